This design comes from an exercise in tuning for small area on the open sky130 flow, not from production work. RTL that was checked went through simulation tests only; none was proved equivalent to the original. Runs are listed by start time; runs that overlapped did not see each other's results, and the first one shown may already differ from the original design. The series may have gaps, and a smaller design here may also do less where the tests do not look. Only the layout flow was run in run 1; the RTL was not checked for function there. Power figures rest on the tool's default switching activity, not on a simulated workload.

--- run.sh ---
#!/bin/bash
# synth_recipe.tcl (not shown) runs the flow's synth.tcl, then flattens the netlist and writes it again
# the make line also repeats each setting of config.mk as NAME=value (left out here)
make -C /OpenROAD-flow-scripts/flow DESIGN_CONFIG=/design/flow/config.mk WORK_HOME=/design/flow/orfs CLKGATE_MAP_FILE= SYNTH_SCRIPT=/design/flow/synth_recipe.tcl finish
--- config.mk ---
export PLATFORM = sky130hd
export DESIGN_NAME = Inverter_25Hz
export DESIGN_NICKNAME = Inverter_25Hz
export VERILOG_FILES = /design/flow/design.v
export SDC_FILE = /design/flow/constraint.sdc
export NUM_CORES = 4
export LEC_CHECK = 0
export CAP_MARGIN = 20
export CORE_MARGIN = 2
export CORE_UTILIZATION = 40
export SLEW_MARGIN = 20
--- constraint.sdc ---
create_clock -name core_clock -period 10.0 [get_ports {CLK_50M}]
set_input_delay 2.0000 -clock core_clock [delete_from_list [all_inputs] [get_ports {CLK_50M}]]
set_output_delay 2.0000 -clock core_clock [all_outputs]
set_load 0.01 [all_outputs]
--- design.v ---
module Inverter_25Hz(CLK_50M,DEV_CLRn,
                     R_PWM_LH_D,R_PWM_RH_D,
							I_PWM1_LL_D,I_PWM1_LH_D,I_PWM1_RL_D,I_PWM1_RH_D,
							I_PWM2_LL_D,I_PWM2_LH_D,I_PWM2_RL_D,I_PWM2_RH_D,
							BusOvp,IP_Ocp,InvOcp1,OP_Ovp1,InvOcp2,OP_Ovp2,
							Reset_D,CPLD1,
							OP_Rly1_D,OP_Rly2_D,OP_Scr1_D,OP_Scr2_D,
							COM1_IPF_C,COM2_IPF_C,COM1_OUT_D,COM2_OUT_D,
							R_PWM_LH_C,R_PWM_RH_C,
							I_PWM1_LL_C,I_PWM1_LH_C,I_PWM1_RL_C,I_PWM1_RH_C,
							I_PWM2_LL_C,I_PWM2_LH_C,I_PWM2_RL_C,I_PWM2_RH_C,
							BusOvp_D,IP_Ocp_D,InvOcp1_D,OP_Ovp1_D,InvOcp2_D,OP_Ovp2_D,
							CPLD2,CPLD_Data,
							EN1_4245,EN2_4245,
							OP_Rly1_C,OP_Rly2_C,OP_Scr1_C,OP_Scr2_C,
							COM1_IPF_D,COM2_IPF_D,COM1_OUT_C,COM2_OUT_C,
							LED1,LED2,LED3,LED4,LED5,LED6);
input CLK_50M,DEV_CLRn;
input R_PWM_LH_D,R_PWM_RH_D;
input I_PWM1_LL_D,I_PWM1_LH_D,I_PWM1_RL_D,I_PWM1_RH_D;
input I_PWM2_LL_D,I_PWM2_LH_D,I_PWM2_RL_D,I_PWM2_RH_D;
input BusOvp,IP_Ocp,InvOcp1,OP_Ovp1,InvOcp2,OP_Ovp2;
input Reset_D;
input CPLD1;
input OP_Rly1_D,OP_Rly2_D,OP_Scr1_D,OP_Scr2_D;
input COM1_IPF_C,COM2_IPF_C,COM1_OUT_D,COM2_OUT_D;
output R_PWM_LH_C,R_PWM_RH_C;
output I_PWM1_LL_C,I_PWM1_LH_C,I_PWM1_RL_C,I_PWM1_RH_C;
output I_PWM2_LL_C,I_PWM2_LH_C,I_PWM2_RL_C,I_PWM2_RH_C;
output BusOvp_D,IP_Ocp_D,InvOcp1_D,OP_Ovp1_D,InvOcp2_D,OP_Ovp2_D;
output CPLD2,CPLD_Data;
output EN1_4245,EN2_4245;
output OP_Rly1_C,OP_Rly2_C,OP_Scr1_C,OP_Scr2_C;
output COM1_IPF_D;
output reg COM2_IPF_D;
output COM1_OUT_C,COM2_OUT_C;
output LED1,LED2,LED3,LED4,LED5,LED6;
wire BusOvp_F,IP_Ocp_F,InvOcp1_F,OP_Ovp1_F,InvOcp2_F,OP_Ovp2_F;
wire R_PWM_LH_w,R_PWM_RH_w;
wire I_PWM1_LL_w,I_PWM1_LH_w,I_PWM1_RL_w,I_PWM1_RH_w;
wire I_PWM2_LL_w,I_PWM2_LH_w,I_PWM2_RL_w,I_PWM2_RH_w;
wire CPLD1_F;
wire InvOcp1_Dy,InvOcp2_Dy,OP_Ovp1_Dy,OP_Ovp2_Dy;
wire CP1;
Protect_Filter PF1(.CLK_50M(CLK_50M),.Rst_n(DEV_CLRn),
                   .BusOvp(BusOvp),.IP_Ocp(IP_Ocp),.InvOcp1(InvOcp1),.OP_Ovp1(OP_Ovp1),.InvOcp2(InvOcp2),.OP_Ovp2(OP_Ovp2),
                   .BusOvp_F(BusOvp_F),.IP_Ocp_F(IP_Ocp_F),.InvOcp1_F(InvOcp1_F),.OP_Ovp1_F(OP_Ovp1_F),.InvOcp2_F(InvOcp2_F),.OP_Ovp2_F(OP_Ovp2_F));
LED_drive LD1(.BusOvp(BusOvp_F),.IP_Ocp(IP_Ocp_F),.InvOcp1(InvOcp1_F),.OP_Ovp1(OP_Ovp1_F),.InvOcp2(InvOcp2_F),.OP_Ovp2(OP_Ovp2_F),
              .LED1(LED1),.LED2(LED2),.LED3(LED3),.LED4(LED4),.LED5(LED5),.LED6(LED6));
PWM_drive PD1(.CLK_50M(CLK_50M),.Rst_n(DEV_CLRn),
              .R_PWM_LH_D(R_PWM_LH_D),.R_PWM_RH_D(R_PWM_RH_D),
				  .I_PWM1_LL_D(I_PWM1_LL_D),.I_PWM1_LH_D(I_PWM1_LH_D),.I_PWM1_RL_D(I_PWM1_RL_D),.I_PWM1_RH_D(I_PWM1_RH_D),
				  .I_PWM2_LL_D(I_PWM2_LL_D),.I_PWM2_LH_D(I_PWM2_LH_D),.I_PWM2_RL_D(I_PWM2_RL_D),.I_PWM2_RH_D(I_PWM2_RH_D),
				  .BusOvp(BusOvp_F),.IP_Ocp(IP_Ocp_F),.InvOcp1(InvOcp1_F),.OP_Ovp1(OP_Ovp1_F),.InvOcp2(InvOcp2_F),.OP_Ovp2(OP_Ovp2_F),
				  .Reset_D(Reset_D),.CPLD1(CPLD1),
				  .R_PWM_LH(R_PWM_LH_w),.R_PWM_RH(R_PWM_RH_w),
				  .I_PWM1_LL(I_PWM1_LL_w),.I_PWM1_LH(I_PWM1_LH_w),.I_PWM1_RL(I_PWM1_RL_w),.I_PWM1_RH(I_PWM1_RH_w),
				  .I_PWM2_LL(I_PWM2_LL_w),.I_PWM2_LH(I_PWM2_LH_w),.I_PWM2_RL(I_PWM2_RL_w),.I_PWM2_RH(I_PWM2_RH_w),
				  .CP1(CP1)
				  );
PWM_4245En PE1(.clk(CLK_50M),.Rst_n(DEV_CLRn),.OP_Rly1_D(OP_Rly1_D),.OP_Rly2_D(OP_Rly2_D),.OP_Scr1_D(OP_Scr1_D),
               .OP_Scr2_D(OP_Scr2_D),.COM1_OUT_D(COM1_OUT_D),.COM2_OUT_D(COM2_OUT_D),
               .En1(EN1_4245),.En2(EN2_4245),
               .OP_Rly1_C(OP_Rly1_C),.OP_Rly2_C(OP_Rly2_C),.OP_Scr1_C(OP_Scr1_C),
					.OP_Scr2_C(OP_Scr2_C),.COM1_OUT_C(COM1_OUT_C),.COM2_OUT_C(COM2_OUT_C));
Protect_CountCur PC1(.CLK_50M(CLK_50M),.Rst_n(DEV_CLRn),.ResetD(Reset_D),.ProTect(InvOcp1_F),.PWMEN(InvOcp1_D));
Protect_CountCur PC2(.CLK_50M(CLK_50M),.Rst_n(DEV_CLRn),.ResetD(Reset_D),.ProTect(InvOcp2_F),.PWMEN(InvOcp2_D));
Protect_CountVol PCV1(.CLK_50M(CLK_50M),.Rst_n(DEV_CLRn),.ResetD(Reset_D),.ProTect(OP_Ovp1_F),.PWMEN(OP_Ovp1_D));
Protect_CountVol PCV2(.CLK_50M(CLK_50M),.Rst_n(DEV_CLRn),.ResetD(Reset_D),.ProTect(OP_Ovp2_F),.PWMEN(OP_Ovp2_D));
Protect_delay pdya1(.clk(CLK_50M),.Rst_n(DEV_CLRn),.Prt(InvOcp1_D),.Prt_dly(InvOcp1_Dy));
Protect_delay pdya2(.clk(CLK_50M),.Rst_n(DEV_CLRn),.Prt(OP_Ovp1_D),.Prt_dly(OP_Ovp1_Dy));
Protect_delay pdyb1(.clk(CLK_50M),.Rst_n(DEV_CLRn),.Prt(InvOcp2_D),.Prt_dly(InvOcp2_Dy));
Protect_delay pdyb2(.clk(CLK_50M),.Rst_n(DEV_CLRn),.Prt(OP_Ovp2_D),.Prt_dly(OP_Ovp2_Dy));
 assign R_PWM_LH_C=(~EN1_4245) ? R_PWM_LH_w : 1'b0; 
 assign R_PWM_RH_C=(~EN1_4245) ? R_PWM_RH_w : 1'b0;
 assign I_PWM1_LL_C=I_PWM1_LL_w;
 assign I_PWM1_LH_C=(InvOcp1_D & OP_Ovp1_D) ? I_PWM1_LH_w : 1'b0; 
 assign I_PWM1_RL_C=I_PWM1_RL_w;
 assign I_PWM1_RH_C=(InvOcp1_D & OP_Ovp1_D) ? I_PWM1_RH_w : 1'b0; 
 assign I_PWM2_LL_C=I_PWM2_LL_w;
 assign I_PWM2_LH_C=(InvOcp2_D & OP_Ovp2_D) ? I_PWM2_LH_w : 1'b0; 
 assign I_PWM2_RL_C=I_PWM2_RL_w;
 assign I_PWM2_RH_C=(InvOcp2_D & OP_Ovp2_D) ? I_PWM2_RH_w : 1'b0; 
COM_Filter CF1(.CLK_50M(CLK_50M),.Rst_n(DEV_CLRn),.COM1_IPF_C(COM1_IPF_C),.COM1_IPF_D(COM1_IPF_D));
always @(posedge CLK_50M)
 begin
   COM2_IPF_D<=COM2_IPF_C; 
 end
assign CPLD_Data=IP_Ocp_F;				  
assign BusOvp_D=BusOvp_F; assign IP_Ocp_D=CP1; 
assign CPLD2=1'b0;
endmodule
module PWM_drive(CLK_50M,Rst_n,
                 R_PWM_LH_D,R_PWM_RH_D,
					  I_PWM1_LL_D,I_PWM1_LH_D,I_PWM1_RL_D,I_PWM1_RH_D,
					  I_PWM2_LL_D,I_PWM2_LH_D,I_PWM2_RL_D,I_PWM2_RH_D,
					  BusOvp,IP_Ocp,InvOcp1,OP_Ovp1,InvOcp2,OP_Ovp2,
					  Reset_D,CPLD1,
					  R_PWM_LH,R_PWM_RH,
					  I_PWM1_LL,I_PWM1_LH,I_PWM1_RL,I_PWM1_RH,
					  I_PWM2_LL,I_PWM2_LH,I_PWM2_RL,I_PWM2_RH,
					  CP1
					  );
input CLK_50M,Rst_n;
input R_PWM_LH_D,R_PWM_RH_D;
input I_PWM1_LL_D,I_PWM1_LH_D,I_PWM1_RL_D,I_PWM1_RH_D;
input I_PWM2_LL_D,I_PWM2_LH_D,I_PWM2_RL_D,I_PWM2_RH_D;
input BusOvp,IP_Ocp,InvOcp1,OP_Ovp1,InvOcp2,OP_Ovp2,Reset_D,CPLD1;
output R_PWM_LH,R_PWM_RH;
output I_PWM1_LL,I_PWM1_LH,I_PWM1_RL,I_PWM1_RH;
output I_PWM2_LL,I_PWM2_LH,I_PWM2_RL,I_PWM2_RH;
output CP1;
reg PFC_EN1,PFC_EN2;
reg INV1_ENE,INV2_ENE;
reg INV1_ENI,INV2_ENI;
reg [7:0] count1,count2;
parameter [1:0] NormalState_PFC=2'b01,ProtectState_PFC=2'b10;
parameter [1:0] NormalState_INV2=2'b01,ProtectState_INV2=2'b10;
parameter [1:0] NormalState_INV1=2'b01,ProtectState_INV1=2'b10;
reg [1:0] State_PFC1,State_PFC2,State_INV2,State_INV1;
wire INV1_ENE_w,INV2_ENE_w;
assign INV1_ENE_w= (InvOcp1 & OP_Ovp1); assign INV2_ENE_w=(InvOcp2 & OP_Ovp2);
reg r_R_PWM_LH1,r_R_PWM_LH2;
reg r_R_PWM_RH1,r_R_PWM_RH2;
always @(posedge CLK_50M)
begin
 if(!Rst_n)
  begin r_R_PWM_LH1<=1'b0; r_R_PWM_LH2<=1'b0; end
 else
  begin r_R_PWM_LH1<=R_PWM_LH_D; r_R_PWM_LH2<=r_R_PWM_LH1; end
end
always @(posedge CLK_50M)
begin
 if(!Rst_n)
  begin r_R_PWM_RH1<=1'b0; r_R_PWM_RH2<=1'b0; end
 else
  begin r_R_PWM_RH1<=R_PWM_RH_D; r_R_PWM_RH2<=r_R_PWM_RH1; end
end
wire Rec_pos1,Rec_pos2;
wire Rec_pos;
assign Rec_pos1=(~r_R_PWM_LH2)&(r_R_PWM_LH1);
assign Rec_pos2=(~r_R_PWM_RH2)&(r_R_PWM_RH1);
assign Rec_pos=Rec_pos1 | Rec_pos2;
reg r_I_PWM1_LH1,r_I_PWM1_RH1,r_I_PWM2_LH1,r_I_PWM2_RH1;
reg r_I_PWM1_LH2,r_I_PWM1_RH2,r_I_PWM2_LH2,r_I_PWM2_RH2;
always @(posedge CLK_50M)
begin
 if(!Rst_n)
  begin r_I_PWM1_LH1<=1'b0; r_I_PWM1_LH2<=1'b0; end
 else
  begin r_I_PWM1_LH1<=I_PWM1_LH_D; r_I_PWM1_LH2<=r_I_PWM1_LH1; end
end
always @(posedge CLK_50M)
begin
 if(!Rst_n)
  begin r_I_PWM1_RH1<=1'b0; r_I_PWM1_RH2<=1'b0; end
 else
  begin r_I_PWM1_RH1<=I_PWM1_RH_D; r_I_PWM1_RH2<=r_I_PWM1_RH1; end
end
always @(posedge CLK_50M)
begin
 if(!Rst_n)
  begin r_I_PWM2_LH1<=1'b0; r_I_PWM2_LH2<=1'b0; end
 else
  begin r_I_PWM2_LH1<=I_PWM2_LH_D; r_I_PWM2_LH2<=r_I_PWM2_LH1; end
end
always @(posedge CLK_50M)
begin
 if(!Rst_n)
  begin r_I_PWM2_RH1<=1'b0; r_I_PWM2_RH2<=1'b0; end
 else
  begin r_I_PWM2_RH1<=I_PWM2_RH_D; r_I_PWM2_RH2<=r_I_PWM2_RH1; end
end
wire Inv1_pos1,Inv1_pos4,Inv2_pos1,Inv2_pos4;
wire Inv1_pos,Inv2_pos;
assign Inv1_pos1=(~r_I_PWM1_LH2)&(r_I_PWM1_LH1);
assign Inv1_pos4=(~r_I_PWM1_RH2)&(r_I_PWM1_RH1);
assign Inv2_pos1=(~r_I_PWM2_LH2)&(r_I_PWM2_LH1);
assign Inv2_pos4=(~r_I_PWM2_RH2)&(r_I_PWM2_RH1);
assign Inv1_pos= Inv1_pos1 | Inv1_pos4;
assign Inv2_pos= Inv2_pos1 | Inv2_pos4;
always @(posedge CLK_50M)
 begin
  if(!Rst_n)
   begin State_PFC1<=NormalState_PFC; PFC_EN1<=1'b1; end
  else
   begin
    case(State_PFC1)
	  NormalState_PFC:
	   begin
	    if(!IP_Ocp)
		  begin State_PFC1<=ProtectState_PFC; PFC_EN1<=1'b0; end
		 else
		  begin State_PFC1<=NormalState_PFC; PFC_EN1<=1'b1; end
	   end
	  ProtectState_PFC:
	   begin
	    if(Reset_D)
		  begin State_PFC1<=NormalState_PFC; PFC_EN1<=1'b1; end
		 else
		  begin
		   if(CPLD1)
			 begin
			  if((Rec_pos)&(IP_Ocp))
			   begin State_PFC1<=NormalState_PFC; PFC_EN1<=1'b1; end
			  else
			   begin State_PFC1<=ProtectState_PFC; PFC_EN1<=1'b0; end
			 end
			else
          begin State_PFC1<=ProtectState_PFC; PFC_EN1<=1'b0; end
	     end
		 end
	  default:
	   begin State_PFC1<=NormalState_PFC;PFC_EN1<=1'b1; end
	 endcase
	end
 end
 always @(posedge CLK_50M)
 begin
  if(!Rst_n)
   begin State_PFC2<=NormalState_PFC; PFC_EN2<=1'b1; end
  else
   begin
    case(State_PFC2)
	  NormalState_PFC:
	   begin
	    if(!BusOvp)
		  begin State_PFC2<=ProtectState_PFC; PFC_EN2<=1'b0; end
		 else
		  begin State_PFC2<=NormalState_PFC; PFC_EN2<=1'b1; end
	   end
	  ProtectState_PFC:
	   begin
	    if((Rec_pos)&(BusOvp))
		  begin State_PFC2<=NormalState_PFC; PFC_EN2<=1'b1; end
		 else
		  begin State_PFC2<=ProtectState_PFC; PFC_EN2<=1'b0; end
	   end
	  default:
	   begin State_PFC2<=NormalState_PFC;PFC_EN2<=1'b1; end
	 endcase
	end
 end
 always @(posedge CLK_50M)
 begin
  if(!Rst_n)
   begin State_INV1<=NormalState_INV1; INV1_ENE<=1'b1; end
  else
   begin
    case(State_INV1)
	  NormalState_INV1:
	   begin
	    if(!INV1_ENE_w)
		  begin State_INV1<=ProtectState_INV1; INV1_ENE<=1'b0; end
		 else
		  begin State_INV1<=NormalState_INV1; INV1_ENE<=1'b1; end
	   end
	  ProtectState_INV1:
	   begin
	    if((Inv1_pos)&(INV1_ENE_w))
		  begin State_INV1<=NormalState_INV1; INV1_ENE<=1'b1; end
		 else
		  begin State_INV1<=ProtectState_INV1; INV1_ENE<=1'b0; end
	   end
	  default:
	   begin State_INV1<=NormalState_INV1;INV1_ENE<=1'b1; end
	 endcase
	end
 end
 always @(posedge CLK_50M)
 begin
  if(!Rst_n)
   begin State_INV2<=NormalState_INV2; INV2_ENE<=1'b1; end
  else
   begin
    case(State_INV2)
	  NormalState_INV2:
	   begin
	    if(!INV2_ENE_w)
		  begin State_INV2<=ProtectState_INV2; INV2_ENE<=1'b0; end
		 else
		  begin State_INV2<=NormalState_INV2; INV2_ENE<=1'b1; end
	   end
	  ProtectState_INV2:
	   begin
	    if((Inv2_pos)&(INV2_ENE_w))
		  begin State_INV2<=NormalState_INV2; INV2_ENE<=1'b1; end
		 else
		  begin State_INV2<=ProtectState_INV2; INV2_ENE<=1'b0; end
	   end
	  default:
	   begin State_INV2<=NormalState_INV2;INV2_ENE<=1'b1; end
	 endcase
	end
 end
always @(posedge CLK_50M)
 begin 
  if(!Rst_n)
   begin count1<=8'd0; end
  else
   begin
	 if(!INV1_ENE)
	  begin
	   if(count1<8'd150)
		 begin count1<=count1+1'b1; end
		else
		 begin count1<=8'd150; end
	  end
	 else
	  begin count1<=8'd0; end
	end
 end
always @(posedge CLK_50M)
 begin
  if(!Rst_n)
   begin INV1_ENI<=1'b0; end
  else
   begin
	 if(count1!=8'd150)
	  begin INV1_ENI<=1'b1; end
	 else
	  begin INV1_ENI<=1'b0; end
	end
 end
 always @(posedge CLK_50M)
 begin 
  if(!Rst_n)
   begin count2<=8'd0; end
  else
   begin
	 if(!INV2_ENE)
	  begin
	   if(count2<8'd150)
		 begin count2<=count2+1'b1; end
		else
		 begin count2<=8'd150; end
	  end
	 else
	  begin count2<=8'd0; end
	end
 end
always @(posedge CLK_50M)
 begin
  if(!Rst_n)
   begin INV2_ENI<=1'b0; end
  else
   begin
	 if(count2!=8'd150)
	  begin INV2_ENI<=1'b1; end
	 else
	  begin INV2_ENI<=1'b0; end
	end
 end
 wire PWM_Pre1,PWM_Pre2;
 assign PWM_Pre1=~((I_PWM1_LL_D & I_PWM1_LH_D) | (I_PWM1_RL_D & I_PWM1_RH_D));
 assign PWM_Pre2=~((I_PWM2_LL_D & I_PWM2_LH_D) | (I_PWM2_RL_D & I_PWM2_RH_D));
 assign R_PWM_LH=(PFC_EN1 & PFC_EN2) ? R_PWM_LH_D : 1'b0; 
 assign R_PWM_RH=(PFC_EN1 & PFC_EN2) ? R_PWM_RH_D : 1'b0;
 assign I_PWM1_LL=I_PWM1_LL_D;
 assign I_PWM1_LH=(INV1_ENE & PWM_Pre1) ? I_PWM1_LH_D : 1'b0; 
 assign I_PWM1_RL=I_PWM1_RL_D;
 assign I_PWM1_RH=(INV1_ENE & PWM_Pre1) ? I_PWM1_RH_D : 1'b0; 
 assign I_PWM2_LL=I_PWM2_LL_D;
 assign I_PWM2_LH=(INV2_ENE & PWM_Pre2) ? I_PWM2_LH_D : 1'b0; 
 assign I_PWM2_RL=I_PWM2_RL_D;
 assign I_PWM2_RH=(INV2_ENE & PWM_Pre2) ? I_PWM2_RH_D : 1'b0; 
 assign CP1=PFC_EN1;	 
endmodule
module Protect_Filter(CLK_50M,Rst_n,
                      BusOvp,IP_Ocp,InvOcp1,OP_Ovp1,InvOcp2,OP_Ovp2,
                      BusOvp_F,IP_Ocp_F,InvOcp1_F,OP_Ovp1_F,InvOcp2_F,OP_Ovp2_F);
input CLK_50M,Rst_n;
input BusOvp,IP_Ocp,InvOcp1,OP_Ovp1,InvOcp2,OP_Ovp2;
output reg BusOvp_F,IP_Ocp_F,InvOcp1_F,OP_Ovp1_F,InvOcp2_F,OP_Ovp2_F;
reg [5:0] count1,count4;
reg [5:0] count2,count5;
reg [5:0] count3,count6;
always @(posedge CLK_50M)
 begin
  if(!Rst_n)
   begin count1<=6'd0; end
  else
   begin
	 if(!IP_Ocp) 
	  begin 
	   if(count1<6'd50)
		 begin count1<=count1+1'b1; end
		else
		 begin count1<=6'd50; end
	  end
	 else
	  begin count1<=6'd0; end
	end
 end	  
 always @(posedge CLK_50M)
 begin
  if(!Rst_n)
   begin count2<=6'd0; end
  else
   begin
	 if(!InvOcp1) 
	  begin 
	   if(count2<6'd50)
		 begin count2<=count2+1'b1; end
		else
		 begin count2<=6'd50; end
	  end
	 else
	  begin count2<=6'd0; end
	end
 end
 always @(posedge CLK_50M)
 begin
  if(!Rst_n)
   begin count3<=6'd0; end
  else
   begin
	 if(!InvOcp2) 
	  begin 
	   if(count3<6'd50)
		 begin count3<=count3+1'b1; end
		else
		 begin count3<=6'd50; end
	  end
	 else
	  begin count3<=6'd0; end
	end
 end
always @(posedge CLK_50M)
 begin
  if(!Rst_n)
   begin count4<=6'd0; end
  else
   begin
	 if(!BusOvp)
	  begin 
	   if(count4<6'd50)
		 begin count4<=count4+1'b1; end
		else
		 begin count4<=6'd50; end
	  end
	 else
	  begin count4<=6'd0; end
	end
 end	  
 always @(posedge CLK_50M)
 begin
  if(!Rst_n)
   begin count5<=6'd0; end
  else
   begin
	 if(!OP_Ovp1) 
	  begin 
	   if(count5<6'd50)
		 begin count5<=count5+1'b1; end
		else
		 begin count5<=6'd50; end
	  end
	 else
	  begin count5<=6'd0; end
	end
 end	  
 always @(posedge CLK_50M)
 begin
  if(!Rst_n)
   begin count6<=6'd0; end
  else
   begin
	 if(!OP_Ovp2) 
	  begin 
	   if(count6<6'd50)
		 begin count6<=count6+1'b1; end
		else
		 begin count6<=6'd50; end
	  end
	 else
	  begin count6<=6'd0; end
	end
 end	  
 always @(posedge CLK_50M)
 begin
   if(!Rst_n)
	 begin IP_Ocp_F<=1'b1; end 
	else
	 begin
	  if(count1!=6'd50)
		begin IP_Ocp_F<=1'b1; end 
	  else 
		begin IP_Ocp_F<=1'b0; end 
	 end
 end
 always @(posedge CLK_50M)
 begin
   if(!Rst_n)
	 begin InvOcp1_F<=1'b1; end 
	else
	 begin
	  if(count2!=6'd50)
		begin InvOcp1_F<=1'b1; end 
	  else 
		begin InvOcp1_F<=1'b0; end 
	 end
 end
 always @(posedge CLK_50M)
 begin
   if(!Rst_n)
	 begin InvOcp2_F<=1'b1; end 
	else
	 begin
	  if(count3!=6'd50)
		begin InvOcp2_F<=1'b1; end 
	  else 
		begin InvOcp2_F<=1'b0; end 
	 end
 end 
 always @(posedge CLK_50M)
 begin
   if(!Rst_n)
	 begin BusOvp_F<=1'b1; end 
	else
	 begin
	  if(count4!=6'd50)
		begin BusOvp_F<=1'b1; end 
	  else 
		begin BusOvp_F<=1'b0; end 
	 end
 end
 always @(posedge CLK_50M)
 begin
   if(!Rst_n)
	 begin OP_Ovp1_F<=1'b1; end 
	else
	 begin
	  if(count5!=6'd50)
		begin OP_Ovp1_F<=1'b1; end 
	  else 
		begin OP_Ovp1_F<=1'b0; end 
	 end
 end
 always @(posedge CLK_50M)
 begin
   if(!Rst_n)
	 begin OP_Ovp2_F<=1'b1; end 
	else
	 begin
	  if(count6!=6'd50)
		begin OP_Ovp2_F<=1'b1; end 
	  else 
		begin OP_Ovp2_F<=1'b0; end 
	 end
 end
endmodule  
module LED_drive(BusOvp,IP_Ocp,InvOcp1,OP_Ovp1,InvOcp2,OP_Ovp2,
                 LED1,LED2,LED3,LED4,LED5,LED6);
input BusOvp,IP_Ocp,InvOcp1,OP_Ovp1,InvOcp2,OP_Ovp2;
output LED1,LED2,LED3,LED4,LED5,LED6;
assign LED1=BusOvp; assign LED2=IP_Ocp; assign LED3=InvOcp1;
assign LED4=OP_Ovp1; assign LED5=InvOcp2; assign LED6=OP_Ovp2;
endmodule
module PWM_4245En(clk,Rst_n,OP_Rly1_D,OP_Rly2_D,OP_Scr1_D,OP_Scr2_D,COM1_OUT_D,COM2_OUT_D,En1,En2,OP_Rly1_C,OP_Rly2_C,OP_Scr1_C,OP_Scr2_C,COM1_OUT_C,COM2_OUT_C);
input clk,Rst_n;
input OP_Rly1_D,OP_Rly2_D,OP_Scr1_D,OP_Scr2_D;
input COM1_OUT_D,COM2_OUT_D;
output reg En1,En2;
output reg OP_Rly1_C,OP_Rly2_C,OP_Scr1_C,OP_Scr2_C;
output reg COM1_OUT_C,COM2_OUT_C;
reg r_COM1_OUT_D1,r_COM1_OUT_D11;
reg [24:0] count;
always @(posedge clk)
 begin
  if(!Rst_n)
   begin count<=25'b0; end
  else
   begin
	   if(count<25'd20000000)
	    begin 
	     count<=count+1'b1; En1<=1'b1; En2<=1'b0; 
		  OP_Rly1_C<=1'b0; OP_Rly2_C<=1'b0; OP_Scr1_C<=1'b1; OP_Scr2_C<=1'b1;
        COM1_OUT_C<=1'b1; COM2_OUT_C<=1'b1;
	    end
	   else
	    begin
	      count<=25'd20000000; En1<=1'b0; En2<=1'b0; 
	      OP_Rly1_C<=OP_Rly1_D; OP_Rly2_C<=OP_Rly2_D; OP_Scr1_C<=OP_Scr1_D; OP_Scr2_C<=OP_Scr2_D;
         COM1_OUT_C<=COM1_OUT_D; COM2_OUT_C<=COM2_OUT_D;
	    end
   end
 end
 endmodule
module Protect_CountCur(CLK_50M,Rst_n,ResetD,ProTect,PWMEN);
input CLK_50M,Rst_n,ResetD,ProTect;
output reg PWMEN;
reg [9:0] count1;
reg [21:0] count2;
reg [1:0] State_INV,State_Circuit;
parameter [1:0] NormalState_INV=2'b01,CountState_INV=2'b10;
parameter [1:0] NormalState_Circuit=2'b01,ShortState_Circuit=2'b10;
reg r_ProTect1,r_ProTect2;
wire ProTect_neg;
reg count_en;
reg Circuit_short;
reg CountFull;
always @(posedge CLK_50M)
 begin
  if(!Rst_n)
   begin
	 r_ProTect1<=1'b0; r_ProTect2<=1'b0;
	end
  else
   begin
	 r_ProTect1<=ProTect; r_ProTect2<=r_ProTect1;
	end
 end
assign ProTect_neg=(r_ProTect2)&(~r_ProTect1);
always @(posedge CLK_50M)
 begin
  if(!Rst_n)
   begin
	 State_INV<=NormalState_INV; count_en<=1'b0;
	end
  else
   begin
	 case(State_INV)
	  NormalState_INV:
	   begin
		 if(!ProTect)
		  begin State_INV<=CountState_INV; count_en<=1'b1; end
		 else
		  begin State_INV<=NormalState_INV; count_en<=1'b0; end
		end
	  CountState_INV:
	   begin
		 if(CountFull)
		  begin State_INV<=NormalState_INV; count_en<=1'b0; end
		 else
		  begin State_INV<=CountState_INV; count_en<=1'b1; end
		end
	  default:
	   begin State_INV<=NormalState_INV; count_en<=1'b0; end
	 endcase
	end
 end
always @(posedge CLK_50M)
 begin
  if(!Rst_n)
   begin count2<=22'd0; CountFull<=1'b0; end
  else
   begin
	 if(count_en)
	  begin 
	   if(count2<22'd3999999)
		 begin count2<=count2+1'b1; CountFull<=1'b0; end
	   else
	    begin count2<=22'd0; CountFull<=1'b1; end
	  end
	 else
	  begin 
	   count2<=22'd0; CountFull<=1'b0;
	  end
	end
 end
always @(posedge CLK_50M)
 begin
  if(!Rst_n)
   begin count1<=10'd0; Circuit_short<=1'b0; end
  else
   begin
	 if(count_en)
	  begin
	   if(!CountFull)
		 begin
	     if(ProTect_neg)
		   begin
		    if(count1<10'd399)
		     begin count1<=count1+1'b1; Circuit_short<=1'b0; end
		    else
		     begin count1<=10'd0; Circuit_short<=1'b1; end
	      end
	     else
	      begin count1<=count1; Circuit_short<=Circuit_short; end
	    end
	   else
	    begin count1<=10'd0; Circuit_short<=1'b0; end
	  end
    else
	  begin count1<=10'd0; Circuit_short<=1'b0; end
	end
 end
always @(posedge CLK_50M)
 begin
  if(!Rst_n)
   begin 
	 State_Circuit<=NormalState_INV; PWMEN<=1'b1; 
	end
  else
   begin
	 case(State_Circuit)
	  NormalState_Circuit:
	   begin
		 if(!Circuit_short)
		  begin State_Circuit<=NormalState_Circuit; PWMEN<=1'b1; end
		 else
		  begin State_Circuit<=ShortState_Circuit;PWMEN<=1'b0; end
		end
	  ShortState_Circuit:
	   begin
		 if(ResetD)
		  begin State_Circuit<=NormalState_Circuit; PWMEN<=1'b1; end
		 else
		  begin State_Circuit<=ShortState_Circuit;PWMEN<=1'b0; end
		end
	  default:
	   begin State_Circuit<=NormalState_Circuit; PWMEN<=1'b1; end
	 endcase
	end
 end
endmodule  
module Protect_CountVol(CLK_50M,Rst_n,ResetD,ProTect,PWMEN);
input CLK_50M,Rst_n,ResetD,ProTect;
output reg PWMEN;
reg [3:0] count1;
reg [19:0] count2;
reg [1:0] State_INV,State_Circuit;
parameter [1:0] NormalState_INV=2'b01,CountState_INV=2'b10;
parameter [1:0] NormalState_Circuit=2'b01,ShortState_Circuit=2'b10;
reg r_ProTect1,r_ProTect2;
wire ProTect_neg;
reg count_en;
reg Circuit_short;
reg CountFull;
always @(posedge CLK_50M)
 begin
  if(!Rst_n)
   begin
	 r_ProTect1<=1'b0; r_ProTect2<=1'b0;
	end
  else
   begin
	 r_ProTect1<=ProTect; r_ProTect2<=r_ProTect1;
	end
 end
assign ProTect_neg=(r_ProTect2)&(~r_ProTect1);
always @(posedge CLK_50M)
 begin
  if(!Rst_n)
   begin
	 State_INV<=NormalState_INV; count_en<=1'b0;
	end
  else
   begin
	 case(State_INV)
	  NormalState_INV:
	   begin
		 if(!ProTect)
		  begin State_INV<=CountState_INV; count_en<=1'b1; end
		 else
		  begin State_INV<=NormalState_INV; count_en<=1'b0; end
		end
	  CountState_INV:
	   begin
		 if(CountFull)
		  begin State_INV<=NormalState_INV; count_en<=1'b0; end
		 else
		  begin State_INV<=CountState_INV; count_en<=1'b1; end
		end
	  default:
	   begin State_INV<=NormalState_INV; count_en<=1'b0; end
	 endcase
	end
 end
always @(posedge CLK_50M)
 begin
  if(!Rst_n)
   begin count2<=20'd0; CountFull<=1'b0; end
  else
   begin
	 if(count_en)
	  begin 
	   if(count2<20'd999999)
		 begin count2<=count2+1'b1; CountFull<=1'b0; end
	   else
	    begin count2<=20'd0; CountFull<=1'b1; end
	  end
	 else
	  begin 
	   count2<=20'd0; CountFull<=1'b0;
	  end
	end
 end
always @(posedge CLK_50M)
 begin
  if(!Rst_n)
   begin count1<=4'd0; Circuit_short<=1'b0; end
  else
   begin
	 if(count_en)
	  begin
	   if(!CountFull)
		 begin
	     if(ProTect_neg)
		   begin
		    if(count1<4'd9)
		     begin count1<=count1+1'b1; Circuit_short<=1'b0; end
		    else
		     begin count1<=4'd0; Circuit_short<=1'b1; end
	      end
	     else
	      begin count1<=count1; Circuit_short<=Circuit_short; end
	    end
	   else
	    begin count1<=4'd0; Circuit_short<=1'b0; end
	  end
    else
	  begin count1<=4'd0; Circuit_short<=1'b0; end
	end
 end
always @(posedge CLK_50M)
 begin
  if(!Rst_n)
   begin 
	 State_Circuit<=NormalState_INV; PWMEN<=1'b1; 
	end
  else
   begin
	 case(State_Circuit)
	  NormalState_Circuit:
	   begin
		 if(!Circuit_short)
		  begin State_Circuit<=NormalState_Circuit; PWMEN<=1'b1; end
		 else
		  begin State_Circuit<=ShortState_Circuit;PWMEN<=1'b0; end
		end
	  ShortState_Circuit:
	   begin
		 if(ResetD)
		  begin State_Circuit<=NormalState_Circuit; PWMEN<=1'b1; end
		 else
		  begin State_Circuit<=ShortState_Circuit;PWMEN<=1'b0; end
		end
	  default:
	   begin State_Circuit<=NormalState_Circuit; PWMEN<=1'b1; end
	 endcase
	end
 end
endmodule  
module Protect_delay(clk,Rst_n,Prt,Prt_dly);
input clk,Rst_n,Prt;
output reg Prt_dly;
reg [7:0] count1;
always @(posedge clk)
 begin 
  if(!Rst_n)
   begin count1<=8'd0; end
  else
   begin
	 if(!Prt)
	  begin
	   if(count1<8'd150)
		 begin count1<=count1+1'b1; end
		else
		 begin count1<=8'd150; end
	  end
	 else
	  begin count1<=8'd0; end
	end
 end
always @(posedge clk)
 begin
  if(!Rst_n)
   begin Prt_dly<=1'b0; end
  else
   begin
	 if(count1!=8'd150)
	  begin Prt_dly<=1'b1; end
	 else
	  begin Prt_dly<=1'b0; end
	end
 end
 endmodule
module COM_Filter(CLK_50M,Rst_n,COM1_IPF_C,COM1_IPF_D);
input CLK_50M,Rst_n,COM1_IPF_C;
output reg COM1_IPF_D;
reg  [9:0] COMFT;
always @(posedge CLK_50M)
 begin
  if(!Rst_n)
   begin
	 COMFT<=10'b0;
	end
  else
   begin
    COMFT[0]<=COM1_IPF_C;COMFT[1]<=COMFT[0];COMFT[2]<=COMFT[1];COMFT[3]<=COMFT[2];COMFT[4]<=COMFT[3];
    COMFT[5]<=COMFT[4];COMFT[6]<=COMFT[5];COMFT[7]<=COMFT[6];COMFT[8]<=COMFT[7];COMFT[9]<=COMFT[8];
	end
 end
wire COMFT_w1,COMFT_w2;
wire [1:0] COMFT_w;
assign COMFT_w1= COMFT[0] & COMFT[1] & COMFT[2] & COMFT[3] & COMFT[4] & COMFT[5] & COMFT[6] & COMFT[7] & COMFT[8] & COMFT[9];
assign COMFT_w2= (~COMFT[0]) & (~COMFT[1]) & (~COMFT[2]) & (~COMFT[3]) & (~COMFT[4]) & (~COMFT[5]) & (~COMFT[6]) & (~COMFT[7]) & (~COMFT[8]) & (~COMFT[9]);
assign COMFT_w={COMFT_w1,COMFT_w2} ;
always @(posedge CLK_50M)
 begin
  if(!Rst_n)
   begin
	 COM1_IPF_D<=1'b0;
	end
  else
   begin
	 case(COMFT_w)
	  2'b10:
	   begin COM1_IPF_D<=1'b1; end
	  2'b01:
	   begin COM1_IPF_D<=1'b0; end
	  2'b00,2'b11:
	   begin COM1_IPF_D<=COM1_IPF_D; end
	  default:
	   begin COM1_IPF_D<=COM1_IPF_D; end
	 endcase
	end
 end
 endmodule
==> results of run 1 <==
## worst max-delay path: stages
cell and delay, ns:
clkdlybuf4s50_1 0.45, a2111oi_0 0.52, clkdlybuf4s50_1 0.63
## where the power goes
| part | internal (uW) | leakage, uW | switching, uW |
|---|---|---|---|
| clock network | 611 | 0.000444 | 392 |
| registers | 1010 | 0.00202 | 4.97 |
| logic | 23.6 | 0.00208 | 22.1 |
## per-stage QoR
stage                     cells  util, %  power [uW]  instance area, um2  hold slack, ns
after floorplan            1155        -        1060               10600           0.418
after global placement     1522     44.0        1080               11500           0.429
after detailed placement   1522     44.0        1080               11500           0.437
after CTS                  1570     47.5        2100               12400           0.451
after global routing       1570     47.5        2140               12400           0.472
final                      1570     47.5        2060               12400           0.445
## state kept, by name, indices dropped and copies added (netlist names), 4 cells and up
| register | flops |
|---|---|
| PCV1.count1 | 4 |
| PCV1.count2 | 20 |
| PC1.count2 | 22 |
| PC1.count1 | 10 |
| PF1.count2 | 6 |
| PF1.count5 | 6 |
| PF1.count4 | 6 |
| PCV2.count2 | 20 |
| PF1.count1 | 6 |
| PC2.count1 | 10 |
| PF1.count6 | 6 |
| PCV2.count1 | 4 |
| PC2.count2 | 22 |
| PE1.count | 25 |
| PF1.count3 | 6 |
| CF1.COMFT | 10 |
## cell usage in the layout (no fill, tap or decap), drive strengths merged, types with 16 or more instances in the layout
cell type      synthesis  routed
ha                    47      47
nand3                 64      64
clkbuf                17      41
nand2                 69      69
xor2                  75      75
nand2b                32      32
nand4                 31      31
a21oi                 25      25
and2                  32      32
nor3                  25      25
inv                   60      60
dfxtp                243     243
a31oi                 16      16
xnor2                 52      52
and3                  34      34
nor2                 184     184
clkdlybuf4s50          0      58
## final cells by class
cell class | instances | share of cell area [%]
multi-input combinational | 813 | 41.5
clock buffer | 41 | 6.61
sequential | 250 | 41.0
clock inverter | 7 | 0.727
timing repair buffer | 64 | 5.03
tap | 335 | 3.38
inverter | 60 | 1.82
## synthesized netlist by cell type (4+ instances only)
library cell	instances	share of area, %
dfxtp_1	243	46
nor2_1	166	5.9
xor2_1	75	6.2
nand2_1	69	2.4
nand3_1	64	3.0
inv_1	60	2.1
xnor2_1	52	4.3
ha_1	47	5.5
and3_1	34	2.0
and2_1	32	1.9
nand2b_1	32	1.9
nand4_1	31	1.8
nor3_1	25	1.2
a21oi_1	24	1.1
nor2_2	18	1.1
clkbuf_1	17	0.60
a31oi_1	16	0.94
nor2b_1	14	0.83
a21boi_0	10	0.71
nor3b_1	9	0.64
o21ai_0	9	0.42
a22oi_1	8	0.57
buf_4	8	0.57
nor4_1	8	0.47
edfxtp_1	7	2.0
and4_1	6	0.50
o311ai_0	6	0.50
buf_2	5	0.24
a2111oi_0	4	0.33
a211oi_1	4	0.28
a221o_1	4	0.38
nand4b_1	4	0.33
or2_2	4	0.24
## worst max path at each step
| stage | endpoint | startpoint | cells past startpoint |
|---|---|---|---|
| 6_report | I_PWM2_LH_C | I_PWM2_RL_D | 3 |
| 5_1_grt | I_PWM2_LH_C | I_PWM2_RL_D | 3 |
| 4_1_cts | I_PWM2_LH_C | I_PWM2_RL_D | 3 |
| 3_5_place_dp | I_PWM2_LH_C | I_PWM2_RL_D | 3 |
| 3_3_place_gp | I_PWM1_RH_C | I_PWM1_RH_D | 4 |
| 2_1_floorplan | I_PWM1_RH_C | I_PWM1_RH_D | 2 |
## cells by family (layout without fill, tap and decap cells)
group | count (synthesis) | count (layout) | synth area share [%]
flops | 250 | 250 | 47.9
compound gates | 110 | 110 | 7.17
mux | 2 | 2 | 0.189
other cells | 1 | 2 | 0.0354
simple gates | 525 | 525 | 25.0
xor+xnor | 127 | 127 | 10.5
fa+ha+maj | 47 | 47 | 5.55
buf+inv | 92 | 172 | 3.74
## metal layers
layer	routed length [um]	vias up	track usage (%)
met3	671	31	2.59
met5	0	-	0
met1	9420	3468	17.7
met4	459	0	4.05
met2	8340	90	22.4
li1	-	4029	-
==> results.cfg, run 1 <==
[min_path]
min_path_cells = 1
min_to = PCV2.count2[0]
holdCritStartpoint = PCV2.count2[0]
hold_class = reg -> reg

[cts]
cts.sinks = 250
cts.repair.resized = 0
clockBufferDepth = 3
clock_latency_ns = 0.52
post_cts_buffers = 0
cts_hold_buffers = 0
path_clk_slew_ns = 0.06
cts_htree_levels = 1
cts_tree = built
cts_root_buf = clkbuf_16
cts_buffers = 27

[route]
firstDrtPassIters = 4
via_per_inst = 4.85
drcViolationCount = 0
antenna_left = 0
drtIter0Drc = 280
wl_per_cell_um = 12.0
routed_wl_um = 18900
vias = 7618

[timing]
hold_viol = 0
max_freq_ghz = 0.179
drv_slew = 0
relSlewSlack_pct = 32.3
finalSetupTns_ns = 0
fin_ws_ns = 4.41
setup_viol_count_final = 0
skew_ns = 0.00807
period_minus_slack_ns = 5.59
worst_pin_slew_ns = 1.01
finalCritPeriodShare_pct = 55.9
rsz0062_at_grt = false

[logic_synthesis]
synthArstFlopShare_pct = 0
synth.yosys.seq_area_share_pct = 47.9
avgSynthCellArea_um2 = 9.19
synth-edff-count = 7
ys_types = 58
ys_ff_latch = 250
synth_cells = 1154
syn_area_mm2 = 0.0106
ys.flop_type = dfxtp_1
yosysWarnings = 8

[flow_run]
cap_violations = 0

[run_status]
status = timing/DRC/antenna clean

[cells_and_area]
syn2layout_area_growth_pct = 16.8
fin_nets = 1291
antenna_cells = 0
multi_input_area_mm2 = 0.00514
layout.area.seq_mm2 = 0.00507
n_fill_cell = 2439
drive_gt1_share_pct = 6.07

[floorplan]
pin_count = 62
core_area_mm2 = 0.0261
dieArea_mm2 = 0.0278
initial_core_util_pct = 40.7
row_count = 59
die-height_um = 167
fp.dieW_um = 167

[global_route]
grt_pass1_vias = 7156
grt_use_total_pct = 13.5
grt-ovfl-total = 0
antenna_found_initial = 0
grt_pass1_wl_um = 32600
grt_max_degree = 56

[placement]
place.gp.congestion = 0.747
place_ws_ns = 4.39
portBuffers = 59
hpwl_um = 12700

[critical_path]
r2r-start = PC1.count2[0]
worstPathArrival_ns = 3.59
cp_data_required_time_ns = 8.00
crit_type = in -> out
rrSetupSlack_ns = 7.84
end_kind = output pin
ff2ff_path_depth = 6
crit_fanout = 3
r2r-end = PC1.count2[2]
critPathLaunchType = primary input

[pwr]
ir_drop_uv = 104
leakage_uw = 0.00455
power_density_mw_per_mm2 = 167
==> inputs of run 2 (changes only) <==
==> design.v (replaced) <==
module Inverter_25Hz(CLK_50M,DEV_CLRn,
                     R_PWM_LH_D,R_PWM_RH_D,
							I_PWM1_LL_D,I_PWM1_LH_D,I_PWM1_RL_D,I_PWM1_RH_D,
							I_PWM2_LL_D,I_PWM2_LH_D,I_PWM2_RL_D,I_PWM2_RH_D,
							BusOvp,IP_Ocp,InvOcp1,OP_Ovp1,InvOcp2,OP_Ovp2,
							Reset_D,CPLD1,
							OP_Rly1_D,OP_Rly2_D,OP_Scr1_D,OP_Scr2_D,
							COM1_IPF_C,COM2_IPF_C,COM1_OUT_D,COM2_OUT_D,
							R_PWM_LH_C,R_PWM_RH_C,
							I_PWM1_LL_C,I_PWM1_LH_C,I_PWM1_RL_C,I_PWM1_RH_C,
							I_PWM2_LL_C,I_PWM2_LH_C,I_PWM2_RL_C,I_PWM2_RH_C,
							BusOvp_D,IP_Ocp_D,InvOcp1_D,OP_Ovp1_D,InvOcp2_D,OP_Ovp2_D,
							CPLD2,CPLD_Data,
							EN1_4245,EN2_4245,
							OP_Rly1_C,OP_Rly2_C,OP_Scr1_C,OP_Scr2_C,
							COM1_IPF_D,COM2_IPF_D,COM1_OUT_C,COM2_OUT_C,
							LED1,LED2,LED3,LED4,LED5,LED6);
input CLK_50M,DEV_CLRn;
input R_PWM_LH_D,R_PWM_RH_D;
input I_PWM1_LL_D,I_PWM1_LH_D,I_PWM1_RL_D,I_PWM1_RH_D;
input I_PWM2_LL_D,I_PWM2_LH_D,I_PWM2_RL_D,I_PWM2_RH_D;
input BusOvp,IP_Ocp,InvOcp1,OP_Ovp1,InvOcp2,OP_Ovp2;
input Reset_D;
input CPLD1;
input OP_Rly1_D,OP_Rly2_D,OP_Scr1_D,OP_Scr2_D;
input COM1_IPF_C,COM2_IPF_C,COM1_OUT_D,COM2_OUT_D;
output R_PWM_LH_C,R_PWM_RH_C;
output I_PWM1_LL_C,I_PWM1_LH_C,I_PWM1_RL_C,I_PWM1_RH_C;
output I_PWM2_LL_C,I_PWM2_LH_C,I_PWM2_RL_C,I_PWM2_RH_C;
output BusOvp_D,IP_Ocp_D,InvOcp1_D,OP_Ovp1_D,InvOcp2_D,OP_Ovp2_D;
output CPLD2,CPLD_Data;
output EN1_4245,EN2_4245;
output OP_Rly1_C,OP_Rly2_C,OP_Scr1_C,OP_Scr2_C;
output COM1_IPF_D;
output reg COM2_IPF_D;
output COM1_OUT_C,COM2_OUT_C;
output LED1,LED2,LED3,LED4,LED5,LED6;
wire BusOvp_F,IP_Ocp_F,InvOcp1_F,OP_Ovp1_F,InvOcp2_F,OP_Ovp2_F;
wire R_PWM_LH_w,R_PWM_RH_w;
wire I_PWM1_LL_w,I_PWM1_LH_w,I_PWM1_RL_w,I_PWM1_RH_w;
wire I_PWM2_LL_w,I_PWM2_LH_w,I_PWM2_RL_w,I_PWM2_RH_w;
wire CPLD1_F;
wire InvOcp1_Dy,InvOcp2_Dy,OP_Ovp1_Dy,OP_Ovp2_Dy;
wire CP1;
Protect_Filter PF1(.CLK_50M(CLK_50M),.Rst_n(DEV_CLRn),
                   .BusOvp(BusOvp),.IP_Ocp(IP_Ocp),.InvOcp1(InvOcp1),.OP_Ovp1(OP_Ovp1),.InvOcp2(InvOcp2),.OP_Ovp2(OP_Ovp2),
                   .BusOvp_F(BusOvp_F),.IP_Ocp_F(IP_Ocp_F),.InvOcp1_F(InvOcp1_F),.OP_Ovp1_F(OP_Ovp1_F),.InvOcp2_F(InvOcp2_F),.OP_Ovp2_F(OP_Ovp2_F));
LED_drive LD1(.BusOvp(BusOvp_F),.IP_Ocp(IP_Ocp_F),.InvOcp1(InvOcp1_F),.OP_Ovp1(OP_Ovp1_F),.InvOcp2(InvOcp2_F),.OP_Ovp2(OP_Ovp2_F),
              .LED1(LED1),.LED2(LED2),.LED3(LED3),.LED4(LED4),.LED5(LED5),.LED6(LED6));
PWM_drive PD1(.CLK_50M(CLK_50M),.Rst_n(DEV_CLRn),
              .R_PWM_LH_D(R_PWM_LH_D),.R_PWM_RH_D(R_PWM_RH_D),
				  .I_PWM1_LL_D(I_PWM1_LL_D),.I_PWM1_LH_D(I_PWM1_LH_D),.I_PWM1_RL_D(I_PWM1_RL_D),.I_PWM1_RH_D(I_PWM1_RH_D),
				  .I_PWM2_LL_D(I_PWM2_LL_D),.I_PWM2_LH_D(I_PWM2_LH_D),.I_PWM2_RL_D(I_PWM2_RL_D),.I_PWM2_RH_D(I_PWM2_RH_D),
				  .BusOvp(BusOvp_F),.IP_Ocp(IP_Ocp_F),.InvOcp1(InvOcp1_F),.OP_Ovp1(OP_Ovp1_F),.InvOcp2(InvOcp2_F),.OP_Ovp2(OP_Ovp2_F),
				  .Reset_D(Reset_D),.CPLD1(CPLD1),
				  .R_PWM_LH(R_PWM_LH_w),.R_PWM_RH(R_PWM_RH_w),
				  .I_PWM1_LL(I_PWM1_LL_w),.I_PWM1_LH(I_PWM1_LH_w),.I_PWM1_RL(I_PWM1_RL_w),.I_PWM1_RH(I_PWM1_RH_w),
				  .I_PWM2_LL(I_PWM2_LL_w),.I_PWM2_LH(I_PWM2_LH_w),.I_PWM2_RL(I_PWM2_RL_w),.I_PWM2_RH(I_PWM2_RH_w),
				  .CP1(CP1)
				  );
PWM_4245En PE1(.clk(CLK_50M),.Rst_n(DEV_CLRn),.OP_Rly1_D(OP_Rly1_D),.OP_Rly2_D(OP_Rly2_D),.OP_Scr1_D(OP_Scr1_D),
               .OP_Scr2_D(OP_Scr2_D),.COM1_OUT_D(COM1_OUT_D),.COM2_OUT_D(COM2_OUT_D),
               .En1(EN1_4245),.En2(EN2_4245),
               .OP_Rly1_C(OP_Rly1_C),.OP_Rly2_C(OP_Rly2_C),.OP_Scr1_C(OP_Scr1_C),
					.OP_Scr2_C(OP_Scr2_C),.COM1_OUT_C(COM1_OUT_C),.COM2_OUT_C(COM2_OUT_C));
Protect_CountCur PC1(.CLK_50M(CLK_50M),.Rst_n(DEV_CLRn),.ResetD(Reset_D),.ProTect(InvOcp1_F),.PWMEN(InvOcp1_D));
Protect_CountCur PC2(.CLK_50M(CLK_50M),.Rst_n(DEV_CLRn),.ResetD(Reset_D),.ProTect(InvOcp2_F),.PWMEN(InvOcp2_D));
Protect_CountVol PCV1(.CLK_50M(CLK_50M),.Rst_n(DEV_CLRn),.ResetD(Reset_D),.ProTect(OP_Ovp1_F),.PWMEN(OP_Ovp1_D));
Protect_CountVol PCV2(.CLK_50M(CLK_50M),.Rst_n(DEV_CLRn),.ResetD(Reset_D),.ProTect(OP_Ovp2_F),.PWMEN(OP_Ovp2_D));
 assign R_PWM_LH_C=(~EN1_4245) ? R_PWM_LH_w : 1'b0;
 assign R_PWM_RH_C=(~EN1_4245) ? R_PWM_RH_w : 1'b0;
 assign I_PWM1_LL_C=I_PWM1_LL_w;
 assign I_PWM1_LH_C=(InvOcp1_D & OP_Ovp1_D) ? I_PWM1_LH_w : 1'b0; 
 assign I_PWM1_RL_C=I_PWM1_RL_w;
 assign I_PWM1_RH_C=(InvOcp1_D & OP_Ovp1_D) ? I_PWM1_RH_w : 1'b0; 
 assign I_PWM2_LL_C=I_PWM2_LL_w;
 assign I_PWM2_LH_C=(InvOcp2_D & OP_Ovp2_D) ? I_PWM2_LH_w : 1'b0; 
 assign I_PWM2_RL_C=I_PWM2_RL_w;
 assign I_PWM2_RH_C=(InvOcp2_D & OP_Ovp2_D) ? I_PWM2_RH_w : 1'b0; 
COM_Filter CF1(.CLK_50M(CLK_50M),.Rst_n(DEV_CLRn),.COM1_IPF_C(COM1_IPF_C),.COM1_IPF_D(COM1_IPF_D));
always @(posedge CLK_50M)
 begin
   COM2_IPF_D<=COM2_IPF_C; 
 end
assign CPLD_Data=IP_Ocp_F;				  
assign BusOvp_D=BusOvp_F; assign IP_Ocp_D=CP1; 
assign CPLD2=1'b0;
endmodule
module PWM_drive(CLK_50M,Rst_n,
                 R_PWM_LH_D,R_PWM_RH_D,
					  I_PWM1_LL_D,I_PWM1_LH_D,I_PWM1_RL_D,I_PWM1_RH_D,
					  I_PWM2_LL_D,I_PWM2_LH_D,I_PWM2_RL_D,I_PWM2_RH_D,
					  BusOvp,IP_Ocp,InvOcp1,OP_Ovp1,InvOcp2,OP_Ovp2,
					  Reset_D,CPLD1,
					  R_PWM_LH,R_PWM_RH,
					  I_PWM1_LL,I_PWM1_LH,I_PWM1_RL,I_PWM1_RH,
					  I_PWM2_LL,I_PWM2_LH,I_PWM2_RL,I_PWM2_RH,
					  CP1
					  );
input CLK_50M,Rst_n;
input R_PWM_LH_D,R_PWM_RH_D;
input I_PWM1_LL_D,I_PWM1_LH_D,I_PWM1_RL_D,I_PWM1_RH_D;
input I_PWM2_LL_D,I_PWM2_LH_D,I_PWM2_RL_D,I_PWM2_RH_D;
input BusOvp,IP_Ocp,InvOcp1,OP_Ovp1,InvOcp2,OP_Ovp2,Reset_D,CPLD1;
output R_PWM_LH,R_PWM_RH;
output I_PWM1_LL,I_PWM1_LH,I_PWM1_RL,I_PWM1_RH;
output I_PWM2_LL,I_PWM2_LH,I_PWM2_RL,I_PWM2_RH;
output CP1;
reg PFC_EN1,PFC_EN2,INV1_ENE,INV2_ENE;
reg r_R_PWM_LH1,r_R_PWM_LH2,r_R_PWM_RH1,r_R_PWM_RH2;
reg r_I_PWM1_LH1,r_I_PWM1_RH1,r_I_PWM2_LH1,r_I_PWM2_RH1;
reg r_I_PWM1_LH2,r_I_PWM1_RH2,r_I_PWM2_LH2,r_I_PWM2_RH2;
always @(posedge CLK_50M)
 begin
  r_R_PWM_LH1<=R_PWM_LH_D; r_R_PWM_LH2<=r_R_PWM_LH1;
  r_R_PWM_RH1<=R_PWM_RH_D; r_R_PWM_RH2<=r_R_PWM_RH1;
  r_I_PWM1_LH1<=I_PWM1_LH_D; r_I_PWM1_LH2<=r_I_PWM1_LH1;
  r_I_PWM1_RH1<=I_PWM1_RH_D; r_I_PWM1_RH2<=r_I_PWM1_RH1;
  r_I_PWM2_LH1<=I_PWM2_LH_D; r_I_PWM2_LH2<=r_I_PWM2_LH1;
  r_I_PWM2_RH1<=I_PWM2_RH_D; r_I_PWM2_RH2<=r_I_PWM2_RH1;
 end
wire Rec_pos  = (~r_R_PWM_LH2 & r_R_PWM_LH1) | (~r_R_PWM_RH2 & r_R_PWM_RH1);
wire Inv1_pos = (~r_I_PWM1_LH2 & r_I_PWM1_LH1) | (~r_I_PWM1_RH2 & r_I_PWM1_RH1);
wire Inv2_pos = (~r_I_PWM2_LH2 & r_I_PWM2_LH1) | (~r_I_PWM2_RH2 & r_I_PWM2_RH1);
wire INV1_ENE_w = InvOcp1 & OP_Ovp1;
wire INV2_ENE_w = InvOcp2 & OP_Ovp2;
always @(posedge CLK_50M)
 begin
  if(!Rst_n)
   begin PFC_EN1<=1'b1; PFC_EN2<=1'b1; INV1_ENE<=1'b1; INV2_ENE<=1'b1; end
  else
   begin
    PFC_EN1 <= PFC_EN1 ? IP_Ocp : (Reset_D | (CPLD1 & Rec_pos & IP_Ocp));
    PFC_EN2 <= BusOvp & (PFC_EN2 | Rec_pos);
    INV1_ENE <= INV1_ENE_w & (INV1_ENE | Inv1_pos);
    INV2_ENE <= INV2_ENE_w & (INV2_ENE | Inv2_pos);
   end
 end
wire PWM_Pre1 = ~((I_PWM1_LL_D & I_PWM1_LH_D) | (I_PWM1_RL_D & I_PWM1_RH_D));
wire PWM_Pre2 = ~((I_PWM2_LL_D & I_PWM2_LH_D) | (I_PWM2_RL_D & I_PWM2_RH_D));
assign R_PWM_LH = PFC_EN1 & PFC_EN2 & R_PWM_LH_D;
assign R_PWM_RH = PFC_EN1 & PFC_EN2 & R_PWM_RH_D;
assign I_PWM1_LL = I_PWM1_LL_D;
assign I_PWM1_LH = INV1_ENE & PWM_Pre1 & I_PWM1_LH_D;
assign I_PWM1_RL = I_PWM1_RL_D;
assign I_PWM1_RH = INV1_ENE & PWM_Pre1 & I_PWM1_RH_D;
assign I_PWM2_LL = I_PWM2_LL_D;
assign I_PWM2_LH = INV2_ENE & PWM_Pre2 & I_PWM2_LH_D;
assign I_PWM2_RL = I_PWM2_RL_D;
assign I_PWM2_RH = INV2_ENE & PWM_Pre2 & I_PWM2_RH_D;
assign CP1 = PFC_EN1;
endmodule
module Filt6(clk, rst_n, x, f);
input clk, rst_n, x;
output reg f;
localparam [5:0] C   = 6'd53;
localparam [5:0] POL = 6'b101010;    
reg  [5:0] s;
wire [5:0] b  = s ^ POL;
wire       a  = &b[4:0];
wire       fb = ~(b[5] ^ b[4]) | a;
wire       clr = x | ~rst_n;
always @(posedge clk)
 begin
  s <= (clr ? C : {b[4:0], fb}) ^ POL;
  f <= ~rst_n | ~(a & b[5]);
 end
endmodule
module Protect_Filter(CLK_50M,Rst_n,
                      BusOvp,IP_Ocp,InvOcp1,OP_Ovp1,InvOcp2,OP_Ovp2,
                      BusOvp_F,IP_Ocp_F,InvOcp1_F,OP_Ovp1_F,InvOcp2_F,OP_Ovp2_F);
input CLK_50M,Rst_n;
input BusOvp,IP_Ocp,InvOcp1,OP_Ovp1,InvOcp2,OP_Ovp2;
output BusOvp_F,IP_Ocp_F,InvOcp1_F,OP_Ovp1_F,InvOcp2_F,OP_Ovp2_F;
Filt6 f1(.clk(CLK_50M),.rst_n(Rst_n),.x(IP_Ocp), .f(IP_Ocp_F));
Filt6 f2(.clk(CLK_50M),.rst_n(Rst_n),.x(InvOcp1),.f(InvOcp1_F));
Filt6 f3(.clk(CLK_50M),.rst_n(Rst_n),.x(InvOcp2),.f(InvOcp2_F));
Filt6 f4(.clk(CLK_50M),.rst_n(Rst_n),.x(BusOvp), .f(BusOvp_F));
Filt6 f5(.clk(CLK_50M),.rst_n(Rst_n),.x(OP_Ovp1),.f(OP_Ovp1_F));
Filt6 f6(.clk(CLK_50M),.rst_n(Rst_n),.x(OP_Ovp2),.f(OP_Ovp2_F));
endmodule
module LED_drive(BusOvp,IP_Ocp,InvOcp1,OP_Ovp1,InvOcp2,OP_Ovp2,
                 LED1,LED2,LED3,LED4,LED5,LED6);
input BusOvp,IP_Ocp,InvOcp1,OP_Ovp1,InvOcp2,OP_Ovp2;
output LED1,LED2,LED3,LED4,LED5,LED6;
assign LED1=BusOvp; assign LED2=IP_Ocp; assign LED3=InvOcp1;
assign LED4=OP_Ovp1; assign LED5=InvOcp2; assign LED6=OP_Ovp2;
endmodule
module PWM_4245En(clk,Rst_n,OP_Rly1_D,OP_Rly2_D,OP_Scr1_D,OP_Scr2_D,COM1_OUT_D,COM2_OUT_D,En1,En2,OP_Rly1_C,OP_Rly2_C,OP_Scr1_C,OP_Scr2_C,COM1_OUT_C,COM2_OUT_C);
input clk,Rst_n;
input OP_Rly1_D,OP_Rly2_D,OP_Scr1_D,OP_Scr2_D;
input COM1_OUT_D,COM2_OUT_D;
output En1,En2;
output OP_Rly1_C,OP_Rly2_C,OP_Scr1_C,OP_Scr2_C;
output COM1_OUT_C,COM2_OUT_C;
localparam [24:0] C0  = 25'd8163750;
localparam [24:0] POL = {13{2'b10}};
reg  [24:0] s;
wire [24:0] b  = s ^ POL;
wire        a  = &b[23:0];
wire        fb = ~(b[24] ^ b[21]) | a;
reg r_rly1, r_rly2, r_scr1, r_scr2, r_com1, r_com2;
always @(posedge clk)
 begin
  s <= (Rst_n ? {b[23:0], fb} : C0) ^ POL;
  r_rly1 <= OP_Rly1_D; r_rly2 <= OP_Rly2_D; r_scr1 <= OP_Scr1_D; r_scr2 <= OP_Scr2_D;
  r_com1 <= COM1_OUT_D; r_com2 <= COM2_OUT_D;
 end
assign En1 = ~(a & b[24]);
assign En2 = 1'b0;
assign OP_Rly1_C = ~En1 & r_rly1;
assign OP_Rly2_C = ~En1 & r_rly2;
assign OP_Scr1_C = En1 | r_scr1;
assign OP_Scr2_C = En1 | r_scr2;
assign COM1_OUT_C = En1 | r_com1;
assign COM2_OUT_C = En1 | r_com2;
endmodule
module ProtCount #(parameter NW = 22, WA = 22, WB = 21,
                   parameter [NW-1:0] WC0 = 0, WT = 0,
                   parameter NE = 9, EA = 9, EB = 5,
                   parameter [NE-1:0] E0 = 0, ECS = 0)
  (clk, rst_n, rd, p, pwmen);
input clk, rst_n, rd, p;
output reg pwmen;
localparam [NW-1:0] WPOL = {(NW+1)/2{2'b10}};
localparam [NE-1:0] EPOL = {(NE+1)/2{2'b10}};
reg r1, r2, en;
reg [NW-1:0] ws;
reg [NE-1:0] es;
wire [NW-1:0] wb = ws ^ WPOL;
wire [NE-1:0] eb = es ^ EPOL;
wire full     = (wb == WT);
wire counting = en & ~full & rst_n;
wire wfb      = ~(wb[WA-1] ^ wb[WB-1]);
wire cs       = (eb == ECS);
wire efb      = ~(eb[EA-1] ^ eb[EB-1]) ^ cs;
wire neg      = r2 & ~r1;
always @(posedge clk)
 begin
  r1 <= p; r2 <= r1;
  en <= rst_n & (en ? ~full : ~p);
  ws <= (counting ? {wb[NW-2:0], wfb} : WC0) ^ WPOL;
  es <= (counting ? (neg ? {eb[NE-2:0], efb} : eb) : E0) ^ EPOL;
  pwmen <= ~rst_n | (pwmen ? ~cs : rd);
 end
endmodule
module Protect_CountCur(CLK_50M,Rst_n,ResetD,ProTect,PWMEN);
input CLK_50M,Rst_n,ResetD,ProTect;
output PWMEN;
ProtCount #(.NW(22), .WA(22), .WB(21), .WC0(22'd0), .WT(22'd1052672),
            .NE(9), .EA(9), .EB(5), .E0(9'd207), .ECS(9'd463))
  pc(.clk(CLK_50M), .rst_n(Rst_n), .rd(ResetD), .p(ProTect), .pwmen(PWMEN));
endmodule
module Protect_CountVol(CLK_50M,Rst_n,ResetD,ProTect,PWMEN);
input CLK_50M,Rst_n,ResetD,ProTect;
output PWMEN;
ProtCount #(.NW(20), .WA(20), .WB(17), .WC0(20'd0), .WT(20'd554474),
            .NE(4), .EA(4), .EB(3), .E0(4'd4), .ECS(4'd12))
  pc(.clk(CLK_50M), .rst_n(Rst_n), .rd(ResetD), .p(ProTect), .pwmen(PWMEN));
endmodule
module Protect_delay(clk,Rst_n,Prt,Prt_dly);
input clk,Rst_n,Prt;
output reg Prt_dly;
reg [7:0] count1;
always @(posedge clk)
 begin 
  if(!Rst_n)
   begin count1<=8'd0; end
  else
   begin
	 if(!Prt)
	  begin
	   if(count1<8'd150)
		 begin count1<=count1+1'b1; end
		else
		 begin count1<=8'd150; end
	  end
	 else
	  begin count1<=8'd0; end
	end
 end
always @(posedge clk)
 begin
  if(!Rst_n)
   begin Prt_dly<=1'b0; end
  else
   begin
	 if(count1!=8'd150)
	  begin Prt_dly<=1'b1; end
	 else
	  begin Prt_dly<=1'b0; end
	end
 end
 endmodule
module COM_Filter(CLK_50M,Rst_n,COM1_IPF_C,COM1_IPF_D);
input CLK_50M,Rst_n,COM1_IPF_C;
output reg COM1_IPF_D;
localparam [3:0] R1  = 4'd2;
localparam [3:0] POL = 4'b1010;
reg v;
reg  [3:0] s;
wire [3:0] b   = s ^ POL;
wire       a   = &b[2:0];
wire       sat = a & b[3];
wire       fb  = ~(b[3] ^ b[2]) | a;
always @(posedge CLK_50M)
 begin
  if(!Rst_n)
   begin v <= 1'b0; s <= 4'b1111 ^ POL; COM1_IPF_D <= 1'b0; end
  else
   begin
    v <= COM1_IPF_C;
    s <= ((COM1_IPF_C ^ v) ? R1 : {b[2:0], fb}) ^ POL;
    if(sat) COM1_IPF_D <= v;
   end
 end
endmodule
==> results.cfg, run 2 <==
[placement]
portBuffers = 59
hpwl_um = 7950
place.gp.congestion = 0.713
place_ws_ns = 4.03

[route]
routed_wl_um = 11800
wl_per_cell_um = 12.5
drtIter0Drc = 150
antenna_left = 0
firstDrtPassIters = 4
drcViolationCount = 0
via_per_inst = 4.73
vias = 4459

[cts]
post_cts_buffers = 0
cts_hold_buffers = 0
cts_root_buf = clkbuf_16
clockBufferDepth = 3
cts_tree = built
cts.repair.resized = 0
cts_htree_levels = 1
clock_latency_ns = 0.50
cts_buffers = 23
cts.sinks = 222
path_clk_slew_ns = 0.06

[floorplan]
dieArea_mm2 = 0.0179
pin_count = 62
initial_core_util_pct = 40.8
core_area_mm2 = 0.0165
row_count = 47
fp.dieW_um = 134
die-height_um = 134

[critical_path]
crit_slowest_cell = clkdlybuf4s50_1
crit_type = in -> out
crit_buf_inv = 3
critPathLaunchType = primary input
cp_data_required_time_ns = 8.00
crit_family = buffers and inverters
crit_fanout = 3
crit_path_max_incr_delay_ns = 0.70
end_kind = output pin
worstPathArrival_ns = 3.84
crit_chain = clkdlybuf4s50_1, inv_1, a2111oi_0, clkdlybuf4s50_1
cp_common_cell = clkdlybuf4s50_1

[global_route]
grt_pass1_vias = 4416
antenna_found_initial = 0
grt-ovfl-total = 0
grt_pass1_wl_um = 20100
grt_use_total_pct = 13.5
grt_max_degree = 69

[logic_synthesis]
ys.flop_type = dfxtp_1
syn_area_mm2 = 0.00674
ys_types = 50
yosys.area.top_type_share_pct = 66.0
synthArstFlopShare_pct = 0
ys_ff_latch = 222
synth_top_area_cell = dfxtp_1
netlist_top_cells_area = dfxtp_1 (66%), nand2_1 (6.2%), nor2_1 (4.1%)
synth.yosys.seq_area_share_pct = 66.0
synth-edff-count = 0
avgSynthCellArea_um2 = 10.4
yosysMostFrequentCell = dfxtp_1
synth_commonest_cells = dfxtp_1 (222), nand2_1 (111), nor2_1 (73), nor2b_1 (27), inv_1 (19)
yosysWarnings = 7
synth_cells = 646

[pwr]
ir_drop_uv = 136
power_density_mw_per_mm2 = 219
leakage_uw = 0.00331

[run_status]
status = timing/DRC/antenna clean

[timing]
fin_ws_ns = 4.16
period_minus_slack_ns = 5.84
worst_pin_slew_ns = 1.08
finalSetupTns_ns = 0
skew_ns = 0.0110
hold_viol = 0
whs_ns = 0.342
setup_viol_count_final = 0
rsz0062_at_grt = false
drv_slew = 0
finalCritPeriodShare_pct = 58.4
max_freq_ghz = 0.171
relSlewSlack_pct = 27.9

[min_path]
hold_class = reg -> reg

[cells_and_area]
multi_input_area_mm2 = 0.00209
regMostFlops = PE1.s
syn2layout_area_growth_pct = 22.6
final_common_cell = dfxtp_1
reg_top3 = PE1.s: 25 flops, PC1.pc.ws: 22 flops, PC2.pc.ws: 22 flops
final_util_pct = 50.0
layout_common_cells = dfxtp_1 (222), nand2_1 (111), nor2_1 (73)
drive_gt1_share_pct = 6.64
fin_nets = 738
antenna_cells = 0
layout.area.seq_mm2 = 0.00444
n_fill_cell = 1478
largest_register_ff_count = 25

[flow_run]
cap_violations = 0
-- run 2: cell types whose count changed after synthesis, moves of 21 or more --
cell and change:
and2_1 -29, and3_1 -30, dfxtp_1 -21, ha_1 -43, inv_1 -41, nand2_1 +42
nand2b_1 -23, nand3_1 -50, nand4_1 -24, nor2_1 -93, xnor2_1 -43, xor2_1 -74
-- run 2: power breakdown --
part           internal (uW)  switching [uW]
Combinational           24.5            21.2
Clock                    520             330
Sequential               905            10.9
-- run 2: layout make-up --
type	instances	area share [%]
inverters	19	0.864
flip-flops and latches	222	53.8
clock buffers	32	8.11
repair buffers	61	7.27
multi-input cells	379	25.3
well taps	220	3.33
clock inverters	10	1.30
-- run 2: worst register-to-register path, cell delays in order, from the launching register on --
cell and delay [ns]:
dfxtp_1 0.33, ha_1 0.15, and4_1 0.20, nand4_1 0.14, o311ai_2 0.96, o21ai_0 0.19
-- run 2: through the flow --
step / total power, uW / std cells / instance area, um2
2_1_floorplan: 958 / 647 / 6740
3_3_place_gp: 979 / 901 / 7480
3_5_place_dp: 981 / 901 / 7480
4_1_cts: 1840 / 943 / 8260
5_1_grt: 1880 / 943 / 8260
6_report: 1810 / 943 / 8260
-- run 2: path summary, 6_finish.rpt --
kind                               startpoint           to  depth (start not counted)  slack [ns]
worst min-delay path               PCV2.pc.r1   PCV2.pc.r2                          0        0.34
worst min register to register     PCV2.pc.r1   PCV2.pc.r2                          0        0.34
worst max-delay path              I_PWM2_RH_D  I_PWM2_RH_C                          4        4.16
worst max register to register  PC2.pc.ws[20]    PC2.pc.en                          5        7.86
-- run 2: kinds of logic (layout without fill, tap and decap cells) --
kind of cell             after synthesis  after routing  share of synthesized area (%)
AND/OR/NAND/NOR                      296            296                           21.8
flip-flops                           222            222                           66.0
AO/OA/AOI/OAI                         66             66                           6.93
buffers and inverters                 46            122                           3.06
XOR/XNOR                              10             10                           1.30
adder cells (fa/ha/maj)                4              4                          0.743
other                                  1              2                         0.0557
multiplexers                           1              1                          0.149
-- run 2: per-layer routing --
metal / vias up / share of wire [%] / global-route usage (%)
li1: 2282 / - / -
met1: 2052 / 48 / 17.1
met2: 96 / 44 / 22.3
met3: 29 / 4.9 / 3.06
met4: 0 / 2.6 / 5.26
met5: - / 0 / 0
==> inputs of run 3 (changes only) <==
==> flow/run.sh (new file) <==
#!/bin/bash
# Standard ORFS layout (bash standard.sh), with two changes made through ORFS's own knobs:
# the port buffers are buf_1 cells, and CTS uses small clock buffers and no dummy loads.
set -euo pipefail
export BUFFER_PORTS_ARGS="-buffer_cell sky130_fd_sc_hd__buf_1"
export CTS_ARGS="-sink_clustering_enable -repair_clock_nets -dont_use_dummy_load -buf_list {sky130_fd_sc_hd__clkbuf_4 sky130_fd_sc_hd__clkbuf_8} -root_buf sky130_fd_sc_hd__clkbuf_8"
bash standard.sh > standard.log 2>&1
==> standard.sh (new file) <==
#!/bin/bash
# synth_recipe.tcl (not shown) runs the flow's synth.tcl, then flattens the netlist and writes it again
# the make line also repeats each setting of config.mk as NAME=value (left out here)
make -C /OpenROAD-flow-scripts/flow DESIGN_CONFIG=/design/flow/config.mk WORK_HOME=/design/flow/orfs CLKGATE_MAP_FILE= SYNTH_SCRIPT=/design/flow/synth_recipe.tcl "${@:-finish}"
removed: run.sh
==> results.cfg, run 3 <==
[floorplan]
fp.dieW_um = 134
initial_core_util_pct = 40.8
die-height_um = 134
dieArea_mm2 = 0.0179
core_area_mm2 = 0.0165
pin_count = 62
row_count = 47

[pwr]
finalPower_uw = 1570
p_comb_share_pct = 2.3
leakage_uw = 0.00303
pwr-share-seq_pct = 58.4
p_int_uw = 1250
power_switching_uw = 324
power.clock.fraction_pct = 39.4
swShare_pct = 20.6
ir_drop_uv = 104
power_density_mw_per_mm2 = 206

[route]
drcViolationCount = 0
routed_wl_um = 11700
firstDrtPassIters = 4
via_per_inst = 4.76
antenna_left = 0
vias = 4462
wl_per_cell_um = 12.5
drtIter0Drc = 182

[critical_path]
worstPathArrival_ns = 2.98
critPathLaunchType = primary input
crit_type = in -> out
end_kind = output pin
cp_data_required_time_ns = 8.00
crit_fanout = 3

[min_path]
hold_class = reg -> reg

[logic_synthesis]
syn_area_mm2 = 0.00674
avgSynthCellArea_um2 = 10.4
yosys.area.top_type_share_pct = 66.0
ys_ff_latch = 222
ys_types = 50
synth_commonest_cells = dfxtp_1 (222), nand2_1 (111), nor2_1 (73), nor2b_1 (27), inv_1 (19)
synthArstFlopShare_pct = 0
yosysMostFrequentCell = dfxtp_1
netlist_top_cells_area = dfxtp_1 (66%), nand2_1 (6.2%), nor2_1 (4.1%)
synth.yosys.seq_area_share_pct = 66.0
yosysWarnings = 7
synth_top_area_cell = dfxtp_1
synth_cells = 646
synth-edff-count = 0
ys.flop_type = dfxtp_1

[placement]
place.gp.congestion = 0.758
portBuffers = 59
hpwl_um = 7860

[cells_and_area]
fin_nets = 752
syn2layout_area_growth_pct = 13.4
largest_register_ff_count = 25
regMostFlops = PE1.s
antenna_cells = 0
reg_top3 = PE1.s: 25 flops, PC1.pc.ws: 22 flops, PC2.pc.ws: 22 flops
final_common_cell = dfxtp_1
layout_common_cells = dfxtp_1 (222), nand2_1 (111), nor2_1 (73)
drive_gt1_share_pct = 6.41

[cts]
cts.repair.resized = 0
cts.sinks = 222
cts_root_buf = clkbuf_8
clockBufferDepth = 3
cts_hold_buffers = 0
cts_buffers = 37
cts_tree = built
cts_htree_levels = 2
clock_latency_ns = 0.50
post_cts_buffers = 0
path_clk_slew_ns = 0.06

[timing]
setup_viol_count_final = 0
hold_viol = 0
period_minus_slack_ns = 4.98
max_freq_ghz = 0.201
relSlewSlack_pct = 45.2
finalSetupTns_ns = 0
finalCritPeriodShare_pct = 49.8
drv_slew = 0
rsz0062_at_grt = false
worst_pin_slew_ns = 0.811
skew_ns = 0.0210

[global_route]
grt_use_total_pct = 13.7
antenna_found_initial = 0
grt_pass1_vias = 4503
grt-ovfl-total = 0
grt_pass1_wl_um = 20200
grt_max_degree = 69

[run_status]
status = timing/DRC/antenna clean

[flow_run]
cap_violations = 0
## run 3: per-stage QoR
step | instance area, um2 | hold slack, ns | instances | utilization, % | setup slack [ns]
CTS | 7630 | 0.338 | 938 | 46.2 | 4.92
detailed placement | 7120 | 0.334 | 901 | 43.1 | 4.92
global placement | 7120 | 0.329 | 901 | 43.1 | 4.90
global route | 7640 | 0.346 | 938 | 46.2 | 4.87
floorplan | 6740 | 0.323 | 647 | - | 5.31
finish | 7640 | 0.339 | 938 | 46.2 | 5.02
## run 3: worst paths after layout
check	start	depth (start not counted)	slack [ns]	endpoint
min	PD1.r_R_PWM_RH1	0	0.34	PD1.r_R_PWM_RH2
max reg2reg	PC1.pc.ws[6]	5	8.14	PC1.pc.ws[0]
min reg2reg	PD1.r_R_PWM_RH1	0	0.34	PD1.r_R_PWM_RH2
max	I_PWM2_RH_D	4	5.02	I_PWM2_RH_C
## run 3: worst max-delay path: stages
cell	delay [ns]
buf_1	0.11
inv_1	0.04
a2111oi_0	0.55
buf_1	0.27
## run 3: power by group through the flow
| stage | Combinational [uW] | Sequential, uW | Clock (uW) |
|---|---|---|---|
| 2_1_floorplan | 25.7 | 932 | 0 |
| 3_3_place_gp | 34.9 | 934 | 0 |
| 3_5_place_dp | 36.5 | 935 | 0 |
| 4_1_cts | 36.7 | 917 | 649 |
| 5_1_grt | 41.6 | 918 | 688 |
| 6_report | 36.1 | 917 | 618 |
## run 3: logic make-up (layout without fill, tap and decap cells)
| logic type | count (synthesis) | count (layout) | share of synthesized area (%) |
|---|---|---|---|
| AOI/OAI and AO/OA | 66 | 66 | 6.93 |
| xor gates and xnor gates | 10 | 10 | 1.30 |
| adders and majority gates | 4 | 4 | 0.743 |
| buffers and inverters | 46 | 117 | 3.06 |
| DFF | 222 | 222 | 66.0 |
| muxes | 1 | 1 | 0.149 |
| other | 1 | 2 | 0.0557 |
| and+or+nand+nor | 296 | 296 | 21.8 |
## run 3: final cells by class
type	instances	area [um2]
Fill cell	1549	8890
Inverter	19	71.3
Clock buffer	37	509
Multi-Input combinational cell	379	2100
Timing Repair Buffer	61	238
Sequential cell	222	4440
Tap cell	220	275
## run 3: layer usage
layer  vias to the layer above  track usage [%]  part of all wire, %
met4                         0             6.62                  2.8
met3                        33             3.74                  5.8
met2                        98             21.9                   45
li1                       2285                -                    -
met1                      2046             17.1                   47
met5                         -                0                    0
==> inputs of run 4 (changes only) <==
==> flow/run.sh (replaced) <==
#!/bin/bash
# Standard ORFS layout (bash standard.sh) with changes made through ORFS's own knobs:
#  - port buffers are buf_1 cells;
#  - CTS uses clkbuf_4 leaf clusters of up to 16 sinks and no dummy loads;
#  - after floorplan, logic cells that synthesis sized up are set back to drive 1.
# standard.sh's make output goes to standard.log; each step's log is under orfs/logs/.
set -euo pipefail
export BUFFER_PORTS_ARGS="-buffer_cell sky130_fd_sc_hd__buf_1"
export CTS_ARGS="-sink_clustering_enable -repair_clock_nets -dont_use_dummy_load -buf_list sky130_fd_sc_hd__clkbuf_8 -root_buf sky130_fd_sc_hd__clkbuf_8 -sink_clustering_size 18 -sink_clustering_max_diameter 60"
export POST_FLOORPLAN_TCL="$PWD/flow/downsize.tcl"
bash standard.sh > standard.log 2>&1
==> flow/downsize.tcl (new file) <==
# Hook run after floorplan (POST_FLOORPLAN_TCL): synthesis sizes some logic cells up for
# fanout; put every combinational cell back to its drive-1 variant. Flip-flops and clock
# cells are left alone. The resizer's later repair_design fixes any slew or cap it needs.
set n 0
foreach inst [[ord::get_db_block] getInsts] {
  set m [[$inst getMaster] getName]
  if {![regexp {^sky130_fd_sc_hd__(\w+)_(\d+)$} $m -> base drv]} { continue }
  if {$drv <= 1} { continue }
  if {[regexp {^(df|edf|sdf|dl|clk|conb|tap|fill|decap)} $base]} { continue }
  set new "sky130_fd_sc_hd__${base}_1"
  if {[get_lib_cells -quiet $new] eq ""} { continue }
  replace_cell [$inst getName] $new
  incr n
}
puts "downsize.tcl: $n cells set to drive 1"
--- a/config.mk
+++ b/config.mk
@@ -9,3 +9,4 @@
 export CORE_MARGIN = 2
-export CORE_UTILIZATION = 40
+export CORE_UTILIZATION = 70
+export PLACE_DENSITY = 0.8
 export SLEW_MARGIN = 20
==> results.cfg, run 4 <==
[timing]
setup_viol_count_final = 0
rsz0062_at_grt = false
period_minus_slack_ns = 4.72
finalSetupTns_ns = 0
hold_viol = 0
relSlewSlack_pct = 44.3
worst_pin_slew_ns = 0.823
finalCritPeriodShare_pct = 47.2
skew_ns = 0.0474
max_freq_ghz = 0.212
drv_slew = 0

[cells_and_area]
antenna_cells = 0
largest_register_ff_count = 25
final_common_cell = dfxtp_1
fin_nets = 732
syn2layout_area_growth_pct = 6.65
drive_gt1_share_pct = 2.87
final_area_mm2 = 0.00718
regMostFlops = PE1.s
layout_common_cells = dfxtp_1 (222), nand2_1 (111), nor2_1 (73)
final_util_pct = 77.4
reg_top3 = PE1.s: 25 flops, PC1.pc.ws: 22 flops, PC2.pc.ws: 22 flops

[route]
firstDrtPassIters = 4
routed_wl_um = 10800
vias = 4429
antenna_left = 0
drtIter0Drc = 124
via_per_inst = 5.36
wl_per_cell_um = 13.0
drcViolationCount = 0

[logic_synthesis]
ys.flop_type = dfxtp_1
synthAdderAreaFrac_pct = 0.743
synth_top_family_by_area = simple AND/OR/NAND/NOR gates
synthSimpleGateAreaFrac_pct = 21.8
yosys.area.top_type_share_pct = 66.0
synth-edff-count = 0
syn_area_mm2 = 0.00674
netlist_top_cells_area = dfxtp_1 (66%), nand2_1 (6.2%), nor2_1 (4.1%)
synth_compound_area_share_pct = 6.93
synth_top_area_cell = dfxtp_1
synth_commonest_cells = dfxtp_1 (222), nand2_1 (111), nor2_1 (73), nor2b_1 (27), inv_1 (19)
yosysMostFrequentCell = dfxtp_1
avgSynthCellArea_um2 = 10.4
yosysWarnings = 7
ys_types = 50
synth-xor-area-share_pct = 1.30
synthArstFlopShare_pct = 0
ys_ff_latch = 222
synth_mux_area_share_pct = 0.149
synth_cells = 646
synth.yosys.seq_area_share_pct = 66.0

[floorplan]
row_count = 35
pin_count = 62
fp.dieW_um = 102
core_area_mm2 = 0.00928
die-height_um = 102
initial_core_util_pct = 72.6
dieArea_mm2 = 0.0104

[min_path]
hold_class = reg -> reg

[critical_path]
crit_family = compound AO/OA/AOI/OAI gates
crit_path_max_incr_delay_ns = 0.38
crit_fanout = 3
cp_data_required_time_ns = 8.00
critPathLaunchType = primary input
crit_buf_inv = 3
end_kind = output pin
crit_slowest_cell = a2111oi_0
crit_chain = buf_1, inv_1, a2111oi_0, buf_1
crit_type = in -> out
cp_common_cell = buf_1
worstPathArrival_ns = 2.72

[run_status]
status = timing/DRC/antenna clean

[placement]
hpwl_um = 7400
place.gp.congestion = 0.772
dpl-instance-area_mm2 = 0.00696
portBuffers = 59

[cts]
cts_buffers = 16
post_cts_buffers = 0
cts.sinks = 222
cts_tree = built
cts_hold_buffers = 0
clockBufferDepth = 3
path_clk_slew_ns = 0.10
cts_root_buf = clkbuf_8
cts.repair.resized = 0
cts_htree_levels = 1
clock_latency_ns = 0.48

[pwr]
p_int_uw = 1060
power.clock.fraction_pct = 29.1
pwr-share-seq_pct = 68.3
finalPower_uw = 1340
ir_drop_uv = 133
leakage_uw = 0.00285
power_switching_uw = 275
power_density_mw_per_mm2 = 186
p_comb_share_pct = 2.6
swShare_pct = 20.6

[global_route]
grt_max_degree = 69
grt_pass1_vias = 4201
grt_use_total_pct = 21.1
grt-ovfl-total = 0
antenna_found_initial = 0
grt_pass1_wl_um = 18100

[flow_run]
cap_violations = 0
## run 4: final timing paths
path                               startpoint           to  slack, ns  cells after the start
worst max-delay path              I_PWM1_RH_D  I_PWM1_RH_C       5.28                      4
worst min-delay path              PF1.f3.s[3]  PF1.f3.s[4]       0.32                      1
worst max register to register  PC2.pc.ws[18]    PC2.pc.en       7.92                      5
worst min register to register    PF1.f3.s[3]  PF1.f3.s[4]       0.32                      1
## run 4: per-layer routing
| metal | share of wire (%) | GRT usage [%] | up-vias |
|---|---|---|---|
| li1 | - | - | 2246 |
| met1 | 46 | 26.6 | 2081 |
| met2 | 48 | 36.9 | 86 |
| met3 | 4.6 | 4.38 | 16 |
| met4 | 1.4 | 6.26 | 0 |
| met5 | 0 | 0 | - |
## run 4: through the flow
| step | setup WS [ns] | std cells | hold WS, ns |
|---|---|---|---|
| floorplan | 5.31 | 647 | 0.323 |
| global placement | 5.33 | 811 | 0.327 |
| detailed placement | 5.26 | 811 | 0.333 |
| CTS | 5.27 | 827 | 0.328 |
| global route | 5.17 | 827 | 0.336 |
| finish | 5.28 | 827 | 0.324 |
## run 4: cells by family after synthesis
kind of cell	count (synthesis)
and+or+nand+nor	296
adders and majority gates	4
buffers and inverters	46
DFF	222
muxes	1
xor gates and xnor gates	10
other	1
AOI/OAI and AO/OA	66
## run 4: power by group through the flow
stage	clock (uW)	combinational (uW)	sequential, uW
final	389	34.7	914
after global routing	430	39.3	917
after CTS	398	34.9	915
after detailed placement	0	34.8	935
after global placement	0	33.1	934
after floorplan	0	25.7	932
## run 4: layout make-up
| type | count | area [um2] |
|---|---|---|
| clock buffer | 16 | 220 |
| tap | 129 | 161 |
| multi-input combinational | 379 | 2040 |
| fill | 661 | 2100 |
| inverter | 19 | 71.3 |
| timing repair buffer | 62 | 245 |
| sequential | 222 | 4440 |
## run 4: worst reg2reg max path: stages (launching register included)
cell and delay, ns:
dfxtp_1 0.33, nor4b_1 0.36, nand3b_1 0.15, o311ai_1 0.74
buf_4 0.30, o21ai_0 0.10
==> inputs of run 5 (changes only) <==
--- a/flow/run.sh
+++ b/flow/run.sh
@@ -8,3 +8,3 @@
 export BUFFER_PORTS_ARGS="-buffer_cell sky130_fd_sc_hd__buf_1"
-export CTS_ARGS="-sink_clustering_enable -repair_clock_nets -dont_use_dummy_load -buf_list sky130_fd_sc_hd__clkbuf_8 -root_buf sky130_fd_sc_hd__clkbuf_8 -sink_clustering_size 18 -sink_clustering_max_diameter 60"
+export CTS_ARGS="-sink_clustering_enable -repair_clock_nets -dont_use_dummy_load -buf_list sky130_fd_sc_hd__clkbuf_4 -root_buf sky130_fd_sc_hd__clkbuf_8 -sink_clustering_size 10 -sink_clustering_max_diameter 50"
 export POST_FLOORPLAN_TCL="$PWD/flow/downsize.tcl"
==> results.cfg, run 5 <==
[logic_synthesis]
ys_ff_latch = 222
synthArstFlopShare_pct = 0
yosysMostFrequentCell = dfxtp_1
netlist_top_cells_area = dfxtp_1 (66%), nand2_1 (6.2%), nor2_1 (4.1%)
syn_area_mm2 = 0.00674
avgSynthCellArea_um2 = 10.4
yosysWarnings = 7
synth_commonest_cells = dfxtp_1 (222), nand2_1 (111), nor2_1 (73), nor2b_1 (27), inv_1 (19)
synth-edff-count = 0
synth.yosys.seq_area_share_pct = 66.0
synth_top_area_cell = dfxtp_1
yosys.area.top_type_share_pct = 66.0
ys_types = 50
synth_cells = 646
ys.flop_type = dfxtp_1

[critical_path]
r2r-start = PC2.pc.ws[20]
cp_data_required_time_ns = 8.00
crit_path_max_incr_delay_ns = 0.38
crit_slowest_cell = a2111oi_0
crit_chain = buf_1, inv_1, a2111oi_0, buf_1
r2r-end = PC2.pc.en
end_kind = output pin
cp_common_cell = buf_1
crit_fanout = 3
worstPathArrival_ns = 2.72
rrSetupSlack_ns = 7.89
ff2ff_path_depth = 6
critPathLaunchType = primary input
crit_type = in -> out

[route]
via_per_inst = 5.29
vias = 4427
wl_per_cell_um = 12.6
antenna_left = 0
firstDrtPassIters = 4
drtIter0Drc = 128
drcViolationCount = 0
routed_wl_um = 10600

[cells_and_area]
reg_top3 = PE1.s: 25 flops, PC1.pc.ws: 22 flops, PC2.pc.ws: 22 flops
antenna_cells = 0
final_common_cell = dfxtp_1
drive_gt1_share_pct = 4.24
final_util_pct = 77.3
fin_nets = 742
regMostFlops = PE1.s
layout_common_cells = dfxtp_1 (222), nand2_1 (111), nor2_1 (73)
largest_register_ff_count = 25
syn2layout_area_growth_pct = 6.56

[global_route]
met3_usage_pct = 4.24
antenna_found_initial = 0
grt_use_total_pct = 21.2
grt_busiest_layer = met2
grt_max_degree = 69
use_met1_pct = 27.0
grt_pass1_wl_um = 18100
grt_pass1_vias = 4214
use_met2_pct = 35.8
grt-ovfl-total = 0

[timing]
finalSetupTns_ns = 0
finalCritPeriodShare_pct = 47.2
setup_viol_count_final = 0
drv_slew = 0
worst_pin_slew_ns = 0.858
skew_ns = 0.0540
max_freq_ghz = 0.212
relSlewSlack_pct = 41.9
hold_viol = 0
rsz0062_at_grt = false
period_minus_slack_ns = 4.72

[cts]
cts_tree = built
cts_htree_levels = 1
clock_latency_ns = 0.50
clockBufferDepth = 3
cts_hold_buffers = 0
path_clk_slew_ns = 0.09
post_cts_buffers = 0
cts.repair.resized = 0
cts_root_buf = clkbuf_8
cts_buffers = 26
cts.sinks = 222

[floorplan]
core_area_mm2 = 0.00928
fp.dieW_um = 102
die-height_um = 102
pin_count = 62
dieArea_mm2 = 0.0104
initial_core_util_pct = 72.6
row_count = 35

[pwr]
power_density_mw_per_mm2 = 185
ir_drop_uv = 116
leakage_uw = 0.00286

[min_path]
holdCritStartpoint = PC2.pc.r1
hold_class = reg -> reg
min_path_cells = 0
min_to = PC2.pc.r2

[placement]
portBuffers = 59
place.gp.congestion = 0.772
hpwl_um = 7400

[flow_run]
cap_violations = 0

[run_status]
status = timing/DRC/antenna clean
[run 5: layout make-up]
type                            count  area, um2
Clock buffer                       26        214
Fill cell                         669       2110
Inverter                           19       71.3
Multi-Input combinational cell    379       2040
Sequential cell                   222       4440
Tap cell                          129        161
Timing Repair Buffer               62        245
[run 5: worst max-delay path, delay by kind of cell]
kind | cells | cell delay [ns]
compound gates | 1 | 0.38
buf+inv | 3 | 0.34
[run 5: through the flow]
step	std cells	hold slack (ns)	worst slack [ns]	instance area, um2	total power, uW
5_1_grt	837	0.273	5.17	7180	1390
3_5_place_dp	811	0.333	5.26	6960	970
6_report	837	0.284	5.28	7180	1330
2_1_floorplan	647	0.323	5.31	6740	958
3_3_place_gp	811	0.327	5.33	6960	967
4_1_cts	837	0.284	5.27	7180	1340
[run 5: cells by family after synthesis]
group,after synthesis,synth area share [%]
AND/OR/NAND/NOR,296,21.8
adder cells (fa/ha/maj),4,0.743
other,1,0.0557
flip-flops,222,66.0
XOR/XNOR,10,1.30
AO/OA/AOI/OAI,66,6.93
multiplexers,1,0.149
buffers and inverters,46,3.06
[run 5: worst max-delay path by stage]
stage | cells after the start | end | slack [ns] | start
after floorplan | 2 | I_PWM1_RH_C | 5.31 | I_PWM1_RH_D
after global placement | 4 | I_PWM2_RH_C | 5.33 | I_PWM2_RH_D
after detailed placement | 4 | I_PWM1_RH_C | 5.26 | I_PWM1_RH_D
after CTS | 4 | I_PWM1_RH_C | 5.27 | I_PWM1_RH_D
after global routing | 4 | I_PWM1_RH_C | 5.17 | I_PWM1_RH_D
final | 4 | I_PWM1_RH_C | 5.28 | I_PWM1_RH_D
[run 5: per-layer routing]
layer,wire length (um),share of wire (%)
met5,0,0
met4,209,2.0
met2,5080,48
met1,4840,46
met3,450,4.3
[run 5: report_power, final]
part	switching, uW	internal (uW)	total, uW
sequential	10.7	904	914
clock	247	134	381
combinational	20.0	14.7	34.6
==> inputs of run 6 (changes only) <==
--- a/design.v
+++ b/design.v
@@ -249,3 +249,3 @@
 output PWMEN;
-ProtCount #(.NW(22), .WA(22), .WB(21), .WC0(22'd0), .WT(22'd1052672),
+ProtCount #(.NW(22), .WA(22), .WB(21), .WC0(22'd2796202), .WT(22'd3492522),
             .NE(9), .EA(9), .EB(5), .E0(9'd207), .ECS(9'd463))
@@ -256,3 +256,3 @@
 output PWMEN;
-ProtCount #(.NW(20), .WA(20), .WB(17), .WC0(20'd0), .WT(20'd554474),
+ProtCount #(.NW(20), .WA(20), .WB(17), .WC0(20'd699050), .WT(20'd330777),
             .NE(4), .EA(4), .EB(3), .E0(4'd4), .ECS(4'd12))
--- a/config.mk
+++ b/config.mk
@@ -9,4 +9,4 @@
 export CORE_MARGIN = 2
-export CORE_UTILIZATION = 70
-export PLACE_DENSITY = 0.8
+export CORE_UTILIZATION = 80
+export PLACE_DENSITY = 0.9
 export SLEW_MARGIN = 20
==> results.cfg, run 6 <==
[critical_path]
end_kind = output pin
critPathLaunchType = primary input
r2r-start = PC1.pc.ws[4]
crit_fanout = 3
crit_type = in -> out
r2r-end = PC1.pc.es[0]
rrSetupSlack_ns = 7.86
ff2ff_path_depth = 5
cp_data_required_time_ns = 8.00
worstPathArrival_ns = 2.88

[logic_synthesis]
netlist_top_cells_area = dfxtp_1 (66%), nor2_1 (7.0%), nand2_1 (3.7%)
synthArstFlopShare_pct = 0
yosys.area.top_type_share_pct = 66.1
ys_types = 48
avgSynthCellArea_um2 = 10.4
synth.yosys.seq_area_share_pct = 66.1
synth_commonest_cells = dfxtp_1 (222), nor2_1 (125), nand2_1 (66), nor2b_1 (26), inv_1 (23)
synth-edff-count = 0
yosysMostFrequentCell = dfxtp_1
syn_area_mm2 = 0.00672
ys.flop_type = dfxtp_1
synth_cells = 648
ys_ff_latch = 222
synth_top_area_cell = dfxtp_1
yosysWarnings = 7

[cells_and_area]
largest_register_ff_count = 25
layout_common_cells = dfxtp_1 (222), nor2_1 (125), nand2_1 (66)
reg_top3 = PE1.s: 25 flops, PC1.pc.ws: 22 flops, PC2.pc.ws: 22 flops
final_cells = 814
syn2layout_area_growth_pct = 6.44
antenna_cells = 0
drive_gt1_share_pct = 4.80
fin_nets = 743
final_common_cell = dfxtp_1
regMostFlops = PE1.s

[cts]
cts_htree_levels = 1
cts_hold_buffers = 0
cts.sinks = 222
path_clk_slew_ns = 0.09
cts.repair.resized = 0
cts_root_buf = clkbuf_8
cts_tree = built
clock_latency_ns = 0.51
cts_buffers = 26
clockBufferDepth = 3
post_cts_buffers = 0

[global_route]
grt_max_degree = 61
grt-ovfl-total = 0
grt_use_total_pct = 26.6
grt_pass1_vias = 4463
grt_pass1_wl_um = 19300
antenna_found_initial = 0

[run_status]
status = timing/DRC/antenna clean

[route]
firstDrtPassIters = 4
wl_per_cell_um = 14.7
routed_wl_um = 11900
antenna_left = 0
drtIter0Drc = 192
vias = 4491
via_per_inst = 5.52
drcViolationCount = 0

[min_path]
hold_class = reg -> reg
min_to = PF1.f2.s[1]
holdCritStartpoint = PF1.f2.s[0]
min_path_cells = 1

[timing]
period_minus_slack_ns = 4.88
worst_pin_slew_ns = 0.830
skew_ns = 0.0501
relSlewSlack_pct = 44.6
setup_viol_count_final = 0
rsz0062_at_grt = false
max_freq_ghz = 0.205
fin_ws_ns = 5.12
finalCritPeriodShare_pct = 48.8
whs_ns = 0.345
hold_viol = 0
finalSetupTns_ns = 0
drv_slew = 0

[placement]
portBuffers = 59
hpwl_um = 8310
place_ws_ns = 5.08
dpl.cell_count = 787
place.gp.congestion = 0.808

[floorplan]
core_area_mm2 = 0.00818
die-height_um = 95.6
initial_core_util_pct = 82.2
row_count = 33
dieArea_mm2 = 0.00915
fp.dieW_um = 95.6
pin_count = 62

[pwr]
ir_drop_uv = 140
leakage_uw = 0.00308
finalPower_uw = 1340
p_comb_share_pct = 2.8
power_density_mw_per_mm2 = 188
swShare_pct = 21.4
power_switching_uw = 287
p_int_uw = 1060
power.clock.fraction_pct = 28.7
pwr-share-seq_pct = 68.4

[flow_run]
cap_violations = 0
==> run 6: cell count changes in the layout (fill, tap and decap cells not counted), moves of 3 or more <==
cell      before  now
o211ai_1      14    3
inv_1         19   23
nor4bb_1       2    5
nand2_1      111   66
nand3_1       14    7
nor2_1        73  125
a211o_1        2   14
==> run 6: through the flow <==
step	area (um2)	util, %
2_1_floorplan	6720	-
3_3_place_gp	6930	84.8
3_5_place_dp	6930	84.8
4_1_cts	7150	87.4
5_1_grt	7150	87.5
6_report	7150	87.5
==> run 6: cell families after synthesis <==
kind of cell	count (synthesis)	share of synthesized area, %
AND/OR/NAND/NOR	293	21.4
flip-flops	222	66.1
AO/OA/AOI/OAI	64	6.74
buffers and inverters	53	3.48
XOR/XNOR	10	1.30
adder cells (fa/ha/maj)	4	0.745
other	1	0.0558
multiplexers	1	0.149
==> run 6: worst max-delay path by stage <==
stage | slack [ns] | startpoint | endpoint | cells past startpoint
3_3_place_gp | 5.01 | I_PWM1_RH_D | I_PWM1_RH_C | 4
5_1_grt | 5.10 | I_PWM1_RH_D | I_PWM1_RH_C | 4
2_1_floorplan | 5.31 | I_PWM1_RH_D | I_PWM1_RH_C | 2
6_report | 5.12 | I_PWM1_RH_D | I_PWM1_RH_C | 4
3_5_place_dp | 5.08 | I_PWM1_RH_D | I_PWM1_RH_C | 4
4_1_cts | 5.13 | I_PWM1_RH_D | I_PWM1_RH_C | 4
==> run 6: layout make-up <==
cell class | instances | area, um2
clock buffers | 26 | 214
inverters | 23 | 86.3
multi-input cells | 374 | 2020
well taps | 105 | 131
repair buffers | 64 | 258
fillers | 431 | 1020
flip-flops and latches | 222 | 4440
==> run 6: per-layer routing <==
metal | vias up | wire length [um] | global-route usage (%)
met3 | 38 | 561 | 5.45
li1 | 2248 | - | -
met2 | 100 | 5960 | 47.8
met5 | - | 0 | 0
met4 | 0 | 354 | 9.52
met1 | 2105 | 5060 | 31.4
==> run 6: worst max-delay path: stages <==
cell and delay (ns):
buf_1 0.12, inv_1 0.05, a2111oi_0 0.44, buf_1 0.26
==> run 6: power groups by stage <==
stage          registers, uW  logic [uW]  clock network, uW
2_1_floorplan            936        26.5                  0
3_3_place_gp             937        34.8                  0
3_5_place_dp             939        37.6                  0
4_1_cts                  919        37.7                391
5_1_grt                  922        42.4                429
6_report                 919        37.8                386
==> inputs of run 7 (changes only) <==
--- a/config.mk
+++ b/config.mk
@@ -9,4 +9,4 @@
 export CORE_MARGIN = 2
-export CORE_UTILIZATION = 80
-export PLACE_DENSITY = 0.9
+export CORE_UTILIZATION = 70
+export PLACE_DENSITY = 0.8
 export SLEW_MARGIN = 20
==> results.cfg, run 7 <==
[run_status]
status = timing/DRC/antenna clean

[route]
firstDrtPassIters = 4
drcViolationCount = 0
met2WireLength_um = 5190
top_layer = met4
drtIter0Drc = 107
wl_met1_um = 4850
wl_met3_um = 407
vias = 4314
antenna_left = 0
routed_wl_um = 10700
via_per_inst = 5.15
wl_per_cell_um = 12.8

[logic_synthesis]
syn_area_mm2 = 0.00672
netlist_top_cells_area = dfxtp_1 (66%), nor2_1 (7.0%), nand2_1 (3.7%)
ys_ff_latch = 222
synth_cells = 648
synth-edff-count = 0
synth.yosys.seq_area_share_pct = 66.1
synthArstFlopShare_pct = 0
synth_top_area_cell = dfxtp_1
synth_commonest_cells = dfxtp_1 (222), nor2_1 (125), nand2_1 (66), nor2b_1 (26), inv_1 (23)
ys.flop_type = dfxtp_1
yosys.area.top_type_share_pct = 66.1
yosysWarnings = 7
yosysMostFrequentCell = dfxtp_1
avgSynthCellArea_um2 = 10.4
ys_types = 48

[pwr]
finalPower_uw = 1340
power_switching_uw = 285
power.clock.fraction_pct = 28.8
p_int_uw = 1060
p_comb_share_pct = 2.7
leakage_uw = 0.00308
power_density_mw_per_mm2 = 187
swShare_pct = 21.3
ir_drop_uv = 127
pwr-share-seq_pct = 68.5

[critical_path]
cp_data_required_time_ns = 8.00
worstPathArrival_ns = 2.75
crit_fanout = 3
cp_common_cell = buf_1
critPathLaunchType = primary input
end_kind = output pin
crit_slowest_cell = a2111oi_0
crit_chain = buf_1, inv_1, a2111oi_0, buf_1
crit_path_max_incr_delay_ns = 0.38
crit_type = in -> out

[cells_and_area]
regMostFlops = PE1.s
reg_top3 = PE1.s: 25 flops, PC1.pc.ws: 22 flops, PC2.pc.ws: 22 flops
syn2layout_area_growth_pct = 6.96
layout_common_cells = dfxtp_1 (222), nor2_1 (125), nand2_1 (66)
final_common_cell = dfxtp_1
antenna_cells = 0
final_area_mm2 = 0.00719
drive_gt1_share_pct = 4.66
fin_nets = 742
largest_register_ff_count = 25

[timing]
setup_viol_count_final = 0
drv_slew = 0
skew_ns = 0.0493
rsz0062_at_grt = false
max_freq_ghz = 0.211
worst_pin_slew_ns = 0.987
hold_viol = 0
relSlewSlack_pct = 33.9
finalCritPeriodShare_pct = 47.5
period_minus_slack_ns = 4.75
finalSetupTns_ns = 0

[cts]
cts_tree = built
cts_root_buf = clkbuf_8
cts.repair.resized = 0
clock_latency_ns = 0.50
path_clk_slew_ns = 0.09
cts_buffers = 26
cts_hold_buffers = 0
post_cts_buffers = 0
cts.sinks = 222
cts_htree_levels = 1
clockBufferDepth = 3

[global_route]
grt-ovfl-total = 0
grt_pass1_vias = 4072
antenna_found_initial = 0
grt_use_total_pct = 20.4
grt_max_degree = 61
grt_pass1_wl_um = 17400

[floorplan]
initial_core_util_pct = 72.4
dieArea_mm2 = 0.0104
fp.dieW_um = 102
row_count = 35
die-height_um = 102
pin_count = 62
core_area_mm2 = 0.00928

[placement]
hpwl_um = 7280
dpl-instance-area_mm2 = 0.00696
portBuffers = 59
place.gp.congestion = 0.775

[flow_run]
cap_violations = 0

[min_path]
hold_class = reg -> reg
run 7: cell counts after synthesis:
Identical to the previous run, type by type.
run 7: worst max-delay path: cells and delay by family:
family | cells | cell delay (ns)
compound gates | 1 | 0.38
buf+inv | 3 | 0.36
run 7: metal layers:
layer,GRT usage (%),vias to the layer above
li1,-,2246
met1,25.7,1982
met2,35.6,68
met3,4.31,18
met4,6.15,0
met5,0,-
run 7: kinds of logic after synthesis:
group	count (synthesis)	synth area share (%)
other	1	0.0558
AO/OA/AOI/OAI	64	6.74
flip-flops	222	66.1
adder cells (fa/ha/maj)	4	0.745
multiplexers	1	0.149
buffers and inverters	53	3.48
XOR/XNOR	10	1.30
AND/OR/NAND/NOR	293	21.4
run 7: power groups by stage:
stage,registers (uW),clock network (uW),logic [uW]
floorplan,936,0,26.5
global placement,937,0,34.5
detailed placement,938,0,36.3
CTS,918,395,36.4
global route,921,428,41.2
finish,918,387,36.0
run 7: worst paths after layout:
| check | startpoint | end | slack [ns] | cells past startpoint |
|---|---|---|---|---|
| min | PC1.pc.r1 | PC1.pc.r2 | 0.35 | 0 |
| max | I_PWM1_RH_D | I_PWM1_RH_C | 5.25 | 4 |
| max reg2reg | PC2.pc.ws[21] | PC2.pc.ws[9] | 7.75 | 7 |
| min reg2reg | PC1.pc.r1 | PC1.pc.r2 | 0.35 | 0 |
run 7: cell type report:
type	count	area, um2
Clock buffer	26	214
Inverter	23	86.3
Timing Repair Buffer	63	253
Multi-Input combinational cell	374	2030
Fill cell	652	2100
Tap cell	129	161
Sequential cell	222	4440
run 7: through the flow:
stage / hold slack [ns] / util (%) / worst slack (ns) / cells
2_1_floorplan: 0.323 / - / 5.31 / 649
6_report: 0.350 / 77.4 / 5.25 / 837
4_1_cts: 0.351 / 77.3 / 5.22 / 837
5_1_grt: 0.348 / 77.4 / 5.11 / 837
3_3_place_gp: 0.325 / 75.0 / 5.32 / 811
3_5_place_dp: 0.332 / 75.0 / 5.22 / 811
==> inputs of run 8 (changes only) <==
--- a/config.mk
+++ b/config.mk
@@ -7,3 +7,3 @@
 export LEC_CHECK = 0
-export CAP_MARGIN = 20
+export CAP_MARGIN = 0
 export CORE_MARGIN = 2
@@ -11,2 +11,2 @@
 export PLACE_DENSITY = 0.8
-export SLEW_MARGIN = 20
+export SLEW_MARGIN = 0
==> results.cfg, run 8 <==
[run_status]
status = timing/DRC/antenna clean

[cells_and_area]
final_common_cell = dfxtp_1
final_area_mm2 = 0.00718
n_fill_cell = 655
largest_register_ff_count = 25
reg_top3 = PE1.s: 25 flops, PC1.pc.ws: 22 flops, PC2.pc.ws: 22 flops
fin_nets = 742
syn2layout_area_growth_pct = 6.82
drive_gt1_share_pct = 4.66
regMostFlops = PE1.s
multi_input_area_mm2 = 0.00202
layout.area.seq_mm2 = 0.00444
antenna_cells = 0
layout_common_cells = dfxtp_1 (222), nor2_1 (125), nand2_1 (66)

[critical_path]
critPathLaunchType = primary input
crit_fanout = 3
cp_data_required_time_ns = 8.00
end_kind = output pin
worstPathArrival_ns = 2.75
crit_type = in -> out

[placement]
portBuffers = 59
hpwl_um = 7280
place.gp.congestion = 0.775
dpl-instance-area_mm2 = 0.00696

[cts]
cts_buffers = 26
post_cts_buffers = 0
clockBufferDepth = 3
path_clk_slew_ns = 0.10
cts_htree_levels = 1
clock_latency_ns = 0.50
cts_root_buf = clkbuf_8
cts_hold_buffers = 0
cts_tree = built
cts.sinks = 222
cts.repair.resized = 0

[route]
drtIter0Drc = 104
via_per_inst = 5.17
antenna_left = 0
firstDrtPassIters = 4
drcViolationCount = 0
vias = 4330
routed_wl_um = 10600
wl_per_cell_um = 12.7

[timing]
finalCritPeriodShare_pct = 47.5
finalSetupTns_ns = 0
relSlewSlack_pct = 26.6
hold_viol = 0
skew_ns = 0.0493
worst_pin_slew_ns = 1.10
rsz0062_at_grt = false
max_freq_ghz = 0.211
period_minus_slack_ns = 4.75
drv_slew = 0
setup_viol_count_final = 0

[logic_synthesis]
synth-edff-count = 0
synthArstFlopShare_pct = 0
yosys.area.top_type_share_pct = 66.1
ys.flop_type = dfxtp_1
yosysMostFrequentCell = dfxtp_1
synth.yosys.seq_area_share_pct = 66.1
syn_area_mm2 = 0.00672
yosysWarnings = 7
synth_cells = 648
ys_ff_latch = 222
synth_top_area_cell = dfxtp_1
ys_types = 48
avgSynthCellArea_um2 = 10.4
synth_commonest_cells = dfxtp_1 (222), nor2_1 (125), nand2_1 (66), nor2b_1 (26), inv_1 (23)
netlist_top_cells_area = dfxtp_1 (66%), nor2_1 (7.0%), nand2_1 (3.7%)

[floorplan]
core_area_mm2 = 0.00928
initial_core_util_pct = 72.4
dieArea_mm2 = 0.0104
fp.dieW_um = 102
pin_count = 62
row_count = 35
die-height_um = 102

[pwr]
ir_drop_uv = 127
power_density_mw_per_mm2 = 187
leakage_uw = 0.00308

[min_path]
hold_class = reg -> reg

[global_route]
antenna_found_initial = 0
grt_max_degree = 61
grt_pass1_wl_um = 17400
grt-ovfl-total = 0
grt_use_total_pct = 20.4
grt_pass1_vias = 4072

[flow_run]
cap_violations = 0
[run 8: cell count changes in the layout (fill, tap and decap cells not counted)]
cell      change
o311ai_2      +1
o311ai_4      -1
[run 8: final cells by class]
class                      instances  area share [%]
clock buffer                      26            2.98
inverter                          23            1.20
multi-input combinational        374            28.1
sequential                       222            61.9
tap                              129            2.25
timing repair buffer              63            3.52
[run 8: power breakdown]
| group | total (uW) | internal [uW] | switching [uW] |
|---|---|---|---|
| Combinational | 35.9 | 15.4 | 20.4 |
| Clock | 387 | 134 | 253 |
| Sequential | 918 | 906 | 12.0 |
| Total | 1340 | 1060 | 285 |
[run 8: logic make-up (layout without fill, tap and decap cells)]
family                     after synthesis  after routing  share of synthesized area [%]
AOI/OAI and AO/OA                       64             64                           6.74
xor gates and xnor gates                10             10                           1.30
adders and majority gates                4              4                          0.745
buffers and inverters                   53            112                           3.48
DFF                                    222            222                           66.1
muxes                                    1              1                          0.149
other                                    1              2                         0.0558
and+or+nand+nor                        293            293                           21.4
[run 8: through the flow]
step	util (%)	std cells	setup slack [ns]	total power (uW)	hold slack, ns
2_1_floorplan	-	649	5.31	962	0.323
3_3_place_gp	75.0	811	5.32	972	0.325
3_5_place_dp	75.0	811	5.22	975	0.332
4_1_cts	77.3	837	5.22	1350	0.351
5_1_grt	77.3	837	5.11	1390	0.348
6_report	77.3	837	5.25	1340	0.348
[run 8: path summary, 6_finish.rpt]
check	slack [ns]	cells past startpoint	from	to
worst min register to register	0.35	0	PC1.pc.r1	PC1.pc.r2
worst max-delay path	5.25	4	I_PWM1_RH_D	I_PWM1_RH_C
worst min-delay path	0.35	0	PC1.pc.r1	PC1.pc.r2
worst max register to register	7.63	5	PC1.pc.ws[4]	PC1.pc.es[5]
[run 8: worst max-delay path, stage by stage]
cell and delay (ns):
buf_1 0.11, inv_1 0.04, a2111oi_0 0.38, buf_1 0.21
[run 8: layer usage]
| layer | vias to the layer above | routed length [um] | track usage (%) |
|---|---|---|---|
| met2 | 66 | 5170 | 35.6 |
| met3 | 18 | 400 | 4.31 |
| li1 | 2245 | - | - |
| met5 | - | 0 | 0 |
| met1 | 2001 | 4840 | 25.7 |
| met4 | 0 | 238 | 6.15 |
==> inputs of run 9 (changes only) <==
==> flow/run.sh (replaced) <==
#!/bin/bash
# Standard ORFS layout (bash standard.sh) with changes made through ORFS's own knobs:
#  - port buffers are buf_1 cells;
#  - CTS uses only clkbuf_4 cells, leaf clusters of up to 10 sinks, and no dummy loads;
#  - after floorplan, logic cells that synthesis sized up are set back to drive 1.
# standard.sh's make output goes to standard.log; each step's log is under orfs/logs/.
set -euo pipefail
export BUFFER_PORTS_ARGS="-buffer_cell sky130_fd_sc_hd__buf_1"
export CTS_ARGS="-sink_clustering_enable -repair_clock_nets -dont_use_dummy_load -buf_list sky130_fd_sc_hd__clkbuf_4 -root_buf sky130_fd_sc_hd__clkbuf_4 -sink_clustering_size 10 -sink_clustering_max_diameter 50"
export POST_FLOORPLAN_TCL="$PWD/flow/downsize.tcl"
bash standard.sh > standard.log 2>&1
==> results.cfg, run 9 <==
[run_status]
status = timing/DRC/antenna clean

[logic_synthesis]
synth-edff-count = 0
synth_cells = 648
netlist_top_cells_area = dfxtp_1 (66%), nor2_1 (7.0%), nand2_1 (3.7%)
synth-xor-area-share_pct = 1.30
synth_top_family_by_area = simple AND/OR/NAND/NOR gates
yosysWarnings = 7
avgSynthCellArea_um2 = 10.4
ys.flop_type = dfxtp_1
yosysMostFrequentCell = dfxtp_1
synthArstFlopShare_pct = 0
ys_ff_latch = 222
synth_commonest_cells = dfxtp_1 (222), nor2_1 (125), nand2_1 (66), nor2b_1 (26), inv_1 (23)
yosys.area.top_type_share_pct = 66.1
synth_top_area_cell = dfxtp_1
syn_area_mm2 = 0.00672
ys_types = 48
synth_mux_area_share_pct = 0.149
synthAdderAreaFrac_pct = 0.745
synth.yosys.seq_area_share_pct = 66.1
synthSimpleGateAreaFrac_pct = 21.4
synth_compound_area_share_pct = 6.74

[cells_and_area]
fin_nets = 742
largest_register_ff_count = 25
antenna_cells = 0
regMostFlops = PE1.s
n_fill_cell = 657
reg_top3 = PE1.s: 25 flops, PC1.pc.ws: 22 flops, PC2.pc.ws: 22 flops
final_cells = 837
drive_gt1_share_pct = 4.66
final_common_cell = dfxtp_1
layout_common_cells = dfxtp_1 (222), nor2_1 (125), nand2_1 (66)
syn2layout_area_growth_pct = 6.54

[timing]
worst_pin_slew_ns = 1.11
max_freq_ghz = 0.211
finalCritPeriodShare_pct = 47.5
setup_viol_count_final = 0
finalSetupTns_ns = 0
hold_viol = 0
drv_slew = 0
rsz0062_at_grt = false
relSlewSlack_pct = 26.1
period_minus_slack_ns = 4.75
skew_ns = 0.0540

[placement]
dpl.cell_count = 811
portBuffers = 59
hpwl_um = 7280
place.gp.congestion = 0.775

[global_route]
grt_use_total_pct = 20.5
grt_max_degree = 61
grt-ovfl-total = 0
grt_pass1_vias = 4069
grt_pass1_wl_um = 17400
antenna_found_initial = 0

[cts]
cts_hold_buffers = 0
clock_latency_ns = 0.60
path_clk_slew_ns = 0.10
cts_htree_levels = 1
cts_tree = built
cts_buffers = 26
cts_root_buf = clkbuf_4
post_cts_buffers = 0
clockBufferDepth = 3
cts.repair.resized = 0
cts.sinks = 222

[critical_path]
crit_type = in -> out
crit_fanout = 3
worstPathArrival_ns = 2.75
cp_data_required_time_ns = 8.00
critPathLaunchType = primary input
end_kind = output pin

[floorplan]
die-height_um = 102
pin_count = 62
fp.dieW_um = 102
row_count = 35
core_area_mm2 = 0.00928
initial_core_util_pct = 72.4
dieArea_mm2 = 0.0104

[pwr]
ir_drop_uv = 127
power_density_mw_per_mm2 = 185
leakage_uw = 0.00307

[route]
drcViolationCount = 0
via_per_inst = 5.17
wl_per_cell_um = 12.7
antenna_left = 0
firstDrtPassIters = 4
routed_wl_um = 10600
drtIter0Drc = 126
vias = 4329

[flow_run]
cap_violations = 0

[min_path]
hold_class = reg -> reg
run 9: cell counts after synthesis:
Identical to the previous run, type by type.
run 9: area by class of cell:
class | count | area [um2] | share of cell area, %
sequential | 222 | 4440 | 62.1
tap | 129 | 161 | 2.25
multi-input combinational | 374 | 2020 | 28.2
clock buffer | 26 | 195 | 2.73
timing repair buffer | 63 | 253 | 3.53
inverter | 23 | 86.3 | 1.21
run 9: kinds of logic (layout without fill, tap and decap cells):
kind of cell | count (synthesis) | count (layout)
muxes | 1 | 1
other | 1 | 2
xor gates and xnor gates | 10 | 10
buffers and inverters | 53 | 112
AOI/OAI and AO/OA | 64 | 64
and+or+nand+nor | 293 | 293
DFF | 222 | 222
adders and majority gates | 4 | 4
run 9: metrics by stage:
stage          setup slack, ns  utilization (%)  hold WS (ns)  total power (uW)  instance area, um2
3_5_place_dp              5.22             75.0         0.332               975                6960
3_3_place_gp              5.32             75.0         0.325               972                6960
4_1_cts                   5.22             77.1         0.351              1330                7160
5_1_grt                   5.11             77.1         0.348              1370                7160
6_report                  5.25             77.1         0.348              1320                7160
2_1_floorplan             5.31                -         0.323               962                6720
run 9: per-layer routing:
layer / global-route usage (%) / part of all wire, %
met1: 25.7 / 45
met2: 35.6 / 48
met3: 4.51 / 3.9
met4: 6.15 / 2.3
met5: 0 / 0
run 9: worst paths after layout:
kind | startpoint | endpoint | depth (start not counted) | slack [ns]
max | I_PWM1_RH_D | I_PWM1_RH_C | 4 | 5.25
min reg2reg | PC1.pc.r1 | PC1.pc.r2 | 0 | 0.35
max reg2reg | PC1.pc.ws[4] | PC1.pc.es[5] | 5 | 7.63
min | PC1.pc.r1 | PC1.pc.r2 | 0 | 0.35
run 9: critical path: stages:
cell	delay, ns
buf_1	0.11
inv_1	0.04
a2111oi_0	0.38
buf_1	0.21
run 9: power breakdown:
part / switching, uW / internal, uW / leakage (uW)
logic: 20.4 / 15.4 / 0.00114
registers: 12.0 / 906 / 0.00181
clock network: 251 / 120 / 0.000120
total: 283 / 1040 / 0.00307
==> inputs of run 10 (changes only) <==
--- a/design.v
+++ b/design.v
@@ -241,3 +241,3 @@
   en <= rst_n & (en ? ~full : ~p);
-  ws <= (counting ? {wb[NW-2:0], wfb} : WC0) ^ WPOL;
+  ws <= (en ? {wb[NW-2:0], wfb} : WC0) ^ WPOL;
   es <= (counting ? (neg ? {eb[NE-2:0], efb} : eb) : E0) ^ EPOL;
@@ -249,3 +249,3 @@
 output PWMEN;
-ProtCount #(.NW(22), .WA(22), .WB(21), .WC0(22'd2796202), .WT(22'd3492522),
+ProtCount #(.NW(22), .WA(22), .WB(21), .WC0(22'd1398101), .WT(22'd1746261),
             .NE(9), .EA(9), .EB(5), .E0(9'd207), .ECS(9'd463))
@@ -256,3 +256,3 @@
 output PWMEN;
-ProtCount #(.NW(20), .WA(20), .WB(17), .WC0(20'd699050), .WT(20'd330777),
+ProtCount #(.NW(20), .WA(20), .WB(17), .WC0(20'd349525), .WT(20'd165388),
             .NE(4), .EA(4), .EB(3), .E0(4'd4), .ECS(4'd12))
==> results.cfg, run 10 <==
[run_status]
status = timing/DRC/antenna clean

[cells_and_area]
layout_common_cells = dfxtp_1 (222), nand2_1 (150), buf_1 (58)
regMostFlops = PE1.s
syn2layout_area_growth_pct = 6.12
drive_gt1_share_pct = 4.01
final_area_mm2 = 0.00711
reg_top3 = PE1.s: 25 flops, PC1.pc.ws: 22 flops, PC2.pc.ws: 22 flops
final_common_cell = dfxtp_1
fin_nets = 733
largest_register_ff_count = 25
antenna_cells = 0

[logic_synthesis]
netlist_top_cells_area = dfxtp_1 (66%), nand2_1 (8.4%), nor2b_1 (2.4%)
avgSynthCellArea_um2 = 10.5
synth_top_area_cell = dfxtp_1
synth.yosys.seq_area_share_pct = 66.3
ys.flop_type = dfxtp_1
yosys.area.top_type_share_pct = 66.3
synthArstFlopShare_pct = 0
ys_ff_latch = 222
synth_commonest_cells = dfxtp_1 (222), nand2_1 (150), nor2_1 (32), nor2b_1 (26), inv_1 (20)
yosysWarnings = 7
synth_cells = 640
syn_area_mm2 = 0.00670
yosysMostFrequentCell = dfxtp_1
ys_types = 52
synth-edff-count = 0

[critical_path]
critPathLaunch = I_PWM1_RL_D
crit_slowest_cell = a2111oi_0
crit_path_max_incr_delay_ns = 0.47
worstPathArrival_ns = 2.76
cp_common_cell = buf_1
ff2ff_path_depth = 4
crit_type = in -> out
crit_family = compound AO/OA/AOI/OAI gates
rrSetupSlack_ns = 7.80
crit_buf_inv = 2
crit_chain = buf_1, a2111oi_0, buf_1
cp.depth = 3
critPathLaunchType = primary input
cp_data_required_time_ns = 8.00
r2r-end = PC2.pc.en
r2r-start = PC2.pc.ws[18]
end_kind = output pin
crit_fanout = 3
critPathCapture = I_PWM1_LH_C

[floorplan]
initial_core_util_pct = 72.2
fp.dieW_um = 102
die-height_um = 102
dieArea_mm2 = 0.0104
pin_count = 62
core_area_mm2 = 0.00928
row_count = 35

[timing]
period_minus_slack_ns = 4.76
finalSetupTns_ns = 0
hold_viol = 0
rsz0062_at_grt = false
setup_viol_count_final = 0
finalCritPeriodShare_pct = 47.6
skew_ns = 0.0519
worst_pin_slew_ns = 1.10
max_freq_ghz = 0.210
drv_slew = 0
relSlewSlack_pct = 25.6

[route]
firstDrtPassIters = 4
drtIter0Drc = 174
antenna_left = 0
wl_per_cell_um = 12.5
via_per_inst = 5.21
routed_wl_um = 10400
vias = 4313
drcViolationCount = 0

[global_route]
grt-ovfl-total = 0
grt_pass1_wl_um = 17600
antenna_found_initial = 0
grt_max_degree = 60
grt_use_total_pct = 20.6
grt_pass1_vias = 4162

[cts]
clockBufferDepth = 3
cts.repair.resized = 0
cts_hold_buffers = 0
cts_buffers = 26
cts.sinks = 222
post_cts_buffers = 0
cts_root_buf = clkbuf_4
path_clk_slew_ns = 0.09
cts_tree = built
clock_latency_ns = 0.57
cts_htree_levels = 1

[pwr]
leakage_uw = 0.00284
ir_drop_uv = 119
power_density_mw_per_mm2 = 186
finalPower_uw = 1320

[placement]
place.gp.congestion = 0.747
dpl-instance-area_mm2 = 0.00692
portBuffers = 59
hpwl_um = 7250

[min_path]
holdCritStartpoint = PC2.pc.ws[12]
min_path_cells = 1
hold_class = reg -> reg

[flow_run]
cap_violations = 0
run 10: cell types whose count changed after synthesis, sizes merged, moves of 2 or more:
cell | before | now
a21oi | 15 | 12
nor4bb | 5 | 2
nand2 | 66 | 150
a211o | 14 | 5
or4 | 1 | 3
a21boi | 1 | 3
o211ai | 3 | 11
nor2 | 125 | 32
and4b | 2 | 0
a21o | 6 | 8
nand2b | 8 | 11
buf | 15 | 12
inv | 23 | 20
run 10: cells by family (layout without fill, tap and decap cells):
family          after synthesis  after routing  synth area share [%]
buf+inv                      48            106                  3.14
flops                       222            222                  66.3
fa+ha+maj                     4              4                 0.747
xor+xnor                     10             10                  1.31
other cells                   1              2                0.0560
mux                           1              1                 0.149
simple gates                288            288                  21.3
compound gates               66             66                  6.96
run 10: stage by stage:
step           hold WS (ns)  util (%)  cells  worst slack (ns)
6_report              0.323      76.6    828              5.24
5_1_grt               0.327      76.6    828              5.19
4_1_cts               0.320      76.6    828              5.19
3_5_place_dp          0.331      74.5    802              5.19
3_3_place_gp          0.328      74.5    802              5.31
2_1_floorplan         0.323         -    641              5.31
run 10: final cells by class:
cell class / instances / area, um2
sequential: 222 / 4440
fill: 690 / 2170
multi-input combinational: 371 / 2010
timing repair buffer: 60 / 230
clock buffer: 26 / 195
tap: 129 / 161
inverter: 20 / 75.1
run 10: report_power, final:
group | switching, uW | internal, uW | total, uW
Clock | 244 | 120 | 364
Sequential | 14.2 | 908 | 922
Combinational | 20.5 | 16.5 | 37.0
Total | 279 | 1040 | 1320
run 10: how the worst min path moves through the flow:
| stage | slack [ns] | end |
|---|---|---|
| 2_1_floorplan | 0.32 | PC1.pc.r2 |
| 3_3_place_gp | 0.33 | PCV2.pc.r2 |
| 3_5_place_dp | 0.33 | PC2.pc.r2 |
| 4_1_cts | 0.32 | PC2.pc.ws[13] |
| 5_1_grt | 0.33 | PC2.pc.ws[13] |
| 6_report | 0.32 | PC2.pc.ws[13] |
run 10: layer usage:
metal	global-route usage, %	vias up	share of wire (%)
li1	-	2239	-
met3	4.31	18	4.5
met1	26.4	1974	48
met5	0	-	0
met4	6.05	0	1.6
met2	35.3	82	46
==> inputs of run 11 (changes only) <==
--- a/design.v
+++ b/design.v
@@ -308,3 +308,3 @@
   if(!Rst_n)
-   begin v <= 1'b0; s <= 4'b1111 ^ POL; COM1_IPF_D <= 1'b0; end
+   begin v <= 1'b0; s <= 4'b1111 ^ POL; end
   else
@@ -313,4 +313,4 @@
     s <= ((COM1_IPF_C ^ v) ? R1 : {b[2:0], fb}) ^ POL;
-    if(sat) COM1_IPF_D <= v;
    end
+  if(sat) COM1_IPF_D <= v;
  end
==> results.cfg, run 11 <==
[run_status]
status = timing/DRC/antenna clean

[route]
antenna_left = 0
vias = 4320
wl_per_cell_um = 12.6
drcViolationCount = 0
drtIter0Drc = 84
routed_wl_um = 10400
firstDrtPassIters = 4
via_per_inst = 5.23

[cts]
cts_htree_levels = 1
cts_root_buf = clkbuf_4
cts.repair.resized = 0
cts_tree = built
path_clk_slew_ns = 0.10
clockBufferDepth = 3
cts_hold_buffers = 0
cts_buffers = 26
post_cts_buffers = 0
cts.sinks = 222
clock_latency_ns = 0.60

[cells_and_area]
reg_top3 = PE1.s: 25 flops, PC1.pc.ws: 22 flops, PC2.pc.ws: 22 flops
largest_register_ff_count = 25
antenna_cells = 0
syn2layout_area_growth_pct = 6.13
layout.area.seq_mm2 = 0.00445
drive_gt1_share_pct = 4.02
n_fill_cell = 650
multi_input_area_mm2 = 0.00199
layout_common_cells = dfxtp_1 (221), nand2_1 (150), buf_1 (58)
fin_nets = 731
final_util_pct = 76.9
regMostFlops = PE1.s
final_common_cell = dfxtp_1

[timing]
skew_ns = 0.0471
finalCritPeriodShare_pct = 47.7
drv_slew = 0
worst_pin_slew_ns = 1.16
max_freq_ghz = 0.210
period_minus_slack_ns = 4.77
rsz0062_at_grt = false
setup_viol_count_final = 0
finalSetupTns_ns = 0
relSlewSlack_pct = 21.2
hold_viol = 0

[logic_synthesis]
synth_top_area_cell = dfxtp_1
synth-xor-area-share_pct = 1.31
syn_area_mm2 = 0.00670
synth.yosys.seq_area_share_pct = 66.5
yosysWarnings = 7
synthAdderAreaFrac_pct = 0.748
synth_mux_area_share_pct = 0
avgSynthCellArea_um2 = 10.5
yosysMostFrequentCell = dfxtp_1
synth_cells = 638
synth_compound_area_share_pct = 6.97
ys_types = 52
synth_commonest_cells = dfxtp_1 (221), nand2_1 (150), nor2_1 (32), nor2b_1 (25), inv_1 (20)
ys.flop_type = dfxtp_1
netlist_top_cells_area = dfxtp_1 (66%), nand2_1 (8.4%), nor2b_1 (2.3%)
synth-edff-count = 1
synthSimpleGateAreaFrac_pct = 21.2
yosys.area.top_type_share_pct = 66.1
synth_top_family_by_area = simple AND/OR/NAND/NOR gates
synthArstFlopShare_pct = 0
ys_ff_latch = 222

[pwr]
p_int_uw = 1050
power_density_mw_per_mm2 = 187
leakage_uw = 0.00283
power.clock.fraction_pct = 27.7
power_switching_uw = 282
ir_drop_uv = 119
p_comb_share_pct = 2.7
pwr-share-seq_pct = 69.6
swShare_pct = 21.2

[critical_path]
crit_fanout = 3
cp_data_required_time_ns = 8.00
critPathLaunchType = primary input
crit_type = in -> out
worstPathArrival_ns = 2.77
end_kind = output pin

[flow_run]
cap_violations = 0

[floorplan]
core_area_mm2 = 0.00924
dieArea_mm2 = 0.0104
fp.dieW_um = 102
initial_core_util_pct = 72.5
row_count = 35
die-height_um = 102
pin_count = 62

[min_path]
hold_class = reg -> reg

[global_route]
grt_use_total_pct = 21.3
grt_max_degree = 59
grt_pass1_wl_um = 18200
grt_pass1_vias = 4264
grt-ovfl-total = 0
antenna_found_initial = 0

[placement]
place.gp.congestion = 0.814
portBuffers = 59
hpwl_um = 7130
## run 11: cell types whose count changed after synthesis
cell / previous run / this run
mux2i_1: 1 / 0
nor2b_1: 26 / 25
edfxtp_1: 0 / 1
dfxtp_1: 222 / 221
## run 11: through the flow
step | area (um2) | hold slack [ns] | setup slack, ns | cells | power [uW]
after global routing | 7110 | 0.345 | 5.09 | 826 | 1390
after CTS | 7110 | 0.351 | 5.29 | 826 | 1340
after detailed placement | 6910 | 0.331 | 5.30 | 800 | 980
after floorplan | 6700 | 0.323 | 5.31 | 639 | 968
final | 7110 | 0.341 | 5.23 | 826 | 1330
after global placement | 6910 | 0.327 | 5.31 | 800 | 978
## run 11: area by class of cell
| cell class | count | share of cell area, % |
|---|---|---|
| tap | 129 | 2.27 |
| inverter | 20 | 1.06 |
| sequential | 222 | 62.7 |
| clock buffer | 26 | 2.75 |
| multi-input combinational | 369 | 28.0 |
| timing repair buffer | 60 | 3.24 |
## run 11: cells by family (layout without fill, tap and decap cells)
| group | Yosys count | in the layout |
|---|---|---|
| AO/OA/AOI/OAI | 66 | 66 |
| XOR/XNOR | 10 | 10 |
| adder cells (fa/ha/maj) | 4 | 4 |
| buffers and inverters | 48 | 106 |
| flip-flops | 222 | 222 |
| other | 1 | 2 |
| AND/OR/NAND/NOR | 287 | 287 |
## run 11: final timing paths
path                       from  cells past startpoint      endpoint  slack [ns]
hold reg to reg    PC2.pc.ws[0]                      1  PC2.pc.ws[1]        0.34
hold / removal     PC2.pc.ws[0]                      1  PC2.pc.ws[1]        0.34
setup / recovery    I_PWM1_RH_D                      4   I_PWM1_RH_C        5.23
setup reg to reg  PC2.pc.ws[18]                      4     PC2.pc.en        7.76
## run 11: power groups by stage
stage | clock (uW) | combinational (uW) | sequential [uW]
final | 367 | 36.5 | 923
after global routing | 417 | 42.5 | 927
after CTS | 380 | 37.0 | 924
after detailed placement | 0 | 36.7 | 944
after global placement | 0 | 35.0 | 943
after floorplan | 0 | 28.1 | 940
## run 11: critical path: stages
cell and delay [ns]:
buf_1 0.12, inv_1 0.05, a2111oi_0 0.40, buf_1 0.20
## run 11: layer usage
metal	part of all wire, %	track usage, %
met4	1.5	6.44
met1	48	27.5
met2	46	36.1
met3	5.1	4.49
met5	0	0
==> inputs of run 12 (changes only) <==
==> flow/run.sh (replaced) <==
#!/bin/bash
# Standard ORFS layout (bash standard.sh) with changes made through ORFS's own knobs:
#  - port buffers are buf_1 cells;
#  - CTS uses only clkbuf_4 cells, leaf clusters of up to 11 sinks, and no dummy loads;
#  - after floorplan, logic cells that synthesis sized up are set back to drive 1.
# standard.sh's make output goes to standard.log; each step's log is under orfs/logs/.
set -euo pipefail
export BUFFER_PORTS_ARGS="-buffer_cell sky130_fd_sc_hd__buf_1"
export CTS_ARGS="-sink_clustering_enable -repair_clock_nets -dont_use_dummy_load -buf_list sky130_fd_sc_hd__clkbuf_4 -root_buf sky130_fd_sc_hd__clkbuf_4 -sink_clustering_size 11 -sink_clustering_max_diameter 45"
export POST_FLOORPLAN_TCL="$PWD/flow/downsize.tcl"
bash standard.sh > standard.log 2>&1
==> results.cfg, run 12 <==
[logic_synthesis]
ys_types = 52
synthAdderAreaFrac_pct = 0.748
synth_top_family_by_area = simple AND/OR/NAND/NOR gates
netlist_top_cells_area = dfxtp_1 (66%), nand2_1 (8.4%), nor2b_1 (2.3%)
syn_area_mm2 = 0.00670
yosysMostFrequentCell = dfxtp_1
synth-xor-area-share_pct = 1.31
synth_commonest_cells = dfxtp_1 (221), nand2_1 (150), nor2_1 (32), nor2b_1 (25), inv_1 (20)
ys.flop_type = dfxtp_1
ys_ff_latch = 222
synthSimpleGateAreaFrac_pct = 21.2
synth.yosys.seq_area_share_pct = 66.5
synthArstFlopShare_pct = 0
synth_mux_area_share_pct = 0
yosysWarnings = 7
synth-edff-count = 1
yosys.area.top_type_share_pct = 66.1
synth_top_area_cell = dfxtp_1
synth_compound_area_share_pct = 6.97
avgSynthCellArea_um2 = 10.5
synth_cells = 638

[timing]
finalCritPeriodShare_pct = 47.7
period_minus_slack_ns = 4.77
worst_pin_slew_ns = 1.17
whs_ns = 0.339
drv_slew = 0
fin_ws_ns = 5.23
rsz0062_at_grt = false
max_freq_ghz = 0.210
hold_viol = 0
setup_viol_count_final = 0
finalSetupTns_ns = 0
skew_ns = 0.0487
relSlewSlack_pct = 20.6

[cells_and_area]
largest_register_ff_count = 25
reg_top3 = PE1.s: 25 flops, PC1.pc.ws: 22 flops, PC2.pc.ws: 22 flops
syn2layout_area_growth_pct = 5.91
final_common_cell = dfxtp_1
layout.area.seq_mm2 = 0.00445
n_fill_cell = 651
drive_gt1_share_pct = 3.74
final_area_mm2 = 0.00709
antenna_cells = 0
multi_input_area_mm2 = 0.00199
layout_common_cells = dfxtp_1 (221), nand2_1 (150), buf_1 (58)
fin_nets = 729
regMostFlops = PE1.s

[pwr]
ir_drop_uv = 121
power_density_mw_per_mm2 = 185
leakage_uw = 0.00282

[floorplan]
die-height_um = 102
initial_core_util_pct = 72.5
row_count = 35
pin_count = 62
core_area_mm2 = 0.00924
dieArea_mm2 = 0.0104
fp.dieW_um = 102

[critical_path]
crit_slowest_cell = a2111oi_0
crit_fanout = 3
cp_data_required_time_ns = 8.00
crit_path_max_incr_delay_ns = 0.40
cp_common_cell = buf_1
worstPathArrival_ns = 2.77
crit_type = in -> out
critPathLaunchType = primary input
end_kind = output pin
crit_chain = buf_1, inv_1, a2111oi_0, buf_1

[cts]
clock_latency_ns = 0.58
cts_hold_buffers = 0
path_clk_slew_ns = 0.11
clockBufferDepth = 3
cts_tree = built
cts_root_buf = clkbuf_4
cts_buffers = 24
cts.sinks = 222
cts.repair.resized = 0
post_cts_buffers = 0
cts_htree_levels = 1

[placement]
place_ws_ns = 5.30
place.gp.congestion = 0.814
portBuffers = 59
hpwl_um = 7130
dpl-instance-area_mm2 = 0.00691

[route]
antenna_left = 0
firstDrtPassIters = 4
wl_per_cell_um = 12.7
via_per_inst = 5.24
drcViolationCount = 0
routed_wl_um = 10500
drtIter0Drc = 87
vias = 4320

[global_route]
antenna_found_initial = 0
grt-ovfl-total = 0
grt_max_degree = 59
grt_pass1_wl_um = 18000
grt_use_total_pct = 21.1
grt_pass1_vias = 4205

[min_path]
hold_class = reg -> reg

[run_status]
status = timing/DRC/antenna clean

[flow_run]
cap_violations = 0
==> run 12: routing by layer <==
layer | global-route usage, % | wire (um)
met4 | 6.34 | 150
met1 | 27.1 | 5050
met5 | 0 | 0
met3 | 4.28 | 497
met2 | 35.9 | 4770
==> run 12: through the flow <==
stage / utilization, % / power (uW) / std cells
final: 76.7 / 1310 / 824
after global routing: 76.7 / 1370 / 824
after CTS: 76.7 / 1330 / 824
after detailed placement: 74.8 / 980 / 800
after global placement: 74.8 / 978 / 800
after floorplan: - / 968 / 639
==> run 12: cell type report <==
type / count / area share, %
sequential: 222 / 62.8
tap: 129 / 2.28
inverter: 20 / 1.06
clock buffer: 24 / 2.54
timing repair buffer: 60 / 3.25
multi-input combinational: 369 / 28.1
==> run 12: logic make-up (layout without fill, tap and decap cells) <==
family                   count (synthesis)  in the layout
AND/OR/NAND/NOR                        287            287
adder cells (fa/ha/maj)                  4              4
buffers and inverters                   48            104
flip-flops                             222            222
XOR/XNOR                                10             10
AO/OA/AOI/OAI                           66             66
other                                    1              2
==> run 12: where the power goes <==
part / total [uW] / internal (uW) / switching [uW]
Clock: 352 / 111 / 241
Combinational: 36.5 / 16.2 / 20.3
Sequential: 924 / 909 / 14.2
==> run 12: path summary, 6_finish.rpt <==
| check | start | end | slack, ns | cells past startpoint |
|---|---|---|---|---|
| setup / recovery | I_PWM1_RH_D | I_PWM1_RH_C | 5.23 | 4 |
| hold / removal | PC2.pc.ws[0] | PC2.pc.ws[1] | 0.34 | 1 |
| setup reg to reg | PC2.pc.ws[18] | PC2.pc.en | 7.75 | 4 |
| hold reg to reg | PC2.pc.ws[0] | PC2.pc.ws[1] | 0.34 | 1 |
==> run 12: critical path: cells and delay by family <==
family,cells,cell delay [ns]
compound gates,1,0.40
buf+inv,3,0.37
==> inputs of run 13 (changes only) <==
--- a/design.v
+++ b/design.v
@@ -109,17 +109,13 @@
 reg PFC_EN1,PFC_EN2,INV1_ENE,INV2_ENE;
-reg r_R_PWM_LH1,r_R_PWM_LH2,r_R_PWM_RH1,r_R_PWM_RH2;
-reg r_I_PWM1_LH1,r_I_PWM1_RH1,r_I_PWM2_LH1,r_I_PWM2_RH1;
-reg r_I_PWM1_LH2,r_I_PWM1_RH2,r_I_PWM2_LH2,r_I_PWM2_RH2;
+reg r_R_PWM_LH1,r_R_PWM_RH1,r_I_PWM1_LH1,r_I_PWM1_RH1,r_I_PWM2_LH1,r_I_PWM2_RH1;
+reg Rec_pos,Inv1_pos,Inv2_pos;
 always @(posedge CLK_50M)
  begin
-  r_R_PWM_LH1<=R_PWM_LH_D; r_R_PWM_LH2<=r_R_PWM_LH1;
-  r_R_PWM_RH1<=R_PWM_RH_D; r_R_PWM_RH2<=r_R_PWM_RH1;
-  r_I_PWM1_LH1<=I_PWM1_LH_D; r_I_PWM1_LH2<=r_I_PWM1_LH1;
-  r_I_PWM1_RH1<=I_PWM1_RH_D; r_I_PWM1_RH2<=r_I_PWM1_RH1;
-  r_I_PWM2_LH1<=I_PWM2_LH_D; r_I_PWM2_LH2<=r_I_PWM2_LH1;
-  r_I_PWM2_RH1<=I_PWM2_RH_D; r_I_PWM2_RH2<=r_I_PWM2_RH1;
+  r_R_PWM_LH1<=R_PWM_LH_D; r_R_PWM_RH1<=R_PWM_RH_D;
+  r_I_PWM1_LH1<=I_PWM1_LH_D; r_I_PWM1_RH1<=I_PWM1_RH_D;
+  r_I_PWM2_LH1<=I_PWM2_LH_D; r_I_PWM2_RH1<=I_PWM2_RH_D;
+  Rec_pos  <= (R_PWM_LH_D & ~r_R_PWM_LH1) | (R_PWM_RH_D & ~r_R_PWM_RH1);
+  Inv1_pos <= (I_PWM1_LH_D & ~r_I_PWM1_LH1) | (I_PWM1_RH_D & ~r_I_PWM1_RH1);
+  Inv2_pos <= (I_PWM2_LH_D & ~r_I_PWM2_LH1) | (I_PWM2_RH_D & ~r_I_PWM2_RH1);
  end
-wire Rec_pos  = (~r_R_PWM_LH2 & r_R_PWM_LH1) | (~r_R_PWM_RH2 & r_R_PWM_RH1);
-wire Inv1_pos = (~r_I_PWM1_LH2 & r_I_PWM1_LH1) | (~r_I_PWM1_RH2 & r_I_PWM1_RH1);
-wire Inv2_pos = (~r_I_PWM2_LH2 & r_I_PWM2_LH1) | (~r_I_PWM2_RH2 & r_I_PWM2_RH1);
 wire INV1_ENE_w = InvOcp1 & OP_Ovp1;
==> results.cfg, run 13 <==
[route]
antenna_left = 0
firstDrtPassIters = 4
drtIter0Drc = 142
via_per_inst = 5.36
vias = 4275
drcViolationCount = 0
routed_wl_um = 10500
wl_per_cell_um = 13.1

[cts]
clockBufferDepth = 3
path_clk_slew_ns = 0.11
cts_buffers = 23
cts_tree = built
post_cts_buffers = 0
cts.sinks = 219
cts_root_buf = clkbuf_4
clock_latency_ns = 0.58
cts_hold_buffers = 0
cts.repair.resized = 0
cts_htree_levels = 1

[placement]
hpwl_um = 7210
portBuffers = 59
place.gp.congestion = 0.823
dpl-instance-area_mm2 = 0.00681

[global_route]
grt_pass1_wl_um = 17500
use_met1_pct = 27.3
antenna_found_initial = 0
grt_pass1_vias = 4068
grt_busiest_layer = met2
met3_usage_pct = 3.86
use_met2_pct = 35.3
grt_max_degree = 59
grt-ovfl-total = 0
grt_use_total_pct = 20.8

[cells_and_area]
final_area_mm2 = 0.00699
reg_top3 = PE1.s: 25 flops, PC1.pc.ws: 22 flops, PC2.pc.ws: 22 flops
antenna_cells = 0
n_fill_cell = 661
syn2layout_area_growth_pct = 5.52
largest_register_ff_count = 25
regMostFlops = PE1.s
final_common_cell = dfxtp_1
layout_common_cells = dfxtp_1 (218), nand2_1 (150), buf_1 (58)
drive_gt1_share_pct = 3.64
fin_nets = 721

[pwr]
p_int_uw = 1020
power_switching_uw = 277
power_density_mw_per_mm2 = 186
leakage_uw = 0.00276
swShare_pct = 21.4
ir_drop_uv = 127
power.clock.fraction_pct = 26.9
pwr-share-seq_pct = 70.3
p_comb_share_pct = 2.9

[timing]
rsz0062_at_grt = false
max_freq_ghz = 0.207
drv_slew = 0
relSlewSlack_pct = 26.2
period_minus_slack_ns = 4.83
finalSetupTns_ns = 0
skew_ns = 0.0169
setup_viol_count_final = 0
hold_viol = 0
finalCritPeriodShare_pct = 48.3
worst_pin_slew_ns = 1.09

[floorplan]
pin_count = 62
row_count = 35
fp.dieW_um = 101
dieArea_mm2 = 0.0103
initial_core_util_pct = 72.0
die-height_um = 101
core_area_mm2 = 0.00920

[critical_path]
crit_type = in -> out
cp_data_required_time_ns = 8.00
worstPathArrival_ns = 2.83
crit_fanout = 3
critPathLaunchType = primary input
ff2ff_path_depth = 4
end_kind = output pin

[run_status]
status = timing/DRC/antenna clean

[logic_synthesis]
ys_types = 51
avgSynthCellArea_um2 = 10.5
synth-edff-count = 1
syn_area_mm2 = 0.00662
synth_mux_area_share_pct = 0
yosys.area.top_type_share_pct = 65.9
yosysMostFrequentCell = dfxtp_1
synthAdderAreaFrac_pct = 0.756
synthSimpleGateAreaFrac_pct = 21.5
synth_commonest_cells = dfxtp_1 (218), nand2_1 (150), nor2_1 (32), nor2b_1 (25)
ys_ff_latch = 219
synth.yosys.seq_area_share_pct = 66.4
synth_top_family_by_area = simple AND/OR/NAND/NOR gates
synth_cells = 631
synth_compound_area_share_pct = 7.05
synth_top_area_cell = dfxtp_1
yosysWarnings = 7
synthArstFlopShare_pct = 0
synth-xor-area-share_pct = 1.32
netlist_top_cells_area = dfxtp_1 (66%), nand2_1 (8.5%), nor2b_1 (2.4%)
ys.flop_type = dfxtp_1

[min_path]
min_path_cells = 0
hold_class = reg -> reg

[flow_run]
cap_violations = 0
-- run 13: through the flow --
| stage | cells | power [uW] | hold slack, ns | setup slack [ns] | util, % |
|---|---|---|---|---|---|
| after global placement | 775 | 966 | 0.327 | 5.34 | 74.1 |
| final | 798 | 1300 | 0.354 | 5.17 | 76.0 |
| after floorplan | 632 | 955 | 0.323 | 5.31 | - |
| after CTS | 798 | 1310 | 0.357 | 5.17 | 76.0 |
| after global routing | 798 | 1350 | 0.363 | 5.14 | 76.0 |
| after detailed placement | 775 | 968 | 0.330 | 5.17 | 74.1 |
-- run 13: per-layer routing --
metal	vias to the layer above	share of wire, %
li1	2207	-
met1	1957	48
met2	87	46
met3	24	4.2
met4	0	2.4
met5	-	0
-- run 13: logic make-up after synthesis --
group / Yosys count
other: 1
AO/OA/AOI/OAI: 66
buffers and inverters: 44
adder cells (fa/ha/maj): 4
AND/OR/NAND/NOR: 287
XOR/XNOR: 10
flip-flops: 219
-- run 13: power groups by stage --
stage / clock [uW] / combinational (uW) / sequential (uW)
2_1_floorplan: 0 / 28.3 / 927
3_3_place_gp: 0 / 35.6 / 930
3_5_place_dp: 0 / 37.1 / 931
4_1_cts: 358 / 37.5 / 911
5_1_grt: 390 / 42.5 / 915
6_report: 349 / 37.1 / 911
-- run 13: area by class of cell --
| class | instances | area [um2] | share of cell area (%) |
|---|---|---|---|
| sequential | 219 | 4390 | 62.9 |
| multi-input combinational | 369 | 1990 | 28.5 |
| timing repair buffer | 60 | 230 | 3.30 |
| clock buffer | 23 | 173 | 2.47 |
| tap | 111 | 139 | 1.99 |
| inverter | 16 | 60.1 | 0.860 |
-- run 13: final timing paths --
| path | slack (ns) | startpoint | to |
|---|---|---|---|
| min reg2reg | 0.35 | PCV2.pc.r1 | PCV2.pc.r2 |
| max | 5.17 | I_PWM2_LL_D | I_PWM2_RH_C |
| max reg2reg | 7.84 | PC2.pc.ws[18] | PC2.pc.en |
| min | 0.35 | PCV2.pc.r1 | PCV2.pc.r2 |
-- run 13: worst max-delay path, cell delays in order --
cell and delay (ns):
buf_1 0.10, a2111oi_0 0.52, buf_1 0.20
==> inputs of run 14 (changes only) <==
--- a/flow/run.sh
+++ b/flow/run.sh
@@ -1,3 +1,4 @@
 #!/bin/bash
-# Standard ORFS layout (bash standard.sh) with changes made through ORFS's own knobs:
+# The standard layout (standard.sh) with these changes, made through ORFS's own knobs:
+#  - synthesis runs flow/synth.tcl: synth_recipe.tcl with abc mapping for area (flow/abc_area.script);
 #  - port buffers are buf_1 cells;
@@ -5,3 +6,3 @@
 #  - after floorplan, logic cells that synthesis sized up are set back to drive 1.
-# standard.sh's make output goes to standard.log; each step's log is under orfs/logs/.
+# The make output goes to standard.log; each step's log is under orfs/logs/.
 set -euo pipefail
@@ -10,2 +11,5 @@
 export POST_FLOORPLAN_TCL="$PWD/flow/downsize.tcl"
-bash standard.sh > standard.log 2>&1
+export MY_ABC_SCRIPT="$PWD/flow/abc_area.script"
+sed "s#SYNTH_SCRIPT=[^ ]*#SYNTH_SCRIPT=$PWD/flow/synth.tcl #" standard.sh > own_standard.sh
+grep -q "SYNTH_SCRIPT=$PWD/flow/synth.tcl" own_standard.sh
+bash own_standard.sh > standard.log 2>&1
==> flow/abc_area.script (new file) <==
strash
dch
map -a
topo
==> flow/synth.tcl (new file) <==
# synth_recipe.tcl (the standard synthesis script) with one change: every abc call maps
# with abc_area.script (area mapping, no buffering or sizing) instead of ORFS's speed script.
# abc only maps the combinational logic; the registers come from the same steps as before.
proc synth {args} { yosys synth -nofsm -noshare {*}$args }
proc abc {args} {
  set i [lsearch -exact $args -script]
  if {$i >= 0} { set args [lreplace $args $i [expr {$i + 1}] -script $::env(MY_ABC_SCRIPT)] }
  yosys abc {*}$args
}
source $::env(SCRIPTS_DIR)/synth.tcl
# left out here: clear keep_hierarchy, flatten, clean up, hide names made inside functions, write 1_2_yosys.v
==> results.cfg, run 14 <==
[cts]
clockBufferDepth = 3
path_clk_slew_ns = 0.10
clock_latency_ns = 0.58
cts_buffers = 23
post_cts_buffers = 0
cts_htree_levels = 1
cts.sinks = 219
cts_tree = built
cts_root_buf = clkbuf_4
cts_hold_buffers = 0
cts.repair.resized = 0

[placement]
hpwl_um = 7420
place.gp.congestion = 0.770
place_ws_ns = 5.26
portBuffers = 59

[cells_and_area]
antenna_cells = 0
regMostFlops = PE1.s
final_common_cell = dfxtp_1
largest_register_ff_count = 25
multi_input_area_mm2 = 0.00183
fin_nets = 767
n_fill_cell = 647
syn2layout_area_growth_pct = 7.57
layout.area.seq_mm2 = 0.00439
layout_common_cells = dfxtp_1 (218), nand2_1 (180), buf_1 (59)
final_util_pct = 76.5
reg_top3 = PE1.s: 25 flops, PC1.pc.ws: 22 flops, PC2.pc.ws: 22 flops
drive_gt1_share_pct = 3.41

[route]
via_per_inst = 5.25
wl_per_cell_um = 12.5
firstDrtPassIters = 5
routed_wl_um = 10500
vias = 4434
antenna_left = 0
drtIter0Drc = 132
drcViolationCount = 0

[critical_path]
crit_type = in -> out
end_kind = output pin
cp_data_required_time_ns = 8.00
worstPathArrival_ns = 2.71
crit_fanout = 3
critPathLaunchType = primary input

[timing]
period_minus_slack_ns = 4.71
finalSetupTns_ns = 0
skew_ns = 0.0242
fin_ws_ns = 5.29
drv_slew = 0
relSlewSlack_pct = 41.7
setup_viol_count_final = 0
finalCritPeriodShare_pct = 47.1
rsz0062_at_grt = false
hold_viol = 0
max_freq_ghz = 0.212
worst_pin_slew_ns = 0.866

[pwr]
ir_drop_uv = 120
power_density_mw_per_mm2 = 187
finalPower_uw = 1300
leakage_uw = 0.00262

[logic_synthesis]
yosys.area.top_type_share_pct = 67.7
avgSynthCellArea_um2 = 9.82
yosysMostFrequentCell = dfxtp_1
synthArstFlopShare_pct = 0
synth_commonest_cells = dfxtp_1 (218), nand2_1 (180), nor2_1 (57), clkinv_1 (43)
netlist_top_cells_area = dfxtp_1 (68%), nand2_1 (10%), nor2_1 (3.3%)
synth_cells = 656
synth-edff-count = 1
synth.yosys.seq_area_share_pct = 68.2
syn_area_mm2 = 0.00644
ys.flop_type = dfxtp_1
yosysWarnings = 7
ys_ff_latch = 219
ys_types = 27
synth_top_area_cell = dfxtp_1

[global_route]
grt_pass1_vias = 4235
grt_max_degree = 31
grt_pass1_wl_um = 17900
grt_use_total_pct = 21.4
grt-ovfl-total = 0
antenna_found_initial = 0

[floorplan]
fp.dieW_um = 100
dieArea_mm2 = 0.00999
pin_count = 62
initial_core_util_pct = 71.1
die-height_um = 100
row_count = 35
core_area_mm2 = 0.00906

[flow_run]
cap_violations = 0

[min_path]
hold_class = reg -> reg

[run_status]
status = timing/DRC/antenna clean
-- run 14: changes by cell type in the layout (fill, tap and decap cells not counted), sizes merged, moves of 9 or more --
cell and change:
clkinv +43, inv -16, nand3 +12, nor2b -25, nand2 +30, o21ai +9, nand4b -11, nor2 +25
nor3 +11, nand2b -11
-- run 14: worst paths after layout --
check | start | to | slack (ns) | cells after the start
worst max-delay path | I_PWM1_LH_D | I_PWM1_LH_C | 5.29 | 5
worst min register to register | PCV2.pc.r1 | PCV2.pc.r2 | 0.36 | 0
worst min-delay path | PCV2.pc.r1 | PCV2.pc.r2 | 0.36 | 0
worst max register to register | PC2.pc.ws[20] | PC2.pc.es[2] | 7.73 | 6
-- run 14: where the power goes --
group	switching [uW]	leakage [uW]	total (uW)	internal, uW
Clock	240	0.000106	347	106
Sequential	14.1	0.00179	911	897
Combinational	23.5	0.000724	38.3	14.9
Total	278	0.00262	1300	1020
-- run 14: critical path, cell delays in order --
cell     delay, ns
buf_1         0.10
a22oi_1       0.18
nand2_1       0.10
nor3_1        0.15
buf_1         0.17
-- run 14: kinds of logic after synthesis --
group                    share of synthesized area, %
AO/OA/AOI/OAI                                    5.40
XOR/XNOR                                         1.36
adder cells (fa/ha/maj)                         0.777
buffers and inverters                            3.44
flip-flops                                       68.2
other                                          0.0582
AND/OR/NAND/NOR                                  20.8
-- run 14: layout make-up --
class	count	area share [%]
flip-flops and latches	219	63.4
multi-input cells	387	26.4
repair buffers	61	3.41
clock buffers	23	2.49
inverters	43	2.33
well taps	111	2.00
-- run 14: metal layers --
metal	wire length (um)	up-vias	global-route usage (%)
met5	0	-	0
met4	269	0	7.38
met3	376	19	3.97
met2	4940	84	36.5
met1	4930	2040	27.5
li1	-	2291	-
-- run 14: stage by stage --
stage               cells  cell area, um2  hold WS [ns]
global route          844            6930         0.374
CTS                   844            6930         0.361
detailed placement    821            6760         0.341
finish                844            6930         0.359
global placement      821            6760         0.337
floorplan             657            6450         0.331
==> inputs of run 15 (changes only) <==
==> flow/abc_area.script (replaced) <==
strash
dch
amap
topo
==> results.cfg, run 15 <==
[run_status]
status = timing/DRC/antenna clean

[min_path]
holdCritStartpoint = PC1.pc.r1
min_to = PC1.pc.r2
min_path_cells = 0
hold_class = reg -> reg

[critical_path]
crit_path_max_incr_delay_ns = 0.53
worstPathArrival_ns = 2.82
cp_common_cell = or4_1
rrSetupSlack_ns = 7.52
r2r-end = PC2.pc.es[8]
r2r-start = PC2.pc.en
crit_buf_inv = 1
crit_fanout = 9
ff2ff_path_depth = 4
cp_data_required_time_ns = 8.00
crit_family = simple AND/OR/NAND/NOR gates
crit_type = reg -> out
crit_chain = or4_1, or4_1, nor3_1, nand2_1, nor4_1, buf_1
end_kind = output pin
crit_slowest_cell = or4_1
critPathLaunchType = flip-flop

[cells_and_area]
final_area_mm2 = 0.00690
n_fill_cell = 613
layout.area.seq_mm2 = 0.00439
multi_input_area_mm2 = 0.00178
largest_register_ff_count = 25
layout_common_cells = dfxtp_1 (218), nand2_1 (143), nor2_1 (59), buf_1 (59), clkinv_1 (48)
final_cells = 817
final_util_pct = 78.4
syn2layout_area_growth_pct = 7.61
drive_gt1_share_pct = 3.53
reg_top3 = PE1.s: 25 flops, PC1.pc.ws: 22 flops, PC2.pc.ws: 22 flops
antenna_cells = 0
fin_nets = 743
regMostFlops = PE1.s
final_common_cell = dfxtp_1

[logic_synthesis]
netlist_top_cells_area = dfxtp_1 (68%), nand2_1 (8.4%), nor2_1 (3.5%)
synth-edff-count = 1
yosys.area.top_type_share_pct = 68.0
yosysMostFrequentCell = dfxtp_1
synthArstFlopShare_pct = 0
synth_cells = 632
ys.flop_type = dfxtp_1
ys_ff_latch = 219
synth.yosys.seq_area_share_pct = 68.5
yosysWarnings = 7
synth_commonest_cells = dfxtp_1 (218), nand2_1 (143), nor2_1 (59), clkinv_1 (48), o21ai_0 (20)
synth_top_area_cell = dfxtp_1
avgSynthCellArea_um2 = 10.1
ys_types = 30
syn_area_mm2 = 0.00641

[route]
wl_per_cell_um = 13.0
routed_wl_um = 10700
firstDrtPassIters = 4
via_per_inst = 5.38
antenna_left = 0
drcViolationCount = 0
vias = 4398
drtIter0Drc = 130

[pwr]
power_density_mw_per_mm2 = 188
ir_drop_uv = 137
leakage_uw = 0.00260

[timing]
skew_ns = 0.0264
drv_slew = 0
setup_viol_count_final = 0
relSlewSlack_pct = 42.2
finalSetupTns_ns = 0
hold_viol = 0
finalCritPeriodShare_pct = 48.2
max_freq_ghz = 0.208
period_minus_slack_ns = 4.82
rsz0062_at_grt = false
worst_pin_slew_ns = 0.860

[cts]
clockBufferDepth = 3
cts_root_buf = clkbuf_4
post_cts_buffers = 0
cts_htree_levels = 1
cts_buffers = 23
cts_tree = built
cts.sinks = 219
cts_hold_buffers = 0
clock_latency_ns = 0.58
cts.repair.resized = 0
path_clk_slew_ns = 0.12

[floorplan]
initial_core_util_pct = 72.8
row_count = 34
core_area_mm2 = 0.00881
dieArea_mm2 = 0.00994
die-height_um = 99.7
pin_count = 62
fp.dieW_um = 99.7

[global_route]
grt-ovfl-total = 0
grt_pass1_wl_um = 18700
grt_pass1_vias = 4359
grt_max_degree = 44
antenna_found_initial = 0
grt_use_total_pct = 22.6

[placement]
dpl-instance-area_mm2 = 0.00673
dpl.cell_count = 794
place.gp.congestion = 0.870
hpwl_um = 7500
portBuffers = 59

[flow_run]
cap_violations = 0
run 15: changes by cell type after synthesis, moves of 7 or more:
cell / change
o211ai_1: -7
or2_2: -8
a211o_1: +8
nand3_1: -15
or2_0: +8
o221ai_1: +8
nand2_1: -37
nor2b_1: +8
run 15: how the worst max path moves through the flow:
stage | depth (start not counted) | from | end
after detailed placement | 5 | I_PWM2_LH_D | I_PWM2_LH_C
after global routing | 6 | PE1.s[5] | R_PWM_RH_C
after floorplan | 3 | I_PWM1_LL_D | I_PWM1_LH_C
after CTS | 6 | PE1.s[5] | R_PWM_RH_C
final | 6 | PE1.s[5] | R_PWM_RH_C
after global placement | 5 | I_PWM2_LH_D | I_PWM2_LH_C
run 15: logic make-up after synthesis:
kind of cell             share of synthesized area [%]
AO/OA/AOI/OAI                                     7.67
AND/OR/NAND/NOR                                   19.2
other                                           0.0585
flip-flops                                        68.5
adder cells (fa/ha/maj)                          0.780
buffers and inverters                             3.75
run 15: report_power, final:
part,switching (uW),leakage [uW],internal (uW)
combinational,23.7,0.000700,14.5
clock,241,0.000106,106
sequential,12.9,0.00179,897
run 15: final cells by class:
type / count / share of cell area [%]
Inverter: 48 / 2.61
Sequential cell: 219 / 63.7
Timing Repair Buffer: 61 / 3.43
Tap cell: 108 / 1.96
Multi-Input combinational cell: 358 / 25.8
Clock buffer: 23 / 2.50
run 15: metrics by stage:
stage / hold slack [ns] / power [uW] / setup slack (ns)
finish: 0.352 / 1290 / 5.18
global route: 0.362 / 1350 / 4.94
CTS: 0.360 / 1310 / 5.14
detailed placement: 0.341 / 968 / 5.29
global placement: 0.336 / 965 / 5.32
floorplan: 0.331 / 952 / 5.46
run 15: routing by layer:
metal	global-route usage [%]	vias up	routed length, um
met5	0	-	0
met4	6.22	0	202
met3	4.85	20	484
met2	39.7	82	5080
met1	28.4	2038	4890
li1	-	2258	-
==> inputs of run 16 (changes only) <==
--- a/design.v
+++ b/design.v
@@ -215,2 +215,3 @@
                    parameter [NW-1:0] WC0 = 0, WT = 0,
+                   parameter JUMP = 0, parameter [NW-1:0] WX = 0,
                    parameter NE = 9, EA = 9, EB = 5,
@@ -225,3 +226,3 @@
 reg [NE-1:0] es;
-wire [NW-1:0] wb = ws ^ WPOL;
+wire [NW-1:0] wb = ws ^ (JUMP ? {NW{1'b0}} : WPOL);
 wire [NE-1:0] eb = es ^ EPOL;
@@ -237,3 +238,6 @@
   en <= rst_n & (en ? ~full : ~p);
-  ws <= (en ? {wb[NW-2:0], wfb} : WC0) ^ WPOL;
+  if (JUMP)
+    ws <= {ws[NW-2:0], counting & (wfb ^ (ws == WX))};
+  else
+    ws <= (en ? {wb[NW-2:0], wfb} : WC0) ^ WPOL;
   es <= (counting ? (neg ? {eb[NE-2:0], efb} : eb) : E0) ^ EPOL;
@@ -245,3 +249,3 @@
 output PWMEN;
-ProtCount #(.NW(22), .WA(22), .WB(21), .WC0(22'd1398101), .WT(22'd1746261),
+ProtCount #(.NW(22), .WA(22), .WB(21), .WC0(22'd0), .WT(22'd2097152), .JUMP(1), .WX(22'd2031875),
             .NE(9), .EA(9), .EB(5), .E0(9'd207), .ECS(9'd463))
--- a/config.mk
+++ b/config.mk
@@ -9,4 +9,4 @@
 export CORE_MARGIN = 2
-export CORE_UTILIZATION = 70
-export PLACE_DENSITY = 0.8
+export CORE_UTILIZATION = 80
+export PLACE_DENSITY = 0.9
 export SLEW_MARGIN = 0
==> results.cfg, run 16 <==
[run_status]
status = timing/DRC/antenna clean

[cells_and_area]
layout_common_cells = dfxtp_1 (218), nand2_1 (101), nor2_1 (65)
final_common_cell = dfxtp_1
regMostFlops = PE1.s
antenna_cells = 0
fin_nets = 722
drive_gt1_share_pct = 3.64
largest_register_ff_count = 25
syn2layout_area_growth_pct = 7.52
reg_top3 = PE1.s: 25 flops, PC1.pc.ws: 22 flops, PC2.pc.ws: 22 flops

[logic_synthesis]
synthAdderAreaFrac_pct = 1.17
syn_area_mm2 = 0.00639
ys_ff_latch = 219
synthArstFlopShare_pct = 0
synth-xor-area-share_pct = 0
yosysWarnings = 7
synthSimpleGateAreaFrac_pct = 18.5
synth_top_area_cell = dfxtp_1
yosysMostFrequentCell = dfxtp_1
yosys.area.top_type_share_pct = 68.3
avgSynthCellArea_um2 = 10.5
synth_mux_area_share_pct = 0
synth_compound_area_share_pct = 7.66
synth.yosys.seq_area_share_pct = 68.8
synth-edff-count = 1
synth_commonest_cells = dfxtp_1 (218), nand2_1 (101), nor2_1 (65), clkinv_1 (49), nor4_1 (21)
synth_cells = 609
ys_types = 32
netlist_top_cells_area = dfxtp_1 (68%), nand2_1 (5.9%), nor2_1 (3.8%)
synth_top_family_by_area = simple AND/OR/NAND/NOR gates
ys.flop_type = dfxtp_1

[cts]
cts_buffers = 23
cts.repair.resized = 0
cts_root_buf = clkbuf_4
cts_hold_buffers = 0
cts.sinks = 219
clock_latency_ns = 0.60
post_cts_buffers = 0
cts_tree = built
path_clk_slew_ns = 0.10
clockBufferDepth = 3
cts_htree_levels = 1

[critical_path]
critPathLaunchType = primary input
cp_common_cell = buf_1
crit_type = in -> out
worstPathArrival_ns = 2.89
crit_path_max_incr_delay_ns = 0.29
crit_slowest_cell = nor3_1
crit_fanout = 2
r2r-start = PCV1.pc.ws[19]
rrSetupSlack_ns = 7.95
end_kind = output pin
r2r-end = PCV1.pc.en
ff2ff_path_depth = 7
cp_data_required_time_ns = 8.00
crit_chain = buf_1, a22oi_1, nand2_1, nor3_1, buf_1

[placement]
hpwl_um = 8850
place.gp.congestion = 0.771
portBuffers = 59

[route]
routed_wl_um = 12600
wl_per_cell_um = 16.1
antenna_left = 0
drcViolationCount = 0
firstDrtPassIters = 5
via_per_inst = 5.78
vias = 4551
drtIter0Drc = 220

[min_path]
holdCritStartpoint = PC2.pc.ws[14]
min_path_cells = 0
min_to = PC2.pc.ws[15]
hold_class = reg -> reg

[floorplan]
core_area_mm2 = 0.00773
pin_count = 62
fp.dieW_um = 93.4
dieArea_mm2 = 0.00872
die-height_um = 93.4
initial_core_util_pct = 82.7
row_count = 32

[pwr]
p_comb_share_pct = 3.1
swShare_pct = 21.9
power.clock.fraction_pct = 27.1
p_int_uw = 1020
ir_drop_uv = 136
leakage_uw = 0.00263
power_density_mw_per_mm2 = 190
power_switching_uw = 285
pwr-share-seq_pct = 69.8

[global_route]
grt_use_total_pct = 29.6
grt_pass1_wl_um = 20700
grt_max_degree = 40
grt-ovfl-total = 0
grt_pass1_vias = 4636
antenna_found_initial = 0

[timing]
skew_ns = 0.0204
period_minus_slack_ns = 4.89
drv_slew = 0
finalSetupTns_ns = 0
worst_pin_slew_ns = 0.706
relSlewSlack_pct = 52.9
finalCritPeriodShare_pct = 48.9
max_freq_ghz = 0.205
setup_viol_count_final = 0
rsz0062_at_grt = false
whs_ns = 0.352
hold_viol = 0

[flow_run]
cap_violations = 0
==> run 16: cell count changes after synthesis, sizes merged, moves of 2 or more <==
cell / before / now
nand2: 143 / 101
or2: 8 / 10
o21bai: 0 / 2
a211oi: 0 / 2
nand3: 4 / 10
nor2: 59 / 65
o21ai: 20 / 15
nor4: 17 / 21
a311oi: 5 / 2
a21oi: 11 / 9
ha: 4 / 6
==> run 16: worst max path at each step <==
stage,from,end,depth (start not counted)
2_1_floorplan,I_PWM1_LL_D,I_PWM1_LH_C,3
3_3_place_gp,I_PWM1_LL_D,I_PWM1_RH_C,5
3_5_place_dp,I_PWM1_LL_D,I_PWM1_LH_C,5
4_1_cts,I_PWM1_LL_D,I_PWM1_LH_C,5
5_1_grt,I_PWM1_LL_D,I_PWM1_LH_C,5
6_report,I_PWM1_LL_D,I_PWM1_RH_C,5
==> run 16: kinds of logic after synthesis <==
group / after synthesis
adder cells (fa/ha/maj): 6
AND/OR/NAND/NOR: 255
flip-flops: 219
other: 1
AO/OA/AOI/OAI: 71
buffers and inverters: 57
==> run 16: cell type report <==
| cell class | count | area, um2 |
|---|---|---|
| flip-flops and latches | 219 | 4390 |
| multi-input cells | 334 | 1760 |
| fillers | 396 | 857 |
| repair buffers | 61 | 236 |
| inverters | 49 | 184 |
| clock buffers | 23 | 173 |
| well taps | 102 | 128 |
==> run 16: power by group through the flow <==
stage	combinational [uW]	clock (uW)	sequential (uW)
after floorplan	24.9	0	925
after global placement	35.9	0	926
after detailed placement	39.7	0	928
after CTS	39.7	356	909
after global routing	44.6	390	912
final	40.0	353	909
==> run 16: metrics by stage <==
stage	area [um2]	utilization (%)	total power, uW	worst slack (ns)	cells
after floorplan	6390	-	949	5.46	610
after global placement	6700	86.7	962	5.13	765
after detailed placement	6700	86.7	968	5.15	765
after CTS	6870	88.9	1300	5.15	788
after global routing	6870	88.9	1350	5.09	788
final	6870	88.9	1300	5.11	788
==> run 16: worst max-delay path, delay by kind of cell <==
family / cells / cell delay [ns]
AO/OA/AOI/OAI: 1 / 0.19
buffers and inverters: 2 / 0.32
AND/OR/NAND/NOR: 2 / 0.38
==> run 16: per-layer routing <==
layer / GRT usage (%) / vias up / part of all wire [%]
met2: 54.5 / 123 / 53
met5: 0 / - / 0
met3: 5.48 / 37 / 4.0
met1: 34.4 / 2186 / 40
met4: 10.5 / 0 / 2.9
li1: - / 2205 / -
==> inputs of run 17 (changes only) <==
--- a/config.mk
+++ b/config.mk
@@ -9,4 +9,4 @@
 export CORE_MARGIN = 2
-export CORE_UTILIZATION = 80
-export PLACE_DENSITY = 0.9
+export CORE_UTILIZATION = 70
+export PLACE_DENSITY = 0.8
 export SLEW_MARGIN = 0
==> results.cfg, run 17 <==
[run_status]
status = timing/DRC/antenna clean

[cells_and_area]
antenna_cells = 0
layout_common_cells = dfxtp_1 (218), nand2_1 (101), nor2_1 (65)
layout.area.seq_mm2 = 0.00439
final_util_pct = 78.1
final_cells = 794
syn2layout_area_growth_pct = 7.64
largest_register_ff_count = 25
final_common_cell = dfxtp_1
reg_top3 = PE1.s: 25 flops, PC1.pc.ws: 22 flops, PC2.pc.ws: 22 flops
drive_gt1_share_pct = 3.64
fin_nets = 722
n_fill_cell = 608
final_area_mm2 = 0.00688
regMostFlops = PE1.s
multi_input_area_mm2 = 0.00176

[min_path]
hold_class = reg -> reg

[logic_synthesis]
synthArstFlopShare_pct = 0
yosysWarnings = 7
ys_types = 32
ys_ff_latch = 219
ys.flop_type = dfxtp_1
synth_commonest_cells = dfxtp_1 (218), nand2_1 (101), nor2_1 (65), clkinv_1 (49), nor4_1 (21)
synth_top_area_cell = dfxtp_1
yosys.area.top_type_share_pct = 68.3
synth.yosys.seq_area_share_pct = 68.8
synth_cells = 609
synth-edff-count = 1
syn_area_mm2 = 0.00639
avgSynthCellArea_um2 = 10.5
netlist_top_cells_area = dfxtp_1 (68%), nand2_1 (5.9%), nor2_1 (3.8%)
yosysMostFrequentCell = dfxtp_1

[cts]
path_clk_slew_ns = 0.10
post_cts_buffers = 0
cts_buffers = 23
cts.repair.resized = 0
cts_tree = built
cts_hold_buffers = 0
clockBufferDepth = 3
cts.sinks = 219
cts_root_buf = clkbuf_4
cts_htree_levels = 1
clock_latency_ns = 0.59

[floorplan]
fp.dieW_um = 99.5
dieArea_mm2 = 0.00991
row_count = 34
pin_count = 62
die-height_um = 99.5
core_area_mm2 = 0.00881
initial_core_util_pct = 72.6

[route]
vias = 4296
firstDrtPassIters = 4
drcViolationCount = 0
via_per_inst = 5.41
drtIter0Drc = 115
antenna_left = 0
routed_wl_um = 10600
wl_per_cell_um = 13.3

[critical_path]
crit_fanout = 2
cp_data_required_time_ns = 8.00
critPathLaunchType = primary input
end_kind = output pin
crit_type = in -> out
worstPathArrival_ns = 2.77

[placement]
portBuffers = 59
place.gp.congestion = 0.816
dpl-instance-area_mm2 = 0.00671
hpwl_um = 7660
dpl.cell_count = 771

[global_route]
grt_busiest_layer = met2
grt_use_total_pct = 22.0
antenna_found_initial = 0
grt_pass1_vias = 4241
grt_max_degree = 28
use_met1_pct = 27.8
grt-ovfl-total = 0
met3_usage_pct = 4.08
grt_pass1_wl_um = 18300
use_met2_pct = 38.5

[pwr]
power.clock.fraction_pct = 26.7
p_int_uw = 1020
power_switching_uw = 273
swShare_pct = 21.2
p_comb_share_pct = 2.9
leakage_uw = 0.00263
ir_drop_uv = 103
pwr-share-seq_pct = 70.4
power_density_mw_per_mm2 = 188

[timing]
drv_slew = 0
rsz0062_at_grt = false
hold_viol = 0
finalSetupTns_ns = 0
skew_ns = 0.0514
period_minus_slack_ns = 4.77
max_freq_ghz = 0.210
relSlewSlack_pct = 55.1
finalCritPeriodShare_pct = 47.7
whs_ns = 0.352
worst_pin_slew_ns = 0.673
setup_viol_count_final = 0

[flow_run]
cap_violations = 0
-- run 17: worst paths after layout --
kind / to / start / slack [ns] / cells after the start
max reg2reg: PC2.pc.es[0] / PC2.pc.ws[13] / 7.97 / 6
max: R_PWM_RH_C / R_PWM_RH_D / 5.23 / 4
min: PC2.pc.ws[11] / PC2.pc.ws[10] / 0.35 / 0
min reg2reg: PC2.pc.ws[11] / PC2.pc.ws[10] / 0.35 / 0
-- run 17: cell type report --
type | instances | area share, %
Sequential cell | 219 | 63.9
Multi-Input combinational cell | 334 | 25.5
Timing Repair Buffer | 61 | 3.44
Inverter | 49 | 2.67
Clock buffer | 23 | 2.51
Tap cell | 108 | 1.96
-- run 17: worst max-delay path, stage by stage --
cell and delay (ns):
buf_1 0.10, clkinv_1 0.09, nor4_1 0.34, buf_1 0.23
-- run 17: power by group through the flow --
stage	Clock, uW	Combinational, uW	Sequential [uW]
2_1_floorplan	0	24.9	925
3_3_place_gp	0	35.7	927
3_5_place_dp	0	37.8	927
4_1_cts	355	37.8	908
5_1_grt	388	43.2	911
6_report	344	37.7	908
-- run 17: kinds of logic after synthesis --
kind of cell | share of synthesized area [%]
simple gates | 18.5
fa+ha+maj | 1.17
compound gates | 7.66
flops | 68.8
buf+inv | 3.82
other cells | 0.0587
-- run 17: per-stage QoR --
stage / total power, uW / setup slack (ns)
2_1_floorplan: 949 / 5.46
3_3_place_gp: 962 / 5.32
3_5_place_dp: 965 / 5.28
4_1_cts: 1300 / 5.28
5_1_grt: 1340 / 5.14
6_report: 1290 / 5.23
-- run 17: per-layer routing --
layer  wire [um]  vias to the layer above
met5           0                        -
met4         292                        0
met3         366                       30
met2        5200                       62
met1        4700                     1992
li1            -                     2212
==> inputs of run 18 (changes only) <==
==> flow/abc_area.script (replaced) <==
strash
dch
amap
strash
dch
amap
topo
==> results.cfg, run 18 <==
[critical_path]
critPathLaunchType = primary input
cp_common_cell = buf_1
cp.depth = 5
crit_family = simple AND/OR/NAND/NOR gates
worstPathArrival_ns = 2.76
crit_chain = buf_1, a22oi_1, nand2_1, nor3_1, buf_1
crit_path_max_incr_delay_ns = 0.20
crit_buf_inv = 2
ff2ff_path_depth = 5
crit_fanout = 3
crit_type = in -> out
cp_data_required_time_ns = 8.00
crit_slowest_cell = nor3_1
end_kind = output pin

[logic_synthesis]
syn_area_mm2 = 0.00638
yosys.area.top_type_share_pct = 68.4
synth_cells = 614
ys_ff_latch = 219
synth_top_area_cell = dfxtp_1
yosysWarnings = 7
synth-edff-count = 1
ys_types = 31
synth_commonest_cells = dfxtp_1 (218), nand2_1 (105), nor2_1 (68), clkinv_1 (54)
avgSynthCellArea_um2 = 10.4
ys.flop_type = dfxtp_1
synth.yosys.seq_area_share_pct = 68.9
netlist_top_cells_area = dfxtp_1 (68%), nand2_1 (6.2%), nor2_1 (4.0%)
yosysMostFrequentCell = dfxtp_1
synthArstFlopShare_pct = 0

[cts]
cts_buffers = 23
cts_htree_levels = 1
cts.sinks = 219
post_cts_buffers = 0
clock_latency_ns = 0.59
cts_tree = built
cts.repair.resized = 0
cts_root_buf = clkbuf_4
cts_hold_buffers = 0
clockBufferDepth = 3
path_clk_slew_ns = 0.11

[timing]
relSlewSlack_pct = 43.6
finalCritPeriodShare_pct = 47.6
setup_viol_count_final = 0
max_freq_ghz = 0.210
worst_pin_slew_ns = 0.835
hold_viol = 0
finalSetupTns_ns = 0
skew_ns = 0.0183
rsz0062_at_grt = false
whs_ns = 0.348
drv_slew = 0
period_minus_slack_ns = 4.76

[route]
firstDrtPassIters = 4
vias = 4370
via_per_inst = 5.47
drcViolationCount = 0
wl_per_cell_um = 13.9
antenna_left = 0
routed_wl_um = 11100
drtIter0Drc = 123

[placement]
place.gp.congestion = 0.827
portBuffers = 59
hpwl_um = 7840

[floorplan]
initial_core_util_pct = 72.8
pin_count = 62
die-height_um = 99.4
row_count = 34
dieArea_mm2 = 0.00989
core_area_mm2 = 0.00876
fp.dieW_um = 99.4

[cells_and_area]
final_util_pct = 78.3
drive_gt1_share_pct = 3.62
final_common_cell = dfxtp_1
largest_register_ff_count = 25
fin_nets = 727
reg_top3 = PE1.s: 25 flops, PC1.pc.ws: 22 flops, PC2.pc.ws: 22 flops
regMostFlops = PE1.s
antenna_cells = 0
layout_common_cells = dfxtp_1 (218), nand2_1 (105), nor2_1 (68)
syn2layout_area_growth_pct = 7.65

[global_route]
grt_use_total_pct = 23.1
grt_max_degree = 41
grt-ovfl-total = 0
grt_pass1_vias = 4242
grt_pass1_wl_um = 19000
antenna_found_initial = 0

[flow_run]
cap_violations = 0

[min_path]
min_path_cells = 0
hold_class = reg -> reg

[pwr]
ir_drop_uv = 138
leakage_uw = 0.00258
power_density_mw_per_mm2 = 189

[run_status]
status = timing/DRC/antenna clean
run 18: final timing paths:
check / end / start / slack [ns]
worst min-delay path: PC1.pc.ws[20] / PC1.pc.ws[19] / 0.35
worst max-delay path: I_PWM2_LH_C / I_PWM2_RH_D / 5.24
worst max register to register: PCV1.pc.es[2] / PCV1.pc.ws[3] / 7.88
worst min register to register: PC1.pc.ws[20] / PC1.pc.ws[19] / 0.35
run 18: layout make-up:
type / instances / area (um2)
Inverter: 54 / 203
Fill cell: 618 / 1900
Multi-Input combinational cell: 334 / 1720
Sequential cell: 219 / 4390
Timing Repair Buffer: 61 / 236
Tap cell: 108 / 135
Clock buffer: 23 / 173
run 18: power breakdown:
| part | total, uW | internal, uW | leakage [uW] | switching [uW] |
|---|---|---|---|---|
| Clock | 353 | 106 | 0.000106 | 247 |
| Sequential | 908 | 896 | 0.00179 | 12.5 |
| Combinational | 38.4 | 14.0 | 0.000681 | 24.3 |
| Total | 1300 | 1020 | 0.00258 | 284 |
run 18: cells by family after synthesis:
logic type | Yosys count | synth area share, %
other | 1 | 0.0588
adders and majority gates | 6 | 1.18
DFF | 219 | 68.9
and+or+nand+nor | 253 | 18.1
AOI/OAI and AO/OA | 73 | 7.59
buffers and inverters | 62 | 4.12
run 18: metrics by stage:
step                worst slack, ns  area [um2]  power (uW)  instances
floorplan                      5.46        6380         949        615
global placement               5.33        6690         962        776
detailed placement             5.23        6690         966        776
CTS                            5.22        6860        1310        799
global route                   4.88        6860        1350        799
finish                         5.24        6860        1300        799
run 18: layer usage:
layer  vias up  global-route usage [%]  routed length [um]
li1       2216                       -                   -
met1      2012                    29.5                4930
met2       113                    40.5                5390
met3        29                    3.87                 485
met4         0                    7.06                 283
met5         -                       0                   0

==> afterwards: timing with drivers on the ports <==
How much do the figures lean on ideal ports? The routed layouts below were timed once more, with nothing changed but the port constraints. Step 1, drivers: a clkbuf_16 drives CLK_50M and a buf_2 each remaining input, both assumed. Step 2 also shifts input and output timing later by t, the mid clock arrival at the registers, as if the neighbouring blocks saw the same clock. a / b / c = ideal / step 1 / step 2; a / b = the first two.
run | t, ns | setup slack, ns | worst setup path at the end
run 1 | 0.567 | 4.408 / 4.375 / 4.375 | input to output
run 2 | 0.538 | 4.155 / 4.126 / 4.126 | input to output
run 3 | 0.524 | 5.024 / 4.985 / 4.985 | input to output
run 4 | 0.491 | 5.278 / 5.253 / 5.253 | input to output
run 5 | 0.509 | 5.277 / 5.251 / 5.251 | input to output
run 6 | 0.522 | 5.119 / 5.093 / 5.093 | input to output
run 7 | 0.514 | 5.253 / 5.228 / 5.228 | input to output
run 8 | 0.515 | 5.253 / 5.228 / 5.228 | input to output
run 9 | 0.609 | 5.254 / 5.228 / 5.228 | input to output
run 10 | 0.578 | 5.235 / 5.212 / 5.212 | input to output
run 11 | 0.603 | 5.229 / 5.206 / 5.206 | input to output
run 12 | 0.587 | 5.229 / 5.206 / 5.206 | input to output
run 13 | 0.597 | 5.174 / 5.130 / 5.130 | input to output
run 14 | 0.608 | 5.286 / 5.263 / 5.263 | input to output
run 15 | 0.601 | 5.181 / 5.150 / 5.254 | input to output
run 16 | 0.611 | 5.112 / 5.089 / 5.089 | input to output
run 17 | 0.599 | 5.232 / 5.208 / 5.208 | input to output
run 18 | 0.607 | 5.240 / 5.212 / 5.216 | input to output
After both steps every run listed still meets setup and hold. For run 13, which loses most, drivers alone change the setup slack by -0.044 ns; drivers and shift together by -0.044 ns.
